From an optimization exercise on the open Yosys and OpenROAD flow, aimed at small area, a short achievable clock period and few clock cycles per item; shortcuts taken in it are not production practice. At most, simulation tests tie the RTL to the original design; equivalence was not proved. Order is by start time. A run may have started before the one above it ended, and the first run may already hold edits. Some runs may be left out. An edit can pass the tests and still lose a function that they never use. For runs 22 to 25, only the layout was checked, not whether the RTL still works. In runs 10 to 14 and 16 to 25 the design's own scripts or RTL, not TritonCTS, make the clock network. The clock port is modelled as an ideal driver, which makes a skipped or thinned clock tree look cheaper than it is; a real chip needs a root buffer or a tree.

==> design/flow/design.v <==
module main(output [95:0] out,output reg [95:0]fec,output reg [15:0]crc,output reg status,input data,clock,start);
    wire [95:0]w_fec;wire fec_status;
    wire [15:0]w_crc;wire crc_status;
    reg b;           
    reg [6:0]c;      
    CRC A(w_crc,crc_status,data,clock,start);
    always @(posedge clock,posedge start) begin
        if(start==1) begin
            c<=0;
            status<=0;
            b<=0;
        end
        else begin
            if(c<32) begin
                b<=data;
                c<=c+1'b1;
            end
            else if(c<48) begin
                b<=crc[15-c+32];
                c<=c+1'b1;
            end
            if(fec_status==1) begin
                status<=1;
            end
        end
    end
    always @(w_crc,w_fec) begin 
         crc=w_crc;
         fec=w_fec;
    end
    FEC B(w_fec,fec_status,b,clock,start);
    interleaver C(fec[23:0],fec[47:24],fec[71:48],fec[95:72],out);
endmodule
module interleaver(
input [23:0] byte0,
input [23:0] byte1,
input [23:0] byte2,
input [23:0] byte3, 
output [95:0]OP
);
wire [23:0] out0,out1,out2,out3;
assign out0 ={byte3[5:0],byte2[5:0],byte1[5:0],byte0[5:0]};
assign out1 ={byte3[11:6],byte2[11:6],byte1[11:6],byte0[11:6]};
assign out2 ={byte3[17:12],byte2[17:12],byte1[17:12],byte0[17:12]};
assign out3 ={byte3[23:18],byte2[23:18],byte1[23:18],byte0[23:18]};
  assign OP[95:0] ={out0[23:0],out1[23:0],out2[23:0],out3[23:0]};
endmodule
module FEC(output reg [95:0]fec,output reg status,input data,clck,start);
    reg [5:0]c;          
    reg [3:0] b;         
    reg f;               
    reg p;               
    always@(posedge clck,posedge start) begin
        if(start==1) begin
            c<=48;
            b<=4'b0000;
            status<=0;
            fec<=0;
            f<=0;
            p<=0;
        end
        else if(c>0) begin
            if(f==1) begin
                fec[2*c-1]<=b[3]+b[1]+b[0];
                fec[2*c-2]<=b[3]+b[2]+b[1]+b[0];
                c<=c-1'b1;  
            end
          	if(p==1) begin       
            	b[3:0]<={data,b[3:1]};
            	f<=1;
          	end
            p<=1;
           if(c==2) status<=1;              
        end
    end
endmodule 
module CRC(output reg [15:0] R,output reg Status,input msb,clck,start);
    reg [5:0]c;
    always@(posedge clck,posedge start) begin
        if(start==1) begin
            R<=16'hFFFF;
            c<=0;
            Status<=0;
        end
        else if(c<32) begin
            R[0]<=R[15]+msb;
            R[1]<=R[0];
            R[2]<=R[1]+R[15]+msb;
            R[14:3]<=R[13:2];
            R[15]<=R[14]+R[15]+msb;
            c<=c+1'b1;
        end
        else Status<=1;
    end
endmodule 
==> design/flow/run.sh <==
#!/bin/bash
# synth_recipe.tcl (not shown) runs the flow's synth.tcl, then flattens the netlist and writes it again
# the make line also repeats each setting of config.mk as NAME=value (left out here)
make -C /OpenROAD-flow-scripts/flow DESIGN_CONFIG=/design/flow/config.mk WORK_HOME=/design/flow/orfs CLKGATE_MAP_FILE= SYNTH_SCRIPT=/design/flow/synth_recipe.tcl finish
==> design/flow/config.mk <==
export PLATFORM = sky130hd
export DESIGN_NAME = main
export DESIGN_NICKNAME = main
export VERILOG_FILES = /design/flow/design.v
export SDC_FILE = /design/flow/constraint.sdc
export NUM_CORES = 4
export LEC_CHECK = 0
export CAP_MARGIN = 20
export CORE_MARGIN = 2
export CORE_UTILIZATION = 40
export SLEW_MARGIN = 20
==> design/flow/constraint.sdc <==
create_clock -name core_clock -period 6.0 [get_ports {clock}]
set_input_delay 1.2000 -clock core_clock [delete_from_list [all_inputs] [get_ports {clock}]]
set_output_delay 1.2000 -clock core_clock [all_outputs]
set_load 0.01 [all_outputs]
==> results of run 1 <==
==> layout make-up <==
| cell class | instances | area (sq um) |
|---|---|---|
| clock inverter | 14 | 151 |
| inverter | 11 | 46.3 |
| sequential | 140 | 3530 |
| tap | 265 | 332 |
| fill | 1729 | 9350 |
| clock buffer | 18 | 450 |
| multi-input combinational | 432 | 3520 |
| timing repair buffer | 217 | 2160 |
==> worst max-delay path, stage by stage, from the launching register on <==
cell and delay, ns:
dfrtp_1 0.60, inv_1 0.19, ha_1 0.32, nor3b_2 0.21, nor4_1 0.68, or3_1 0.47
nand2_1 0.13, ha_1 0.40, nor4b_1 0.44, nand4_2 0.30, a2111oi_2 0.62, nand4_1 0.22
a21oi_1 0.19, mux2_2 0.36
==> cells by family (layout without fill, tap and decap cells) <==
logic type | after synthesis | count (layout) | share of synthesized area (%)
AOI/OAI and AO/OA | 124 | 124 | 11.5
buffers and inverters | 141 | 260 | 12.2
muxes | 93 | 93 | 14.0
DFF | 140 | 140 | 44.1
and+or+nand+nor | 170 | 170 | 11.9
adders and majority gates | 17 | 17 | 2.66
xor gates and xnor gates | 28 | 28 | 3.58
==> metrics by stage <==
stage	utilization [%]	setup slack, ns	std cells
floorplan	-	1.08	713
global placement	49.1	1.04	1065
detailed placement	49.1	0.794	1065
CTS	52.1	0.776	1097
global route	52.1	0.234	1097
finish	52.1	0.747	1097
==> cell usage after synthesis (4+ instances only) <==
master    number  area [sq um]
xnor2_1       18           158
mux2_2        73           822
buf_2          5          25.0
nor2_1        19          71.3
a21oi_1       27           135
nand4_1       11          68.8
buf_4        100           751
nor3_1        14          70.1
nor4_1         4          25.0
dfrtp_1      122          3050
ha_1          17           213
nor2_2         7          43.8
xor2_1         6          52.6
o31ai_1       26           195
inv_1          9          33.8
nand2_1       39           146
nand3_1       27           135
or3_1          5          31.3
nand2b_1       5          31.3
buf_6          9           101
mux2_1        10           113
nor2b_1       10          62.6
dfstp_2       18           473
mux4_2         5           113
clkbuf_1      14          52.6
a21oi_2       10          87.6
mux2_4         5          75.1
o21ai_0       33           165
==> placed cells by master (no fill, tap or decap), types with 19 or more instances in the layout <==
master           Yosys  routed
a21oi_1             27      27
nand2_1             39      39
clkdlybuf4s50_1      0     211
mux2_2              73      73
nand3_1             27      27
nor2_1              19      19
dfrtp_1            122     122
o21ai_0             33      33
o31ai_1             26      26
==> sequential cells by signal, summed over array words and instances, names as in the netlist <==
signal / flops
B.status: 1
b: 1
A.c: 6
c: 7
status: 1
B.f: 1
B.fec: 96
B.b: 4
A.R: 16
B.c: 6
B.p: 1
==> metal layers <==
| layer | wire length [microns] | global-route usage [%] |
|---|---|---|
| met1 | 9240 | 25.9 |
| met2 | 9830 | 31.4 |
| met3 | 806 | 3.54 |
| met4 | 373 | 6.18 |
| met5 | 0 | 0 |
==> worst max-delay path by stage <==
stage | startpoint | endpoint | cells past startpoint
6_report | B.c[0] | B.fec[56] | 13
5_1_grt | B.c[0] | B.fec[56] | 13
4_1_cts | B.c[0] | B.fec[56] | 13
3_5_place_dp | B.c[0] | B.fec[56] | 13
3_3_place_gp | B.c[0] | B.fec[50] | 13
2_1_floorplan | start | A.c[0] | 1
==> key figures, run 1 <==
STA
  • Tcrit/Tclk final: 87.6%
  • RSZ-0062 raised after global routing: no
  • Tightest Pin Transition: 1.13 ns
  • Tmin final: 5.25 ns
  • Final setup violation count: 0
  • Endpoints failing hold: 0
  • Fin Setup TNS: 0 ns
  • Hold Worst Slack: 0.465 ns
  • Layout Skew: 0.0162 ns
  • Fmax: 190 MHz
  • Slew HR: 24.7%
  • Final max-slew violation count: 0

Layout
  • Number of nets in the layout: 839
  • Design Area, Final: 0.0102 sq mm
  • Share of cells above drive strength 1: 23.3%
  • Layout area overhead: 27.2%
  • Diode count: 0

Route
  • 1st-iter DRT viols: 288
  • Routed Antenna Nets: 0
  • Vias: 5721
  • Pre-antenna DRT Iters: 6
  • Drt wl/cell: 18.5 microns
  • DRC violations left: 0
  • Final WL: 20200 microns
  • Vias/cell: 5.22

Floorplan
  • DIE HEIGHT: 145 microns
  • Die area: 0.0212 sq mm
  • Boundary Pins: 212
  • # rows: 51
  • Core footprint: 0.0195 sq mm
  • Initial core utilization: 41.0%
  • Die W: 145 microns

Critical path
  • CP Class: register to register
  • CP Launch Type: register
  • CP Capture Type: register
  • CP required: 6.31 ns
  • Flop2flop setup slack: 0.75 ns
  • CP arrival: 5.56 ns
  • Worst-path fanout max: 11
  • R2R Path End: B.fec[56]
  • Reg2reg start: B.c[0]
  • R2R depth: 13

Run
  • Reported max-cap violation count: 0

Synthesis
  • Synth warn: 3
  • Post-synth net total: 733
  • Seq cells post-synth: 140
  • Syn Std Cell Area: 0.00800 sq mm
  • Cell count after synthesis: 713
  • Post-synth top flop: dfrtp_1
  • EDFF count, synth: 0
  • Mean area per synthesized cell: 11.2 sq um
  • Synth unique cells: 70
  • Async S/R FF share, synth: 100%
  • Seq/Total Area, Yosys: 44.1%

Clock network
  • CTS hold repair buffers: 0
  • Max Root-Sink Buffers: 2
  • Insertion delay to the later sink of the worst-skew pair: 0.43 ns
  • CTS sink count: 140
  • CTS tree: built
  • Post_cts resized: 0
  • Clock-pin slew on the worst setup and hold paths: 0.06 ns
  • Post-CTS Setup Bufs: 0
  • H-Tree Depth: 4
  • Root Driver: clkbuf_16
  • Num CTS Buffers: 17

Global routing
  • First-pass GRT wire length: 32500 microns
  • Tot GR Track Use: 19.2%
  • Overflow after GRT: 0
  • Initial antenna violation count: 0
  • Largest net degree at the start of global routing: 88
  • Vias in the first global route: 5725

Place
  • Routability cong.: 0.787
  • Placed inst area: 0.00958 sq mm
  • Port Buffers: 211
  • Detailed-placement wirelength estimate: 14500 microns

Min path
  • Hold Path End: status
  • Worst min path class: register to register
  • Worst hold start: status
  • Worst Hold Depth: 1

Run status
  • Outcome: finished clean
Testbench counts, summed over its fixed seeds: cycles 26,112, messages 512.
Power of run 1 is not shown: the default activity estimate is doubtful for this run.
==> run 2: changes to the inputs <==
==> design/flow/design.v (replaced) <==
module main(output [95:0] out,output reg [95:0]fec,output reg [15:0]crc,output reg status,input data,clock,start);
    reg [4:0]  c;        
    reg [31:0] m;        
    reg [15:0] R;        
    always @(posedge clock, posedge start) begin
        if (start) begin
            c      <= 5'd0;
            status <= 1'b0;
        end else begin
            c <= c + 1'b1;
            if (c == 5'd31) status <= 1'b1;
        end
    end
    always @(posedge clock) begin
        if (!status) m <= {data, m[31:1]};
    end
    wire fb = R[15] ^ data;
    always @(posedge clock, posedge start) begin
        if (start) R <= 16'hFFFF;
        else if (!status) R <= {R[14]^fb, R[13:2], R[1]^fb, R[0], fb};
    end
    wire [47:0] u = {R[0],R[1],R[2],R[3],R[4],R[5],R[6],R[7],
                     R[8],R[9],R[10],R[11],R[12],R[13],R[14],R[15], m};
    wire [47:0] p = u ^ {u[46:0], 1'b0};             
    wire [47:0] q = {p[45:0], 2'b00};                
    wire [47:0] hi = u ^ q;
    wire [47:0] lo = hi ^ {u[46:0], 1'b0};
    integer k;
    always @* begin
        crc = R;
        for (k = 0; k < 48; k = k + 1) begin
            fec[95-2*k] = hi[k];
            fec[94-2*k] = lo[k];
        end
    end
    interleaver C(fec[23:0],fec[47:24],fec[71:48],fec[95:72],out);
endmodule
module interleaver(
input [23:0] byte0,
input [23:0] byte1,
input [23:0] byte2,
input [23:0] byte3,
output [95:0]OP
);
wire [23:0] out0,out1,out2,out3;
assign out0 ={byte3[5:0],byte2[5:0],byte1[5:0],byte0[5:0]};
assign out1 ={byte3[11:6],byte2[11:6],byte1[11:6],byte0[11:6]};
assign out2 ={byte3[17:12],byte2[17:12],byte1[17:12],byte0[17:12]};
assign out3 ={byte3[23:18],byte2[23:18],byte1[23:18],byte0[23:18]};
assign OP[95:0] ={out0[23:0],out1[23:0],out2[23:0],out3[23:0]};
endmodule
==> run 2 against run 1 <==
- still clean
- critical path depth fell by 9
- first-iteration DRC count shrank 81%
- synthesized area shrank 51%
- sequential share of layout area down 7.1 points
- clock-buffer cell count fell by 12
- setup slack better by 1.9 ns
- non-clock buffer count down 5
- sequential cell count fell by 86
- worst hold slack worse by 0.014 ns
- highest routed layer unchanged
==> key figures, run 2 <==
Run status
  • Outcome: finished clean

Floorplan
  • DIE HEIGHT: 103 microns
  • Boundary Pins: 212
  • Core footprint: 0.00968 sq mm
  • Die area: 0.0107 sq mm
  • Die W: 103 microns
  • Initial core utilization: 40.8%
  • # rows: 36

STA
  • Final max-slew violation count: 0
  • Fin Setup TNS: 0 ns
  • Endpoints failing hold: 0
  • Fmax: 303 MHz
  • Final setup violation count: 0
  • Tcrit/Tclk final: 55.1%
  • Slew HR: 43.8%
  • RSZ-0062 raised after global routing: no
  • Tightest Pin Transition: 0.842 ns
  • Layout Skew: 0.00434 ns
  • Tmin final: 3.30 ns

Route
  • Pre-antenna DRT Iters: 4
  • DRC violations left: 0
  • Drt wl/cell: 14.1 microns
  • Vias: 2543
  • Vias/cell: 4.30
  • Routed Antenna Nets: 0
  • 1st-iter DRT viols: 56
  • Final WL: 8350 microns

Synthesis
  • EDFF count, synth: 32
  • Mean area per synthesized cell: 11.4 sq um
  • Syn Std Cell Area: 0.00395 sq mm
  • Yosys top cell area share: 26.8%
  • Seq cells post-synth: 54
  • Synth Area in Compound Gates: 0.127%
  • Mux cell area share after synthesis: 3.99%
  • Largest family of logic cells by synthesized area: XOR/XNOR gates
  • Top post-synthesis cells by area: xnor2_1, edfxtp_1, buf_4, dfstp_2, xor2_1
  • Post-synth net total: 350
  • Synth unique cells: 17
  • Cell count after synthesis: 345
  • Simple-Gate Fraction of Synth Area: 0.634%
  • Synth Area in XOR/XNOR: 35.6%
  • Most frequent cell after synthesis: xnor2_1
  • Post-Synth Adder-Cell Area: 0.634%
  • Seq/Total Area, Yosys: 38.8%
  • Post-synth top cells: xnor2_1, buf_4, xor2_1
  • Yosys top cell by area: xnor2_1
  • Async S/R FF share, synth: 40.7%
  • Post-synth top flop: edfxtp_1
  • Synth warn: 1

Place
  • Routability cong.: 0.745
  • Detailed-placement wirelength estimate: 6770 microns
  • Port Buffers: 211

Critical path
  • CP Launch Type: register
  • CP max-delay cell: dfstp_2
  • Slowest stage delay, CP: 0.62 ns
  • R2R depth: 4
  • CP Capture Type: output pin
  • Worst setup path end: fec[0]
  • Reg2reg start: status
  • CP cell instances: xnor2_1 -> xnor2_2 -> xor2_1 -> clkdlybuf4s50_1
  • CP arrival: 2.10 ns
  • R2R Path End: R[15]
  • Logic depth of the worst setup path including buffers: 4
  • CP Class: register to output pin
  • CP required: 4.80 ns
  • Worst-path fanout max: 6
  • Flop2flop setup slack: 4.06 ns
  • CP delay by family, top: flip-flops
  • Setup crit start: R[3]
  • WP buf/inv: 1

Clock network
  • CTS hold repair buffers: 0
  • Post_cts resized: 0
  • Insertion delay to the later sink of the worst-skew pair: 0.30 ns
  • Max Root-Sink Buffers: 2
  • H-Tree Depth: 2
  • Clock-pin slew on the worst setup and hold paths: 0.09 ns
  • CTS tree: built
  • CTS sink count: 54
  • Post-CTS Setup Bufs: 0
  • Root Driver: clkbuf_8
  • Num CTS Buffers: 5

Layout
  • Regs by FF count: m x32, R x16, c x5
  • Most frequent cells in the layout: clkdlybuf4s50_1, xnor2_1, xor2_1, edfxtp_1, dfstp_2
  • Share of cells above drive strength 1: 9.17%
  • Layout area overhead: 40.9%
  • Max reg flops: 32
  • Commonest non-fill, non-tap cell in the layout: clkdlybuf4s50_1
  • Number of nets in the layout: 462
  • Fill cell count: 842
  • Diode count: 0
  • Top reg by flops: m

Run
  • Reported max-cap violation count: 0

Global routing
  • Vias in the first global route: 2449
  • Tot GR Track Use: 14.8%
  • First-pass GRT wire length: 12400 microns
  • Initial antenna violation count: 0
  • Largest net degree at the start of global routing: 23
  • Overflow after GRT: 0

Min path
  • Worst min path class: register to register
## run 2: cell types whose count changed after synthesis, moves of 19 or more
cell,change
nand2_1,-37
dfrtp_1,-116
o21ai_0,-32
a21oi_1,-27
xor2_1,+28
edfxtp_1,+32
xnor2_1,+103
mux2_2,-59
nor2_1,-19
nand3_1,-26
o31ai_1,-26
## run 2: final cells by class
cell class / count / area, sq um / share of cell area (%)
inverter: 4 / 15.0 / 0.270
timing repair buffer: 212 / 2120 / 38.1
tap: 133 / 166 / 2.99
clock buffer: 6 / 72.6 / 1.30
clock inverter: 2 / 37.5 / 0.675
multi-input combinational: 180 / 1620 / 29.1
sequential: 54 / 1530 / 27.5
## run 2: worst register-to-register path: cells and delay by family (launching register included)
family                    cells  cell delay (ns)
DFF                           1             0.79
xor gates and xnor gates      1             0.11
and+or+nand+nor               1             0.11
buffers and inverters         2             0.87
## run 2: logic make-up after synthesis
group,Yosys count
adder cells (fa/ha/maj),2
XOR/XNOR,158
multiplexers,14
AND/OR/NAND/NOR,5
flip-flops,54
AO/OA/AOI/OAI,1
buffers and inverters,111
## run 2: stage by stage
stage	worst slack, ns	cells	hold WS [ns]	utilization, %	cell area, sq um
floorplan	3.32	345	0.421	-	3950
global placement	3.07	583	0.441	56.3	5450
detailed placement	3.03	583	0.441	56.3	5450
CTS	2.68	591	0.455	57.4	5560
global route	2.56	591	0.489	57.4	5560
finish	2.70	591	0.451	57.4	5560
## run 2: worst min-delay path by stage
| stage | startpoint | end | slack (ns) | cells after the start |
|---|---|---|---|---|
| finish | c[0] | c[0] | 0.45 | 1 |
| global route | c[3] | c[3] | 0.49 | 1 |
| CTS | c[0] | c[0] | 0.46 | 1 |
| detailed placement | c[0] | c[0] | 0.44 | 1 |
| global placement | c[0] | c[0] | 0.44 | 1 |
| floorplan | m[2] | m[1] | 0.42 | 0 |
## run 2: per-layer routing
layer	track usage (%)	routed length, microns
met5	0	0
met4	3.34	76
met3	2.82	573
met2	25.8	4210
met1	19.2	3480
Testbench counts for the RTL of run 2, summed over its fixed seeds: cycles 16,896, messages 512.
Power of run 2 is not shown: the default activity estimate is doubtful for this run.
==> run 3: changes to the inputs <==
==> design/flow/flow/run.sh (new file) <==
#!/bin/bash
# Standard ORFS layout (standard.sh, unchanged synthesis), with the
# port buffers made from the smallest plain buffer instead of a delay cell.
set -euo pipefail
bash standard.sh 'BUFFER_PORTS_ARGS=-buffer_cell sky130_fd_sc_hd__buf_1' finish > standard_flow.log 2>&1
==> design/flow/standard.sh (new file) <==
#!/bin/bash
# synth_recipe.tcl (not shown) runs the flow's synth.tcl, then flattens the netlist and writes it again
# the make line also repeats each setting of config.mk as NAME=value (left out here)
make -C /OpenROAD-flow-scripts/flow DESIGN_CONFIG=/design/flow/config.mk WORK_HOME=/design/flow/orfs CLKGATE_MAP_FILE= SYNTH_SCRIPT=/design/flow/synth_recipe.tcl "${@:-finish}"
removed: design/flow/run.sh
==> run 3 against run 2 <==
- still clean on timing, DRC and antenna
- core utilization down 13 points
- largest cell class is now multi-input combinational cells
- critical path depth unchanged
- non-clock buffer count stayed put
- cell count unchanged
==> key figures, run 3 <==
Critical path
  • CP Class: register to output pin
  • CP required: 4.80 ns
  • CP arrival: 1.68 ns
  • Reg2reg start: status
  • R2R Path End: R[15]
  • CP Launch Type: register
  • Worst-path fanout max: 6
  • CP Capture Type: output pin
  • Flop2flop setup slack: 4.16 ns
  • R2R depth: 4

Global routing
  • Tot GR Track Use: 12.4%
  • Largest net degree at the start of global routing: 26
  • First-pass GRT wire length: 10400 microns
  • Overflow after GRT: 0
  • Initial antenna violation count: 0
  • Vias in the first global route: 2152

STA
  • RSZ-0062 raised after global routing: no
  • Tmin final: 2.88 ns
  • Tcrit/Tclk final: 48.1%
  • Endpoints failing hold: 0
  • Final max-slew violation count: 0
  • Fin Setup TNS: 0 ns
  • Layout Skew: 0.00592 ns
  • Tightest Pin Transition: 0.840 ns
  • Slew HR: 43.9%
  • Fmax: 347 MHz
  • Final setup violation count: 0

Clock network
  • Post-CTS Setup Bufs: 0
  • H-Tree Depth: 2
  • Clock-pin slew on the worst setup and hold paths: 0.09 ns
  • CTS tree: built
  • Insertion delay to the later sink of the worst-skew pair: 0.30 ns
  • CTS hold repair buffers: 0
  • Root Driver: clkbuf_8
  • Post_cts resized: 0
  • Max Root-Sink Buffers: 2
  • CTS sink count: 54
  • Num CTS Buffers: 5

Route
  • DRC violations left: 0
  • Final WL: 7200 microns
  • Vias/cell: 4.22
  • Vias: 2493
  • Pre-antenna DRT Iters: 4
  • 1st-iter DRT viols: 50
  • Drt wl/cell: 12.2 microns
  • Routed Antenna Nets: 0

Floorplan
  • DIE HEIGHT: 103 microns
  • Die area: 0.0107 sq mm
  • Die W: 103 microns
  • Boundary Pins: 212
  • Initial core utilization: 40.8%
  • Core footprint: 0.00968 sq mm
  • # rows: 36

Min path
  • Worst hold start: c[0]
  • Hold Path End: c[0]
  • Worst min path class: register to register
  • Worst Hold Depth: 1

Synthesis
  • Post-synth top flop: edfxtp_1
  • Yosys top cell by area: xnor2_1
  • Post-synth top cells: xnor2_1, buf_4, xor2_1
  • Top post-synthesis cells by area: xnor2_1, edfxtp_1, buf_4, dfstp_2, xor2_1
  • Post-synth net total: 350
  • Synth warn: 1
  • Syn Std Cell Area: 0.00395 sq mm
  • Most frequent cell after synthesis: xnor2_1
  • Seq/Total Area, Yosys: 38.8%
  • Synth unique cells: 17
  • Seq cells post-synth: 54
  • Async S/R FF share, synth: 40.7%
  • Cell count after synthesis: 345
  • Mean area per synthesized cell: 11.4 sq um
  • Yosys top cell area share: 26.8%
  • EDFF count, synth: 32

Place
  • DP Cell Count: 583
  • Detailed-placement wirelength estimate: 5710 microns
  • Placed inst area: 0.00413 sq mm
  • Routability cong.: 0.711
  • Port Buffers: 211

Layout
  • Share of cells above drive strength 1: 9.39%
  • Number of nets in the layout: 462
  • Regs by FF count: m x32, R x16, c x5
  • Most frequent cells in the layout: buf_1, xnor2_1, xor2_1, edfxtp_1, dfstp_2
  • Design Area, Final: 0.00426 sq mm
  • Fill cell count: 938
  • Layout area overhead: 8.02%
  • Top reg by flops: m
  • Diode count: 0
  • Finished Layout Cells: 591
  • Max reg flops: 32
  • Commonest non-fill, non-tap cell in the layout: buf_1

Run status
  • Outcome: finished clean

Run
  • Reported max-cap violation count: 0
## run 3: how the worst max path moves through the flow
stage / start / to / slack [ns] / cells past startpoint
after floorplan: R[3] / out[72] / 3.32 / 4
after global placement: R[3] / fec[0] / 3.47 / 4
after detailed placement: R[3] / out[72] / 3.45 / 4
after CTS: R[3] / out[72] / 3.10 / 4
after global routing: m[0] / fec[88] / 2.93 / 4
final: R[3] / out[72] / 3.12 / 4
## run 3: metrics by stage
stage               hold WS (ns)  setup slack, ns  util, %
floorplan                  0.421             3.32        -
global placement           0.435             3.47     42.7
detailed placement         0.454             3.45     42.7
CTS                        0.470             3.10     44.0
global route               0.478             2.93     44.0
finish                     0.462             3.12     44.0
## run 3: logic make-up after synthesis
logic type	share of synthesized area [%]
AOI/OAI and AO/OA	0.127
xor gates and xnor gates	35.6
adders and majority gates	0.634
buffers and inverters	20.2
DFF	38.8
muxes	3.99
and+or+nand+nor	0.634
## run 3: area by class of cell
class	count	area (sq um)	area share, %
clock buffer	8	133	3.11
inverter	4	15.0	0.352
multi-input combinational	180	1620	38.0
sequential	54	1530	35.9
tap	133	166	3.90
timing repair buffer	212	800	18.8
## run 3: per-layer routing
metal	routed length, microns	GRT usage, %	part of all wire [%]	vias to the layer above
met4	92	4.15	1.3	0
met5	0	0	0	-
met2	3600	20.7	50	120
met1	3040	16.2	42	1156
li1	-	-	-	1210
met3	457	2.49	6.4	7
## run 3: worst max-delay path: stages (launching register included)
cell and delay (ns):
dfstp_2 0.62, xnor2_1 0.22, xnor2_2 0.17, xor2_1 0.20
buf_1 0.17
Power of run 3 is not shown: the default activity estimate is doubtful for this run.
==> run 4: changes to the inputs <==
--- a/design/flow/design.v
+++ b/design/flow/design.v
@@ -16,5 +16,5 @@
     end
     wire fb = R[15] ^ data;
-    always @(posedge clock, posedge start) begin
+    always @(posedge clock) begin
         if (start) R <= 16'hFFFF;
         else if (!status) R <= {R[14]^fb, R[13:2], R[1]^fb, R[0], fb};
@@ -22,17 +22,31 @@
     wire [47:0] u = {R[0],R[1],R[2],R[3],R[4],R[5],R[6],R[7],
                      R[8],R[9],R[10],R[11],R[12],R[13],R[14],R[15], m};
-    wire [47:0] p = u ^ {u[46:0], 1'b0};             
-    wire [47:0] q = {p[45:0], 2'b00};                
-    wire [47:0] hi = u ^ q;
-    wire [47:0] lo = hi ^ {u[46:0], 1'b0};
-    integer k;
+    wire [47:0] p, hi, lo;
+    assign p[0] = u[0];
+    assign hi[1:0] = u[1:0];
+    assign lo[0] = u[0];
+    assign lo[1] = p[1];
+    genvar k;
+    generate
+        for (k = 1; k < 48; k = k + 1) begin : gp
+            xor2 xp(p[k], u[k], u[k-1]);
+        end
+        for (k = 2; k < 48; k = k + 1) begin : gc
+            xor2 xh(hi[k], u[k], p[k-2]);
+            xor2 xl(lo[k], p[k], p[k-2]);
+        end
+    endgenerate
+    integer i;
     always @* begin
         crc = R;
-        for (k = 0; k < 48; k = k + 1) begin
-            fec[95-2*k] = hi[k];
-            fec[94-2*k] = lo[k];
+        for (i = 0; i < 48; i = i + 1) begin
+            fec[95-2*i] = hi[i];
+            fec[94-2*i] = lo[i];
         end
     end
     interleaver C(fec[23:0],fec[47:24],fec[71:48],fec[95:72],out);
+endmodule
+module xor2(output y, input a, b);
+    assign y = a ^ b;
 endmodule
 module interleaver(
--- a/design/flow/config.mk
+++ b/design/flow/config.mk
@@ -10,2 +10,4 @@
 export CORE_UTILIZATION = 40
 export SLEW_MARGIN = 20
+export SYNTH_HIERARCHICAL = 1
+export SYNTH_MINIMUM_KEEP_SIZE = 0
==> run 4 against run 3 <==
- non-clock buffer count is the same
- synthesized cell count fell by 0.87%
- maximum frequency is 1.5% lower
- worst hold slack worse by 0.0069 ns
- core utilization shrank 0.16 points
- first-iteration DRC count is the same
- critical path type unchanged
- clock-buffer cell count unchanged
- cell count down 3.6%
- sequential share of layout area is 0.27 points lower
- via count decreased by 2.2%
- critical path depth decreased by 1
- setup slack worse by 0.045 ns
==> key figures, run 4 <==
Floorplan
  • Core footprint: 0.00915 sq mm
  • DIE HEIGHT: 101 microns
  • # rows: 35
  • Die W: 101 microns
  • Die area: 0.0101 sq mm
  • Boundary Pins: 212
  • Initial core utilization: 40.9%

Global routing
  • Initial antenna violation count: 0
  • Largest net degree at the start of global routing: 22
  • Vias in the first global route: 2077
  • First-pass GRT wire length: 10300 microns
  • Tot GR Track Use: 12.9%
  • Overflow after GRT: 0

Place
  • Pre-CTS setup slack: 3.35 ns
  • Detailed-placement wirelength estimate: 5800 microns
  • Placed inst area: 0.00390 sq mm
  • Port Buffers: 211
  • Routability cong.: 0.738

STA
  • Final max-slew violation count: 0
  • Fin Setup TNS: 0 ns
  • Fmax: 341 MHz
  • RSZ-0062 raised after global routing: no
  • Tmin final: 2.93 ns
  • Final setup violation count: 0
  • Tightest Pin Transition: 0.869 ns
  • PnR worst setup slack: 3.07 ns
  • Endpoints failing hold: 0
  • Slew HR: 42.0%
  • Layout Skew: 0.00698 ns
  • Tcrit/Tclk final: 48.8%

Clock network
  • Max Root-Sink Buffers: 2
  • Insertion delay to the later sink of the worst-skew pair: 0.30 ns
  • CTS hold repair buffers: 0
  • Post_cts resized: 0
  • Num CTS Buffers: 5
  • CTS tree: built
  • CTS sink count: 54
  • H-Tree Depth: 2
  • Post-CTS Setup Bufs: 0
  • Root Driver: clkbuf_8
  • Clock-pin slew on the worst setup and hold paths: 0.10 ns

Layout
  • Share of cells above drive strength 1: 1.96%
  • Footprint of the multi-input gates: 0.00152 sq mm
  • Diode count: 0
  • Max reg flops: 32
  • Top reg by flops: m
  • Most frequent cells in the layout: buf_1, xor2_1, edfxtp_1, dfxtp_1
  • Regs by FF count: m x32, R x16, c x5
  • Commonest non-fill, non-tap cell in the layout: buf_1
  • Fill cell count: 887
  • Design Area, Final: 0.00402 sq mm
  • FF/Latch Area: 0.00143 sq mm
  • Layout area overhead: 7.25%
  • Number of nets in the layout: 463

Critical path
  • CP required: 4.80 ns
  • Slowest stage delay, CP: 0.56 ns
  • CP delay by family, top: XOR/XNOR gates
  • CP Launch Type: register
  • Setup crit start: R[15]
  • WP buf/inv: 1
  • R2R Path End: R[0]
  • CP cell instances: xor2_1 -> xor2_1 -> buf_1
  • Flop2flop setup slack: 3.85 ns
  • Reg2reg start: status
  • CP Class: register to output pin
  • Worst-path fanout max: 7
  • CP Capture Type: output pin
  • CP max-delay cell: dfxtp_1
  • R2R depth: 4
  • CP arrival: 1.73 ns
  • Worst setup path end: fec[30]
  • Top cell by count, worst path: xor2_1
  • Logic depth of the worst setup path including buffers: 3

Synthesis
  • Top post-synthesis cells by area: xor2_1, edfxtp_1, buf_4, dfxtp_1, dfrtp_1
  • Synth Area in XOR/XNOR: 33.7%
  • Post-synth top cells: xor2_1, buf_4, edfxtp_1
  • Seq/Total Area, Yosys: 38.2%
  • Synth Area in Compound Gates: 0.401%
  • Yosys top cell by area: xor2_1
  • Yosys top cell area share: 33.0%
  • Syn Std Cell Area: 0.00374 sq mm
  • Seq cells post-synth: 54
  • Largest family of logic cells by synthesized area: XOR/XNOR gates
  • Synth unique cells: 19
  • Post-synth top flop: edfxtp_1
  • Mean area per synthesized cell: 10.9 sq um
  • Synth warn: 7
  • Post-synth net total: 347
  • Most frequent cell after synthesis: xor2_1
  • EDFF count, synth: 32
  • Async S/R FF share, synth: 11.1%
  • Mux cell area share after synthesis: 3.74%
  • Post-Synth Adder-Cell Area: 0.668%
  • Cell count after synthesis: 342
  • Simple-Gate Fraction of Synth Area: 2.17%

Route
  • 1st-iter DRT viols: 50
  • Routed Antenna Nets: 0
  • Vias/cell: 4.28
  • Final WL: 7100 microns
  • Pre-antenna DRT Iters: 4
  • Vias: 2439
  • DRC violations left: 0
  • Drt wl/cell: 12.5 microns

Min path
  • Worst min path class: register to register

Run status
  • Outcome: finished clean

Run
  • Reported max-cap violation count: 0
## run 4: cell types whose count changed after synthesis, moves of 2 or more
cell | previous run | this run
dfstp_2 | 16 | 0
buf_2 | 7 | 1
mux2_2 | 14 | 0
buf_6 | 0 | 2
xnor2_1 | 121 | 3
nand2_1 | 2 | 14
mux2i_1 | 0 | 14
xnor2_2 | 3 | 0
xor2_1 | 34 | 141
dfxtp_1 | 0 | 16
## run 4: cells by family (layout without fill, tap and decap cells)
logic type,Yosys count,in the layout
xor gates and xnor gates,144,144
buffers and inverters,106,223
DFF,54,54
and+or+nand+nor,19,19
muxes,14,14
AOI/OAI and AO/OA,3,3
adders and majority gates,2,2
## run 4: area by class of cell
| cell class | count | share of cell area, % |
|---|---|---|
| Multi-Input combinational cell | 182 | 37.9 |
| Sequential cell | 54 | 35.6 |
| Timing Repair Buffer | 212 | 19.9 |
| Tap cell | 111 | 3.46 |
| Clock buffer | 8 | 2.77 |
| Inverter | 3 | 0.280 |
## run 4: modules after synthesis, one instance, submodules excluded
module | cells inside | copies in the design
main | 107 | 1
interleaver | 96 | 1
xor2 | 1 | 139
## run 4: worst min-delay path by stage
stage               startpoint  endpoint  slack (ns)  cells past startpoint
CTS                       c[0]      c[0]        0.46                      1
floorplan                 c[0]      c[0]        0.42                      1
detailed placement        c[0]      c[0]        0.45                      1
global placement          c[0]      c[0]        0.44                      1
global route              c[0]      c[0]        0.48                      1
finish                    c[0]      c[0]        0.46                      1
## run 4: stage by stage
step | hold slack, ns | utilization [%] | instances
final | 0.455 | 43.9 | 570
after global routing | 0.483 | 43.9 | 570
after CTS | 0.464 | 43.9 | 570
after detailed placement | 0.450 | 42.7 | 562
after global placement | 0.438 | 42.7 | 562
after floorplan | 0.423 | - | 342
## run 4: worst register-to-register path: stages (launching register included)
cell     delay, ns
dfrtp_1       0.92
inv_1         0.48
buf_4         0.38
mux2i_1       0.19
nand2_1       0.06
## run 4: layer usage
layer	GRT usage [%]	wire length, microns	vias up
li1	-	-	1215
met1	16.7	3080	1106
met2	22.5	3550	116
met3	2.08	436	2
met4	2.85	29	0
met5	0	0	-
Testbench counts for the RTL of run 4, summed over its fixed seeds: cycles 16,896, messages 512.
Power of run 4 is not shown: the default activity estimate is doubtful for this run.
==> run 5: changes to the inputs <==
--- a/design/flow/config.mk
+++ b/design/flow/config.mk
@@ -9,4 +9,5 @@
 export CORE_MARGIN = 2
 export CORE_UTILIZATION = 40
+export SETUP_SLACK_MARGIN = 3.8
 export SLEW_MARGIN = 20
 export SYNTH_HIERARCHICAL = 1
==> run 5 against run 4 <==
- still clean on timing, DRC and antenna
- critical path type unchanged
- cell count is 12% higher
- clock-buffer cell count is 1 lower
- clock skew is 0.0040 ns lower
- via count is 13% higher
==> key figures, run 5 <==
Run status
  • Outcome: finished clean

Global routing
  • Overflow after GRT: 0
  • Vias in the first global route: 2535
  • Initial antenna violation count: 0
  • Tot GR Track Use: 16.2%
  • Largest net degree at the start of global routing: 30
  • First-pass GRT wire length: 12800 microns

Layout
  • Most frequent cells in the layout: buf_2, xor2_1, xor2_2, buf_4, edfxtp_1
  • Diode count: 0
  • Fill cell count: 755
  • Regs by FF count: m x32, R x16, c x5
  • Number of nets in the layout: 532
  • Commonest non-fill, non-tap cell in the layout: buf_2
  • Max reg flops: 32
  • Finished Layout Cells: 639
  • Share of cells above drive strength 1: 69.9%
  • FF/Latch Area: 0.00149 sq mm
  • Footprint of the multi-input gates: 0.00224 sq mm
  • Top reg by flops: m
  • Design Area, Final: 0.00569 sq mm
  • Layout area overhead: 52.0%

Route
  • Final WL: 8340 microns
  • Pre-antenna DRT Iters: 4
  • 1st-iter DRT viols: 28
  • DRC violations left: 0
  • Vias/cell: 4.30
  • Drt wl/cell: 13.0 microns
  • Vias: 2745
  • Routed Antenna Nets: 0

Critical path
  • CP required: 4.80 ns
  • WP buf/inv: 1
  • CP delay by family, top: XOR/XNOR gates
  • CP max-delay cell: edfxtp_1
  • CP Launch Type: register
  • Worst-path fanout max: 3
  • Slowest stage delay, CP: 0.49 ns
  • CP Class: register to output pin
  • CP Capture Type: output pin
  • CP arrival: 1.53 ns
  • CP cell instances: xor2_2 -> xor2_1 -> buf_2

Synthesis
  • Synth warn: 7
  • Cell count after synthesis: 342
  • Most frequent cell after synthesis: xor2_1
  • Post-synth top flop: edfxtp_1
  • Mean area per synthesized cell: 10.9 sq um
  • Syn Std Cell Area: 0.00374 sq mm
  • Seq cells post-synth: 54
  • Seq/Total Area, Yosys: 38.2%
  • Async S/R FF share, synth: 11.1%
  • Yosys top cell by area: xor2_1
  • Yosys top cell area share: 33.0%
  • Post-synth top cells: xor2_1, buf_4, edfxtp_1
  • EDFF count, synth: 32
  • Synth unique cells: 19
  • Top post-synthesis cells by area: xor2_1, edfxtp_1, buf_4, dfxtp_1, dfrtp_1
  • Post-synth net total: 347

STA
  • Tmin final: 2.73 ns
  • PnR worst setup slack: 3.27 ns
  • Final setup violation count: 0
  • RSZ-0062 raised after global routing: yes
  • Tightest Pin Transition: 0.690 ns
  • Fmax: 366 MHz
  • Tcrit/Tclk final: 45.5%
  • Final max-slew violation count: 0
  • Slew HR: 53.9%
  • Fin Setup TNS: 0 ns
  • Endpoints failing hold: 0
  • Layout Skew: 0.00300 ns

Clock network
  • Root Driver: clkbuf_8
  • Num CTS Buffers: 5
  • Insertion delay to the later sink of the worst-skew pair: 0.30 ns
  • Max Root-Sink Buffers: 2
  • H-Tree Depth: 2
  • Clock-pin slew on the worst setup and hold paths: 0.09 ns
  • CTS tree: built
  • CTS sink count: 54

Min path
  • Worst min path class: register to register

Place
  • Routability cong.: 0.719
  • Pre-CTS setup slack: 3.53 ns
  • DP Cell Count: 562
  • Port Buffers: 211
  • Detailed-placement wirelength estimate: 5820 microns
  • Placed inst area: 0.00465 sq mm

Run
  • Reported max-cap violation count: 0

Floorplan
  • Boundary Pins: 212
  • DIE HEIGHT: 101 microns
  • # rows: 35
  • Die W: 101 microns
  • Core footprint: 0.00915 sq mm
  • Die area: 0.0101 sq mm
  • Initial core utilization: 40.9%
## run 5: cell counts after synthesis
Identical to the previous run, type by type.
## run 5: cell families (layout without fill, tap and decap cells)
kind of cell / after synthesis / count (layout) / share of synthesized area, %
and+or+nand+nor: 19 / 19 / 2.17
muxes: 14 / 14 / 3.74
AOI/OAI and AO/OA: 3 / 3 / 0.401
DFF: 54 / 54 / 38.2
adders and majority gates: 2 / 2 / 0.668
xor gates and xnor gates: 144 / 144 / 33.7
buffers and inverters: 106 / 292 / 21.1
## run 5: per-layer routing
layer	track usage, %	wire [microns]
met1	20.4	3370
met2	28.8	4410
met3	3.47	522
met4	2.85	36
met5	0	0
## run 5: worst paths after layout
check / cells past startpoint / slack (ns) / startpoint / end
max in group asynchronous: 2 / 4.50 / start / status
min in group asynchronous: 2 / 1.00 / start / c[1]
setup / recovery: 3 / 3.27 / m[6] / fec[77]
hold reg to reg: 1 / 0.46 / c[0] / c[0]
setup reg to reg: 5 / 4.26 / status / R[0]
hold / removal: 1 / 0.46 / c[0] / c[0]
## run 5: layout make-up
type / count / area share, %
Clock buffer: 7 / 1.52
Clock inverter: 1 / 0.0880
Inverter: 3 / 0.198
Multi-Input combinational cell: 182 / 39.4
Sequential cell: 54 / 26.2
Tap cell: 111 / 2.44
Timing Repair Buffer: 281 / 30.1
## run 5: repair_timing
item	in CTS	in global routing
cloned	0	0
hold buffers	0	0
resized for setup	192	58
endpoints found under the setup margin	193	203
pin swaps	91	51
buffers inserted	60	9
## run 5: stage by stage
| stage | utilization [%] | hold WS, ns |
|---|---|---|
| final | 62.2 | 0.455 |
| after global routing | 62.2 | 0.482 |
| after floorplan | - | 0.423 |
| after detailed placement | 50.8 | 0.448 |
| after CTS | 59.9 | 0.462 |
| after global placement | 50.8 | 0.436 |
## run 5: worst reg2reg max path: cells and delay by family, from the launching register on
family / cells / cell delay (ns)
buffers and inverters: 3 / 0.79
DFF: 1 / 0.50
muxes: 1 / 0.25
and+or+nand+nor: 1 / 0.07
## run 5: Yosys stat by module (local to each module, per instance)
module	flops+latches	cells
interleaver	0	96
main	54	107
xor2	0	1
Power of run 5 is not shown: the default activity estimate is doubtful for this run.
==> run 6: changes to the inputs <==
--- a/design/flow/config.mk
+++ b/design/flow/config.mk
@@ -9,5 +9,5 @@
 export CORE_MARGIN = 2
 export CORE_UTILIZATION = 40
-export SETUP_SLACK_MARGIN = 3.8
+export SETUP_SLACK_MARGIN = 3.25
 export SLEW_MARGIN = 20
 export SYNTH_HIERARCHICAL = 1
==> run 6 against run 5 <==
- worst hold slack about the same
- cell count decreased by 5.3%
- synthesized area unchanged
- wire length decreased by 1.8%
- largest cell class unchanged
- clock skew increased by 0.0090 ns
- sequential share of layout area increased by 3.0 points
==> key figures, run 6 <==
Floorplan
  • Die W: 101 microns
  • Initial core utilization: 40.9%
  • # rows: 35
  • Die area: 0.0101 sq mm
  • DIE HEIGHT: 101 microns
  • Boundary Pins: 212
  • Core footprint: 0.00915 sq mm

Layout
  • Finished Core Util: 54.5%
  • Number of nets in the layout: 498
  • Regs by FF count: m x32, R x16, c x5
  • Commonest non-fill, non-tap cell in the layout: buf_2
  • Layout area overhead: 33.2%
  • Share of cells above drive strength 1: 47.2%
  • Max reg flops: 32
  • Finished Layout Cells: 605
  • Diode count: 0
  • Top reg by flops: m
  • Most frequent cells in the layout: buf_2, buf_1, xor2_1, xor2_2, buf_4

Run
  • Reported max-cap violation count: 0

Global routing
  • Initial antenna violation count: 0
  • Tot GR Track Use: 13.5%
  • Largest net degree at the start of global routing: 22
  • Overflow after GRT: 0
  • First-pass GRT wire length: 10700 microns
  • Vias in the first global route: 2175

Route
  • Vias: 2607
  • 1st-iter DRT viols: 50
  • Vias/cell: 4.31
  • DRC violations left: 0
  • Pre-antenna DRT Iters: 4
  • Routed Antenna Nets: 0
  • Final WL: 8180 microns
  • Drt wl/cell: 13.5 microns

Synthesis
  • Yosys top cell area share: 33.0%
  • Top post-synthesis cells by area: xor2_1, edfxtp_1, buf_4, dfxtp_1, dfrtp_1
  • Yosys top cell by area: xor2_1
  • Post-synth top cells: xor2_1, buf_4, edfxtp_1
  • Synth warn: 7
  • Post-synth top flop: edfxtp_1
  • Mean area per synthesized cell: 10.9 sq um
  • Syn Std Cell Area: 0.00374 sq mm
  • EDFF count, synth: 32
  • Seq/Total Area, Yosys: 38.2%
  • Async S/R FF share, synth: 11.1%
  • Seq cells post-synth: 54
  • Most frequent cell after synthesis: xor2_1
  • Cell count after synthesis: 342
  • Synth unique cells: 19
  • Post-synth net total: 347

Place
  • Detailed-placement wirelength estimate: 5800 microns
  • Port Buffers: 211
  • Routability cong.: 0.738
  • DP Cell Count: 562

STA
  • Endpoints failing hold: 0
  • RSZ-0062 raised after global routing: yes
  • Hold Worst Slack: 0.455 ns
  • Layout Skew: 0.0119 ns
  • Slew HR: 55.5%
  • Fin Setup TNS: 0 ns
  • Final setup violation count: 0
  • Tmin final: 2.79 ns
  • Fmax: 359 MHz
  • Tcrit/Tclk final: 46.5%
  • Tightest Pin Transition: 0.667 ns
  • Final max-slew violation count: 0

Clock network
  • CTS sink count: 54
  • Insertion delay to the later sink of the worst-skew pair: 0.30 ns
  • CTS tree: built
  • Clock-pin slew on the worst setup and hold paths: 0.10 ns
  • Num CTS Buffers: 5
  • Max Root-Sink Buffers: 2
  • H-Tree Depth: 2
  • CTS hold repair buffers: 0
  • Root Driver: clkbuf_8

Critical path
  • CP Capture Type: output pin
  • WP buf/inv: 1
  • CP required: 4.80 ns
  • Flop2flop setup slack: 4.11 ns
  • CP delay by family, top: XOR/XNOR gates
  • CP arrival: 1.59 ns
  • Worst-path fanout max: 3
  • CP Launch Type: register
  • CP cell instances: xor2_2 -> xor2_1 -> buf_2
  • CP max-delay cell: edfxtp_1
  • Slowest stage delay, CP: 0.51 ns
  • CP Class: register to output pin

Min path
  • Worst min path class: register to register

Run status
  • Outcome: finished clean
[run 6: cell counts after synthesis]
Identical to the previous run, type by type.
[run 6: final timing paths]
check                      startpoint       to  depth (start not counted)
max                             m[28]  out[57]                          3
min                              c[0]     c[0]                          1
max reg2reg                    status     R[0]                          4
min reg2reg                      c[0]     c[0]                          1
max in group asynchronous       start   status                          2
min in group asynchronous       start     c[1]                          2
[run 6: kinds of logic after synthesis]
| kind of cell | after synthesis | synth area share, % |
|---|---|---|
| AOI/OAI and AO/OA | 3 | 0.401 |
| muxes | 14 | 3.74 |
| xor gates and xnor gates | 144 | 33.7 |
| and+or+nand+nor | 19 | 2.17 |
| DFF | 54 | 38.2 |
| adders and majority gates | 2 | 0.668 |
| buffers and inverters | 106 | 21.1 |
[run 6: worst reg2reg max path, stage by stage, from the launching register on]
cell,delay (ns)
dfrtp_2,0.60
inv_1,0.47
buf_4,0.40
mux2i_1,0.24
nand2_1,0.06
[run 6: layout make-up]
cell class | instances | area (sq um)
multi-input combinational | 182 | 2040
sequential | 54 | 1460
timing repair buffer | 247 | 1220
tap | 111 | 139
inverter | 3 | 11.3
clock buffer | 8 | 111
fill | 785 | 4170
[run 6: stage by stage]
step                cell area, sq um  worst slack (ns)
global route                    4990              3.13
floorplan                       3740              3.51
CTS                             4380              3.19
finish                          4990              3.21
detailed placement              3900              3.35
global placement                3900              3.37
[run 6: Yosys stat by module (local to each module, per instance)]
module / copies in the design / area [sq um] / cells / flip-flops and latches
main: 1 / 1810 / 107 / 54
interleaver: 1 / 721 / 96 / 0
xor2: 139 / 8.76 / 1 / 0
[run 6: timing repair]
item	4_1_cts	5_1_grt
setup endpoints to repair	133	171
pin swaps	8	70
setup buffers	8	27
resized for setup	53	243
[run 6: per-layer routing]
layer | track usage [%] | routed length (microns) | vias up
li1 | - | - | 1230
met3 | 2.15 | 450 | 2
met5 | 0 | 0 | -
met4 | 2.85 | 29 | 0
met2 | 24.1 | 4300 | 112
met1 | 17.3 | 3400 | 1263
Power of run 6 is not shown: the default activity estimate is doubtful for this run.
==> run 7: changes to the inputs <==
--- a/design/flow/config.mk
+++ b/design/flow/config.mk
@@ -9,5 +9,5 @@
 export CORE_MARGIN = 2
 export CORE_UTILIZATION = 40
-export SETUP_SLACK_MARGIN = 3.25
+export SETUP_SLACK_MARGIN = 3.1
 export SLEW_MARGIN = 20
 export SYNTH_HIERARCHICAL = 1
==> run 7 against run 6 <==
- core utilization shrank 9.1 points
- synthesized area did not move
- global-route usage fell by 0.63 points
- synthesized cell count unchanged
- cell count fell by 5.6%
- register-to-register slack worse by 0.26 ns
- clock skew is 0.0033 ns lower
- maximum frequency decreased by 1.6%
- sequential cell count unchanged
- worst hold slack better by 0.00053 ns
- highest routed layer unchanged
==> key figures, run 7 <==
Run status
  • Outcome: finished clean

Critical path
  • WP buf/inv: 1
  • CP Launch Type: register
  • CP Capture Type: output pin
  • CP cell instances: xor2_2 -> xor2_1 -> buf_1
  • CP delay by family, top: XOR/XNOR gates
  • CP Class: register to output pin
  • Worst-path fanout max: 4
  • CP max-delay cell: edfxtp_1
  • CP arrival: 1.63 ns
  • CP required: 4.80 ns
  • Slowest stage delay, CP: 0.52 ns

Route
  • Drt wl/cell: 12.6 microns
  • DRC violations left: 0
  • Vias/cell: 4.28
  • 1st-iter DRT viols: 43
  • Final WL: 7170 microns
  • Vias: 2442
  • Routed Antenna Nets: 0
  • Pre-antenna DRT Iters: 6

Layout
  • Finished Layout Cells: 571
  • Commonest non-fill, non-tap cell in the layout: buf_1
  • Regs by FF count: m x32, R x16, c x5
  • Diode count: 0
  • Most frequent cells in the layout: buf_1, xor2_1, edfxtp_1, xor2_2
  • Layout area overhead: 10.9%
  • Max reg flops: 32
  • Number of nets in the layout: 464
  • Top reg by flops: m
  • Fill cell count: 877
  • Share of cells above drive strength 1: 6.30%

Synthesis
  • Yosys top cell area share: 33.0%
  • Syn Std Cell Area: 0.00374 sq mm
  • Cell count after synthesis: 342
  • Seq/Total Area, Yosys: 38.2%
  • Seq cells post-synth: 54
  • Most frequent cell after synthesis: xor2_1
  • Mean area per synthesized cell: 10.9 sq um
  • Post-synth net total: 347
  • Synth unique cells: 19
  • EDFF count, synth: 32
  • Async S/R FF share, synth: 11.1%
  • Post-synth top flop: edfxtp_1
  • Synth warn: 7
  • Top post-synthesis cells by area: xor2_1, edfxtp_1, buf_4, dfxtp_1, dfrtp_1
  • Post-synth top cells: xor2_1, buf_4, edfxtp_1
  • Yosys top cell by area: xor2_1

Floorplan
  • DIE HEIGHT: 101 microns
  • Core footprint: 0.00915 sq mm
  • Initial core utilization: 40.9%
  • # rows: 35
  • Die W: 101 microns
  • Die area: 0.0101 sq mm
  • Boundary Pins: 212

STA
  • RSZ-0062 raised after global routing: yes
  • Layout Skew: 0.00862 ns
  • Slew HR: 42.0%
  • Final setup violation count: 0
  • Final max-slew violation count: 0
  • Tcrit/Tclk final: 47.2%
  • Fmax: 353 MHz
  • Tmin final: 2.83 ns
  • Tightest Pin Transition: 0.869 ns
  • Hold Worst Slack: 0.455 ns
  • Fin Setup TNS: 0 ns
  • Endpoints failing hold: 0

Clock network
  • Max Root-Sink Buffers: 2
  • H-Tree Depth: 2
  • CTS sink count: 54
  • Insertion delay to the later sink of the worst-skew pair: 0.30 ns
  • CTS tree: built
  • Clock-pin slew on the worst setup and hold paths: 0.10 ns
  • CTS hold repair buffers: 0
  • Root Driver: clkbuf_8
  • Num CTS Buffers: 5

Place
  • Port Buffers: 211
  • Detailed-placement wirelength estimate: 5800 microns
  • Routability cong.: 0.738
  • DP Cell Count: 562

Min path
  • Worst min path class: register to register

Global routing
  • Initial antenna violation count: 0
  • Tot GR Track Use: 12.9%
  • First-pass GRT wire length: 10300 microns
  • Vias in the first global route: 2074
  • Largest net degree at the start of global routing: 22
  • Overflow after GRT: 0

Run
  • Reported max-cap violation count: 0
-- run 7: cell counts after synthesis --
Identical to the previous run, type by type.
-- run 7: logic make-up after synthesis --
family	Yosys count	share of synthesized area [%]
DFF	54	38.2
muxes	14	3.74
and+or+nand+nor	19	2.17
xor gates and xnor gates	144	33.7
buffers and inverters	106	21.1
adders and majority gates	2	0.668
AOI/OAI and AO/OA	3	0.401
-- run 7: stage by stage --
step | area, sq um | util [%] | worst slack, ns
2_1_floorplan | 3740 | - | 3.51
3_3_place_gp | 3900 | 42.7 | 3.37
3_5_place_dp | 3900 | 42.7 | 3.35
4_1_cts | 4020 | 44.0 | 3.00
5_1_grt | 4150 | 45.4 | 3.06
6_report | 4150 | 45.4 | 3.17
-- run 7: layout make-up --
type / count / area, sq um / area share [%]
tap: 111 / 139 / 3.34
inverter: 3 / 11.3 / 0.271
multi-input combinational: 182 / 1650 / 39.7
timing repair buffer: 213 / 807 / 19.4
sequential: 54 / 1430 / 34.5
clock buffer: 8 / 111 / 2.68
-- run 7: worst paths after layout --
path                            startpoint  endpoint  slack [ns]  cells after the start
worst max register to register      status      R[0]        3.85                      4
worst min-delay path                  c[0]      c[0]        0.46                      1
min in group asynchronous            start      c[1]        0.97                      2
worst min register to register        c[0]      c[0]        0.46                      1
worst max-delay path                 m[29]   fec[30]        3.17                      3
max in group asynchronous            start    status        4.59                      2
-- run 7: worst reg2reg max path, stage by stage, from the launching register on --
cell and delay (ns):
dfrtp_1 0.92, inv_1 0.48, buf_4 0.38, mux2i_1 0.19
nand2_1 0.06
-- run 7: routing by layer --
layer	share of wire, %	track usage, %
met5	0	0
met1	43	16.7
met4	0.40	2.85
met3	5.8	2.08
met2	51	22.5
-- run 7: repair_timing --
action                     CTS  global route
setup buffers                0             1
gates resized for setup      1            18
setup endpoints to repair   14            37
pin swaps                    0             1
-- run 7: Yosys stat by module, one instance, submodules excluded --
module       flip-flops and latches  cells inside  area (sq um)  times used
interleaver                       0            96           721           1
xor2                              0             1          8.76         139
main                             54           107          1810           1
Power of run 7 is not shown: the default activity estimate is doubtful for this run.
==> run 8: changes to the inputs <==
--- a/design/flow/config.mk
+++ b/design/flow/config.mk
@@ -9,5 +9,7 @@
 export CORE_MARGIN = 2
 export CORE_UTILIZATION = 40
-export SETUP_SLACK_MARGIN = 3.1
+export CTS_BUF_LIST = sky130_fd_sc_hd__clkbuf_16
+export CTS_CLUSTER_DIAMETER = 500
+export CTS_CLUSTER_SIZE = 100
 export SLEW_MARGIN = 20
 export SYNTH_HIERARCHICAL = 1
==> run 8 against run 7 <==
- still clean on timing, DRC and antenna
- via count hardly changed
- sequential cell count unchanged
- non-clock buffer count is 1 lower
- synthesized cell count did not move
- design area is 2.2% lower
- maximum frequency decreased by 2.0%
- critical endpoint unchanged
- largest cell class unchanged
- highest routed layer unchanged
==> key figures, run 8 <==
Run status
  • Outcome: finished clean

Route
  • 1st-iter DRT viols: 38
  • Routed Antenna Nets: 0
  • WL met3: 488 microns
  • M1 wire length: 3030 microns
  • DRC violations left: 0
  • Vias/cell: 4.28
  • Drt wl/cell: 12.4 microns
  • Vias: 2440
  • Pre-antenna DRT Iters: 4
  • Final WL: 7090 microns
  • DR top layer: met4
  • Length of routed met2 wiring: 3540 microns

Synthesis
  • Syn Std Cell Area: 0.00374 sq mm
  • Seq/Total Area, Yosys: 38.2%
  • Cell count after synthesis: 342
  • Mean area per synthesized cell: 10.9 sq um
  • Seq cells post-synth: 54
  • Yosys top cell area share: 33.0%
  • Post-synth net total: 347
  • Post-synth top cells: xor2_1, buf_4, edfxtp_1
  • Yosys top cell by area: xor2_1
  • Async S/R FF share, synth: 11.1%
  • Post-synth top flop: edfxtp_1
  • Synth unique cells: 19
  • Synth warn: 7
  • EDFF count, synth: 32
  • Top post-synthesis cells by area: xor2_1, edfxtp_1, buf_4, dfxtp_1, dfrtp_1
  • Most frequent cell after synthesis: xor2_1

Min path
  • Worst min path class: register to register
  • Worst hold start: c[0]

Clock network
  • CTS hold repair buffers: 0
  • CTS sink count: 54
  • Post-CTS Setup Bufs: 0
  • Insertion delay to the later sink of the worst-skew pair: 0.29 ns
  • Root Driver: clkbuf_16
  • Max Root-Sink Buffers: 2
  • Clock-pin slew on the worst setup and hold paths: 0.07 ns
  • H-Tree Depth: 2
  • Num CTS Buffers: 5
  • Post_cts resized: 0
  • CTS tree: built

Global routing
  • Overflow after GRT: 0
  • Largest net degree at the start of global routing: 22
  • Vias in the first global route: 2079
  • Tot GR Track Use: 12.8%
  • Initial antenna violation count: 0
  • First-pass GRT wire length: 10300 microns

Critical path
  • R2R Path End: R[0]
  • CP Capture Type: output pin
  • Flop2flop setup slack: 3.83 ns
  • CP Launch Type: register
  • CP arrival: 1.69 ns
  • Worst setup path end: fec[30]
  • Reg2reg start: status
  • R2R depth: 4
  • CP Class: register to output pin
  • CP required: 4.80 ns
  • Setup crit start: m[29]
  • Worst-path fanout max: 4

STA
  • RSZ-0062 raised after global routing: no
  • Final max-slew violation count: 0
  • Fin Setup TNS: 0 ns
  • Fmax: 346 MHz
  • Endpoints failing hold: 0
  • Final setup violation count: 0
  • Tmin final: 2.89 ns
  • Tcrit/Tclk final: 48.2%
  • Layout Skew: 0.00574 ns
  • Tightest Pin Transition: 0.880 ns
  • Slew HR: 41.3%

Layout
  • Footprint of the multi-input gates: 0.00152 sq mm
  • FF/Latch Area: 0.00143 sq mm
  • Most frequent cells in the layout: buf_1, xor2_1, edfxtp_1, dfxtp_1
  • Layout area overhead: 8.49%
  • Diode count: 0
  • Share of cells above drive strength 1: 1.74%
  • Number of nets in the layout: 463
  • Top reg by flops: m
  • Max reg flops: 32
  • Fill cell count: 889
  • Regs by FF count: m x32, R x16, c x5
  • Commonest non-fill, non-tap cell in the layout: buf_1

Floorplan
  • Die area: 0.0101 sq mm
  • Core footprint: 0.00915 sq mm
  • # rows: 35
  • Boundary Pins: 212
  • Initial core utilization: 40.9%
  • DIE HEIGHT: 101 microns
  • Die W: 101 microns

Place
  • Port Buffers: 211
  • Detailed-placement wirelength estimate: 5800 microns
  • Routability cong.: 0.738

Run
  • Reported max-cap violation count: 0
[run 8: cell counts after synthesis]
Identical to the previous run, type by type.
[run 8: final cells by class]
type                            count  area share, %
Inverter                            3          0.277
Timing Repair Buffer              212           19.7
Sequential cell                    54           35.2
Clock buffer                        6           3.70
Tap cell                          111           3.42
Clock inverter                      2          0.185
Multi-Input combinational cell    182           37.5
[run 8: metrics by stage]
stage               cells  utilization, %  setup WS (ns)  hold slack [ns]  instance area [sq um]
global route          570            44.4           2.94            0.478                   4060
CTS                   570            44.4           3.04            0.460                   4060
global placement      562            42.7           3.37            0.438                   3900
floorplan             342               -           3.51            0.423                   3740
detailed placement    562            42.7           3.35            0.450                   3900
finish                570            44.4           3.11            0.451                   4060
[run 8: per-layer routing]
layer / global-route usage [%] / up-vias
li1: - / 1216
met1: 16.6 / 1105
met2: 22.5 / 117
met3: 2.08 / 2
met4: 2.85 / 0
met5: 0 / -
[run 8: kinds of logic (layout without fill, tap and decap cells)]
| family | after synthesis | in the layout | share of synthesized area [%] |
|---|---|---|---|
| AO/OA/AOI/OAI | 3 | 3 | 0.401 |
| XOR/XNOR | 144 | 144 | 33.7 |
| adder cells (fa/ha/maj) | 2 | 2 | 0.668 |
| buffers and inverters | 106 | 223 | 21.1 |
| flip-flops | 54 | 54 | 38.2 |
| multiplexers | 14 | 14 | 3.74 |
| AND/OR/NAND/NOR | 19 | 19 | 2.17 |
[run 8: worst max-delay path, cell delays in order (launching register included)]
cell	delay [ns]
edfxtp_1	0.47
xor2_1	0.44
xor2_1	0.29
buf_1	0.22
[run 8: worst min path at each step]
stage                       to  slack [ns]  cells past startpoint
final                     c[0]        0.45                      1
after global routing      c[0]        0.48                      1
after CTS                 c[0]        0.46                      1
after detailed placement  c[0]        0.45                      1
after global placement    c[0]        0.44                      1
after floorplan           c[0]        0.42                      1
[run 8: Yosys stat by module, one instance, submodules excluded]
module	cell area [sq um]	flip-flops and latches
interleaver	721	0
xor2	8.76	0
main	1810	54
Power of run 8 is not shown: the default activity estimate is doubtful for this run.
==> run 9: changes to the inputs <==
--- a/design/flow/config.mk
+++ b/design/flow/config.mk
@@ -9,7 +9,7 @@
 export CORE_MARGIN = 2
 export CORE_UTILIZATION = 40
-export CTS_BUF_LIST = sky130_fd_sc_hd__clkbuf_16
-export CTS_CLUSTER_DIAMETER = 500
-export CTS_CLUSTER_SIZE = 100
+export CTS_BUF_LIST = sky130_fd_sc_hd__clkbuf_8
+export CTS_CLUSTER_DIAMETER = 200
+export CTS_CLUSTER_SIZE = 30
 export SLEW_MARGIN = 20
 export SYNTH_HIERARCHICAL = 1
==> run 9 against run 8 <==
- critical path depth unchanged
- critical path type unchanged
- synthesized cell count unchanged
- critical endpoint unchanged
- highest routed layer unchanged
- largest cell class unchanged
- global-route usage about the same
- clock-buffer cell count unchanged
==> key figures, run 9 <==
Clock network
  • Post_cts resized: 0
  • Root Driver: clkbuf_8
  • Num CTS Buffers: 5
  • Post-CTS Setup Bufs: 0
  • H-Tree Depth: 2
  • Max Root-Sink Buffers: 2
  • Clock-pin slew on the worst setup and hold paths: 0.10 ns
  • Insertion delay to the later sink of the worst-skew pair: 0.30 ns
  • CTS sink count: 54
  • CTS hold repair buffers: 0
  • CTS tree: built

Synthesis
  • Top post-synthesis cells by area: xor2_1, edfxtp_1, buf_4, dfxtp_1, dfrtp_1
  • Post-synth top flop: edfxtp_1
  • Post-synth top cells: xor2_1, buf_4, edfxtp_1
  • Async S/R FF share, synth: 11.1%
  • Seq/Total Area, Yosys: 38.2%
  • Cell count after synthesis: 342
  • Yosys top cell by area: xor2_1
  • Seq cells post-synth: 54
  • Yosys top cell area share: 33.0%
  • Synth unique cells: 19
  • Most frequent cell after synthesis: xor2_1
  • EDFF count, synth: 32
  • Mean area per synthesized cell: 10.9 sq um
  • Synth warn: 7
  • Post-synth net total: 347
  • Syn Std Cell Area: 0.00374 sq mm

Floorplan
  • DIE HEIGHT: 101 microns
  • Die W: 101 microns
  • Boundary Pins: 212
  • Initial core utilization: 40.9%
  • # rows: 35
  • Die area: 0.0101 sq mm
  • Core footprint: 0.00915 sq mm

Route
  • Drt wl/cell: 12.4 microns
  • DRC violations left: 0
  • 1st-iter DRT viols: 50
  • Vias/cell: 4.28
  • Final WL: 7090 microns
  • Vias: 2437
  • Pre-antenna DRT Iters: 4
  • Routed Antenna Nets: 0

Critical path
  • CP delay by family, top: XOR/XNOR gates
  • CP arrival: 1.73 ns
  • Slowest stage delay, CP: 0.56 ns
  • CP max-delay cell: dfxtp_1
  • WP buf/inv: 1
  • CP Class: register to output pin
  • CP cell instances: xor2_1 -> xor2_1 -> buf_1
  • CP required: 4.80 ns
  • Top cell by count, worst path: xor2_1
  • CP Launch Type: register
  • CP Capture Type: output pin
  • Worst-path fanout max: 7

STA
  • PnR worst setup slack: 3.07 ns
  • Tmin final: 2.93 ns
  • Tightest Pin Transition: 0.869 ns
  • Final setup violation count: 0
  • Fin Setup TNS: 0 ns
  • Slew HR: 42.0%
  • Tcrit/Tclk final: 48.8%
  • Final max-slew violation count: 0
  • Fmax: 341 MHz
  • Endpoints failing hold: 0
  • RSZ-0062 raised after global routing: no
  • Layout Skew: 0.00792 ns
  • Hold Worst Slack: 0.455 ns

Global routing
  • Tot GR Track Use: 12.9%
  • Overflow after GRT: 0
  • Initial antenna violation count: 0
  • First-pass GRT wire length: 10300 microns
  • Largest net degree at the start of global routing: 22
  • Vias in the first global route: 2077

Layout
  • Max reg flops: 32
  • Commonest non-fill, non-tap cell in the layout: buf_1
  • Regs by FF count: m x32, R x16, c x5
  • Share of cells above drive strength 1: 1.96%
  • Most frequent cells in the layout: buf_1, xor2_1, edfxtp_1, dfxtp_1
  • Top reg by flops: m
  • Fill cell count: 886
  • Diode count: 0
  • Layout area overhead: 7.39%
  • Number of nets in the layout: 463

Place
  • Detailed-placement wirelength estimate: 5800 microns
  • Pre-CTS setup slack: 3.35 ns
  • Port Buffers: 211
  • Routability cong.: 0.738

Min path
  • Worst min path class: register to register

Run status
  • Outcome: finished clean

Run
  • Reported max-cap violation count: 0
==> run 9: path summary, 6_finish.rpt <==
| path | cells after the start | slack, ns | end | from |
|---|---|---|---|---|
| setup / recovery | 3 | 3.07 | fec[30] | R[15] |
| hold / removal | 1 | 0.46 | c[0] | c[0] |
| setup reg to reg | 4 | 3.85 | R[0] | status |
| hold reg to reg | 1 | 0.46 | c[0] | c[0] |
| max in group asynchronous | 2 | 4.59 | status | start |
| min in group asynchronous | 2 | 0.97 | c[1] | start |
==> run 9: cells by family after synthesis <==
family / after synthesis / synth area share [%]
fa+ha+maj: 2 / 0.668
compound gates: 3 / 0.401
xor+xnor: 144 / 33.7
buf+inv: 106 / 21.1
mux: 14 / 3.74
flops: 54 / 38.2
simple gates: 19 / 2.17
==> run 9: final cells by class <==
type | instances | area (sq um) | share of cell area [%]
clock buffer | 6 | 82.6 | 2.05
clock inverter | 2 | 33.8 | 0.840
inverter | 3 | 11.3 | 0.280
multi-input combinational | 182 | 1520 | 37.9
sequential | 54 | 1430 | 35.6
tap | 111 | 139 | 3.45
timing repair buffer | 212 | 800 | 19.9
==> run 9: metal layers <==
metal	track usage [%]	share of wire [%]
met3	2.08	6.1
met5	0	0
met1	16.7	43
met2	22.5	50
met4	2.85	0.41
==> run 9: per-stage QoR <==
| step | cell area (sq um) | util [%] | cells |
|---|---|---|---|
| floorplan | 3740 | - | 342 |
| global placement | 3900 | 42.7 | 562 |
| detailed placement | 3900 | 42.7 | 562 |
| CTS | 4020 | 43.9 | 570 |
| global route | 4020 | 43.9 | 570 |
| finish | 4020 | 43.9 | 570 |
==> run 9: Yosys stat by module, one instance, submodules excluded <==
module	cells	times used	area (sq um)
main	107	1	1810
xor2	1	139	8.76
interleaver	96	1	721
Power of run 9 is not shown: the default activity estimate is doubtful for this run.
==> run 10: changes to the inputs <==
==> design/flow/flow/run.sh (replaced) <==
#!/bin/bash
# Standard ORFS layout (standard.sh, unchanged synthesis), with the
# port buffers made from the smallest plain buffer instead of a delay cell,
# and a flat one-level clock distribution (flow/clk.tcl) instead of an H-tree.
set -euo pipefail
bash standard.sh 'BUFFER_PORTS_ARGS=-buffer_cell sky130_fd_sc_hd__buf_1' \
  "PRE_CTS_TCL=$PWD/flow/clk.tcl" finish > standard_flow.log 2>&1
==> design/flow/flow/clk.tcl (new file) <==
# Manual clock distribution, sourced before CTS in place of clock_tree_synthesis:
# the clock port drives NBUF clock buffers, each feeding the flip-flops of one
# vertical slice of the placement (every register sees the same one-buffer path).
set nbuf [expr {[info exists ::env(CLK_NBUF)] ? $::env(CLK_NBUF) : 2}]
set bufcell [expr {[info exists ::env(CLK_BUF)] ? $::env(CLK_BUF) : "sky130_fd_sc_hd__clkbuf_16"}]
set block [ord::get_db_block]
set clknet [$block findNet clock]
set sinks {}
foreach it [$clknet getITerms] {
  set inst [$it getInst]
  set b [$inst getBBox]
  lappend sinks [list $it [expr {([$b xMin] + [$b xMax]) / 2}] [expr {([$b yMin] + [$b yMax]) / 2}]]
}
set sinks [lsort -integer -index 1 $sinks]
set n [llength $sinks]
set master [[ord::get_db] findMaster $bufcell]
for {set g 0} {$g < $nbuf} {incr g} {
  set lo [expr {$g * $n / $nbuf}]
  set hi [expr {($g + 1) * $n / $nbuf - 1}]
  set grp [lrange $sinks $lo $hi]
  set sx 0; set sy 0
  foreach s $grp { incr sx [lindex $s 1]; incr sy [lindex $s 2] }
  set cx [expr {$sx / [llength $grp]}]
  set cy [expr {$sy / [llength $grp]}]
  set buf [odb::dbInst_create $block $master clkbuf_man_$g]
  set net [odb::dbNet_create $block clknet_man_$g]
  $net setSigType CLOCK
  [$buf findITerm A] connect $clknet
  [$buf findITerm X] connect $net
  foreach s $grp { set it [lindex $s 0]; $it disconnect; $it connect $net }
  $buf setLocation $cx $cy
  $buf setPlacementStatus PLACED
  puts "clock buffer $g: [llength $grp] sinks at $cx $cy"
}
set_propagated_clock [all_clocks]
proc clock_tree_synthesis {args} { puts "clock_tree_synthesis skipped: manual clock buffers" }
--- a/design/flow/config.mk
+++ b/design/flow/config.mk
@@ -9,7 +9,4 @@
 export CORE_MARGIN = 2
 export CORE_UTILIZATION = 40
-export CTS_BUF_LIST = sky130_fd_sc_hd__clkbuf_8
-export CTS_CLUSTER_DIAMETER = 200
-export CTS_CLUSTER_SIZE = 30
 export SLEW_MARGIN = 20
 export SYNTH_HIERARCHICAL = 1
==> run 10 against run 9 <==
- still clean on timing, DRC and antenna
- cell count shrank 1.1%
- synthesized area unchanged
- core utilization fell by 0.72 points
- synthesized cell count did not move
- via count decreased by 0.53%
- sequential share of layout area increased by 0.60 points
- clock skew shrank 0.0060 ns
- largest cell class unchanged
==> key figures, run 10 <==
Run status
  • Outcome: finished clean

Critical path
  • Worst-path fanout max: 7
  • CP max-delay cell: dfxtp_1
  • CP Class: register to output pin
  • R2R depth: 4
  • CP required: 4.80 ns
  • CP Capture Type: output pin
  • Slowest stage delay, CP: 0.56 ns
  • CP Launch Type: register
  • CP arrival: 1.60 ns
  • Top cell by count, worst path: xor2_1
  • CP cell instances: xor2_1 -> xor2_1 -> buf_1

Synthesis
  • Yosys top cell area share: 33.0%
  • Async S/R FF share, synth: 11.1%
  • Post-synth top flop: edfxtp_1
  • Most frequent cell after synthesis: xor2_1
  • Syn Std Cell Area: 0.00374 sq mm
  • Synth unique cells: 19
  • EDFF count, synth: 32
  • Seq cells post-synth: 54
  • Top post-synthesis cells by area: xor2_1, edfxtp_1, buf_4, dfxtp_1, dfrtp_1
  • Seq/Total Area, Yosys: 38.2%
  • Post-synth net total: 347
  • Synth warn: 7
  • Mean area per synthesized cell: 10.9 sq um
  • Yosys top cell by area: xor2_1
  • Cell count after synthesis: 342
  • Post-synth top cells: xor2_1, buf_4, edfxtp_1

Clock network
  • Post-CTS Setup Bufs: 0
  • CTS hold repair buffers: 0
  • Insertion delay to the later sink of the worst-skew pair: 0.16 ns
  • Post_cts resized: 0
  • Clock-pin slew on the worst setup and hold paths: 0.10 ns

Route
  • Routed Antenna Nets: 0
  • Final WL: 7100 microns
  • Vias/cell: 4.30
  • Pre-antenna DRT Iters: 4
  • DRC violations left: 0
  • Drt wl/cell: 12.6 microns
  • Vias: 2424
  • 1st-iter DRT viols: 29

Layout
  • Regs by FF count: m x32, R x16, c x5
  • Most frequent cells in the layout: buf_1, xor2_1, edfxtp_1, dfxtp_1
  • Diode count: 0
  • Layout area overhead: 5.61%
  • Max reg flops: 32
  • Commonest non-fill, non-tap cell in the layout: buf_1
  • Number of nets in the layout: 460
  • Share of cells above drive strength 1: 0.883%
  • Fill cell count: 895
  • Top reg by flops: m

Place
  • Routability cong.: 0.738
  • Detailed-placement wirelength estimate: 5800 microns
  • Port Buffers: 211

STA
  • Fin Setup TNS: 0 ns
  • Layout Skew: 0.00196 ns
  • Tightest Pin Transition: 0.875 ns
  • Final max-slew violation count: 0
  • Tcrit/Tclk final: 46.7%
  • Endpoints failing hold: 0
  • Tmin final: 2.80 ns
  • RSZ-0062 raised after global routing: no
  • Final setup violation count: 0
  • Slew HR: 41.7%
  • Fmax: 357 MHz

Floorplan
  • Boundary Pins: 212
  • Die area: 0.0101 sq mm
  • Initial core utilization: 40.9%
  • Die W: 101 microns
  • # rows: 35
  • DIE HEIGHT: 101 microns
  • Core footprint: 0.00915 sq mm

Run
  • Reported max-cap violation count: 0

Global routing
  • Vias in the first global route: 2055
  • Tot GR Track Use: 12.3%
  • First-pass GRT wire length: 10200 microns
  • Largest net degree at the start of global routing: 28
  • Overflow after GRT: 0
  • Initial antenna violation count: 0

Min path
  • Worst Hold Depth: 1
  • Worst min path class: register to register
==> run 10: layout make-up <==
cell class              instances  area (sq um)  share of cell area, %
multi-input cells             182          1520                   38.5
inverters                       3          11.3                  0.285
flip-flops and latches         54          1430                   36.2
well taps                     111           139                   3.51
plain buffers                   2          50.0                   1.27
repair buffers                212           800                   20.2
==> run 10: per-stage QoR <==
step                      instances  setup WS (ns)  hold slack, ns  utilization (%)  cell area [sq um]
after global routing            564           3.04           0.485             43.2               3950
after CTS                       564           3.14           0.466             43.2               3950
after global placement          562           3.37           0.438             42.7               3900
after detailed placement        562           3.35           0.450             42.7               3900
after floorplan                 342           3.51           0.423                -               3740
final                           564           3.20           0.457             43.2               3950
==> run 10: worst max-delay path, delay by kind of cell (launching register included) <==
kind / cells / cell delay (ns)
xor+xnor: 2 / 0.66
buf+inv: 1 / 0.22
flops: 1 / 0.56
==> run 10: final timing paths <==
| path | startpoint | to | slack [ns] |
|---|---|---|---|
| worst max-delay path | R[15] | fec[30] | 3.20 |
| worst min-delay path | c[0] | c[0] | 0.46 |
| worst max register to register | status | R[0] | 3.83 |
| worst min register to register | c[0] | c[0] | 0.46 |
| max in group asynchronous | start | status | 4.47 |
| min in group asynchronous | start | c[1] | 1.11 |
==> run 10: layer usage <==
| layer | vias to the layer above | share of wire [%] | GRT usage [%] |
|---|---|---|---|
| met4 | 0 | 0.49 | 0.632 |
| met5 | - | 0 | 0 |
| met2 | 108 | 50 | 22.8 |
| met3 | 2 | 5.7 | 0.693 |
| li1 | 1210 | - | - |
| met1 | 1104 | 44 | 16.4 |
==> run 10: kinds of logic after synthesis <==
logic type                 synth area share, %
AOI/OAI and AO/OA                        0.401
adders and majority gates                0.668
and+or+nand+nor                           2.17
xor gates and xnor gates                  33.7
DFF                                       38.2
muxes                                     3.74
buffers and inverters                     21.1
==> run 10: modules after synthesis (local to each module, per instance) <==
module | flops+latches | cells
main | 54 | 107
xor2 | 0 | 1
interleaver | 0 | 96
Power of run 10 is not shown: the default activity estimate is doubtful for this run.
==> run 11: changes to the inputs <==
--- a/design/flow/flow/clk.tcl
+++ b/design/flow/flow/clk.tcl
@@ -35,2 +35,3 @@
 set_propagated_clock [all_clocks]
 proc clock_tree_synthesis {args} { puts "clock_tree_synthesis skipped: manual clock buffers" }
+source [file join [file dirname [info script]] size.tcl]
==> design/flow/flow/size.tcl (new file) <==
if {![info exists ::sz_keep_parasitics]} { estimate_parasitics -placement }
proc sz_area {} {
  set a 0
  foreach i [get_cells *] {
    set lc [get_lib_cells -quiet [get_property $i ref_name]]
    if {$lc ne ""} { set a [expr {$a + [get_property $lc area]}] }
  }
  return $a
}
proc sz_family {ref} {
  if {![regexp {^(sky130_fd_sc_hd__\w+?)_(\d+)$} $ref -> base sz]} { return {} }
  set out {}
  foreach lc [get_lib_cells -quiet ${base}_*] {
    set n [get_name $lc]
    if {[lsearch $::env(DONT_USE_CELLS) $n] >= 0} continue
    if {[regexp "^${base}_(\\d+)\$" $n -> s2] && $s2 > $sz} { lappend out [list $n $s2] }
  }
  return [lsort -integer -index 1 $out]
}
proc sz_carea {ref} { return [get_property [get_lib_cells $ref] area] }
set sz_period [expr {[info exists ::env(FLOW_PERIOD_NS)] ? $::env(FLOW_PERIOD_NS) : 6.0}]
set sz_A [sz_area]
set sz_best [expr {($sz_period - [worst_slack -max]) * $sz_A}]
set sz_bestn 0
set sz_done {}
puts "size: start period [expr {$sz_period - [worst_slack -max]}] area $sz_A"
for {set it 0} {$it < 200} {incr it} {
  set pe [lindex [find_timing_paths -path_delay max -group_path_count 1 -sort_by_slack] 0]
  set ep [get_property $pe endpoint]
  set s0 [get_property $ep slack_max]
  set cands {}
  foreach pt [get_property $pe points] {
    set pin [get_property $pt pin]
    if {[string first / [get_full_name $pin]] < 0} continue
    lappend cands [get_full_name [get_cells -of_objects $pin]]
  }
  set pick {}; set rate 0
  foreach c [lsort -unique $cands] {
    set cell [get_cells $c]
    set ref [get_property $cell ref_name]
    foreach f [sz_family $ref] {
      set n [lindex $f 0]
      replace_cell $cell $n
      set g [expr {[get_property $ep slack_max] - $s0}]
      set da [expr {[sz_carea $n] - [sz_carea $ref]}]
      replace_cell $cell $ref
      if {$da > 0 && $g > 0 && $g / $da > $rate} { set rate [expr {$g / $da}]; set pick [list $c $ref $n $da] }
    }
  }
  if {$pick eq ""} break
  replace_cell [get_cells [lindex $pick 0]] [lindex $pick 2]
  set sz_A [expr {$sz_A + [lindex $pick 3]}]
  lappend sz_done $pick
  set sc [expr {($sz_period - [worst_slack -max]) * $sz_A}]
  if {$sc < $sz_best} { set sz_best $sc; set sz_bestn [llength $sz_done] }
}
# undo the moves after the best state
for {set i [expr {[llength $sz_done] - 1}]} {$i >= $sz_bestn} {incr i -1} {
  set d [lindex $sz_done $i]
  replace_cell [get_cells [lindex $d 0]] [lindex $d 1]
}
foreach d [lrange $sz_done 0 [expr {$sz_bestn - 1}]] { puts "size: [lindex $d 0] [lindex $d 1] -> [lindex $d 2]" }
puts "size: kept $sz_bestn of [llength $sz_done] moves; period [expr {$sz_period - [worst_slack -max]}] area [sz_area]"
==> run 11 against run 10 <==
- setup slack gained 0.042 ns
- clock skew grew 0.0011 ns
- sequential cell count is the same
==> key figures, run 11 <==
Run status
  • Outcome: finished clean

Critical path
  • Worst-path fanout max: 7
  • CP Capture Type: output pin
  • Flop2flop setup slack: 4.12 ns
  • CP cell instances: xor2_1 -> xor2_1 -> buf_2
  • Reg2reg start: status
  • CP max-delay cell: dfxtp_1
  • R2R Path End: R[0]
  • CP required: 4.80 ns
  • R2R depth: 4
  • Slowest stage delay, CP: 0.53 ns
  • CP arrival: 1.56 ns
  • Top cell by count, worst path: xor2_1
  • CP Launch Type: register
  • CP Class: register to output pin

Synthesis
  • Async S/R FF share, synth: 11.1%
  • Syn Std Cell Area: 0.00374 sq mm
  • Synth unique cells: 19
  • Cell count after synthesis: 342
  • Seq/Total Area, Yosys: 38.2%
  • Seq cells post-synth: 54
  • Top post-synthesis cells by area: xor2_1, edfxtp_1, buf_4, dfxtp_1, dfrtp_1
  • Yosys top cell area share: 33.0%
  • Post-synth net total: 347
  • Synth warn: 7
  • Most frequent cell after synthesis: xor2_1
  • Post-synth top cells: xor2_1, buf_4, edfxtp_1
  • Mean area per synthesized cell: 10.9 sq um
  • Yosys top cell by area: xor2_1
  • Post-synth top flop: edfxtp_1
  • EDFF count, synth: 32

Floorplan
  • Core footprint: 0.00915 sq mm
  • Initial core utilization: 40.9%
  • Die W: 101 microns
  • Die area: 0.0101 sq mm
  • DIE HEIGHT: 101 microns
  • # rows: 35
  • Boundary Pins: 212

Route
  • Routed Antenna Nets: 0
  • 1st-iter DRT viols: 26
  • DRC violations left: 0
  • Vias/cell: 4.31
  • Pre-antenna DRT Iters: 5
  • Drt wl/cell: 12.7 microns
  • Final WL: 7140 microns
  • Vias: 2433

Layout
  • Layout area overhead: 7.72%
  • Share of cells above drive strength 1: 14.8%
  • Diode count: 0
  • Top reg by flops: m
  • Most frequent cells in the layout: buf_1, xor2_1, buf_2, edfxtp_1, dfxtp_1
  • Commonest non-fill, non-tap cell in the layout: buf_1
  • Max reg flops: 32
  • Regs by FF count: m x32, R x16, c x5
  • Number of nets in the layout: 460

Clock network
  • Post_cts resized: 0
  • Post-CTS Setup Bufs: 0
  • CTS hold repair buffers: 0
  • Clock-pin slew on the worst setup and hold paths: 0.10 ns
  • Insertion delay to the later sink of the worst-skew pair: 0.16 ns

STA
  • Tightest Pin Transition: 0.662 ns
  • Tmin final: 2.76 ns
  • RSZ-0062 raised after global routing: no
  • Fin Setup TNS: 0 ns
  • Slew HR: 55.8%
  • Endpoints failing hold: 0
  • Hold Worst Slack: 0.456 ns
  • Final setup violation count: 0
  • Fmax: 362 MHz
  • Tcrit/Tclk final: 46.0%
  • Layout Skew: 0.00302 ns
  • Final max-slew violation count: 0

Place
  • Routability cong.: 0.738
  • Port Buffers: 211
  • Detailed-placement wirelength estimate: 5800 microns

Global routing
  • Tot GR Track Use: 12.3%
  • Largest net degree at the start of global routing: 28
  • Vias in the first global route: 2078
  • First-pass GRT wire length: 10300 microns
  • Initial antenna violation count: 0
  • Overflow after GRT: 0

Min path
  • Worst hold start: c[0]
  • Worst Hold Depth: 1
  • Hold Path End: c[0]
  • Worst min path class: register to register

Run
  • Reported max-cap violation count: 0
-- run 11: cell types whose count changed in the layout (fill, tap and decap cells not counted) --
cell,change
dfrtp_1,-1
buf_2,+62
dfrtp_2,+1
buf_1,-62
-- run 11: worst max path at each step --
| stage | from | endpoint | slack [ns] | cells past startpoint |
|---|---|---|---|---|
| 2_1_floorplan | m[0] | out[46] | 3.51 | 3 |
| 3_3_place_gp | R[15] | fec[27] | 3.37 | 3 |
| 3_5_place_dp | R[15] | out[78] | 3.35 | 3 |
| 4_1_cts | R[15] | out[78] | 3.15 | 3 |
| 5_1_grt | R[15] | fec[24] | 3.06 | 3 |
| 6_report | R[15] | fec[30] | 3.24 | 3 |
-- run 11: per-stage QoR --
step	area [sq um]	std cells	setup slack, ns	util, %
global placement	3900	562	3.37	42.7
floorplan	3740	342	3.51	-
finish	4030	564	3.24	44.1
global route	4030	564	3.06	44.1
CTS	4030	564	3.15	44.1
detailed placement	3900	562	3.35	42.7
-- run 11: cell families after synthesis --
group | share of synthesized area (%)
muxes | 3.74
and+or+nand+nor | 2.17
AOI/OAI and AO/OA | 0.401
adders and majority gates | 0.668
buffers and inverters | 21.1
DFF | 38.2
xor gates and xnor gates | 33.7
-- run 11: worst max-delay path, delay by kind of cell, from the launching register on --
kind	cells	cell delay, ns
xor gates and xnor gates	2	0.66
buffers and inverters	1	0.20
DFF	1	0.53
-- run 11: Yosys stat by module, one instance, submodules excluded --
| module | flip-flops and latches | cell area, sq um |
|---|---|---|
| xor2 | 0 | 8.76 |
| main | 54 | 1810 |
| interleaver | 0 | 721 |
-- run 11: cell type report --
class / count / area, sq um
Fill cell: 893 / 5120
Multi-Input combinational cell: 182 / 1520
Sequential cell: 54 / 1430
Timing Repair Buffer: 212 / 877
Tap cell: 111 / 139
Buffer: 2 / 50.0
Inverter: 3 / 11.3
-- run 11: metal layers --
layer	up-vias	GRT usage (%)	routed length, microns
met5	-	0	0
met4	0	0.632	35
met3	2	0.693	460
met2	113	23.1	3580
met1	1109	16.4	3060
li1	1209	-	-
Power of run 11 is not shown: the default activity estimate is doubtful for this run.
==> run 12: changes to the inputs <==
==> design/flow/flow/run.sh (replaced) <==
#!/bin/bash
# Standard ORFS layout (standard.sh, unchanged synthesis), with the
# port buffers made from the smallest plain buffer instead of a delay cell,
# a flat one-level clock distribution (flow/clk.tcl) instead of an H-tree,
# and greedy gate sizing on global-route parasitics (flow/grt.tcl, flow/size.tcl).
set -euo pipefail
bash standard.sh 'BUFFER_PORTS_ARGS=-buffer_cell sky130_fd_sc_hd__buf_1' \
  "PRE_CTS_TCL=$PWD/flow/clk.tcl" "PRE_GLOBAL_ROUTE_TCL=$PWD/flow/grt.tcl" \
  finish > standard_flow.log 2>&1
--- a/design/flow/flow/clk.tcl
+++ b/design/flow/flow/clk.tcl
@@ -35,3 +35,2 @@
 set_propagated_clock [all_clocks]
 proc clock_tree_synthesis {args} { puts "clock_tree_synthesis skipped: manual clock buffers" }
-source [file join [file dirname [info script]] size.tcl]
==> design/flow/flow/grt.tcl (new file) <==
# Sourced before global routing: the timing repair that follows global routing
# runs the greedy sizing in flow/size.tcl on global-route parasitics instead.
set ::sz_script [file join [file dirname [info script]] size.tcl]
proc repair_timing_helper {args} { source $::sz_script }
--- a/design/flow/flow/size.tcl
+++ b/design/flow/flow/size.tcl
@@ -1,3 +1,3 @@
-if {![info exists ::sz_keep_parasitics]} { estimate_parasitics -placement }
+if {![info exists ::sz_keep_parasitics]} { estimate_parasitics -global_routing }
 proc sz_area {} {
   set a 0
--- a/design/flow/config.mk
+++ b/design/flow/config.mk
@@ -8,5 +8,5 @@
 export CAP_MARGIN = 20
 export CORE_MARGIN = 2
-export CORE_UTILIZATION = 40
+export CORE_UTILIZATION = 65
 export SLEW_MARGIN = 20
 export SYNTH_HIERARCHICAL = 1
==> run 12 against run 11 <==
- still clean
- first-iteration DRC count grew to 3.2 times the previous value
- maximum frequency rose by 0.53%
- setup slack gained 0.015 ns
- synthesized cell count stayed put
- synthesized area unchanged
- clock skew is 0.0032 ns higher
- core utilization increased by 29 points
- wire length increased by 0.69%
- critical endpoint is now fec[21]
==> key figures, run 12 <==
Run status
  • Outcome: finished clean

Critical path
  • R2R depth: 3
  • Worst-path fanout max: 6
  • Flop2flop setup slack: 4.44 ns
  • CP Launch Type: register
  • CP required: 4.80 ns
  • CP arrival: 1.55 ns
  • Reg2reg start: status
  • CP Capture Type: output pin
  • CP Class: register to output pin
  • R2R Path End: m[9]

Layout
  • Max reg flops: 32
  • Design Area, Final: 0.00404 sq mm
  • Share of cells above drive strength 1: 22.2%
  • Top reg by flops: m
  • Regs by FF count: m x32, R x16, c x5
  • Most frequent cells in the layout: xor2_1, buf_1, buf_2, edfxtp_1, dfxtp_1
  • Layout area overhead: 7.89%
  • Number of nets in the layout: 461
  • Commonest non-fill, non-tap cell in the layout: xor2_1
  • Diode count: 0

Place
  • Port Buffers: 211
  • Placed inst area: 0.00386 sq mm
  • Routability cong.: 0.742
  • Detailed-placement wirelength estimate: 5610 microns

Synthesis
  • Post-synth top flop: edfxtp_1
  • Post-synth net total: 347
  • Syn Std Cell Area: 0.00374 sq mm
  • Most frequent cell after synthesis: xor2_1
  • Yosys top cell area share: 33.0%
  • Synth unique cells: 19
  • Yosys top cell by area: xor2_1
  • Top post-synthesis cells by area: xor2_1, edfxtp_1, buf_4, dfxtp_1, dfrtp_1
  • Cell count after synthesis: 342
  • Seq cells post-synth: 54
  • Synth warn: 7
  • Post-synth top cells: xor2_1, buf_4, edfxtp_1
  • EDFF count, synth: 32
  • Seq/Total Area, Yosys: 38.2%
  • Async S/R FF share, synth: 11.1%
  • Mean area per synthesized cell: 10.9 sq um

Route
  • Pre-antenna DRT Iters: 4
  • DRC violations left: 0
  • M1 wire length: 2960 microns
  • WL met3: 394 microns
  • 1st-iter DRT viols: 84
  • Vias/cell: 4.72
  • Routed Antenna Nets: 0
  • Length of routed met2 wiring: 3800 microns
  • Vias: 2483
  • DR top layer: met4
  • Final WL: 7190 microns
  • Drt wl/cell: 13.7 microns

STA
  • Layout Skew: 0.00625 ns
  • Slew HR: 54.4%
  • Final setup violation count: 0
  • Fmax: 364 MHz
  • Tcrit/Tclk final: 45.8%
  • Endpoints failing hold: 0
  • Fin Setup TNS: 0 ns
  • Final max-slew violation count: 0
  • Tmin final: 2.75 ns
  • Tightest Pin Transition: 0.683 ns

Global routing
  • Overflow after GRT: 0
  • First-pass GRT wire length: 10400 microns
  • Largest net degree at the start of global routing: 31
  • Tot GR Track Use: 20.3%
  • Vias in the first global route: 2056
  • Initial antenna violation count: 0

Clock network
  • Post_cts resized: 0
  • CTS hold repair buffers: 0
  • Post-CTS Setup Bufs: 0
  • Insertion delay to the later sink of the worst-skew pair: 0.16 ns
  • Clock-pin slew on the worst setup and hold paths: 0.10 ns

Floorplan
  • Die area: 0.00638 sq mm
  • DIE HEIGHT: 79.9 microns
  • Boundary Pins: 212
  • Die W: 79.9 microns
  • Core footprint: 0.00554 sq mm
  • # rows: 27
  • Initial core utilization: 67.6%

Min path
  • Hold Path End: c[0]
  • Worst min path class: register to register
  • Worst Hold Depth: 1
  • Worst hold start: c[0]

Run
  • Reported max-cap violation count: 0
run 12: routing by layer:
layer / vias to the layer above / global-route usage [%]
li1: 1209 / -
met1: 1169 / 27.2
met5: - / 0
met3: 3 / 1.13
met2: 102 / 38.0
met4: 0 / 0.678
run 12: cell type report:
class	instances	area, sq um
plain buffers	2	50.0
fillers	413	1500
inverters	3	11.3
multi-input cells	182	1530
flip-flops and latches	54	1430
well taps	72	90.1
repair buffers	213	926
run 12: through the flow:
stage	worst slack, ns	instances	util [%]	hold slack [ns]
2_1_floorplan	3.51	342	-	0.423
6_report	3.25	526	72.9	0.456
3_5_place_dp	3.44	524	69.7	0.442
3_3_place_gp	3.45	524	69.7	0.441
5_1_grt	3.16	526	72.9	0.471
4_1_cts	3.24	526	70.6	0.458
run 12: Yosys stat by module, one instance, submodules excluded:
| module | cells inside | times used | cell area (sq um) |
|---|---|---|---|
| interleaver | 96 | 1 | 721 |
| main | 107 | 1 | 1810 |
| xor2 | 1 | 139 | 8.76 |
run 12: logic make-up after synthesis:
kind of cell | Yosys count | share of synthesized area (%)
xor+xnor | 144 | 33.7
buf+inv | 106 | 21.1
flops | 54 | 38.2
simple gates | 19 | 2.17
mux | 14 | 3.74
compound gates | 3 | 0.401
fa+ha+maj | 2 | 0.668
run 12: worst max-delay path: stages (launching register included):
cell and delay (ns):
dfxtp_1 0.49, xor2_1 0.42, xor2_1 0.29, buf_2 0.18
run 12: how the worst max path moves through the flow:
stage	start	end	slack, ns	cells past startpoint
3_3_place_gp	R[11]	fec[18]	3.45	3
4_1_cts	R[13]	fec[21]	3.24	3
6_report	R[13]	fec[21]	3.25	3
2_1_floorplan	m[0]	out[46]	3.51	3
5_1_grt	R[12]	fec[21]	3.16	3
3_5_place_dp	R[13]	fec[21]	3.44	3
Power of run 12 is not shown: the default activity estimate is doubtful for this run.
==> run 13: changes to the inputs <==
==> design/flow/flow/run.sh (replaced) <==
#!/bin/bash
# Standard ORFS layout (standard.sh, unchanged synthesis), with the
# port buffers made from the smallest plain buffer instead of a delay cell,
# and a flat one-level clock distribution (flow/clk.tcl) instead of an H-tree.
set -euo pipefail
bash standard.sh 'BUFFER_PORTS_ARGS=-buffer_cell sky130_fd_sc_hd__buf_1' \
  "PRE_CTS_TCL=$PWD/flow/clk.tcl" finish > standard_flow.log 2>&1
removed: design/flow/flow/grt.tcl
removed: design/flow/flow/size.tcl
==> run 13 against run 12 <==
- cell count is the same
- highest routed layer unchanged
- still clean
- register-to-register slack about the same
- synthesized cell count stayed put
- design area down 3.1%
- synthesized area is the same
- core utilization shrank 2.3 points
- sequential share of layout area is 1.1 points higher
- largest cell class unchanged
==> key figures, run 13 <==
Clock network
  • Insertion delay to the later sink of the worst-skew pair: 0.16 ns
  • CTS hold repair buffers: 0
  • Post_cts resized: 0
  • Post-CTS Setup Bufs: 0
  • Clock-pin slew on the worst setup and hold paths: 0.10 ns

Synthesis
  • Post-synth top flop: edfxtp_1
  • Post-synth top cells: xor2_1, buf_4, edfxtp_1
  • Yosys top cell area share: 33.0%
  • Seq/Total Area, Yosys: 38.2%
  • Synth unique cells: 19
  • Cell count after synthesis: 342
  • Seq cells post-synth: 54
  • Syn Std Cell Area: 0.00374 sq mm
  • Post-synth net total: 347
  • Top post-synthesis cells by area: xor2_1, edfxtp_1, buf_4, dfxtp_1, dfrtp_1
  • Async S/R FF share, synth: 11.1%
  • Mean area per synthesized cell: 10.9 sq um
  • Yosys top cell by area: xor2_1
  • Synth warn: 7
  • Most frequent cell after synthesis: xor2_1
  • EDFF count, synth: 32

Layout
  • Fill cell count: 436
  • Number of nets in the layout: 461
  • Max reg flops: 32
  • Diode count: 0
  • Regs by FF count: m x32, R x16, c x5
  • Top reg by flops: m
  • Layout area overhead: 4.51%
  • Share of cells above drive strength 1: 1.10%
  • Commonest non-fill, non-tap cell in the layout: buf_1
  • Design Area, Final: 0.00391 sq mm
  • Most frequent cells in the layout: buf_1, xor2_1, edfxtp_1, dfxtp_1
  • Footprint of the multi-input gates: 0.00152 sq mm
  • FF/Latch Area: 0.00143 sq mm

Floorplan
  • Initial core utilization: 67.6%
  • Die area: 0.00638 sq mm
  • DIE HEIGHT: 79.9 microns
  • Boundary Pins: 212
  • Core footprint: 0.00554 sq mm
  • # rows: 27
  • Die W: 79.9 microns

STA
  • Tightest Pin Transition: 0.674 ns
  • Fin Setup TNS: 0 ns
  • Fmax: 363 MHz
  • RSZ-0062 raised after global routing: no
  • Endpoints failing hold: 0
  • Tcrit/Tclk final: 45.9%
  • Layout Skew: 0.00582 ns
  • Tmin final: 2.76 ns
  • Final setup violation count: 0
  • Hold Worst Slack: 0.457 ns
  • Slew HR: 55.0%
  • Final max-slew violation count: 0

Global routing
  • Vias in the first global route: 2056
  • Largest net degree at the start of global routing: 31
  • Tot GR Track Use: 20.3%
  • Overflow after GRT: 0
  • Initial antenna violation count: 0
  • First-pass GRT wire length: 10400 microns

Place
  • Detailed-placement wirelength estimate: 5610 microns
  • Placed inst area: 0.00386 sq mm
  • Port Buffers: 211
  • Routability cong.: 0.742

Route
  • M1 wire length: 2980 microns
  • DR top layer: met4
  • Length of routed met2 wiring: 3690 microns
  • Vias/cell: 4.67
  • Routed Antenna Nets: 0
  • Vias: 2459
  • Final WL: 7080 microns
  • WL met3: 381 microns
  • Pre-antenna DRT Iters: 4
  • 1st-iter DRT viols: 87
  • DRC violations left: 0
  • Drt wl/cell: 13.5 microns

Critical path
  • Top cell by count, worst path: xor2_1
  • Logic depth of the worst setup path including buffers: 3
  • CP delay by family, top: XOR/XNOR gates
  • CP max-delay cell: dfxtp_1
  • CP Class: register to output pin
  • CP cell instances: xor2_1 -> xor2_1 -> buf_1
  • R2R depth: 3
  • CP Launch Type: register
  • Slowest stage delay, CP: 0.49 ns
  • WP buf/inv: 1
  • Worst-path fanout max: 6
  • CP arrival: 1.56 ns
  • CP required: 4.80 ns
  • CP Capture Type: output pin

Run
  • Reported max-cap violation count: 0

Min path
  • Worst min path class: register to register
  • Worst Hold Depth: 1

Run status
  • Outcome: finished clean
-- run 13: cell count changes in the layout (fill, tap and decap cells not counted) --
cell,change
buf_1,+95
buf_2,-95
xor2_1,+1
xor2_2,-1
-- run 13: per-module statistics from Yosys (local to each module, per instance) --
module,copies in the design,cells
xor2,139,1
interleaver,1,96
main,1,107
-- run 13: kinds of logic after synthesis --
logic type,share of synthesized area [%]
xor gates and xnor gates,33.7
AOI/OAI and AO/OA,0.401
buffers and inverters,21.1
muxes,3.74
adders and majority gates,0.668
and+or+nand+nor,2.17
DFF,38.2
-- run 13: worst paths after layout --
path / startpoint / slack [ns] / to
setup / recovery: R[13] / 3.24 / fec[20]
hold / removal: c[0] / 0.46 / c[0]
setup reg to reg: status / 4.43 / m[9]
hold reg to reg: c[0] / 0.46 / c[0]
max in group asynchronous: start / 4.46 / status
min in group asynchronous: start / 1.11 / c[1]
-- run 13: metal layers --
metal	global-route usage, %	vias to the layer above
li1	-	1207
met1	27.2	1147
met2	38.0	102
met3	1.13	3
met4	0.678	0
met5	0	-
-- run 13: per-stage QoR --
step           util, %  worst slack, ns  std cells
6_report          70.6             3.24        526
5_1_grt           70.6             3.13        526
4_1_cts           70.6             3.24        526
3_5_place_dp      69.7             3.44        524
3_3_place_gp      69.7             3.45        524
2_1_floorplan        -             3.51        342
-- run 13: cell type report --
class,count,share of cell area [%]
Sequential cell,54,36.6
Multi-Input combinational cell,182,38.9
Inverter,3,0.288
Timing Repair Buffer,213,20.6
Tap cell,72,2.30
Buffer,2,1.28
Power of run 13 is not shown: the default activity estimate is doubtful for this run.
==> run 14: changes to the inputs <==
--- a/design/flow/design.v
+++ b/design/flow/design.v
@@ -3,4 +3,5 @@
     reg [31:0] m;        
     reg [15:0] R;        
+    wire cz = (c[3:0] == 4'd0);
     always @(posedge clock, posedge start) begin
         if (start) begin
@@ -8,6 +9,6 @@
             status <= 1'b0;
         end else begin
-            c <= c + 1'b1;
-            if (c == 5'd31) status <= 1'b1;
+            c <= {c[3:0], c[4] ^ c[2] ^ cz};
+            if (c[4] && cz) status <= 1'b1;
         end
     end
==> design/flow/flow/run.sh (replaced) <==
#!/bin/bash
# Standard ORFS layout (standard.sh, unchanged synthesis) with:
#  - port buffers made from the smallest plain buffer instead of a delay cell;
#  - a flat one-level clock distribution (flow/clk.tcl) instead of an H-tree;
#  - two passes: the first pass's routed, extracted layout plans gate upsizing
#    (flow/plan.tcl, flow/size.tcl), and the second pass redoes CTS onwards with it.
set -euo pipefail
args=('BUFFER_PORTS_ARGS=-buffer_cell sky130_fd_sc_hd__buf_1' "PRE_CTS_TCL=$PWD/flow/clk.tcl")
R=orfs/results/sky130hd/main/base
L=orfs/logs/sky130hd/main/base
rm -f sizes.txt
bash standard.sh "${args[@]}" finish > pass1_flow.log 2>&1
openroad -no_init -exit flow/plan.tcl > plan.log 2>&1
mkdir -p pass1
cp -r "$L" pass1/logs
cp "$R/6_final.odb" pass1/
rm -f "$R"/4_* "$R"/5_* "$R"/6_* out/final.def
bash standard.sh "${args[@]}" finish > pass2_flow.log 2>&1
--- a/design/flow/flow/clk.tcl
+++ b/design/flow/flow/clk.tcl
@@ -1,7 +1,9 @@
-# Manual clock distribution, sourced before CTS in place of clock_tree_synthesis:
-# the clock port drives NBUF clock buffers, each feeding the flip-flops of one
-# vertical slice of the placement (every register sees the same one-buffer path).
-set nbuf [expr {[info exists ::env(CLK_NBUF)] ? $::env(CLK_NBUF) : 2}]
-set bufcell [expr {[info exists ::env(CLK_BUF)] ? $::env(CLK_BUF) : "sky130_fd_sc_hd__clkbuf_16"}]
+# Sourced before CTS in place of clock_tree_synthesis: the clock port drives two
+# clock buffers, each feeding the flip-flops of one half of the placement (every
+# register sees the same one-buffer clock path). Then, on the second pass, the
+# gate sizes planned from the first pass (sizes.txt) are applied; CTS's detailed
+# placement that follows legalises them.
+set nbuf 2
+set bufcell sky130_fd_sc_hd__clkbuf_16
 set block [ord::get_db_block]
 set clknet [$block findNet clock]
@@ -35,2 +37,13 @@
 set_propagated_clock [all_clocks]
 proc clock_tree_synthesis {args} { puts "clock_tree_synthesis skipped: manual clock buffers" }
+
+set sizes [file join [file dirname [info script]] .. sizes.txt]
+if {[file exists $sizes]} {
+  set f [open $sizes]
+  foreach line [split [read $f] \n] {
+    if {[llength $line] != 2} continue
+    replace_cell [get_cells [lindex $line 0]] [lindex $line 1]
+    puts "sized [lindex $line 0] -> [lindex $line 1]"
+  }
+  close $f
+}
==> design/flow/flow/plan.tcl (new file) <==
# Load the first pass's final layout with its extracted parasitics and plan the
# gate sizes (flow/size.tcl); writes sizes.txt in the work folder.
set P $::env(FLOW_HOME)/platforms/sky130hd
set R orfs/results/sky130hd/main/base
read_db $R/6_final.odb
read_liberty $P/lib/sky130_fd_sc_hd__tt_025C_1v80.lib
read_sdc $R/6_final.sdc
source $P/setRC.tcl
read_spef $R/6_final.spef
set_propagated_clock [all_clocks]
set ::env(DONT_USE_CELLS) [exec sh -c {sed -n 's/^export DONT_USE_CELLS *[+:?]*= *//p' $0} $P/config.mk]
set ::sz_out sizes.txt
source [file join [file dirname [info script]] size.tcl]
==> design/flow/flow/size.tcl (new file) <==
proc sz_area {} {
  set a 0
  foreach i [get_cells *] {
    set lc [get_lib_cells -quiet [get_property $i ref_name]]
    if {$lc ne ""} { set a [expr {$a + [get_property $lc area]}] }
  }
  return $a
}
proc sz_family {ref} {
  if {![regexp {^(sky130_fd_sc_hd__\w+?)_(\d+)$} $ref -> base sz]} { return {} }
  set out {}
  foreach lc [get_lib_cells -quiet ${base}_*] {
    set n [get_name $lc]
    if {[lsearch $::env(DONT_USE_CELLS) $n] >= 0} continue
    if {[regexp "^${base}_(\\d+)\$" $n -> s2] && $s2 > $sz} { lappend out [list $n $s2] }
  }
  return [lsort -integer -index 1 $out]
}
proc sz_carea {ref} { return [get_property [get_lib_cells $ref] area] }
set sz_period [expr {[info exists ::env(FLOW_PERIOD_NS)] ? $::env(FLOW_PERIOD_NS) : 6.0}]
set sz_A [sz_area]
set sz_best [expr {($sz_period - [worst_slack -max]) * $sz_A}]
set sz_bestn 0
set sz_done {}
puts "size: start period [expr {$sz_period - [worst_slack -max]}] area $sz_A"
for {set it 0} {$it < 200} {incr it} {
  set pe [lindex [find_timing_paths -path_delay max -group_path_count 1 -sort_by_slack] 0]
  set ep [get_property $pe endpoint]
  set s0 [get_property $ep slack_max]
  set cands {}
  foreach pt [get_property $pe points] {
    set pin [get_property $pt pin]
    if {[string first / [get_full_name $pin]] < 0} continue
    lappend cands [get_full_name [get_cells -of_objects $pin]]
  }
  set pick {}; set rate 0
  foreach c [lsort -unique $cands] {
    set cell [get_cells $c]
    set ref [get_property $cell ref_name]
    foreach f [sz_family $ref] {
      set n [lindex $f 0]
      replace_cell $cell $n
      set g [expr {[get_property $ep slack_max] - $s0}]
      set da [expr {[sz_carea $n] - [sz_carea $ref]}]
      replace_cell $cell $ref
      if {$da > 0 && $g > 0 && $g / $da > $rate} { set rate [expr {$g / $da}]; set pick [list $c $ref $n $da] }
    }
  }
  if {$pick eq ""} break
  replace_cell [get_cells [lindex $pick 0]] [lindex $pick 2]
  set sz_A [expr {$sz_A + [lindex $pick 3]}]
  lappend sz_done $pick
  set sc [expr {($sz_period - [worst_slack -max]) * $sz_A}]
  if {$sc < $sz_best} { set sz_best $sc; set sz_bestn [llength $sz_done] }
}
# undo the moves after the best state
for {set i [expr {[llength $sz_done] - 1}]} {$i >= $sz_bestn} {incr i -1} {
  set d [lindex $sz_done $i]
  replace_cell [get_cells [lindex $d 0]] [lindex $d 1]
}
set f [open $::sz_out w]
foreach d [lrange $sz_done 0 [expr {$sz_bestn - 1}]] {
  puts "size: [lindex $d 0] [lindex $d 1] -> [lindex $d 2]"
  puts $f [list [lindex $d 0] [lindex $d 2]]
}
close $f
puts "size: kept $sz_bestn of [llength $sz_done] moves; period [expr {$sz_period - [worst_slack -max]}] area [sz_area]"
==> run 14 against run 13 <==
- sequential cell count is the same
- still clean
- register-to-register slack gained 0.12 ns
- global-route usage shrank 0.34 points
- maximum frequency grew 3.1%
- largest cell class unchanged
- die area shrank 0.99%
- cell count shrank 0.57%
==> key figures, run 14 <==
Run status
  • Outcome: finished clean

Floorplan
  • Boundary Pins: 212
  • Die area: 0.00632 sq mm
  • Core footprint: 0.00551 sq mm
  • DIE HEIGHT: 79.5 microns
  • # rows: 27
  • Die W: 79.5 microns
  • Initial core utilization: 67.3%

STA
  • RSZ-0062 raised after global routing: no
  • Tightest Pin Transition: 0.651 ns
  • Endpoints failing hold: 0
  • Layout Skew: 0.00371 ns
  • Hold Worst Slack: 0.382 ns
  • Fin Setup TNS: 0 ns
  • Final setup violation count: 0
  • Tmin final: 2.67 ns
  • Slew HR: 56.5%
  • Tcrit/Tclk final: 44.5%
  • Fmax: 374 MHz
  • Final max-slew violation count: 0

Synthesis
  • Top post-synthesis cells by area: xor2_1, edfxtp_1, buf_4, dfxtp_1, dfrtp_1
  • Seq cells post-synth: 54
  • Seq/Total Area, Yosys: 38.6%
  • Most frequent cell after synthesis: xor2_1
  • Largest family of logic cells by synthesized area: XOR/XNOR gates
  • Post-synth top cells: xor2_1, buf_4, edfxtp_1
  • Post-synth top flop: edfxtp_1
  • Yosys top cell by area: xor2_1
  • Post-Synth Adder-Cell Area: 0%
  • Synth Area in Compound Gates: 0.405%
  • Mean area per synthesized cell: 10.9 sq um
  • Post-synth net total: 342
  • Synth unique cells: 19
  • Mux cell area share after synthesis: 3.78%
  • Async S/R FF share, synth: 11.1%
  • Yosys top cell area share: 33.1%
  • Synth warn: 7
  • EDFF count, synth: 32
  • Cell count after synthesis: 339
  • Syn Std Cell Area: 0.00370 sq mm
  • Synth Area in XOR/XNOR: 33.8%
  • Simple-Gate Fraction of Synth Area: 2.26%

Critical path
  • CP required: 4.80 ns
  • Slowest stage delay, CP: 0.50 ns
  • CP cell instances: xor2_1 -> xor2_1 -> buf_1
  • CP delay by family, top: XOR/XNOR gates
  • Top cell by count, worst path: xor2_1
  • CP Class: register to output pin
  • CP arrival: 1.47 ns
  • CP Launch Type: register
  • CP Capture Type: output pin
  • CP max-delay cell: edfxtp_1
  • Worst-path fanout max: 4
  • WP buf/inv: 1

Route
  • Final WL: 7020 microns
  • Vias: 2461
  • Pre-antenna DRT Iters: 4
  • 1st-iter DRT viols: 79
  • Routed Antenna Nets: 0
  • Vias/cell: 4.71
  • Drt wl/cell: 13.4 microns
  • DRC violations left: 0

Layout
  • Number of nets in the layout: 456
  • Fill cell count: 478
  • Max reg flops: 32
  • Layout area overhead: 5.07%
  • Design Area, Final: 0.00389 sq mm
  • Regs by FF count: m x32, R x16, c x5
  • Share of cells above drive strength 1: 3.10%
  • Top reg by flops: m
  • Diode count: 0
  • Commonest non-fill, non-tap cell in the layout: buf_1
  • Most frequent cells in the layout: buf_1, xor2_1, edfxtp_1, nand2_1, mux2i_1

Clock network
  • Clock-pin slew on the worst setup and hold paths: 0.10 ns
  • Post-CTS Setup Bufs: 0
  • Insertion delay to the later sink of the worst-skew pair: 0.16 ns
  • Post_cts resized: 0
  • CTS hold repair buffers: 0

Place
  • Port Buffers: 211
  • Detailed-placement wirelength estimate: 5550 microns
  • Placed inst area: 0.00383 sq mm
  • Routability cong.: 0.758

Global routing
  • Overflow after GRT: 0
  • Vias in the first global route: 2026
  • Largest net degree at the start of global routing: 34
  • First-pass GRT wire length: 10200 microns
  • Tot GR Track Use: 19.9%
  • Initial antenna violation count: 0

Min path
  • Worst min path class: register to register

Run
  • Reported max-cap violation count: 0
## run 14: cell types whose count changed in the layout (fill, tap and decap cells not counted), sizes merged
cell / delta
nand3: -1
inv: -1
nor2: +1
nand2: +1
nand3b: +1
ha: -2
and3: -1
nor3: +1
xor2: -1
or2: -1
## run 14: modules after synthesis (local to each module, per instance)
module	copies in the design	area [sq um]
main	1	1770
xor2	139	8.76
interleaver	1	721
## run 14: path summary, 6_finish.rpt
| kind | startpoint | endpoint | slack [ns] | cells past startpoint |
|---|---|---|---|---|
| max | m[7] | fec[75] | 3.33 | 3 |
| min | c[3] | c[4] | 0.38 | 0 |
| max reg2reg | status | m[7] | 4.55 | 3 |
| min reg2reg | c[3] | c[4] | 0.38 | 0 |
| max in group asynchronous | start | c[4] | 4.47 | 2 |
| min in group asynchronous | start | c[2] | 1.12 | 2 |
## run 14: final cells by class
type	count	area [sq um]	area share [%]
sequential	54	1440	37.0
inverter	2	7.51	0.193
timing repair buffer	213	813	20.9
tap	72	90.1	2.31
buffer	2	50.0	1.29
multi-input combinational	180	1490	38.3
## run 14: worst register-to-register path, stage by stage, from the launching register on
cell,delay [ns]
dfrtp_1,0.37
buf_4,0.22
inv_1,0.12
buf_4,0.39
## run 14: cell families (layout without fill, tap and decap cells)
logic type,count (synthesis),after routing
xor gates and xnor gates,143,143
AOI/OAI and AO/OA,3,3
DFF,54,54
muxes,14,14
buffers and inverters,105,217
and+or+nand+nor,20,20
## run 14: metrics by stage
stage | cells | utilization, % | setup slack, ns
floorplan | 339 | - | 3.51
global placement | 521 | 69.5 | 3.31
detailed placement | 521 | 69.5 | 3.38
CTS | 523 | 70.7 | 3.31
global route | 523 | 70.7 | 3.21
finish | 523 | 70.7 | 3.33
## run 14: per-layer routing
metal,GRT usage (%),wire length [microns]
met5,0,0
met4,0.862,32
met3,1.13,458
met2,38.4,3700
met1,25.8,2830
Testbench counts for the RTL of run 14, summed over its fixed seeds: cycles 16,896, messages 512.
Power of run 14 is not shown: the default activity estimate is doubtful for this run.
==> run 15: changes to the inputs <==
--- a/design/flow/config.mk
+++ b/design/flow/config.mk
@@ -8,5 +8,5 @@
 export CAP_MARGIN = 20
 export CORE_MARGIN = 2
-export CORE_UTILIZATION = 65
+export CORE_UTILIZATION = 90
 export SLEW_MARGIN = 20
 export SYNTH_HIERARCHICAL = 1
==> run 15 against run 14 <==
- the run now fails in global placement without I/O
- synthesized area unchanged
- synthesized cell count unchanged
==> key figures, run 15 <==
Synthesis
  • Async S/R FF share, synth: 11.1%
  • Most frequent cell after synthesis: xor2_1
  • Mean area per synthesized cell: 10.9 sq um
  • Simple-Gate Fraction of Synth Area: 2.26%
  • Synth unique cells: 19
  • Post-synth top cells: xor2_1, buf_4, edfxtp_1
  • Yosys top cell by area: xor2_1
  • Synth warn: 7
  • Synth Area in Compound Gates: 0.405%
  • Syn Std Cell Area: 0.00370 sq mm
  • Top post-synthesis cells by area: xor2_1, edfxtp_1, buf_4, dfxtp_1, dfrtp_1
  • Largest family of logic cells by synthesized area: XOR/XNOR gates
  • Mux cell area share after synthesis: 3.78%
  • Synth Area in XOR/XNOR: 33.8%
  • Cell count after synthesis: 339
  • Seq/Total Area, Yosys: 38.6%
  • Post-synth top flop: edfxtp_1
  • Post-Synth Adder-Cell Area: 0%
  • Yosys top cell area share: 33.1%
  • Seq cells post-synth: 54
  • Post-synth net total: 342
  • EDFF count, synth: 32

Run status
  • First Err: [ERROR GPL-0301] Utilization 103.703 % exceeds 100%.
  • Outcome: stopped before the end
  • Stopped at: global placement without I/O

Floorplan
  • Die W: 68.2 microns
  • Initial core utilization: 93.3%
  • DIE HEIGHT: 68.2 microns
  • # rows: 23
-- run 15: cell counts after synthesis --
No cell type changed its count.
-- run 15: kinds of logic after synthesis --
| logic type | after synthesis |
|---|---|
| xor gates and xnor gates | 143 |
| buffers and inverters | 105 |
| DFF | 54 |
| and+or+nand+nor | 20 |
| muxes | 14 |
| AOI/OAI and AO/OA | 3 |
-- run 15: per-module statistics from Yosys (local to each module, per instance) --
module / flops+latches / copies in the design / cells inside
xor2: 0 / 139 / 1
main: 54 / 1 / 104
interleaver: 0 / 1 / 96
==> run 16: changes to the inputs <==
--- a/design/flow/config.mk
+++ b/design/flow/config.mk
@@ -8,5 +8,5 @@
 export CAP_MARGIN = 20
 export CORE_MARGIN = 2
-export CORE_UTILIZATION = 90
+export CORE_UTILIZATION = 80
 export SLEW_MARGIN = 20
 export SYNTH_HIERARCHICAL = 1
==> run 16 against run 15 <==
- now clean on timing, DRC and antenna
- synthesized area unchanged
- synthesized cell count unchanged
==> key figures, run 16 <==
Global routing
  • First-pass GRT wire length: 10800 microns
  • Vias in the first global route: 2165
  • Tot GR Track Use: 26.5%
  • Largest net degree at the start of global routing: 28
  • Initial antenna violation count: 0
  • Overflow after GRT: 0

Synthesis
  • Mean area per synthesized cell: 10.9 sq um
  • Async S/R FF share, synth: 11.1%
  • Seq/Total Area, Yosys: 38.6%
  • Syn Std Cell Area: 0.00370 sq mm
  • Cell count after synthesis: 339
  • Synth warn: 7
  • Post-synth top flop: edfxtp_1
  • Yosys top cell area share: 33.1%
  • Post-synth net total: 342
  • Yosys top cell by area: xor2_1
  • Top post-synthesis cells by area: xor2_1, edfxtp_1, buf_4, dfxtp_1, dfrtp_1
  • Synth unique cells: 19
  • Post-synth top cells: xor2_1, buf_4, edfxtp_1
  • EDFF count, synth: 32
  • Most frequent cell after synthesis: xor2_1
  • Seq cells post-synth: 54

Clock network
  • Post_cts resized: 0
  • Clock-pin slew on the worst setup and hold paths: 0.11 ns
  • Insertion delay to the later sink of the worst-skew pair: 0.17 ns
  • Post-CTS Setup Bufs: 0
  • CTS hold repair buffers: 0

STA
  • Final setup violation count: 0
  • Final max-slew violation count: 0
  • Tmin final: 2.72 ns
  • Endpoints failing hold: 0
  • Fmax: 368 MHz
  • RSZ-0062 raised after global routing: no
  • Tightest Pin Transition: 0.663 ns
  • Layout Skew: 0.00945 ns
  • Tcrit/Tclk final: 45.3%
  • Slew HR: 55.8%
  • Fin Setup TNS: 0 ns

Critical path
  • CP required: 4.80 ns
  • CP Launch Type: register
  • Worst-path fanout max: 4
  • CP arrival: 1.52 ns
  • CP Class: register to output pin
  • R2R depth: 3
  • CP Capture Type: output pin

Layout
  • Regs by FF count: m x32, R x16, c x5
  • Fill cell count: 264
  • Number of nets in the layout: 456
  • Top reg by flops: m
  • Commonest non-fill, non-tap cell in the layout: buf_1
  • Layout area overhead: 4.53%
  • Most frequent cells in the layout: buf_1, xor2_1, edfxtp_1, nand2_1, mux2i_1
  • Max reg flops: 32
  • Share of cells above drive strength 1: 3.33%
  • Diode count: 0

Floorplan
  • DIE HEIGHT: 72.1 microns
  • Core footprint: 0.00441 sq mm
  • Die area: 0.00519 sq mm
  • Boundary Pins: 212
  • Initial core utilization: 83.9%
  • Die W: 72.1 microns
  • # rows: 24

Route
  • DRC violations left: 0
  • Vias: 2478
  • Routed Antenna Nets: 0
  • Pre-antenna DRT Iters: 4
  • 1st-iter DRT viols: 99
  • Final WL: 7710 microns
  • Drt wl/cell: 15.3 microns
  • Vias/cell: 4.93

Run
  • Reported max-cap violation count: 0

Min path
  • Worst min path class: register to register
  • Worst Hold Depth: 0

Run status
  • Outcome: finished clean

Place
  • Detailed-placement wirelength estimate: 6110 microns
  • Port Buffers: 211
  • Routability cong.: 0.806
run 16: cells by family after synthesis:
family                    Yosys count  share of synthesized area, %
buffers and inverters             105                          21.1
DFF                                54                          38.6
xor gates and xnor gates          143                          33.8
and+or+nand+nor                    20                          2.26
AOI/OAI and AO/OA                   3                         0.405
muxes                              14                          3.78
run 16: layout make-up:
type | instances | area [sq um] | share of cell area (%)
buffer | 2 | 50.0 | 1.29
inverter | 2 | 7.51 | 0.194
multi-input combinational | 180 | 1500 | 38.7
sequential | 54 | 1440 | 37.1
tap | 52 | 65.1 | 1.68
timing repair buffer | 213 | 816 | 21.1
run 16: through the flow:
step	utilization [%]	std cells	instance area (sq um)	hold slack, ns	worst slack, ns
5_1_grt	87.7	503	3870	0.419	3.18
3_3_place_gp	86.1	501	3800	0.362	3.46
6_report	87.7	503	3870	0.396	3.28
4_1_cts	87.7	503	3870	0.403	3.27
2_1_floorplan	-	339	3700	0.355	3.51
3_5_place_dp	86.1	501	3800	0.382	3.41
run 16: per-layer routing:
metal / vias up / wire, microns / GRT usage, %
met5: - / 0 / 0
met1: 1158 / 2930 / 32.4
met2: 116 / 4340 / 53.6
met3: 5 / 417 / 1.67
met4: 0 / 33 / 1.26
li1: 1199 / - / -
run 16: critical path: stages, from the launching register on:
cell and delay [ns]:
edfxtp_1 0.48, xor2_1 0.40, xor2_1 0.29, buf_1 0.19
run 16: final timing paths:
kind                       endpoint  slack [ns]  startpoint
max                         fec[53]        3.28       m[18]
min reg2reg                    c[4]        0.40        c[3]
min                            c[4]        0.40        c[3]
max in group asynchronous      c[1]        4.47       start
min in group asynchronous      c[4]        1.10       start
max reg2reg                    m[2]        4.18      status
run 16: Yosys stat by module (local to each module, per instance):
module | flops+latches | times used | cell area [sq um]
interleaver | 0 | 1 | 721
xor2 | 0 | 139 | 8.76
main | 54 | 1 | 1770
Power of run 16 is not shown: the default activity estimate is doubtful for this run.
==> run 17: changes to the inputs <==
--- a/design/flow/flow/clk.tcl
+++ b/design/flow/flow/clk.tcl
@@ -1,8 +1,8 @@
-# Sourced before CTS in place of clock_tree_synthesis: the clock port drives two
-# clock buffers, each feeding the flip-flops of one half of the placement (every
+# Sourced before CTS in place of clock_tree_synthesis: the clock port drives three
+# clock buffers, each feeding the flip-flops of one slice of the placement (every
 # register sees the same one-buffer clock path). Then, on the second pass, the
 # gate sizes planned from the first pass (sizes.txt) are applied; CTS's detailed
 # placement that follows legalises them.
-set nbuf 2
+set nbuf 3
 set bufcell sky130_fd_sc_hd__clkbuf_16
 set block [ord::get_db_block]
--- a/design/flow/config.mk
+++ b/design/flow/config.mk
@@ -8,5 +8,5 @@
 export CAP_MARGIN = 20
 export CORE_MARGIN = 2
-export CORE_UTILIZATION = 80
+export CORE_UTILIZATION = 65
 export SLEW_MARGIN = 20
 export SYNTH_HIERARCHICAL = 1
==> run 17 against run 16 <==
- critical path type unchanged
- critical path depth is the same
- cell count rose by 4.2%
- design area increased by 1.1%
- largest cell class unchanged
- first-iteration DRC count down 47%
- clock skew decreased by 0.0051 ns
==> key figures, run 17 <==
Critical path
  • CP required: 4.80 ns
  • Worst-path fanout max: 6
  • CP delay by family, top: XOR/XNOR gates
  • CP Launch Type: register
  • CP arrival: 1.45 ns
  • CP max-delay cell: dfxtp_1
  • Top cell by count, worst path: xor2_1
  • CP Capture Type: output pin
  • Flop2flop setup slack: 4.56 ns
  • CP Class: register to output pin
  • Slowest stage delay, CP: 0.49 ns
  • WP buf/inv: 1
  • CP cell instances: xor2_1 -> xor2_1 -> buf_2

Route
  • DRC violations left: 0
  • 1st-iter DRT viols: 52
  • Vias: 2466
  • Vias/cell: 4.71
  • Length of routed met2 wiring: 3690 microns
  • WL met3: 441 microns
  • Routed Antenna Nets: 0
  • Pre-antenna DRT Iters: 4
  • Drt wl/cell: 13.3 microns
  • DR top layer: met4
  • M1 wire length: 2820 microns
  • Final WL: 6980 microns

Synthesis
  • Seq/Total Area, Yosys: 38.6%
  • Seq cells post-synth: 54
  • Largest family of logic cells by synthesized area: XOR/XNOR gates
  • Simple-Gate Fraction of Synth Area: 2.26%
  • Async S/R FF share, synth: 11.1%
  • Mean area per synthesized cell: 10.9 sq um
  • Syn Std Cell Area: 0.00370 sq mm
  • Post-synth top cells: xor2_1, buf_4, edfxtp_1
  • Most frequent cell after synthesis: xor2_1
  • Synth Area in XOR/XNOR: 33.8%
  • Post-synth top flop: edfxtp_1
  • Cell count after synthesis: 339
  • EDFF count, synth: 32
  • Post-Synth Adder-Cell Area: 0%
  • Yosys top cell area share: 33.1%
  • Synth unique cells: 19
  • Mux cell area share after synthesis: 3.78%
  • Post-synth net total: 342
  • Synth Area in Compound Gates: 0.405%
  • Synth warn: 7
  • Yosys top cell by area: xor2_1
  • Top post-synthesis cells by area: xor2_1, edfxtp_1, buf_4, dfxtp_1, dfrtp_1

Global routing
  • Tot GR Track Use: 19.9%
  • Largest net degree at the start of global routing: 34
  • Overflow after GRT: 0
  • First-pass GRT wire length: 10200 microns
  • Vias in the first global route: 2050
  • Initial antenna violation count: 0

Floorplan
  • # rows: 27
  • Initial core utilization: 67.3%
  • Boundary Pins: 212
  • Die W: 79.5 microns
  • Core footprint: 0.00551 sq mm
  • DIE HEIGHT: 79.5 microns
  • Die area: 0.00632 sq mm

STA
  • Fmax: 377 MHz
  • Final max-slew violation count: 0
  • Tightest Pin Transition: 0.659 ns
  • Endpoints failing hold: 0
  • Layout Skew: 0.00433 ns
  • Final setup violation count: 0
  • PnR worst setup slack: 3.35 ns
  • Slew HR: 56.0%
  • RSZ-0062 raised after global routing: no
  • Tmin final: 2.65 ns
  • Tcrit/Tclk final: 44.2%
  • Fin Setup TNS: 0 ns

Layout
  • Regs by FF count: m x32, R x16, c x5
  • Diode count: 0
  • Layout area overhead: 5.67%
  • Finished Layout Cells: 524
  • Share of cells above drive strength 1: 3.32%
  • Fill cell count: 474
  • Max reg flops: 32
  • Finished Core Util: 71.1%
  • Commonest non-fill, non-tap cell in the layout: buf_1
  • Number of nets in the layout: 457
  • Top reg by flops: m
  • Most frequent cells in the layout: buf_1, xor2_1, edfxtp_1, nand2_1, mux2i_1

Clock network
  • Clock-pin slew on the worst setup and hold paths: 0.07 ns
  • Post_cts resized: 0
  • CTS hold repair buffers: 0
  • Post-CTS Setup Bufs: 0
  • Insertion delay to the later sink of the worst-skew pair: 0.14 ns

Place
  • Routability cong.: 0.758
  • Detailed-placement wirelength estimate: 5550 microns
  • Pre-CTS setup slack: 3.38 ns
  • Port Buffers: 211
  • DP Cell Count: 521

Min path
  • Worst min path class: register to register

Run
  • Reported max-cap violation count: 0

Run status
  • Outcome: finished clean
## run 17: worst reg2reg max path, stage by stage, from the launching register on
cell,delay (ns)
dfrtp_1,0.36
buf_4,0.22
inv_1,0.12
buf_4,0.39
## run 17: path summary, 6_finish.rpt
path / end / from / cells past startpoint
worst min-delay path: c[4] / c[3] / 0
worst max register to register: m[1] / status / 3
min in group asynchronous: c[0] / start / 2
worst max-delay path: out[4] / R[14] / 3
max in group asynchronous: status / start / 2
worst min register to register: c[4] / c[3] / 0
## run 17: Yosys stat by module (local to each module, per instance)
module | area, sq um | cells | flip-flops and latches
interleaver | 721 | 96 | 0
xor2 | 8.76 | 1 | 0
main | 1770 | 104 | 54
## run 17: through the flow
stage / cell area, sq um / hold slack (ns)
floorplan: 3700 / 0.355
global placement: 3830 / 0.361
detailed placement: 3830 / 0.363
CTS: 3920 / 0.380
global route: 3920 / 0.389
finish: 3920 / 0.377
## run 17: final cells by class
cell class / count / area, sq um / area share [%]
Multi-Input combinational cell: 180 / 1490 / 38.1
Timing Repair Buffer: 213 / 813 / 20.8
Inverter: 2 / 7.51 / 0.192
Tap cell: 72 / 90.1 / 2.30
Sequential cell: 54 / 1440 / 36.7
Buffer: 3 / 75.1 / 1.92
## run 17: cell families (layout without fill, tap and decap cells)
group	after synthesis	count (layout)
xor+xnor	143	143
buf+inv	105	218
simple gates	20	20
flops	54	54
compound gates	3	3
mux	14	14
## run 17: metal layers
layer	up-vias	track usage (%)
li1	1199	-
met1	1150	25.8
met2	115	38.3
met3	2	1.13
met4	0	0.862
met5	-	0
Power of run 17 is not shown: the default activity estimate is doubtful for this run.
==> run 18: changes to the inputs <==
--- a/design/flow/flow/clk.tcl
+++ b/design/flow/flow/clk.tcl
@@ -1,8 +1,8 @@
-# Sourced before CTS in place of clock_tree_synthesis: the clock port drives three
-# clock buffers, each feeding the flip-flops of one slice of the placement (every
+# Sourced before CTS in place of clock_tree_synthesis: the clock port drives two
+# clock buffers, each feeding the flip-flops of one half of the placement (every
 # register sees the same one-buffer clock path). Then, on the second pass, the
 # gate sizes planned from the first pass (sizes.txt) are applied; CTS's detailed
 # placement that follows legalises them.
-set nbuf 3
+set nbuf 2
 set bufcell sky130_fd_sc_hd__clkbuf_16
 set block [ord::get_db_block]
--- a/design/flow/config.mk
+++ b/design/flow/config.mk
@@ -8,5 +8,5 @@
 export CAP_MARGIN = 20
 export CORE_MARGIN = 2
-export CORE_UTILIZATION = 65
+export CORE_UTILIZATION = 72
 export SLEW_MARGIN = 20
 export SYNTH_HIERARCHICAL = 1
==> run 18 against run 17 <==
- still clean on timing, DRC and antenna
- sequential share of layout area down 0.19 points
- setup slack worse by 0.038 ns
- first-iteration DRC count up 17%
- largest cell class unchanged
==> key figures, run 18 <==
Run status
  • Outcome: finished clean

Layout
  • Most frequent cells in the layout: buf_1, xor2_1, edfxtp_1, nand2_1, buf_2
  • Max reg flops: 32
  • Fill cell count: 375
  • Finished Layout Cells: 521
  • Commonest non-fill, non-tap cell in the layout: buf_1
  • Number of nets in the layout: 456
  • Top reg by flops: m
  • Diode count: 0
  • Share of cells above drive strength 1: 6.65%
  • Layout area overhead: 6.32%
  • Regs by FF count: m x32, R x16, c x5

Synthesis
  • Post-synth top cells: xor2_1, buf_4, edfxtp_1
  • Seq cells post-synth: 54
  • Post-Synth Adder-Cell Area: 0%
  • Post-synth net total: 342
  • Simple-Gate Fraction of Synth Area: 2.26%
  • Syn Std Cell Area: 0.00370 sq mm
  • Synth Area in XOR/XNOR: 33.8%
  • Mux cell area share after synthesis: 3.78%
  • Top post-synthesis cells by area: xor2_1, edfxtp_1, buf_4, dfxtp_1, dfrtp_1
  • Largest family of logic cells by synthesized area: XOR/XNOR gates
  • Yosys top cell area share: 33.1%
  • Synth Area in Compound Gates: 0.405%
  • Post-synth top flop: edfxtp_1
  • Seq/Total Area, Yosys: 38.6%
  • Most frequent cell after synthesis: xor2_1
  • EDFF count, synth: 32
  • Synth warn: 7
  • Async S/R FF share, synth: 11.1%
  • Synth unique cells: 19
  • Mean area per synthesized cell: 10.9 sq um
  • Yosys top cell by area: xor2_1
  • Cell count after synthesis: 339

Floorplan
  • DIE HEIGHT: 75.7 microns
  • # rows: 26
  • Boundary Pins: 212
  • Initial core utilization: 73.5%
  • Die W: 75.7 microns
  • Core footprint: 0.00504 sq mm
  • Die area: 0.00574 sq mm

Critical path
  • WP buf/inv: 1
  • CP Capture Type: output pin
  • CP required: 4.80 ns
  • CP delay by family, top: XOR/XNOR gates
  • CP Class: register to output pin
  • CP max-delay cell: edfxtp_1
  • Top cell by count, worst path: xor2_1
  • CP arrival: 1.49 ns
  • CP Launch Type: register
  • CP cell instances: xor2_1 -> xor2_1 -> buf_2
  • Setup crit start: m[29]
  • Worst-path fanout max: 4
  • Slowest stage delay, CP: 0.50 ns
  • Reg2reg start: status

Route
  • DRC violations left: 0
  • Drt wl/cell: 13.4 microns
  • Final WL: 7010 microns
  • 1st-iter DRT viols: 61
  • Vias/cell: 4.71
  • Pre-antenna DRT Iters: 4
  • Vias: 2453
  • Routed Antenna Nets: 0

Clock network
  • Post_cts resized: 0
  • Post-CTS Setup Bufs: 0
  • Clock-pin slew on the worst setup and hold paths: 0.10 ns
  • Insertion delay to the later sink of the worst-skew pair: 0.16 ns
  • CTS hold repair buffers: 0

Min path
  • Worst min path class: register to register
  • Worst hold start: c[0]

Place
  • Detailed-placement wirelength estimate: 5510 microns
  • DP Cell Count: 519
  • Port Buffers: 211
  • Routability cong.: 0.758

STA
  • Final max-slew violation count: 0
  • Final setup violation count: 0
  • Endpoints failing hold: 0
  • Fin Setup TNS: 0 ns
  • Tightest Pin Transition: 0.647 ns
  • Layout Skew: 0.00631 ns
  • Tcrit/Tclk final: 44.9%
  • Slew HR: 56.9%
  • RSZ-0062 raised after global routing: no
  • Fmax: 372 MHz
  • Tmin final: 2.69 ns

Global routing
  • Vias in the first global route: 1958
  • Overflow after GRT: 0
  • Largest net degree at the start of global routing: 31
  • First-pass GRT wire length: 9660 microns
  • Tot GR Track Use: 21.3%
  • Initial antenna violation count: 0

Run
  • Reported max-cap violation count: 0
run 18: cell count changes in the layout (fill, tap and decap cells not counted), sizes merged:
cell    previous run  this run
clkbuf             3         2
run 18: path summary, 6_finish.rpt:
path / end / slack [ns] / cells after the start
max in group asynchronous: c[4] / 4.49 / 2
min: c[1] / 0.39 / 0
min in group asynchronous: c[3] / 1.10 / 2
max: fec[34] / 3.31 / 3
max reg2reg: m[13] / 4.44 / 3
min reg2reg: c[1] / 0.39 / 0
run 18: per-stage QoR:
step | hold slack, ns | instance area, sq um | utilization [%] | worst slack [ns]
final | 0.387 | 3940 | 78.1 | 3.31
after CTS | 0.400 | 3940 | 78.1 | 3.32
after floorplan | 0.355 | 3700 | - | 3.51
after global placement | 0.359 | 3820 | 75.9 | 3.46
after detailed placement | 0.363 | 3820 | 75.9 | 3.44
after global routing | 0.410 | 3940 | 78.1 | 3.20
run 18: layer usage:
metal / share of wire, % / wire length [microns] / up-vias / global-route usage [%]
met1: 43 / 3000 / 1143 / 29.7
met5: 0 / 0 / - / 0
li1: - / - / 1202 / -
met2: 51 / 3590 / 104 / 38.5
met3: 5.2 / 365 / 4 / 1.32
met4: 0.63 / 44 / 0 / 1.36
run 18: cells by family after synthesis:
kind of cell,count (synthesis)
buf+inv,105
simple gates,20
compound gates,3
mux,14
xor+xnor,143
flops,54
run 18: area by class of cell:
class	instances	area [sq um]	share of cell area (%)
timing repair buffer	213	826	21.0
sequential	54	1440	36.5
inverter	2	7.51	0.191
buffer	2	50.0	1.27
tap	70	87.6	2.22
multi-input combinational	180	1530	38.8
run 18: modules after synthesis, one instance, submodules excluded:
module | area (sq um) | flip-flops and latches | cells
interleaver | 721 | 0 | 96
xor2 | 8.76 | 0 | 1
main | 1770 | 54 | 104
Power of run 18 is not shown: the default activity estimate is doubtful for this run.
==> run 19: changes to the inputs <==
--- a/design/flow/design.v
+++ b/design/flow/design.v
@@ -13,12 +13,22 @@
         end
     end
-    always @(posedge clock) begin
-        if (!status) m <= {data, m[31:1]};
-    end
+    wire ns = ~status;
+    wire [31:0] m_d;
+    genvar j;
+    generate
+        for (j = 0; j < 32; j = j + 1) begin : gm
+            hold2 hm(m_d[j], status, ns, m[j], j == 31 ? data : m[(j + 1) % 32]);
+        end
+    endgenerate
+    always @(posedge clock) m <= m_d;
     wire fb = R[15] ^ data;
-    always @(posedge clock) begin
-        if (start) R <= 16'hFFFF;
-        else if (!status) R <= {R[14]^fb, R[13:2], R[1]^fb, R[0], fb};
-    end
+    wire [15:0] Rn = {R[14]^fb, R[13:2], R[1]^fb, R[0], fb};
+    wire [15:0] R_d;
+    generate
+        for (j = 0; j < 16; j = j + 1) begin : gr
+            hold3 hr(R_d[j], status, ns, R[j], Rn[j], start);
+        end
+    endgenerate
+    always @(posedge clock) R <= R_d;
     wire [47:0] u = {R[0],R[1],R[2],R[3],R[4],R[5],R[6],R[7],
                      R[8],R[9],R[10],R[11],R[12],R[13],R[14],R[15], m};
@@ -51,4 +61,10 @@
     assign y = a ^ b;
 endmodule
+module hold2(output y, input s, ns, q, d);
+    assign y = (s & q) | (ns & d);
+endmodule
+module hold3(output y, input s, ns, q, d, st);
+    assign y = (s & q) | (ns & d) | st;
+endmodule
 module interleaver(
 input [23:0] byte0,
--- a/design/flow/config.mk
+++ b/design/flow/config.mk
@@ -8,5 +8,5 @@
 export CAP_MARGIN = 20
 export CORE_MARGIN = 2
-export CORE_UTILIZATION = 72
+export CORE_UTILIZATION = 65
 export SLEW_MARGIN = 20
 export SYNTH_HIERARCHICAL = 1
==> run 19 against run 18 <==
- highest routed layer unchanged
- die area is 10% higher
- core utilization is 7.6 points lower
- sequential cell count stayed put
- critical path depth stayed put
- via count is 9.8% higher
- first-iteration DRC count is 92% higher
- cell count is 3.6% higher
==> key figures, run 19 <==
STA
  • RSZ-0062 raised after global routing: no
  • Final max-slew violation count: 0
  • Tcrit/Tclk final: 43.4%
  • Endpoints failing hold: 0
  • Slew HR: 41.2%
  • Fmax: 384 MHz
  • Final setup violation count: 0
  • Tmin final: 2.60 ns
  • Tightest Pin Transition: 0.882 ns
  • Layout Skew: 0.00911 ns
  • Fin Setup TNS: 0 ns

Place
  • Port Buffers: 211
  • Detailed-placement wirelength estimate: 5420 microns
  • Placed inst area: 0.00374 sq mm
  • Routability cong.: 0.866
  • DP Cell Count: 538

Global routing
  • Vias in the first global route: 2155
  • Met1 Use GR: 27.8%
  • Largest net degree at the start of global routing: 51
  • Grt met3 use: 1.58%
  • Overflow after GRT: 0
  • GR Util met2: 36.9%
  • Initial antenna violation count: 0
  • Tot GR Track Use: 20.3%
  • First-pass GRT wire length: 10800 microns
  • Busiest layer in global routing: met2

Synthesis
  • Mux cell area share after synthesis: 0%
  • Most frequent cell after synthesis: xor2_1
  • Synth unique cells: 15
  • Mean area per synthesized cell: 10.1 sq um
  • Top post-synthesis cells by area: xor2_1, dfxtp_1, buf_4, a22o_1, a221o_1
  • Simple-Gate Fraction of Synth Area: 0.846%
  • Yosys top cell area share: 32.9%
  • Synth Area in Compound Gates: 12.2%
  • Post-synth net total: 370
  • Synth warn: 7
  • Post-synth top flop: dfxtp_1
  • Post-Synth Adder-Cell Area: 0%
  • Seq/Total Area, Yosys: 30.0%
  • Post-synth top cells: xor2_1, buf_4, dfxtp_1
  • Yosys top cell by area: xor2_1
  • Synth Area in XOR/XNOR: 33.6%
  • Seq cells post-synth: 54
  • EDFF count, synth: 0
  • Async S/R FF share, synth: 11.1%
  • Largest family of logic cells by synthesized area: XOR/XNOR gates
  • Cell count after synthesis: 367
  • Syn Std Cell Area: 0.00370 sq mm

Route
  • Final WL: 7150 microns
  • Drt wl/cell: 13.2 microns
  • Routed Antenna Nets: 0
  • Vias/cell: 4.99
  • 1st-iter DRT viols: 117
  • DRC violations left: 0
  • Vias: 2694
  • Pre-antenna DRT Iters: 4

Floorplan
  • # rows: 27
  • Core footprint: 0.00551 sq mm
  • Die area: 0.00631 sq mm
  • DIE HEIGHT: 79.4 microns
  • Initial core utilization: 67.2%
  • Die W: 79.4 microns
  • Boundary Pins: 212

Run status
  • Outcome: finished clean

Critical path
  • Top cell by count, worst path: xor2_1
  • Slowest stage delay, CP: 0.49 ns
  • CP arrival: 1.40 ns
  • Worst-path fanout max: 5
  • CP Class: register to output pin
  • R2R depth: 3
  • CP Capture Type: output pin
  • CP max-delay cell: dfxtp_1
  • CP required: 4.80 ns
  • WP buf/inv: 1
  • CP Launch Type: register
  • CP cell instances: xor2_1 -> xor2_1 -> buf_1
  • CP delay by family, top: XOR/XNOR gates
  • Logic depth of the worst setup path including buffers: 3

Layout
  • Finished Layout Cells: 540
  • Diode count: 0
  • Fill cell count: 457
  • Max reg flops: 32
  • Top reg by flops: m
  • Layout area overhead: 4.94%
  • Design Area, Final: 0.00388 sq mm
  • Regs by FF count: m x32, R x16, c x5
  • Commonest non-fill, non-tap cell in the layout: buf_1
  • Share of cells above drive strength 1: 10.5%
  • FF/Latch Area: 0.00114 sq mm
  • Number of nets in the layout: 473
  • Footprint of the multi-input gates: 0.00177 sq mm
  • Most frequent cells in the layout: buf_1, xor2_1, a22o_1, dfxtp_1, buf_2

Clock network
  • CTS hold repair buffers: 0
  • Clock-pin slew on the worst setup and hold paths: 0.10 ns
  • Post-CTS Setup Bufs: 0
  • Post_cts resized: 0
  • Insertion delay to the later sink of the worst-skew pair: 0.16 ns

Min path
  • Worst min path class: register to register
  • Worst Hold Depth: 0

Run
  • Reported max-cap violation count: 0
run 19: cell count changes in the layout (fill, tap and decap cells not counted), sizes merged, moves of 14 or more:
cell    delta
a221o     +16
a22o      +32
dfxtp     +32
edfxtp    -32
mux2i     -14
nand2     -15
run 19: path summary, 6_finish.rpt:
check | from | endpoint | slack (ns)
hold / removal | c[3] | c[4] | 0.40
min in group asynchronous | start | status | 1.27
setup reg to reg | status | R[8] | 3.59
setup / recovery | m[22] | out[10] | 3.40
hold reg to reg | c[3] | c[4] | 0.40
max in group asynchronous | start | status | 4.52
run 19: routing by layer:
| layer | share of wire (%) | vias up |
|---|---|---|
| met5 | 0 | - |
| met4 | 0.41 | 0 |
| met3 | 6.1 | 2 |
| met2 | 50 | 107 |
| met1 | 43 | 1270 |
| li1 | - | 1315 |
run 19: cell families (layout without fill, tap and decap cells):
kind of cell	after synthesis	count (layout)
flops	54	54
compound gates	50	50
simple gates	5	5
xor+xnor	142	142
buf+inv	116	217
run 19: worst reg2reg max path: cells and delay by family (launching register included):
family,cells,cell delay [ns]
flip-flops,1,0.95
buffers and inverters,2,1.01
AO/OA/AOI/OAI,1,0.35
run 19: Yosys stat by module (local to each module, per instance):
module / flops+latches / area, sq um
main: 54 / 1320
interleaver: 0 / 721
hold3: 0 / 10.0
hold2: 0 / 8.76
xor2: 0 / 8.76
run 19: through the flow:
step | hold WS [ns] | util [%] | worst slack, ns
2_1_floorplan | 0.367 | - | 3.52
3_3_place_gp | 0.378 | 67.9 | 3.51
3_5_place_dp | 0.380 | 67.9 | 3.50
4_1_cts | 0.403 | 70.5 | 3.39
5_1_grt | 0.416 | 70.5 | 3.29
6_report | 0.404 | 70.5 | 3.40
run 19: final cells by class:
cell class	instances	share of cell area, %
buffer	2	1.29
timing repair buffer	212	21.2
tap	72	2.32
sequential	54	29.4
multi-input combinational	197	45.5
inverter	3	0.290
Testbench counts for the RTL of run 19, summed over its fixed seeds: cycles 16,896, messages 512.
Power of run 19 is not shown: the default activity estimate is doubtful for this run.
==> run 20: changes to the inputs <==
--- a/design/flow/flow/size.tcl
+++ b/design/flow/flow/size.tcl
@@ -24,5 +24,5 @@
 set sz_done {}
 puts "size: start period [expr {$sz_period - [worst_slack -max]}] area $sz_A"
-for {set it 0} {$it < 200} {incr it} {
+for {set it 0} {$it < 500} {incr it} {
   set pe [lindex [find_timing_paths -path_delay max -group_path_count 1 -sort_by_slack] 0]
   set ep [get_property $pe endpoint]
==> run 20 against run 19 <==
- core utilization did not move
- register-to-register slack barely moved
- worst hold slack did not move
==> key figures, run 20 <==
Place
  • Port Buffers: 211
  • Detailed-placement wirelength estimate: 5420 microns
  • Routability cong.: 0.866
  • Placed inst area: 0.00374 sq mm

STA
  • Tightest Pin Transition: 0.882 ns
  • RSZ-0062 raised after global routing: no
  • Endpoints failing hold: 0
  • Tmin final: 2.60 ns
  • Slew HR: 41.2%
  • Fin Setup TNS: 0 ns
  • Layout Skew: 0.00911 ns
  • Final max-slew violation count: 0
  • Final setup violation count: 0
  • Tcrit/Tclk final: 43.4%
  • Fmax: 384 MHz

Critical path
  • Slowest stage delay, CP: 0.49 ns
  • CP cell instances: xor2_1 -> xor2_1 -> buf_1
  • Reg2reg start: status
  • CP arrival: 1.40 ns
  • CP delay by family, top: XOR/XNOR gates
  • CP required: 4.80 ns
  • Setup crit start: m[22]
  • CP Launch Type: register
  • CP max-delay cell: dfxtp_1
  • WP buf/inv: 1
  • Worst-path fanout max: 5
  • Top cell by count, worst path: xor2_1
  • CP Capture Type: output pin
  • CP Class: register to output pin

Synthesis
  • Seq cells post-synth: 54
  • Top post-synthesis cells by area: xor2_1, dfxtp_1, buf_4, a22o_1, a221o_1
  • Yosys top cell by area: xor2_1
  • Post-synth net total: 370
  • Cell count after synthesis: 367
  • Mean area per synthesized cell: 10.1 sq um
  • Async S/R FF share, synth: 11.1%
  • Syn Std Cell Area: 0.00370 sq mm
  • Synth warn: 7
  • Yosys top cell area share: 32.9%
  • Seq/Total Area, Yosys: 30.0%
  • EDFF count, synth: 0
  • Post-synth top flop: dfxtp_1
  • Synth unique cells: 15
  • Post-synth top cells: xor2_1, buf_4, dfxtp_1
  • Most frequent cell after synthesis: xor2_1

Min path
  • Worst hold start: c[3]
  • Worst min path class: register to register

Run status
  • Outcome: finished clean

Clock network
  • CTS hold repair buffers: 0
  • Post-CTS Setup Bufs: 0
  • Clock-pin slew on the worst setup and hold paths: 0.10 ns
  • Insertion delay to the later sink of the worst-skew pair: 0.16 ns
  • Post_cts resized: 0

Route
  • DRC violations left: 0
  • Routed Antenna Nets: 0
  • Vias/cell: 4.99
  • 1st-iter DRT viols: 117
  • Vias: 2694
  • Drt wl/cell: 13.2 microns
  • Pre-antenna DRT Iters: 4
  • Final WL: 7150 microns

Layout
  • Top reg by flops: m
  • Layout area overhead: 4.94%
  • Commonest non-fill, non-tap cell in the layout: buf_1
  • Diode count: 0
  • Regs by FF count: m x32, R x16, c x5
  • Design Area, Final: 0.00388 sq mm
  • Number of nets in the layout: 473
  • Share of cells above drive strength 1: 10.5%
  • Most frequent cells in the layout: buf_1, xor2_1, a22o_1, dfxtp_1, buf_2
  • Max reg flops: 32

Floorplan
  • Core footprint: 0.00551 sq mm
  • Initial core utilization: 67.2%
  • Die area: 0.00631 sq mm
  • Boundary Pins: 212
  • Die W: 79.4 microns
  • # rows: 27
  • DIE HEIGHT: 79.4 microns

Run
  • Reported max-cap violation count: 0

Global routing
  • First-pass GRT wire length: 10800 microns
  • Overflow after GRT: 0
  • Largest net degree at the start of global routing: 51
  • Vias in the first global route: 2155
  • Initial antenna violation count: 0
  • Tot GR Track Use: 20.3%
-- run 20: cell families after synthesis --
logic type	share of synthesized area, %
and+or+nand+nor	0.846
AOI/OAI and AO/OA	12.2
DFF	30.0
buffers and inverters	23.2
xor gates and xnor gates	33.6
-- run 20: metal layers --
layer | vias to the layer above | routed length, microns | global-route usage [%]
met3 | 2 | 434 | 1.58
met2 | 107 | 3610 | 36.9
met5 | - | 0 | 0
met4 | 0 | 29 | 1.03
li1 | 1315 | - | -
met1 | 1270 | 3080 | 27.8
-- run 20: final timing paths --
kind	to	slack, ns	cells past startpoint
setup / recovery	out[10]	3.40	3
hold / removal	c[4]	0.40	0
setup reg to reg	R[8]	3.59	3
hold reg to reg	c[4]	0.40	0
max in group asynchronous	status	4.52	2
min in group asynchronous	status	1.27	2
-- run 20: area by class of cell --
type / instances / area, sq um
multi-input combinational: 197 / 1770
fill: 457 / 1630
sequential: 54 / 1140
timing repair buffer: 212 / 825
tap: 72 / 90.1
buffer: 2 / 50.0
inverter: 3 / 11.3
-- run 20: metrics by stage --
stage | cells | setup WS, ns | utilization [%] | hold WS [ns]
after floorplan | 367 | 3.52 | - | 0.367
after global placement | 538 | 3.51 | 67.9 | 0.378
after detailed placement | 538 | 3.50 | 67.9 | 0.380
after CTS | 540 | 3.39 | 70.5 | 0.403
after global routing | 540 | 3.29 | 70.5 | 0.416
final | 540 | 3.40 | 70.5 | 0.404
-- run 20: Yosys stat by module (local to each module, per instance) --
module | times used | cells | cell area, sq um
interleaver | 1 | 96 | 721
xor2 | 139 | 1 | 8.76
hold3 | 16 | 1 | 10.0
hold2 | 32 | 1 | 8.76
main | 1 | 84 | 1320
Power of run 20 is not shown: the default activity estimate is doubtful for this run.
==> run 21: changes to the inputs <==
==> design/flow/flow/run.sh (replaced) <==
#!/bin/bash
# Standard ORFS layout (standard.sh, unchanged synthesis) with:
#  - port buffers made from the smallest plain buffer instead of a delay cell;
#  - a flat one-level clock distribution (flow/clk.tcl) instead of an H-tree;
#  - three passes: after each of the first two, the routed, extracted layout
#    plans more gate upsizing (flow/plan.tcl, flow/size.tcl, appended to
#    sizes.txt), and the next pass redoes CTS onwards with all of it.
set -euo pipefail
args=('BUFFER_PORTS_ARGS=-buffer_cell sky130_fd_sc_hd__buf_1' "PRE_CTS_TCL=$PWD/flow/clk.tcl")
R=orfs/results/sky130hd/main/base
L=orfs/logs/sky130hd/main/base
rm -f sizes.txt
bash standard.sh "${args[@]}" finish > pass1_flow.log 2>&1
for p in 1 2; do
  openroad -no_init -exit flow/plan.tcl > plan$p.log 2>&1
  mkdir -p pass$p
  cp -r "$L" pass$p/logs
  cp "$R/6_final.odb" pass$p/
  rm -f "$R"/4_* "$R"/5_* "$R"/6_* out/final.def
  bash standard.sh "${args[@]}" finish > pass$((p + 1))_flow.log 2>&1
done
--- a/design/flow/flow/size.tcl
+++ b/design/flow/flow/size.tcl
@@ -24,5 +24,5 @@
 set sz_done {}
 puts "size: start period [expr {$sz_period - [worst_slack -max]}] area $sz_A"
-for {set it 0} {$it < 500} {incr it} {
+for {set it 0} {$it < 200} {incr it} {
   set pe [lindex [find_timing_paths -path_delay max -group_path_count 1 -sort_by_slack] 0]
   set ep [get_property $pe endpoint]
@@ -59,5 +59,5 @@
   replace_cell [get_cells [lindex $d 0]] [lindex $d 1]
 }
-set f [open $::sz_out w]
+set f [open $::sz_out a]
 foreach d [lrange $sz_done 0 [expr {$sz_bestn - 1}]] {
   puts "size: [lindex $d 0] [lindex $d 1] -> [lindex $d 2]"
==> run 21 against run 20 <==
- sequential cell count unchanged
- wire length unchanged
- critical path type unchanged
- largest cell class unchanged
- global-route usage hardly changed
- highest routed layer unchanged
- still clean
- setup slack improved by 0.0066 ns
- register-to-register slack about the same
- die area unchanged
==> key figures, run 21 <==
Run
  • Reported max-cap violation count: 0

Route
  • DRC violations left: 0
  • 1st-iter DRT viols: 118
  • Routed Antenna Nets: 0
  • Final WL: 7150 microns
  • Vias/cell: 5.00
  • Vias: 2699
  • Drt wl/cell: 13.2 microns
  • Pre-antenna DRT Iters: 4

Synthesis
  • Yosys top cell by area: xor2_1
  • Yosys top cell area share: 32.9%
  • EDFF count, synth: 0
  • Post-synth net total: 370
  • Post-synth top cells: xor2_1, buf_4, dfxtp_1
  • Seq cells post-synth: 54
  • Post-synth top flop: dfxtp_1
  • Most frequent cell after synthesis: xor2_1
  • Synth unique cells: 15
  • Cell count after synthesis: 367
  • Seq/Total Area, Yosys: 30.0%
  • Top post-synthesis cells by area: xor2_1, dfxtp_1, buf_4, a22o_1, a221o_1
  • Async S/R FF share, synth: 11.1%
  • Mean area per synthesized cell: 10.1 sq um
  • Syn Std Cell Area: 0.00370 sq mm
  • Synth warn: 7

Critical path
  • CP required: 4.80 ns
  • CP Class: register to output pin
  • CP Capture Type: output pin
  • CP arrival: 1.40 ns
  • CP Launch Type: register
  • Worst-path fanout max: 6

STA
  • Slew HR: 41.5%
  • Fin Setup TNS: 0 ns
  • Tmin final: 2.60 ns
  • RSZ-0062 raised after global routing: no
  • Final setup violation count: 0
  • Final max-slew violation count: 0
  • Layout Skew: 0.00928 ns
  • Tightest Pin Transition: 0.878 ns
  • Tcrit/Tclk final: 43.3%
  • Fmax: 385 MHz
  • Endpoints failing hold: 0

Floorplan
  • DIE HEIGHT: 79.4 microns
  • Core footprint: 0.00551 sq mm
  • Initial core utilization: 67.2%
  • Die W: 79.4 microns
  • # rows: 27
  • Boundary Pins: 212
  • Die area: 0.00631 sq mm

Clock network
  • Post_cts resized: 0
  • Insertion delay to the later sink of the worst-skew pair: 0.16 ns
  • Post-CTS Setup Bufs: 0
  • Clock-pin slew on the worst setup and hold paths: 0.10 ns
  • CTS hold repair buffers: 0

Place
  • Detailed-placement wirelength estimate: 5420 microns
  • Port Buffers: 211
  • Routability cong.: 0.866

Min path
  • Worst min path class: register to register

Layout
  • Most frequent cells in the layout: buf_1, xor2_1, a22o_1, dfxtp_1, buf_2
  • Regs by FF count: m x32, R x16, c x5
  • Footprint of the multi-input gates: 0.00177 sq mm
  • Top reg by flops: m
  • Layout area overhead: 5.11%
  • Commonest non-fill, non-tap cell in the layout: buf_1
  • Diode count: 0
  • FF/Latch Area: 0.00114 sq mm
  • Max reg flops: 32
  • Fill cell count: 460
  • Number of nets in the layout: 473
  • Share of cells above drive strength 1: 11.5%

Run status
  • Outcome: finished clean

Global routing
  • Vias in the first global route: 2160
  • First-pass GRT wire length: 10800 microns
  • Initial antenna violation count: 0
  • Overflow after GRT: 0
  • Tot GR Track Use: 20.4%
  • Largest net degree at the start of global routing: 51
-- run 21: cell counts after synthesis --
No cell type changed its count.
-- run 21: layer usage --
metal	routed length (microns)	global-route usage [%]	part of all wire (%)
met5	0	0	0
met4	29	1.03	0.41
met3	427	1.58	6.0
met2	3620	37.0	51
met1	3080	27.8	43
-- run 21: through the flow --
step / worst slack (ns) / utilization, % / cells / hold slack [ns] / area [sq um]
after floorplan: 3.52 / - / 367 / 0.367 / 3700
after global placement: 3.51 / 67.9 / 538 / 0.378 / 3740
after detailed placement: 3.50 / 67.9 / 538 / 0.380 / 3740
after CTS: 3.39 / 70.6 / 540 / 0.404 / 3890
after global routing: 3.29 / 70.6 / 540 / 0.416 / 3890
final: 3.40 / 70.6 / 540 / 0.404 / 3890
-- run 21: final cells by class --
cell class | instances | area share (%)
sequential | 54 | 29.4
buffer | 2 | 1.29
tap | 72 | 2.32
inverter | 3 | 0.290
multi-input combinational | 197 | 45.4
timing repair buffer | 212 | 21.3
-- run 21: cells by family (layout without fill, tap and decap cells) --
kind of cell              Yosys count  in the layout  synth area share [%]
and+or+nand+nor                     5              5                 0.846
AOI/OAI and AO/OA                  50             50                  12.2
xor gates and xnor gates          142            142                  33.6
buffers and inverters             116            217                  23.2
DFF                                54             54                  30.0
-- run 21: critical path: stages (launching register included) --
cell and delay [ns]:
dfxtp_2 0.41, xor2_1 0.38, xor2_1 0.24, buf_1 0.20
-- run 21: worst paths after layout --
check | from | endpoint | slack, ns | cells after the start
setup / recovery | R[6] | out[52] | 3.40 | 3
hold reg to reg | c[3] | c[4] | 0.40 | 0
setup reg to reg | status | R[8] | 3.59 | 3
hold / removal | c[3] | c[4] | 0.40 | 0
min in group asynchronous | start | status | 1.27 | 2
max in group asynchronous | start | status | 4.53 | 2
-- run 21: modules after synthesis, one instance, submodules excluded --
| module | flip-flops and latches | times used | cell area (sq um) |
|---|---|---|---|
| hold2 | 0 | 32 | 8.76 |
| main | 54 | 1 | 1320 |
| interleaver | 0 | 1 | 721 |
| hold3 | 0 | 16 | 10.0 |
| xor2 | 0 | 139 | 8.76 |
Power of run 21 is not shown: the default activity estimate is doubtful for this run.
==> run 22: changes to the inputs <==
==> design/flow/design.v (replaced) <==
module main(output [95:0] out,output reg [95:0]fec,output reg [15:0]crc,output reg status,input data,clock,start);
    reg [4:0]  c;        
    reg        run;      
    reg [2:0]  h;        
    reg [31:0] H, L;     
    reg [31:0] T;        
    reg [15:0] R;        
    wire cz = (c[3:0] == 4'd0);
    wire last = c[4] & cz;
    always @(posedge clock, posedge start) begin
        if (start) begin
            c      <= 5'd0;
            status <= 1'b0;
            h      <= 3'd0;
        end else begin
            c <= {c[3:0], c[4] ^ c[2] ^ cz};
            if (last) status <= 1'b1;
            h <= {h[1:0], data};
        end
    end
    always @(posedge clock, posedge start) begin
        if (start) run <= 1'b1;
        else if (last) run <= 1'b0;
    end
    wire hs = ~run;
    wire fb = R[15] ^ data;
    wire [15:0] Rn = {R[14]^fb, R[13:2], R[1]^fb, R[0], fb};
    wire [15:0] R_d;
    genvar j;
    generate
        for (j = 0; j < 16; j = j + 1) begin : gr
            hold3 hr(R_d[j], hs, run, R[j], Rn[j], start);
        end
    endgenerate
    always @(posedge clock) R <= R_d;
    wire [18:0] v = {Rn[0],Rn[1],Rn[2],Rn[3],Rn[4],Rn[5],Rn[6],Rn[7],
                     Rn[8],Rn[9],Rn[10],Rn[11],Rn[12],Rn[13],Rn[14],Rn[15], data, h[0], h[1]};
    reg [31:0] Tn;
    integer k;
    always @* begin
        for (k = 32; k < 48; k = k + 1) begin
            Tn[2*(47-k)+1] = v[k-29] ^ v[k-31] ^ v[k-32];
            Tn[2*(47-k)]   = v[k-29] ^ v[k-30] ^ v[k-31] ^ v[k-32];
        end
    end
    wire hi_in = data ^ h[1] ^ h[2];
    wire lo_in = hi_in ^ h[0];
    wire [31:0] H_d, L_d, T_d;
    generate
        for (j = 0; j < 32; j = j + 1) begin : gc
            hold2 hh(H_d[j], hs, run, H[j], j == 31 ? hi_in : H[(j + 1) % 32]);
            hold2 hl(L_d[j], hs, run, L[j], j == 31 ? lo_in : L[(j + 1) % 32]);
            hold2 ht(T_d[j], hs, run, T[j], Tn[j]);
        end
    endgenerate
    always @(posedge clock) begin
        H <= H_d;
        L <= L_d;
        T <= T_d;
    end
    integer i;
    always @* begin
        crc = R;
        for (i = 0; i < 32; i = i + 1) begin
            fec[95-2*i] = H[i];
            fec[94-2*i] = L[i];
        end
        fec[31:0] = T;
    end
    interleaver C(fec[23:0],fec[47:24],fec[71:48],fec[95:72],out);
endmodule
module hold2(output y, input s, ns, q, d);
    assign y = (s & q) | (ns & d);
endmodule
module hold3(output y, input s, ns, q, d, st);
    assign y = (s & q) | (ns & d) | st;
endmodule
module interleaver(
input [23:0] byte0,
input [23:0] byte1,
input [23:0] byte2,
input [23:0] byte3,
output [95:0]OP
);
wire [23:0] out0,out1,out2,out3;
assign out0 ={byte3[5:0],byte2[5:0],byte1[5:0],byte0[5:0]};
assign out1 ={byte3[11:6],byte2[11:6],byte1[11:6],byte0[11:6]};
assign out2 ={byte3[17:12],byte2[17:12],byte1[17:12],byte0[17:12]};
assign out3 ={byte3[23:18],byte2[23:18],byte1[23:18],byte0[23:18]};
assign OP[95:0] ={out0[23:0],out1[23:0],out2[23:0],out3[23:0]};
endmodule
==> design/flow/flow/run.sh (replaced) <==
#!/bin/bash
# Standard ORFS layout (standard.sh, unchanged synthesis) with:
#  - port buffers made from the smallest plain buffer instead of a delay cell;
#  - a flat one-level clock distribution (flow/clk.tcl) instead of an H-tree;
#  - two passes: the first pass's routed, extracted layout plans gate upsizing
#    (flow/plan.tcl, flow/size.tcl), and the second pass redoes CTS onwards with it.
set -euo pipefail
args=('BUFFER_PORTS_ARGS=-buffer_cell sky130_fd_sc_hd__buf_1' "PRE_CTS_TCL=$PWD/flow/clk.tcl")
R=orfs/results/sky130hd/main/base
L=orfs/logs/sky130hd/main/base
rm -f sizes.txt
bash standard.sh "${args[@]}" finish > pass1_flow.log 2>&1
openroad -no_init -exit flow/plan.tcl > plan.log 2>&1
mkdir -p pass1
cp -r "$L" pass1/logs
cp "$R/6_final.odb" pass1/
rm -f "$R"/4_* "$R"/5_* "$R"/6_* out/final.def
bash standard.sh "${args[@]}" finish > pass2_flow.log 2>&1
--- a/design/flow/flow/clk.tcl
+++ b/design/flow/flow/clk.tcl
@@ -1,8 +1,2 @@
-# Sourced before CTS in place of clock_tree_synthesis: the clock port drives two
-# clock buffers, each feeding the flip-flops of one half of the placement (every
-# register sees the same one-buffer clock path). Then, on the second pass, the
-# gate sizes planned from the first pass (sizes.txt) are applied; CTS's detailed
-# placement that follows legalises them.
-set nbuf 2
 set bufcell sky130_fd_sc_hd__clkbuf_16
 set block [ord::get_db_block]
@@ -16,4 +10,5 @@
 set sinks [lsort -integer -index 1 $sinks]
 set n [llength $sinks]
+set nbuf [expr {min(4, ($n + 26) / 27)}]
 set master [[ord::get_db] findMaster $bufcell]
 for {set g 0} {$g < $nbuf} {incr g} {
--- a/design/flow/flow/size.tcl
+++ b/design/flow/flow/size.tcl
@@ -59,5 +59,5 @@
   replace_cell [get_cells [lindex $d 0]] [lindex $d 1]
 }
-set f [open $::sz_out a]
+set f [open $::sz_out w]
 foreach d [lrange $sz_done 0 [expr {$sz_bestn - 1}]] {
   puts "size: [lindex $d 0] [lindex $d 1] -> [lindex $d 2]"
==> run 22 against run 21 <==
- still clean
- cell count increased by 14%
- maximum frequency increased by 5.5%
- register-to-register slack got worse by 0.05 ns
- global-route usage decreased by 1.3 points
- synthesized area increased by 32%
- sequential share of layout area increased by 19 points
- worst hold slack got worse by 0.014 ns
- sequential cell count increased by 68
- core utilization decreased by 0.078 points
- design area increased by 32%
- setup slack improved by 0.14 ns
- critical path type is now register to register
- critical endpoint is now R[15]
- largest cell class is now registers
==> key figures, run 22 <==
Run status
  • Outcome: finished clean

Floorplan
  • Boundary Pins: 212
  • Die W: 90.5 microns
  • Core footprint: 0.00725 sq mm
  • # rows: 31
  • Die area: 0.00820 sq mm
  • DIE HEIGHT: 90.5 microns
  • Initial core utilization: 67.1%

Place
  • Routability cong.: 0.735
  • Detailed-placement wirelength estimate: 5900 microns
  • DP Cell Count: 609
  • Port Buffers: 211
  • Placed inst area: 0.00498 sq mm

Global routing
  • First-pass GRT wire length: 13500 microns
  • Vias in the first global route: 2604
  • Initial antenna violation count: 0
  • Overflow after GRT: 0
  • Largest net degree at the start of global routing: 115
  • Tot GR Track Use: 19.0%

STA
  • Layout Skew: 0.00625 ns
  • Fmax: 407 MHz
  • Tcrit/Tclk final: 41.0%
  • Slew HR: 27.6%
  • Fin Setup TNS: 0 ns
  • Endpoints failing hold: 0
  • RSZ-0062 raised after global routing: no
  • Final max-slew violation count: 0
  • Final setup violation count: 0
  • Tightest Pin Transition: 1.09 ns
  • Tmin final: 2.46 ns

Clock network
  • Post-CTS Setup Bufs: 0
  • Post_cts resized: 0
  • CTS hold repair buffers: 0
  • Insertion delay to the later sink of the worst-skew pair: 0.17 ns
  • Clock-pin slew on the worst setup and hold paths: 0.11 ns

Min path
  • Worst min path class: register to register
  • Worst Hold Depth: 0

Layout
  • Diode count: 0
  • Most frequent cells in the layout: buf_1, dfxtp_1, a22o_1, xnor2_1
  • Regs by FF count: H x32, L x32, T x32
  • FF/Latch Area: 0.00250 sq mm
  • Design Area, Final: 0.00511 sq mm
  • Share of cells above drive strength 1: 1.75%
  • Commonest non-fill, non-tap cell in the layout: buf_1
  • Footprint of the multi-input gates: 0.00154 sq mm
  • Number of nets in the layout: 519
  • Finished Layout Cells: 613
  • Layout area overhead: 5.09%
  • Finished Core Util: 70.5%
  • Fill cell count: 590

Run
  • Reported max-cap violation count: 0

Synthesis
  • Synth Area in XOR/XNOR: 10.6%
  • Synth Area in Compound Gates: 20.6%
  • Largest family of logic cells by synthesized area: compound AO/OA/AOI/OAI gates
  • Cell count after synthesis: 407
  • Synth warn: 7
  • Yosys top cell area share: 46.1%
  • Simple-Gate Fraction of Synth Area: 0.591%
  • Syn Std Cell Area: 0.00487 sq mm
  • Most frequent cell after synthesis: dfxtp_1
  • Mux cell area share after synthesis: 0%
  • Post-synth net total: 410
  • Seq/Total Area, Yosys: 51.2%
  • Async S/R FF share, synth: 8.20%
  • EDFF count, synth: 0
  • Post-Synth Adder-Cell Area: 0%
  • Synth unique cells: 16
  • Post-synth top cells: dfxtp_1, buf_4, a22o_1
  • Post-synth top flop: dfxtp_1
  • Top post-synthesis cells by area: dfxtp_1, a22o_1, buf_4, xnor2_1, dfrtp_1
  • Mean area per synthesized cell: 12.0 sq um
  • Yosys top cell by area: dfxtp_1
  • Seq cells post-synth: 122

Critical path
  • CP required: 6.07 ns
  • CP arrival: 2.53 ns
  • R2R depth: 3
  • Worst-path fanout max: 114
  • CP Class: register to register
  • CP Capture Type: register
  • CP Launch Type: register

Route
  • Routed Antenna Nets: 0
  • Drt wl/cell: 14.1 microns
  • Final WL: 8650 microns
  • Vias/cell: 5.26
  • DRC violations left: 0
  • Pre-antenna DRT Iters: 5
  • 1st-iter DRT viols: 157
  • Vias: 3225
run 22: changes by cell type after synthesis, moves of 3 or more:
cell / delta
a22o_1: +64
buf_4: -4
dfrtp_1: +3
dfxtp_1: +64
xnor2_1: +35
xor2_1: -123
run 22: logic make-up (layout without fill, tap and decap cells):
logic type	Yosys count	in the layout
compound gates	112	112
xor+xnor	56	56
buf+inv	112	219
flops	122	122
simple gates	5	5
run 22: area by class of cell:
type | instances | share of cell area (%)
repair buffers | 212 | 15.9
multi-input cells | 173 | 30.2
flip-flops and latches | 122 | 48.8
plain buffers | 4 | 1.96
well taps | 99 | 2.42
inverters | 3 | 0.734
run 22: path summary, 6_finish.rpt:
| kind | to | slack, ns | from |
|---|---|---|---|
| max | R[15] | 3.54 | run |
| min | c[1] | 0.39 | c[0] |
| max reg2reg | R[15] | 3.54 | run |
| min reg2reg | c[1] | 0.39 | c[0] |
| max in group asynchronous | run | 4.35 | start |
| min in group asynchronous | c[0] | 1.35 | start |
run 22: through the flow:
stage / hold WS (ns) / setup slack [ns]
floorplan: 0.355 / 2.36
global placement: 0.358 / 2.78
detailed placement: 0.366 / 2.77
CTS: 0.392 / 3.53
global route: 0.411 / 3.37
finish: 0.391 / 3.54
run 22: metal layers:
layer	track usage (%)	routed length, microns	up-vias
met1	27.3	4020	1525
met4	1.54	80	0
met3	1.17	422	6
met5	0	0	-
met2	33.2	4130	112
li1	-	-	1582
run 22: critical path, cell delays in order, from the launching register on:
cell and delay, ns:
dfstp_4 1.31, clkinv_16 0.30, buf_12 0.28, a221o_1 0.38
run 22: Yosys stat by module (local to each module, per instance):
module	times used	area, sq um
main	1	3150
hold3	16	10.0
interleaver	1	721
hold2	96	8.76
Power of run 22 is not shown: the default activity estimate is doubtful for this run.
==> run 23: changes to the inputs <==
--- a/design/flow/flow/clk.tcl
+++ b/design/flow/flow/clk.tcl
@@ -33,4 +33,9 @@
 proc clock_tree_synthesis {args} { puts "clock_tree_synthesis skipped: manual clock buffers" }
 
+# Buffer the high-fanout nets (the hold-gate selects) with a fanout limit.
+estimate_parasitics -placement
+set_max_fanout 16 [current_design]
+repair_design
+
 set sizes [file join [file dirname [info script]] .. sizes.txt]
 if {[file exists $sizes]} {
==> run 23 against run 22 <==
- still clean on timing, DRC and antenna
- cell count grew 2.8%
- first-iteration DRC count shrank 24%
- global-route usage grew 1.9 points
- synthesized cell count is the same
- via count grew 3.9%
- worst hold slack gained 0.0065 ns
- maximum frequency shrank 31%
- design area grew 2.9%
- critical path depth grew 3
- synthesized area is the same
- largest cell class unchanged
- highest routed layer unchanged
==> key figures, run 23 <==
Run status
  • Outcome: finished clean

Global routing
  • Tot GR Track Use: 20.9%
  • GR Util met2: 38.3%
  • Vias in the first global route: 2806
  • Largest net degree at the start of global routing: 32
  • First-pass GRT wire length: 14600 microns
  • Grt met3 use: 1.17%
  • Overflow after GRT: 0
  • Busiest layer in global routing: met2
  • Initial antenna violation count: 0
  • Met1 Use GR: 28.7%

Layout
  • Fill cell count: 579
  • Footprint of the multi-input gates: 0.00154 sq mm
  • Commonest non-fill, non-tap cell in the layout: buf_1
  • Number of nets in the layout: 536
  • Finished Core Util: 72.5%
  • Diode count: 0
  • Share of cells above drive strength 1: 2.64%
  • Most frequent cells in the layout: buf_1, dfxtp_1, a22o_1, xnor2_1
  • Layout area overhead: 8.10%
  • Regs by FF count: H x32, L x32, T x32
  • FF/Latch Area: 0.00250 sq mm

Synthesis
  • Cell count after synthesis: 407
  • Yosys top cell area share: 46.1%
  • Syn Std Cell Area: 0.00487 sq mm
  • Post-synth net total: 410
  • Mean area per synthesized cell: 12.0 sq um
  • Yosys top cell by area: dfxtp_1
  • Seq cells post-synth: 122
  • EDFF count, synth: 0
  • Async S/R FF share, synth: 8.20%
  • Synth warn: 7
  • Synth unique cells: 16
  • Most frequent cell after synthesis: dfxtp_1
  • Post-synth top cells: dfxtp_1, buf_4, a22o_1
  • Top post-synthesis cells by area: dfxtp_1, a22o_1, buf_4, xnor2_1, dfrtp_1
  • Post-synth top flop: dfxtp_1
  • Seq/Total Area, Yosys: 51.2%

Critical path
  • CP required: 6.06 ns
  • Slowest stage delay, CP: 0.74 ns
  • CP delay by family, top: buffers and inverters
  • CP Launch Type: register
  • Worst-path fanout max: 16
  • CP Capture Type: register
  • CP Class: register to register
  • Top cell by count, worst path: clkdlybuf4s50_2
  • WP buf/inv: 5
  • CP cell instances: clkdlybuf4s50_2 -> clkinv_4 -> buf_6 -> clkdlybuf4s50_2 -> clkdlybuf4s50_2 -> a221o_1
  • CP max-delay cell: clkdlybuf4s50_2
  • CP arrival: 3.64 ns

STA
  • Fin Setup TNS: 0 ns
  • Final setup violation count: 0
  • Tmin final: 3.58 ns
  • RSZ-0062 raised after global routing: no
  • Fmax: 279 MHz
  • Final max-slew violation count: 0
  • Tightest Pin Transition: 0.612 ns
  • Slew HR: 59.1%
  • Tcrit/Tclk final: 59.7%
  • Endpoints failing hold: 0
  • Layout Skew: 0.00666 ns
  • PnR worst setup slack: 2.42 ns

Floorplan
  • Die area: 0.00820 sq mm
  • Initial core utilization: 67.1%
  • # rows: 31
  • Core footprint: 0.00725 sq mm
  • Die W: 90.5 microns
  • Boundary Pins: 212
  • DIE HEIGHT: 90.5 microns

Clock network
  • Post_cts resized: 0
  • Post-CTS Setup Bufs: 0
  • Clock-pin slew on the worst setup and hold paths: 0.11 ns
  • Insertion delay to the later sink of the worst-skew pair: 0.17 ns
  • CTS hold repair buffers: 0

Route
  • Drt wl/cell: 14.8 microns
  • DRC violations left: 0
  • Pre-antenna DRT Iters: 6
  • Vias: 3350
  • Final WL: 9300 microns
  • Routed Antenna Nets: 0
  • 1st-iter DRT viols: 119
  • Vias/cell: 5.32

Place
  • Port Buffers: 211
  • Routability cong.: 0.735
  • Pre-CTS setup slack: 2.77 ns
  • Detailed-placement wirelength estimate: 5900 microns

Min path
  • Worst min path class: register to register

Run
  • Reported max-cap violation count: 0
-- run 23: cell counts after synthesis --
Identical to the previous run, type by type.
-- run 23: kinds of logic (layout without fill, tap and decap cells) --
logic type	after synthesis	count (layout)	share of synthesized area, %
AND/OR/NAND/NOR	5	5	0.591
AO/OA/AOI/OAI	112	112	20.6
XOR/XNOR	56	56	10.6
buffers and inverters	112	236	17.0
flip-flops	122	122	51.2
-- run 23: per-module statistics from Yosys, one instance, submodules excluded --
module	cells inside	copies in the design	area, sq um
interleaver	96	1	721
hold2	1	96	8.76
hold3	1	16	10.0
main	199	1	3150
-- run 23: worst register-to-register path: stages, from the launching register on --
cell and delay (ns):
dfstp_4 0.68, clkdlybuf4s50_2 0.74, clkinv_4 0.15, buf_6 0.14, clkdlybuf4s50_2 0.61, clkdlybuf4s50_2 0.72, a221o_1 0.43
-- run 23: final timing paths --
kind                       start     to  slack [ns]  depth (start not counted)
setup reg to reg             run  R[15]        2.42                          6
setup / recovery             run  R[15]        2.42                          6
max in group asynchronous  start    run        3.78                          3
hold / removal              c[1]   c[2]        0.40                          0
hold reg to reg             c[1]   c[2]        0.40                          0
min in group asynchronous  start   c[0]        1.91                          3
-- run 23: final cells by class --
type	instances	share of cell area, %
Timing Repair Buffer	229	18.6
Tap cell	99	2.35
Inverter	3	0.309
Multi-Input combinational cell	173	29.3
Buffer	4	1.90
Sequential cell	122	47.5
-- run 23: metal layers --
metal	vias up	part of all wire (%)
li1	1615	-
met1	1611	44
met2	120	51
met3	4	4.9
met4	0	0.65
met5	-	0
-- run 23: per-stage QoR --
stage                     hold slack, ns  instances  cell area [sq um]
after floorplan                    0.355        407               4870
after global placement             0.358        609               4980
after detailed placement           0.366        609               4980
after CTS                          0.400        630               5260
after global routing               0.426        630               5260
final                              0.397        630               5260
Power of run 23 is not shown: the default activity estimate is doubtful for this run.
==> run 24: changes to the inputs <==
--- a/design/flow/flow/clk.tcl
+++ b/design/flow/flow/clk.tcl
@@ -36,4 +36,5 @@
 estimate_parasitics -placement
 set_max_fanout 16 [current_design]
+set_dont_use [get_lib_cells {*clkdlybuf* *dlygate* *dlymetal*}]
 repair_design
 
==> run 24 against run 23 <==
- sequential cell count unchanged
- die area unchanged
- maximum frequency up 61%
- critical path type is now input port to register
- first-iteration DRC count up 1.7%
- cell count unchanged
- sequential share of layout area up 0.79 points
- core utilization down 1.2 points
- register-to-register slack better by 1.4 ns
==> key figures, run 24 <==
Synthesis
  • Syn Std Cell Area: 0.00487 sq mm
  • Post-synth net total: 410
  • Top post-synthesis cells by area: dfxtp_1, a22o_1, buf_4, xnor2_1, dfrtp_1
  • Post-synth top cells: dfxtp_1, buf_4, a22o_1
  • Seq/Total Area, Yosys: 51.2%
  • Mean area per synthesized cell: 12.0 sq um
  • Seq cells post-synth: 122
  • EDFF count, synth: 0
  • Yosys top cell area share: 46.1%
  • Post-synth top flop: dfxtp_1
  • Async S/R FF share, synth: 8.20%
  • Most frequent cell after synthesis: dfxtp_1
  • Cell count after synthesis: 407
  • Synth warn: 7
  • Yosys top cell by area: dfxtp_1
  • Synth unique cells: 16

Clock network
  • Post_cts resized: 0
  • Post-CTS Setup Bufs: 0
  • Clock-pin slew on the worst setup and hold paths: 0.11 ns
  • Insertion delay to the later sink of the worst-skew pair: 0.17 ns
  • CTS hold repair buffers: 0

STA
  • Tmin final: 2.22 ns
  • Fin Setup TNS: 0 ns
  • Fmax: 451 MHz
  • Layout Skew: 0.00902 ns
  • Final max-slew violation count: 0
  • PnR worst setup slack: 3.78 ns
  • RSZ-0062 raised after global routing: no
  • Tightest Pin Transition: 0.718 ns
  • Slew HR: 52.2%
  • Tcrit/Tclk final: 37.0%
  • Final setup violation count: 0
  • Endpoints failing hold: 0

Critical path
  • CP delay by family, top: XOR/XNOR gates
  • CP Class: input port to register
  • CP Capture Type: register
  • CP required: 6.07 ns
  • WP buf/inv: 1
  • Worst-path fanout max: 5
  • CP max-delay cell: xor3_2
  • Slowest stage delay, CP: 0.48 ns
  • CP Launch Type: input port
  • CP arrival: 2.29 ns
  • CP cell instances: buf_12 -> xor3_2 -> xnor2_2 -> xnor2_1 -> a22o_1

Min path
  • Worst min path class: register to register

Floorplan
  • Die area: 0.00820 sq mm
  • DIE HEIGHT: 90.5 microns
  • Die W: 90.5 microns
  • # rows: 31
  • Boundary Pins: 212
  • Core footprint: 0.00725 sq mm
  • Initial core utilization: 67.1%

Layout
  • Number of nets in the layout: 536
  • Finished Core Util: 71.3%
  • Layout area overhead: 6.32%
  • Most frequent cells in the layout: buf_1, dfxtp_1, a22o_1, xnor2_1
  • Commonest non-fill, non-tap cell in the layout: buf_1
  • Diode count: 0
  • Fill cell count: 586
  • Design Area, Final: 0.00517 sq mm
  • Share of cells above drive strength 1: 3.20%
  • Regs by FF count: H x32, L x32, T x32

Place
  • Port Buffers: 211
  • Detailed-placement wirelength estimate: 5900 microns
  • Pre-CTS setup slack: 2.77 ns
  • Routability cong.: 0.735
  • Placed inst area: 0.00498 sq mm

Global routing
  • First-pass GRT wire length: 14300 microns
  • Initial antenna violation count: 0
  • Overflow after GRT: 0
  • Vias in the first global route: 2760
  • Tot GR Track Use: 20.5%
  • Largest net degree at the start of global routing: 32

Route
  • 1st-iter DRT viols: 121
  • Drt wl/cell: 14.3 microns
  • Vias: 3326
  • DRC violations left: 0
  • Final WL: 9040 microns
  • Routed Antenna Nets: 0
  • Pre-antenna DRT Iters: 4
  • Vias/cell: 5.28

Run status
  • Outcome: finished clean

Run
  • Reported max-cap violation count: 0
run 24: changes by cell type in the layout (fill, tap and decap cells not counted):
cell and delta:
buf_4 +2, buf_12 +1, clkdlybuf4s50_2 -5, clkinv_2 +1
xnor2_1 -1, buf_1 +10, buf_6 -1, clkinv_4 -1
clkdlybuf4s50_1 -12, xnor2_2 +1, buf_2 +5
run 24: layout make-up:
class,count,area [sq um],share of cell area (%)
plain buffers,4,100,1.93
inverters,3,12.5,0.242
multi-input cells,173,1550,30.0
flip-flops and latches,122,2500,48.3
well taps,99,124,2.39
repair buffers,229,890,17.2
run 24: worst paths after layout:
path / startpoint / to / slack (ns) / cells past startpoint
worst max-delay path: data / T[25] / 3.78 / 5
worst min-delay path: c[0] / c[1] / 0.39 / 0
worst max register to register: run / R[3] / 3.86 / 6
worst min register to register: c[0] / c[1] / 0.39 / 0
max in group asynchronous: start / run / 4.26 / 3
min in group asynchronous: start / c[0] / 1.44 / 3
run 24: worst register-to-register path, cell delays in order, from the launching register on:
cell	delay [ns]
dfstp_4	0.68
buf_4	0.22
clkinv_2	0.15
buf_4	0.17
buf_1	0.19
buf_2	0.27
a221o_1	0.37
run 24: cell families (layout without fill, tap and decap cells):
kind of cell | after synthesis | after routing | synth area share, %
flops | 122 | 122 | 51.2
compound gates | 112 | 112 | 20.6
buf+inv | 112 | 236 | 17.0
xor+xnor | 56 | 56 | 10.6
simple gates | 5 | 5 | 0.591
run 24: stage by stage:
stage / std cells / hold WS, ns
2_1_floorplan: 407 / 0.355
3_3_place_gp: 609 / 0.358
3_5_place_dp: 609 / 0.366
4_1_cts: 630 / 0.392
5_1_grt: 630 / 0.411
6_report: 630 / 0.392
run 24: layer usage:
layer	track usage, %	vias to the layer above	wire length (microns)
li1	-	1618	-
met1	28.1	1579	4030
met2	37.4	125	4470
met3	1.25	4	479
met4	1.15	0	60
met5	0	-	0
run 24: modules after synthesis (local to each module, per instance):
| module | times used | flops+latches |
|---|---|---|
| hold3 | 16 | 0 |
| main | 1 | 122 |
| hold2 | 96 | 0 |
| interleaver | 1 | 0 |
Power of run 24 is not shown: the default activity estimate is doubtful for this run.
==> run 25: changes to the inputs <==
--- a/design/flow/design.v
+++ b/design/flow/design.v
@@ -24,26 +24,44 @@
     end
     wire hs = ~run;
-    wire fb = R[15] ^ data;
+    wire fb;
     wire [15:0] Rn = {R[14]^fb, R[13:2], R[1]^fb, R[0], fb};
+    xor2 xfb(fb, R[15], data);
+    wire r15n, r2n;
+    xor2 x15(r15n, R[14] ^ R[15], data);
+    xor2 x2(r2n, R[1] ^ R[15], data);
+    wire [15:0] Rd = {r15n, R[13:2], r2n, R[0], fb};
     wire [15:0] R_d;
     genvar j;
     generate
         for (j = 0; j < 16; j = j + 1) begin : gr
-            hold3 hr(R_d[j], hs, run, R[j], Rn[j], start);
+            hold3 hr(R_d[j], hs, run, R[j], Rd[j], start);
         end
     endgenerate
     always @(posedge clock) R <= R_d;
-    wire [18:0] v = {Rn[0],Rn[1],Rn[2],Rn[3],Rn[4],Rn[5],Rn[6],Rn[7],
-                     Rn[8],Rn[9],Rn[10],Rn[11],Rn[12],Rn[13],Rn[14],Rn[15], data, h[0], h[1]};
-    reg [31:0] Tn;
+    wire [15:0] Rn0 = {R[14]^R[15], R[13:2], R[1]^R[15], R[0], R[15]};
+    wire [18:0] v0 = {Rn0[0],Rn0[1],Rn0[2],Rn0[3],Rn0[4],Rn0[5],Rn0[6],Rn0[7],
+                      Rn0[8],Rn0[9],Rn0[10],Rn0[11],Rn0[12],Rn0[13],Rn0[14],Rn0[15], 1'b0, h[0], h[1]};
+    reg [31:0] T0;
     integer k;
     always @* begin
         for (k = 32; k < 48; k = k + 1) begin
-            Tn[2*(47-k)+1] = v[k-29] ^ v[k-31] ^ v[k-32];
-            Tn[2*(47-k)]   = v[k-29] ^ v[k-30] ^ v[k-31] ^ v[k-32];
+            T0[2*(47-k)+1] = v0[k-29] ^ v0[k-31] ^ v0[k-32];
+            T0[2*(47-k)]   = v0[k-29] ^ v0[k-30] ^ v0[k-31] ^ v0[k-32];
         end
     end
-    wire hi_in = data ^ h[1] ^ h[2];
-    wire lo_in = hi_in ^ h[0];
+    localparam [31:0] TD = 32'ha3000034;
+    wire [31:0] Tn;
+    generate
+        for (j = 0; j < 32; j = j + 1) begin : gt
+            if (TD[j]) begin : gx
+                xor2 xt(Tn[j], T0[j], data);
+            end else begin : gn
+                assign Tn[j] = T0[j];
+            end
+        end
+    endgenerate
+    wire hi_in, lo_in;
+    xor2 xhi(hi_in, h[1] ^ h[2], data);
+    xor2 xlo(lo_in, h[0] ^ h[1] ^ h[2], data);
     wire [31:0] H_d, L_d, T_d;
     generate
@@ -70,4 +88,7 @@
     interleaver C(fec[23:0],fec[47:24],fec[71:48],fec[95:72],out);
 endmodule
+module xor2(output y, input a, b);
+    assign y = a ^ b;
+endmodule
 module hold2(output y, input s, ns, q, d);
     assign y = (s & q) | (ns & d);
==> run 25 against run 24 <==
- still clean
- sequential share of layout area shrank 0.88 points
- register-to-register slack gained 0.17 ns
- design area grew 2.9%
- clock skew grew 0.0024 ns
- global-route usage grew 1.9 points
- synthesized cell count grew 1.2%
- setup slack gained 0.24 ns
- maximum frequency grew 12%
- wire length grew 9.0%
==> key figures, run 25 <==
Run status
  • Outcome: finished clean

Synthesis
  • Yosys top cell by area: dfxtp_1
  • Most frequent cell after synthesis: dfxtp_1
  • Synth unique cells: 16
  • Seq cells post-synth: 122
  • Yosys top cell area share: 45.6%
  • Mean area per synthesized cell: 11.9 sq um
  • EDFF count, synth: 0
  • Post-synth net total: 415
  • Async S/R FF share, synth: 8.20%
  • Syn Std Cell Area: 0.00492 sq mm
  • Cell count after synthesis: 412
  • Top post-synthesis cells by area: dfxtp_1, a22o_1, buf_4, xor2_1, xnor2_1
  • Synth warn: 7
  • Post-synth top cells: dfxtp_1, buf_4, a22o_1
  • Seq/Total Area, Yosys: 50.7%
  • Post-synth top flop: dfxtp_1

Layout
  • Share of cells above drive strength 1: 7.49%
  • Finished Layout Cells: 633
  • Layout area overhead: 8.27%
  • Footprint of the multi-input gates: 0.00159 sq mm
  • Regs by FF count: H x32, L x32, T x32
  • Most frequent cells in the layout: buf_1, dfxtp_1, a22o_1, xor2_1, xnor2_1
  • Commonest non-fill, non-tap cell in the layout: buf_1
  • Diode count: 0
  • Number of nets in the layout: 539
  • Fill cell count: 579
  • Design Area, Final: 0.00532 sq mm
  • FF/Latch Area: 0.00252 sq mm

Clock network
  • Post_cts resized: 0
  • CTS hold repair buffers: 0
  • Clock-pin slew on the worst setup and hold paths: 0.11 ns
  • Post-CTS Setup Bufs: 0
  • Insertion delay to the later sink of the worst-skew pair: 0.17 ns

Floorplan
  • Core footprint: 0.00729 sq mm
  • DIE HEIGHT: 91.0 microns
  • # rows: 31
  • Die W: 91.0 microns
  • Die area: 0.00828 sq mm
  • Initial core utilization: 67.4%
  • Boundary Pins: 212

Route
  • Routed Antenna Nets: 0
  • Final WL: 9860 microns
  • DRC violations left: 0
  • Vias/cell: 5.33
  • 1st-iter DRT viols: 100
  • Vias: 3373
  • Drt wl/cell: 15.6 microns
  • Pre-antenna DRT Iters: 4

Min path
  • Worst min path class: register to register

Critical path
  • CP Class: register to output pin
  • CP delay by family, top: flip-flops
  • Worst-path fanout max: 5
  • Flop2flop setup slack: 4.03 ns
  • WP buf/inv: 1
  • Slowest stage delay, CP: 0.40 ns
  • CP max-delay cell: dfxtp_2
  • CP required: 4.80 ns
  • CP Launch Type: register
  • CP Capture Type: output pin
  • CP arrival: 0.78 ns
  • CP cell instances: buf_1

Global routing
  • First-pass GRT wire length: 15600 microns
  • Overflow after GRT: 0
  • Tot GR Track Use: 22.4%
  • Initial antenna violation count: 0
  • Largest net degree at the start of global routing: 32
  • Vias in the first global route: 2923

STA
  • Slew HR: 50.0%
  • Final setup violation count: 0
  • Fin Setup TNS: 0 ns
  • Tmin final: 1.98 ns
  • PnR worst setup slack: 4.02 ns
  • Fmax: 506 MHz
  • Layout Skew: 0.0114 ns
  • Tightest Pin Transition: 0.750 ns
  • RSZ-0062 raised after global routing: no
  • Final max-slew violation count: 0
  • Endpoints failing hold: 0
  • Tcrit/Tclk final: 33.0%

Place
  • DP Cell Count: 613
  • Detailed-placement wirelength estimate: 6330 microns
  • Pre-CTS setup slack: 2.67 ns
  • Routability cong.: 0.717
  • Port Buffers: 211
  • Placed inst area: 0.00502 sq mm

Run
  • Reported max-cap violation count: 0
## run 25: cell count changes in the layout (fill, tap and decap cells not counted), sizes merged
| cell | change |
|---|---|
| buf | -1 |
| xor2 | +17 |
| inv | -1 |
| xnor2 | -11 |
| xor3 | -1 |
## run 25: metal layers
metal	share of wire, %	wire length, microns	vias to the layer above	GRT usage (%)
li1	-	-	1629	-
met1	45	4440	1633	32.4
met2	50	4920	105	38.8
met3	4.0	396	6	1.24
met4	1.1	107	0	2.27
met5	0	0	-	0
## run 25: cell families (layout without fill, tap and decap cells)
group           after synthesis  count (layout)  synth area share, %
compound gates              112             112                 20.4
buf+inv                     112             234                 16.9
flops                       122             122                 50.7
simple gates                  5               5                0.585
xor+xnor                     61              61                 11.4
## run 25: stage by stage
stage          utilization, %  hold WS, ns
6_report                 73.0        0.390
5_1_grt                  73.0        0.413
4_1_cts                  73.0        0.395
3_5_place_dp             68.8        0.365
3_3_place_gp             68.8        0.363
2_1_floorplan               -        0.355
## run 25: path summary, 6_finish.rpt
check / start / end / depth (start not counted)
min in group asynchronous: start / status / 3
hold reg to reg: c[0] / c[1] / 0
hold / removal: c[0] / c[1] / 0
setup reg to reg: run / H[3] / 8
setup / recovery: R[0] / crc[0] / 1
max in group asynchronous: start / run / 3
## run 25: layout make-up
class | count | share of cell area, %
flip-flops and latches | 122 | 47.4
multi-input cells | 178 | 29.9
repair buffers | 228 | 18.2
well taps | 99 | 2.33
plain buffers | 4 | 1.88
inverters | 2 | 0.376
## run 25: per-module statistics from Yosys (local to each module, per instance)
module	times used	cell area (sq um)
hold2	96	8.76
interleaver	1	721
main	1	3090
hold3	16	10.0
xor2	12	8.76
Power of run 25 is not shown: the default activity estimate is doubtful for this run.

-- static timing again, ports no longer ideal --
Ports are ideal in the flow. The routed layouts listed here were re-timed in OpenROAD.
Step 1, drivers: a clkbuf_16 drives clock and a buf_2 each remaining input, both assumed.
Step 2 also shifts input and output timing later by t, the mid clock arrival at the registers, as if the neighbouring blocks saw the same clock.
Slacks: no drivers / after step 1 / after step 2; pairs: no drivers / after step 1.
| run | t (ns) | setup slack, ns | slew at the worst register clock pin (ns) |
|---|---|---|---|
| run 1 | 0.466 | 0.747 / 0.747 / 0.747 | 0.07 / 0.07 |
| run 2 | 0.328 | 2.696 / 2.667 / 2.995 | 0.09 / 0.09 |
| run 3 | 0.334 | 3.115 / 3.083 / 3.416 | 0.10 / 0.10 |
| run 4 | 0.325 | 3.070 / 3.040 / 3.365 | 0.10 / 0.10 |
| run 5 | 0.332 | 3.270 / 3.238 / 3.570 | 0.09 / 0.09 |
| run 6 | 0.325 | 3.212 / 3.181 / 3.506 | 0.10 / 0.10 |
| run 7 | 0.325 | 3.167 / 3.137 / 3.461 | 0.10 / 0.10 |
| run 8 | 0.317 | 3.108 / 3.073 / 3.390 | 0.07 / 0.07 |
| run 9 | 0.324 | 3.071 / 3.041 / 3.365 | 0.10 / 0.10 |
| run 10 | 0.214 | 3.196 / 3.145 / 3.359 | 0.10 / 0.10 |
| run 11 | 0.214 | 3.238 / 3.186 / 3.400 | 0.10 / 0.10 |
| run 12 | 0.207 | 3.252 / 3.206 / 3.413 | 0.10 / 0.10 |
| run 13 | 0.207 | 3.245 / 3.198 / 3.405 | 0.10 / 0.10 |
| run 14 | 0.205 | 3.327 / 3.279 / 3.484 | 0.10 / 0.10 |
| run 16 | 0.207 | 3.283 / 3.237 / 3.443 | 0.11 / 0.11 |
| run 17 | 0.197 | 3.346 / 3.288 / 3.485 | 0.07 / 0.07 |
| run 18 | 0.208 | 3.309 / 3.259 / 3.467 | 0.10 / 0.10 |
| run 19 | 0.205 | 3.398 / 3.351 / 3.556 | 0.10 / 0.10 |
| run 20 | 0.205 | 3.398 / 3.351 / 3.556 | 0.10 / 0.10 |
| run 21 | 0.205 | 3.405 / 3.358 / 3.562 | 0.10 / 0.10 |
| run 22 | 0.237 | 3.541 / 3.541 / 3.371 | 0.11 / 0.11 |
| run 23 | 0.236 | 2.418 / 2.418 / 2.418 | 0.11 / 0.11 |
| run 24 | 0.239 | 3.782 / 3.781 / 3.542 | 0.11 / 0.11 |
| run 25 | 0.237 | 4.023 / 3.951 / 3.952 | 0.11 / 0.11 |
After both steps setup and hold are still met in every run listed. For run 24, which loses most, drivers alone change the setup slack by -0.001 ns; drivers and shift together by -0.240 ns.
